Source: an optimization exercise on an open RTL-to-GDS flow (aim: a short achievable clock period and few clock cycles). Production flows keep margins and buffers that such runs may drop. Where RTL was checked, it was by simulation tests only, not by an equivalence proof against the original. Runs are listed by start time; runs that overlapped did not see each other's results, and the first one shown may already differ from the original design. The series may have gaps, and a smaller design here may also do less where the tests do not look. Function not checked in runs 4 and 5: the RTL went through the layout flow alone. Power figures rest on the tool's default switching activity, not on a simulated workload.

==> flow/config.mk <==
export PLATFORM = sky130hd
export DESIGN_NAME = top_proc
export DESIGN_NICKNAME = top_proc
export VERILOG_FILES = /design/flow/design.v
export SDC_FILE = /design/flow/constraint.sdc
export NUM_CORES = 4
export LEC_CHECK = 0
export CAP_MARGIN = 20
export CORE_MARGIN = 2
export CORE_UTILIZATION = 40
export PLACE_DENSITY = 0.6
export SLEW_MARGIN = 20
==> flow/constraint.sdc <==
create_clock -name core_clock -period 13.0 [get_ports {clk}]
set_input_delay 2.6000 -clock core_clock [delete_from_list [all_inputs] [get_ports {clk}]]
set_output_delay 2.6000 -clock core_clock [all_outputs]
set_load 0.01 [all_outputs]
==> flow/design.v <==
`timescale 1ns/1ps
module alu (output reg [31:0] result,
            output reg zero,
    		input wire [31:0] op1,
    		input wire [31:0] op2,
    		input wire [3:0] alu_op);
  parameter [3:0] ALU_AND = 4'b0000,
                  ALU_OR = 4'b0001,
                  ALU_ADD = 4'b0010,
                  ALU_SUB = 4'b0110,
                  ALU_LESS = 4'b0100,
                  ALU_SHIFTR = 4'b1000,
                  ALU_SHIFTL = 4'b1001,
                  ALU_ARITHMR = 4'b1100,
                  ALU_XOR = 4'b0101;
  always @(*) 
    begin
      case (alu_op)  
        ALU_AND: result = op1 & op2;
        ALU_OR:  result = op1 | op2;
		ALU_ADD: result = op1 + op2;
		ALU_SUB: result = op1 - op2;
		ALU_LESS:  result = ($signed(op1) < $signed(op2)) ? 32'b1 : 32'b0;
		ALU_SHIFTR: result = op1 >> op2[4:0];
		ALU_SHIFTL: result = op1 << op2[4:0];
		ALU_ARITHMR: result = $signed(op1) >>> op2[4:0];
		ALU_XOR: result = op1 ^ op2;
        default: result = 32'b0;
      endcase
    end
  always @(*) 
    begin  
      zero = (result == 32'b0) ? 1'b1 : 1'b0;
    end
endmodule
`timescale 1ns/1ps
module regfile #(parameter DATAWIDTH = 32,  
                 parameter COUNT = 32)  
  (output wire [DATAWIDTH-1:0] readData1,  
   output wire [DATAWIDTH-1:0] readData2,  
   input wire clk,  
   input wire [4:0] readReg1,  
   input wire [4:0] readReg2,  
   input wire [4:0] writeReg,  
   input wire [DATAWIDTH-1:0] writeData,  
   input wire write);  
  reg[DATAWIDTH-1:0] registers [0:COUNT-1];  
  always @(posedge clk)
    begin
      if(write)  
        begin
          registers[writeReg] <= writeData;
        end
    end
  assign readData1 = (readReg1 == 5'd0) ? {DATAWIDTH{1'b0}} : registers[readReg1];
  assign readData2 = (readReg2 == 5'd0) ? {DATAWIDTH{1'b0}} : registers[readReg2];
endmodule
`timescale 1ns/1ps
module datapath #(parameter [31:0] INITIAL_PC = 32'h00400000)
(
  	output reg [31:0] PC,  
    output wire Zero,  
  	output wire [31:0] dAddress,  
  	output wire [31:0] dWriteData,  
  	output wire [31:0] WriteBackData,  
    input wire clk,  
    input wire rst,  
  	input wire [31:0] instr,  
    input wire PCSrc,  
    input wire ALUSrc,  
    input wire RegWrite,  
 	input wire MemToReg,  
  	input wire [3:0] ALUCtrl,  
  	input wire loadPC,  
  	input wire [31:0] dReadData);  
    wire [6:0] opcode = instr[6:0];
    wire [4:0] rd = instr[11:7];
    wire [2:0] funct3 = instr[14:12];
    wire [4:0] rs1 = instr[19:15];
    wire [4:0] rs2 = instr[24:20];
    wire [6:0] funct7 = instr[31:25];
    reg [31:0] imm;
    always @(*) begin
        case (opcode)
            7'b0010011, 7'b0000011, 7'b1100111:  
                imm = {{20{instr[31]}}, instr[31:20]};
            7'b0100011:  
                imm = {{20{instr[31]}}, instr[31:25], instr[11:7]};
            7'b1100011:  
                imm = {{19{instr[31]}}, instr[31], instr[7], instr[30:25], instr[11:8], 1'b0};
            7'b0110111, 7'b0010111:  
                imm = {instr[31:12], 12'b0};
            7'b1101111:  
                imm = {{11{instr[31]}}, instr[31], instr[19:12], instr[20], instr[30:21], 1'b0};
            default:
                imm = 32'b0;
        endcase
    end
    wire [31:0] readData1, readData2;
    regfile #(32, 32) regfile_inst (
      .readData1(readData1),
      .readData2(readData2),
      .clk(clk),
      .readReg1(rs1),
      .readReg2(rs2),
      .writeReg(rd),
      .writeData(WriteBackData),
      .write(RegWrite)
    );
  wire [31:0] alu_op2 = ALUSrc ? imm : readData2;
  wire [31:0] aluResult;
  alu alu_inst (
    .result(aluResult),
    .zero(Zero),
    .op1(readData1),
    .op2(alu_op2),
    .alu_op(ALUCtrl)
  );
  assign dAddress = aluResult;
  assign dWriteData = readData2;
  assign WriteBackData = MemToReg ? dReadData : aluResult;
  always @(posedge clk)
    begin
      if(rst)  
        PC <= INITIAL_PC;
      else if(loadPC)  
        PC <= PCSrc ? (PC + imm) : PC + 4;  
    end
endmodule
`timescale 1ns/1ps
module top_proc #(parameter [31:0] INITIAL_PC = 32'h00400000)
  (
    output wire [31:0] PC,             
    output wire [31:0] dAddress,       
    output wire [31:0] dWriteData,     
    output wire MemRead,               
    output wire MemWrite,              
    input wire clk,                    
    input wire rst,                    
    input wire [31:0] instr,           
    input wire [31:0] dReadData);      
  localparam [6:0] OP_R    = 7'b0110011,
                   OP_I    = 7'b0010011,
                   OP_LW   = 7'b0000011,
                   OP_SW   = 7'b0100011,
                   OP_BEQ  = 7'b1100011;
  localparam [2:0] S_IF  = 3'd0,
                   S_ID  = 3'd1,
                   S_EX  = 3'd2,
                   S_MEM = 3'd3,
                   S_WB  = 3'd4;
  wire [6:0] opcode = instr[6:0];
  wire [2:0] funct3 = instr[14:12];
  wire [6:0] funct7 = instr[31:25];
  wire is_r   = (opcode == OP_R);
  wire is_i   = (opcode == OP_I);
  wire is_lw  = (opcode == OP_LW);
  wire is_sw  = (opcode == OP_SW);
  wire is_beq = (opcode == OP_BEQ);
  reg [2:0] state;
  always @(posedge clk)
    begin
      if (rst)
        state <= S_IF;
      else
        case (state)
          S_IF:    state <= S_ID;
          S_ID:    state <= S_EX;
          S_EX:    state <= S_MEM;
          S_MEM:   state <= S_WB;
          default: state <= S_IF;
        endcase
    end
  reg [3:0] ALUCtrl;
  always @(*)
    begin
      if (is_lw || is_sw)
        ALUCtrl = 4'b0010;                  
      else if (is_beq)
        ALUCtrl = 4'b0110;                  
      else
        case (funct3)
          3'b000:  ALUCtrl = (is_r && funct7[5]) ? 4'b0110 : 4'b0010;  
          3'b001:  ALUCtrl = 4'b1001;       
          3'b010:  ALUCtrl = 4'b0100;       
          3'b100:  ALUCtrl = 4'b0101;       
          3'b101:  ALUCtrl = funct7[5] ? 4'b1100 : 4'b1000;  
          3'b110:  ALUCtrl = 4'b0001;       
          default: ALUCtrl = 4'b0000;       
        endcase
    end
  wire Zero;
  wire [31:0] WriteBackData;
  wire in_mem = (state == S_MEM);
  wire in_wb  = (state == S_WB);
  assign MemRead  = (in_mem | in_wb) & is_lw;
  assign MemWrite = in_mem & is_sw;
  wire RegWrite = in_wb & (is_r | is_i | is_lw);
  wire loadPC   = in_wb;
  wire PCSrc    = is_beq & Zero;
  wire ALUSrc   = is_i | is_lw | is_sw;
  wire MemToReg = is_lw;
  datapath #(
    .INITIAL_PC(INITIAL_PC)
  ) datapath_inst (
    .PC(PC),
    .Zero(Zero),
    .dAddress(dAddress),
    .dWriteData(dWriteData),
    .WriteBackData(WriteBackData),
    .clk(clk),
    .rst(rst),
    .instr(instr),
    .PCSrc(PCSrc),
    .ALUSrc(ALUSrc),
    .RegWrite(RegWrite),
    .MemToReg(MemToReg),
    .ALUCtrl(ALUCtrl),
    .loadPC(loadPC),
    .dReadData(dReadData)
  );
endmodule
==> flow/run.sh <==
#!/bin/bash
# synth_recipe.tcl (not shown) runs the flow's synth.tcl, then flattens the netlist and writes it again
# the make line also repeats each setting of config.mk as NAME=value (left out here)
make -C /OpenROAD-flow-scripts/flow DESIGN_CONFIG=/design/flow/config.mk WORK_HOME=/design/flow/orfs CLKGATE_MAP_FILE= SYNTH_SCRIPT=/design/flow/synth_recipe.tcl finish
==> summary.txt, run 1 <==
Run status
  – Status: complete, no violations

Synthesis
  – Share of async-settable or async-resettable flops after synthesis: 0%
  – Synthesis Warnings: 4
  – Synthesized instance count: roughly 4700
  – Count of cell types in the netlist: 97
  – EDFF count, synth: 1024
  – Top_reg_cell synth: edfxtp_1
  – Avg Inst Size Synth: ~13 um^2
  – Synth Cell Area: 61500 um^2
  – Top cell type's share of synthesized area: 50.0%
  – FF+latch count, synth: 1059
  – Post-synth top area cell: edfxtp_1
  – Synth area leaders: edfxtp_1, mux4_2, mux2i_1
  – Post-synthesis sequential area ratio: around 50%

Die
  – # IOs: 164
  – Die Span Y: 396 um
  – Die Wd: between 300 and 400 um
  – Die ar.: 157000 um^2
  – Cell Rows: 143
  – Initial core utilization: 40.4%
  – Core area: 152000 um^2

Route
  – DR WL/cell: 35.7 um
  – DR vias: ~47000
  – DR pass1 iterations: 7
  – 1st-iter DRT viols: 6532
  – Total Wirelength: 251 mm
  – Drt drc: 0
  – Vias per std cell: 6.71
  – Antenna Violating Nets Remaining: 0

Pwr
  – Peak supply drop: 113 uV
  – Net Sw Frac: 31.1%
  – Logic pwr share: between 20% and 30%
  – Clock Power Share: 32.9%
  – Cell internal pwr: 6570 uW
  – Static Leak: ~0.024 uW
  – Pwr dens: 136 nW/um^2
  – Sequential fraction of design power: 42.4%
  – NetSw: 2970 uW

CTS
  – Resized cells post-CTS: 0
  – Htree depth: 3
  – Clock Latency Late Sink: about 760 ps
  – # hold bufs at CTS: 0
  – CTS tree: built
  – Number of buffers created by CTS: 105
  – CTS root buffer: clkbuf_16
  – Clock sink total: 1059
  – Clk buf depth: 3
  – Clk slew on worst S/H paths: ~60 ps
  – Setup bufs post-CTS: 0

Layout
  – Non-Filler Instances: 7021
  – FILL cells: 13400
  – Area grow syn2layout: 14.1%
  – Final instance area: 70200 um^2
  – Nets: 5098
  – Most common cell after layout, fill and taps aside: edfxtp_1
  – Most frequent cells in the layout: edfxtp_1, mux2i_1, mux4_2
  – Area of the multi-input gates: 28500 um^2
  – Layout cells sized above 1: approximately a fifth
  – Sequential Area: 31500 um^2

Placement
  – RD Place Congestion: 1.04
  – Port Buffer Count: 163
  – # placed instances: about 6800
  – DP HPWL: 166 mm
  – Placed cell area: 66600 um^2

Global route
  – Largest net degree at the start of global routing: 107
  – Remaining global-route overflow: 0
  – Vias in the first global route: 45300
  – Total GRT Usage: 31.3%
  – Global-route wire length before repair: roughly 350 mm
  – Initial antenna violation count: 5

STA
  – RSZ-0062 raised after global routing: no
  – Worst hold slack: 492 ps
  – Period utilization: a little over nine tenths
  – Post-route minimum period: about 13000 ps
  – Max Transition Viols Final: 0
  – Skew final: 76.5 ps
  – Final setup TNS: 0 ps
  – Final hold viol count: 0
  – # setup viols final: 0
  – Achievable Freq: between 70 and 80 MHz
  – Slew HR: 21.7%
  – Least-Margin Pin Slew: 1150 ps

Hold path
  – Worst hold path type: flop to flop
  – Hold path cells: 2
  – Min-Delay Startpoint: datapath_inst.PC[0]
  – Hold EP: datapath_inst.PC[0]

Setup path
  – Worst EP required: roughly 10000 ps
  – Crit end category: primary output
  – Crit path launch type: primary input
  – Reg2Reg Depth: 28
  – Reg2reg end: datapath_inst.PC[27]
  – Flop2flop setup slack: 4410 ps
  – Worst Path Arrival: ~10000 ps
  – Critical path fanouts, max: 14
  – CP Class: primary input to primary output
  – R2r startpoint: datapath_inst.regfile_inst.registers[3][5]

Job
  – Max-cap violations: 0
metrics by stage:
stage                     utilization [%]  setup WS (ps)  total power, uW
final                                46.1            189             9540
after global routing                 46.1           13.9             9800
after CTS                            46.0           58.1             9500
after detailed placement             43.7           63.2             6400
after global placement               43.7           29.6             6400
after floorplan                         -           1230             5360
state kept, by name, indices dropped and copies added (netlist names):
signal                                flops
datapath_inst.regfile_inst.registers   1024
datapath_inst.PC                         32
state                                     3
worst max path at each step:
| stage | startpoint | endpoint | slack, ps |
|---|---|---|---|
| finish | instr[3] | dAddress[30] | 190 |
| global placement | instr[21] | dAddress[30] | 30 |
| floorplan | instr[20] | dAddress[30] | 1230 |
| CTS | instr[21] | dAddress[30] | 60 |
| detailed placement | instr[21] | dAddress[30] | 60 |
| global route | instr[4] | dAddress[30] | 10 |
critical path, stage by stage:
cell and delay (ps):
clkdlybuf4s50_1 540, or4bb_1 580, nor2_1 480, o21a_1 670, a21o_1 580, nand2_1 480, nand2_1 280, inv_1 100
ha_1 250, or3_1 310, o31ai_1 440, o21ai_0 270, a211oi_1 380, o211a_1 190, o21ai_0 80, buf_4 160
a21oi_1 140, o21bai_1 90, a221o_1 320, a21oi_2 470, buf_4 240, inv_1 40, clkdlybuf4s50_1 460
layout make-up:
| class | count | share of cell area (%) |
|---|---|---|
| clock buffer | 134 | 3.93 |
| antenna | 5 | 0.0178 |
| multi-input combinational | 3196 | 40.6 |
| tap | 2030 | 3.62 |
| clock inverter | 62 | 1.08 |
| sequential | 1059 | 44.8 |
| timing repair buffer | 420 | 5.27 |
| inverter | 115 | 0.615 |
kinds of logic after synthesis:
kind of cell / Yosys count / synth area share (%)
and+or+nand+nor: 1171 / 9.21
DFF: 1059 / 51.2
AOI/OAI and AO/OA: 1038 / 11.9
muxes: 814 / 21.2
buffers and inverters: 467 / 3.22
adders and majority gates: 135 / 2.78
xor gates and xnor gates: 38 / 0.541
per-layer routing:
metal / share of wire [%] / GRT usage [%]
met5: 0 / 0
met2: 46 / 49.9
met4: 6.6 / 17.4
met3: 9.5 / 5.33
met1: 38 / 40.7
synthesized netlist by cell type (all sizes together), types with 41 or more instances:
library cell and number:
a211oi 75, a21o 42, a21oi 190, a22oi 174, a31oi 42, buf 169
clkbuf 183, edfxtp 1024, ha 132, inv 114, mux2i 413, mux4 390
nand2 271, nand3 152, nor2 333, nor3 117, nor4 41, o211ai 57
o21ai 116, o22ai 58
power by group through the flow:
stage          Combinational (uW)  Sequential, uW  Clock [uW]
2_1_floorplan                1240            4120           0
3_3_place_gp                 2280            4120           0
3_5_place_dp                 2280            4120           0
4_1_cts                      2290            4040        3170
5_1_grt                      2470            4040        3290
6_report                     2360            4040        3140
Testbench counts, summed over its fixed seeds: cycles 81,386.
==> run 2: changes to the inputs <==
==> flow/design.v (replaced) <==
`timescale 1ns/1ps
module alu (output wire [31:0] result,
            input wire [31:0] op1,
            input wire [31:0] op2,
            input wire        sub,
            input wire        arith,
            input wire [6:0]  sel);
  wire [31:0] sum = op1 + op2 + {31'b0, sub};
  wire lt = (op1[31] == op2[31]) ? op1[31] : sum[31];
  wire [31:0] sll = op1 << op2[4:0];
  wire [32:0] sr_in = {arith & op1[31], op1};
  wire [32:0] sr_out = $signed(sr_in) >>> op2[4:0];
  assign result = ({32{sel[0]}} & sum)
                | ({32{sel[1]}} & {31'b0, lt})
                | ({32{sel[2]}} & (op1 ^ op2))
                | ({32{sel[3]}} & (op1 | op2))
                | ({32{sel[4]}} & (op1 & op2))
                | ({32{sel[5]}} & sll)
                | ({32{sel[6]}} & sr_out[31:0]);
endmodule
`timescale 1ns/1ps
module regfile (output wire [31:0] readData1,
                output wire [31:0] readData2,
                input wire clk,
                input wire [4:0] readReg1,
                input wire [4:0] readReg2,
                input wire [4:0] writeReg,
                input wire [31:0] writeData,
                input wire write);
  reg [31:0] registers [1:31];
  always @(posedge clk)
    if (write && writeReg != 5'd0)
      registers[writeReg] <= writeData;
  assign readData1 = (readReg1 == 5'd0) ? 32'b0 : registers[readReg1];
  assign readData2 = (readReg2 == 5'd0) ? 32'b0 : registers[readReg2];
endmodule
`timescale 1ns/1ps
module datapath #(parameter [31:0] INITIAL_PC = 32'h00400000)
  (output wire [31:0] PC,
   output wire [31:0] dAddress,
   output wire [31:0] dWriteData,
   output wire MemRead,
   output wire MemWrite,
   input wire clk,
   input wire rst,
   input wire [31:0] instr,
   input wire [31:0] dReadData);
  localparam [6:0] OP_R   = 7'b0110011,
                   OP_I   = 7'b0010011,
                   OP_LW  = 7'b0000011,
                   OP_SW  = 7'b0100011,
                   OP_BEQ = 7'b1100011;
  reg [31:2] pc_f;
  assign PC = {pc_f, 2'b00};
  reg        valid_d;
  reg [31:0] ir_d;
  reg [31:2] pc_d;
  reg        valid_e;
  reg [31:0] op1_e, op2_e, sd_e;
  reg        sub_e, arith_e;
  reg [6:0]  sel_e;
  reg [4:0]  rd_e;
  reg        we_e;       
  reg        lw_e;       
  reg        ld_e;       
  reg        st_e;       
  reg        br_e;       
  reg        pred_e;     
  reg [31:2] alt_e;      
  reg [31:0] res_m, sd_m;
  reg [4:0]  rd_m;
  reg        we_m, ld_m, st_m;
  wire [6:0] opc = ir_d[6:0];
  wire [2:0] f3  = ir_d[14:12];
  wire       f7b5 = ir_d[30];
  wire [4:0] rs1 = ir_d[19:15];
  wire [4:0] rs2 = ir_d[24:20];
  wire [4:0] rd  = ir_d[11:7];
  wire is_r   = (opc == OP_R);
  wire is_i   = (opc == OP_I);
  wire is_lw  = (opc == OP_LW);
  wire is_sw  = (opc == OP_SW);
  wire is_beq = (opc == OP_BEQ);
  wire is_alu = is_r | is_i;
  wire [31:0] imm_i = {{20{ir_d[31]}}, ir_d[31:20]};
  wire [31:0] imm_s = {{20{ir_d[31]}}, ir_d[31:25], ir_d[11:7]};
  wire [31:2] imm_b = {{19{ir_d[31]}}, ir_d[31], ir_d[7], ir_d[30:25], ir_d[11:9]};
  wire        imm_b1 = ir_d[8];  
  wire use1 = is_alu | is_lw | is_sw | is_beq;
  wire use2 = is_r | is_sw | is_beq;
  wire op_add = (is_alu & f3 == 3'b000 & ~(is_r & f7b5)) | is_lw | is_sw;
  wire op_sub = is_r & f3 == 3'b000 & f7b5;
  wire op_slt = is_alu & f3 == 3'b010;
  wire op_xor = is_alu & f3 == 3'b100;
  wire op_or  = is_alu & f3 == 3'b110;
  wire op_and = is_alu & f3 == 3'b111;
  wire op_sll = is_alu & f3 == 3'b001;
  wire op_sr  = is_alu & f3 == 3'b101;
  wire inv2   = op_sub | op_slt;
  wire [31:0] wb_m = ld_m ? dReadData : res_m;
  wire [31:0] rf1, rf2;
  regfile regfile_inst (
    .readData1(rf1), .readData2(rf2), .clk(clk),
    .readReg1(rs1), .readReg2(rs2),
    .writeReg(rd_m), .writeData(wb_m), .write(we_m));
  wire [31:0] alu_e;
  alu alu_inst (.result(alu_e), .op1(op1_e), .op2(op2_e),
                .sub(sub_e), .arith(arith_e), .sel(sel_e));
  wire hitE1 = we_e & (rd_e == rs1);
  wire hitE2 = we_e & (rd_e == rs2);
  wire hitM1 = we_m & (rd_m == rs1);
  wire hitM2 = we_m & (rd_m == rs2);
  wire [31:0] fwd1 = hitE1 ? alu_e : hitM1 ? wb_m : rf1;
  wire [31:0] fwd2 = hitE2 ? alu_e : hitM2 ? wb_m : rf2;
  wire stall = valid_d & lw_e & (((rd_e == rs1) & use1) | ((rd_e == rs2) & use2));
  wire [31:2] tgt_d  = pc_d + imm_b;
  wire [31:2] next_d = pc_d + 30'd1;
  wire        pred_d = (rs1 == rs2) | ir_d[31];
  wire        cond_d = (rs1 != rs2);
  wire eq_e = (op1_e == op2_e);
  wire mispred = br_e & (eq_e ^ pred_e);
  wire redirect_d = valid_d & is_beq & pred_d & ~stall;
  wire [31:0] b_sel = (is_i | is_lw) ? imm_i : is_sw ? imm_s : fwd2;
  always @(posedge clk) begin
    if (rst) begin
      pc_f    <= INITIAL_PC[31:2];
      valid_d <= 1'b0;
    end else if (mispred) begin
      pc_f    <= alt_e;
      valid_d <= 1'b0;
    end else if (stall) begin
    end else if (redirect_d) begin
      pc_f    <= tgt_d;
      valid_d <= 1'b0;
    end else begin
      pc_f    <= pc_f + 30'd1;
      valid_d <= 1'b1;
    end
    if (!stall) begin
      ir_d <= instr;
      pc_d <= pc_f;
    end
  end
  wire go_e = valid_d & ~stall & ~mispred;
  always @(posedge clk) begin
    if (rst) begin
      valid_e <= 1'b0; we_e <= 1'b0; lw_e <= 1'b0; ld_e <= 1'b0;
      st_e <= 1'b0; br_e <= 1'b0;
    end else begin
      valid_e <= go_e;
      we_e    <= go_e & (is_alu | is_lw) & (rd != 5'd0) & ~is_lw;
      lw_e    <= go_e & is_lw & (rd != 5'd0);
      ld_e    <= go_e & is_lw;
      st_e    <= go_e & is_sw;
      br_e    <= go_e & is_beq & cond_d;
    end
    op1_e   <= fwd1;
    op2_e   <= inv2 ? ~b_sel : b_sel;
    sd_e    <= fwd2;
    sub_e   <= inv2;
    arith_e <= f7b5;
    sel_e   <= {op_sr, op_sll, op_and, op_or, op_xor, op_slt, op_add | op_sub};
    rd_e    <= rd;
    pred_e  <= pred_d;
    alt_e   <= pred_d ? next_d : tgt_d;
  end
  always @(posedge clk) begin
    if (rst) begin
      we_m <= 1'b0; ld_m <= 1'b0; st_m <= 1'b0;
    end else begin
      we_m <= we_e | lw_e;
      ld_m <= ld_e;
      st_m <= st_e;
    end
    res_m <= alu_e;
    sd_m  <= sd_e;
    rd_m  <= rd_e;
  end
  assign dAddress   = res_m;
  assign dWriteData = sd_m;
  assign MemRead    = ld_m;
  assign MemWrite   = st_m;
endmodule
`timescale 1ns/1ps
module top_proc #(parameter [31:0] INITIAL_PC = 32'h00400000)
  (
    output wire [31:0] PC,             
    output wire [31:0] dAddress,       
    output wire [31:0] dWriteData,     
    output wire MemRead,               
    output wire MemWrite,              
    input wire clk,                    
    input wire rst,                    
    input wire [31:0] instr,           
    input wire [31:0] dReadData);      
  datapath #(.INITIAL_PC(INITIAL_PC)) datapath_inst (
    .PC(PC), .dAddress(dAddress), .dWriteData(dWriteData),
    .MemRead(MemRead), .MemWrite(MemWrite),
    .clk(clk), .rst(rst), .instr(instr), .dReadData(dReadData));
endmodule
--- a/flow/config.mk
+++ b/flow/config.mk
@@ -5,8 +5,10 @@
 export SDC_FILE = /design/flow/constraint.sdc
 export NUM_CORES = 4
 export LEC_CHECK = 0
+export ABC_CLOCK_PERIOD_IN_PS = 3000
 export CAP_MARGIN = 20
 export CORE_MARGIN = 2
 export CORE_UTILIZATION = 40
 export PLACE_DENSITY = 0.6
+export SETUP_SLACK_MARGIN = 5
 export SLEW_MARGIN = 20
==> summary.txt, run 2 <==
CTS
  – Clk buf depth: 3
  – Clock sink total: 1313
  – Clk slew on worst S/H paths: around 60 ps
  – Setup bufs post-CTS: 0
  – # hold bufs at CTS: 0
  – CTS tree: built
  – CTS root buffer: clkbuf_16
  – Htree depth: 4
  – Clock Latency Late Sink: about 800 ps
  – Resized cells post-CTS: 0
  – Number of buffers created by CTS: 141

Route
  – Drt drc: 0
  – DR pass1 iterations: 6
  – DR vias: 43600
  – Total Wirelength: roughly 220 mm
  – DR WL/cell: 32.0 um
  – Vias per std cell: around 6.4
  – 1st-iter DRT viols: 5415
  – Antenna Violating Nets Remaining: 0

Synthesis
  – Synthesis Warnings: 2
  – Avg Inst Size Synth: 14.8 um^2
  – Synthesized instance count: 4490
  – Post-synth top area cell: edfxtp_1
  – Synth Cell Area: about 66000 um^2
  – Share of async-settable or async-resettable flops after synthesis: 0%
  – Top_reg_cell synth: edfxtp_1
  – Top cells by instance count after synthesis: edfxtp_1, mux4_2, a21oi_1, nor2_1, dfxtp_1
  – EDFF count, synth: 1054
  – Synth area leaders: edfxtp_1, mux4_2, dfxtp_1
  – Count of cell types in the netlist: 81
  – Top cell type's share of synthesized area: 47.6%
  – Post-synthesis sequential area ratio: between 50% and 60%
  – Cell with the most instances after synthesis: edfxtp_1
  – FF+latch count, synth: 1313

Pwr
  – Cell internal pwr: 7320 uW
  – Static Leak: 0.0265 uW
  – NetSw: 2490 uW
  – Net Sw Frac: 25.4%
  – Overall Power: a little under 10000 uW
  – Pwr dens: around 130 nW/um^2
  – Peak supply drop: about 130 uV
  – Sequential fraction of design power: 47.9%
  – Clock Power Share: 40.3%
  – Logic pwr share: a little under an eighth

Layout
  – Max FFs per register: 992
  – Reg with most FFs: datapath_inst.regfile_inst.registers
  – Non-Filler Instances: 6857
  – FILL cells: 14200
  – Area grow syn2layout: 12.8%
  – Most common cell after layout, fill and taps aside: edfxtp_1
  – Layout cells sized above 1: 22.7%
  – Sequential Area: roughly 37000 um^2
  – Nets: 4717
  – Area of the multi-input gates: 28000 um^2
  – Most frequent cells in the layout: edfxtp_1, mux4_2, a21oi_1

STA
  – Period utilization: 37.7%
  – RSZ-0062 raised after global routing: no
  – Final setup TNS: 0 ps
  – Skew final: approximately 42 ps
  – Least-Margin Pin Slew: 1270 ps
  – Max Transition Viols Final: 0
  – Achievable Freq: 204 MHz
  – Post-route minimum period: 4910 ps
  – Final hold viol count: 0
  – Slew HR: 15.3%
  – Setup WS post-layout: 8090 ps
  – # setup viols final: 0

Placement
  – # placed instances: between 6000 and 7000
  – RD Place Congestion: 0.977
  – DP HPWL: around 130 mm
  – Port Buffer Count: ~160
  – Dpl ws: 8200 ps

Setup path
  – Crit path launch: datapath_inst.ld_m
  – Worst EP required: 10400 ps
  – Crit path max-delay family: buffers and inverters
  – Worst setup path end: MemRead
  – Crit end category: primary output
  – CP Class: flop to primary output
  – Reg2reg end: datapath_inst.lw_e
  – Worst Path Arrival: 2310 ps
  – Crit path launch type: flop
  – Reg2Reg Depth: 12
  – Buf/Inv on CP: 2
  – Flop2flop setup slack: 8140 ps
  – CP Cell Sequence: buf_4 > clkdlybuf4s50_1
  – Critical path fanouts, max: 33
  – Critical path depth: 2
  – Critical Path Max Stage Delay: 680 ps
  – R2r startpoint: datapath_inst.op1_e[19]
  – Critical path's slowest cell: clkdlybuf4s50_1

Die
  – Initial core utilization: 40.3%
  – Die Span Y: a little over 400 um
  – # IOs: 164
  – Die Wd: 412 um
  – Core area: between 150000 and 200000 um^2
  – Die ar.: 169000 um^2
  – Cell Rows: 149

Global route
  – Initial antenna violation count: 9
  – Global-route wire length before repair: 312 mm
  – Largest net degree at the start of global routing: 126
  – Vias in the first global route: 42800
  – Remaining global-route overflow: 0
  – Total GRT Usage: 25.7%

Job
  – Max-cap violations: 0

Hold path
  – Worst hold path type: flop to flop
  – Min-Delay Startpoint: datapath_inst.sd_e[8]

Run status
  – Status: complete, no violations
## run 2: cell types whose count changed after synthesis, sizes merged, moves of 72 or more
cell   delta
mux2i   -240
mux4    +228
dfxtp   +224
a22oi   -153
a21oi   +106
nand3    -85
xnor2    +72
## run 2: stage by stage
| stage | util (%) | area [um^2] | hold WS (ps) |
|---|---|---|---|
| finish | 45.4 | 75000 | 331 |
| global placement | 42.7 | 70400 | 316 |
| CTS | 45.4 | 74900 | 332 |
| global route | 45.4 | 75000 | 332 |
| detailed placement | 42.7 | 70400 | 317 |
| floorplan | - | 66500 | 310 |
## run 2: layout make-up
class                   instances  share of cell area, %
flip-flops and latches       1313                   49.2
multi-input cells            2714                   37.3
clock buffers                 189                   5.21
well taps                    2189                   3.65
repair buffers                260                   3.25
clock inverters                69                  0.806
inverters                     122                  0.612
diodes                          1                0.00334
## run 2: power by group through the flow
stage                     Clock [uW]  Combinational, uW  Sequential [uW]
final                           3960               1150             4700
after global routing            4180               1230             4700
after CTS                       4020               1140             4690
after detailed placement           0               1140             4780
after global placement             0               1140             4780
after floorplan                    0                835             4690
## run 2: worst min-delay path by stage
stage | end | slack (ps) | cells after the start
2_1_floorplan | datapath_inst.sd_m[0] | 310 | 0
3_3_place_gp | datapath_inst.sd_m[29] | 320 | 0
3_5_place_dp | datapath_inst.sd_m[8] | 320 | 0
4_1_cts | datapath_inst.sd_m[10] | 330 | 0
5_1_grt | datapath_inst.sd_m[29] | 330 | 0
6_report | datapath_inst.sd_m[8] | 330 | 0
## run 2: cell families (layout without fill, tap and decap cells)
| logic type | Yosys count | after routing | share of synthesized area [%] |
|---|---|---|---|
| DFF | 1313 | 1313 | 55.4 |
| muxes | 847 | 847 | 24.5 |
| AOI/OAI and AO/OA | 843 | 843 | 8.23 |
| and+or+nand+nor | 791 | 791 | 5.31 |
| buffers and inverters | 464 | 640 | 2.89 |
| xor gates and xnor gates | 132 | 132 | 1.74 |
| adders and majority gates | 99 | 99 | 1.90 |
| other | 1 | 3 | 0.00564 |
## run 2: routing by layer
| layer | GRT usage (%) | vias to the layer above | wire, um |
|---|---|---|---|
| met5 | 0 | - | 68 |
| met4 | 10.6 | 12 | 8950 |
| met3 | 5.32 | 455 | 21500 |
| met2 | 39.5 | 2382 | 101000 |
| met1 | 35.5 | 22600 | 87500 |
| li1 | - | 18100 | - |
Testbench counts for the RTL of run 2, summed over its fixed seeds: cycles 18,394.
==> run 3: changes to the inputs <==
--- a/flow/design.v
+++ b/flow/design.v
@@ -52,10 +52,6 @@
                    OP_BEQ = 7'b1100011;
   reg [31:2] pc_f;
   assign PC = {pc_f, 2'b00};
-  reg        valid_d;
-  reg [31:0] ir_d;
-  reg [31:2] pc_d;
-  reg        valid_e;
   reg [31:0] op1_e, op2_e, sd_e;
   reg        sub_e, arith_e;
   reg [6:0]  sel_e;
@@ -69,23 +65,24 @@
   reg [31:2] alt_e;      
   reg [31:0] res_m, sd_m;
   reg [4:0]  rd_m;
-  reg        we_m, ld_m, st_m;
-  wire [6:0] opc = ir_d[6:0];
-  wire [2:0] f3  = ir_d[14:12];
-  wire       f7b5 = ir_d[30];
-  wire [4:0] rs1 = ir_d[19:15];
-  wire [4:0] rs2 = ir_d[24:20];
-  wire [4:0] rd  = ir_d[11:7];
+  reg        we_m;       
+  reg        lw_m;       
+  reg        ld_m, st_m;
+  wire [6:0] opc  = instr[6:0];
+  wire [2:0] f3   = instr[14:12];
+  wire       f7b5 = instr[30];
+  wire [4:0] rs1  = instr[19:15];
+  wire [4:0] rs2  = instr[24:20];
+  wire [4:0] rd   = instr[11:7];
   wire is_r   = (opc == OP_R);
   wire is_i   = (opc == OP_I);
   wire is_lw  = (opc == OP_LW);
   wire is_sw  = (opc == OP_SW);
   wire is_beq = (opc == OP_BEQ);
   wire is_alu = is_r | is_i;
-  wire [31:0] imm_i = {{20{ir_d[31]}}, ir_d[31:20]};
-  wire [31:0] imm_s = {{20{ir_d[31]}}, ir_d[31:25], ir_d[11:7]};
-  wire [31:2] imm_b = {{19{ir_d[31]}}, ir_d[31], ir_d[7], ir_d[30:25], ir_d[11:9]};
-  wire        imm_b1 = ir_d[8];  
+  wire [31:0] imm_i = {{20{instr[31]}}, instr[31:20]};
+  wire [31:0] imm_s = {{20{instr[31]}}, instr[31:25], instr[11:7]};
+  wire [31:2] imm_b = {{19{instr[31]}}, instr[31], instr[7], instr[30:25], instr[11:9]};
   wire use1 = is_alu | is_lw | is_sw | is_beq;
   wire use2 = is_r | is_sw | is_beq;
   wire op_add = (is_alu & f3 == 3'b000 & ~(is_r & f7b5)) | is_lw | is_sw;
@@ -97,7 +94,7 @@
   wire op_sll = is_alu & f3 == 3'b001;
   wire op_sr  = is_alu & f3 == 3'b101;
   wire inv2   = op_sub | op_slt;
-  wire [31:0] wb_m = ld_m ? dReadData : res_m;
+  wire [31:0] wb_m = lw_m ? dReadData : res_m;
   wire [31:0] rf1, rf2;
   regfile regfile_inst (
     .readData1(rf1), .readData2(rf2), .clk(clk),
@@ -112,47 +109,36 @@
   wire hitM2 = we_m & (rd_m == rs2);
   wire [31:0] fwd1 = hitE1 ? alu_e : hitM1 ? wb_m : rf1;
   wire [31:0] fwd2 = hitE2 ? alu_e : hitM2 ? wb_m : rf2;
-  wire stall = valid_d & lw_e & (((rd_e == rs1) & use1) | ((rd_e == rs2) & use2));
-  wire [31:2] tgt_d  = pc_d + imm_b;
-  wire [31:2] next_d = pc_d + 30'd1;
-  wire        pred_d = (rs1 == rs2) | ir_d[31];
-  wire        cond_d = (rs1 != rs2);
-  wire eq_e = (op1_e == op2_e);
+  wire eq_e    = (op1_e == op2_e);
   wire mispred = br_e & (eq_e ^ pred_e);
-  wire redirect_d = valid_d & is_beq & pred_d & ~stall;
+  wire stall = lw_e & (((rd_e == rs1) & use1) | ((rd_e == rs2) & use2));
+  wire        pred   = (rs1 == rs2) | instr[31];
+  wire        taken  = is_beq & pred;
+  wire [31:2] tgt    = pc_f + imm_b;
+  wire [31:2] next   = pc_f + 30'd1;
   wire [31:0] b_sel = (is_i | is_lw) ? imm_i : is_sw ? imm_s : fwd2;
   always @(posedge clk) begin
-    if (rst) begin
-      pc_f    <= INITIAL_PC[31:2];
-      valid_d <= 1'b0;
-    end else if (mispred) begin
-      pc_f    <= alt_e;
-      valid_d <= 1'b0;
-    end else if (stall) begin
-    end else if (redirect_d) begin
-      pc_f    <= tgt_d;
-      valid_d <= 1'b0;
-    end else begin
-      pc_f    <= pc_f + 30'd1;
-      valid_d <= 1'b1;
-    end
-    if (!stall) begin
-      ir_d <= instr;
-      pc_d <= pc_f;
-    end
+    if (rst)
+      pc_f <= INITIAL_PC[31:2];
+    else if (mispred)
+      pc_f <= alt_e;
+    else if (stall)
+      pc_f <= pc_f;
+    else if (taken)
+      pc_f <= tgt;
+    else
+      pc_f <= next;
   end
-  wire go_e = valid_d & ~stall & ~mispred;
+  wire go = ~mispred & ~stall;
   always @(posedge clk) begin
     if (rst) begin
-      valid_e <= 1'b0; we_e <= 1'b0; lw_e <= 1'b0; ld_e <= 1'b0;
-      st_e <= 1'b0; br_e <= 1'b0;
+      we_e <= 1'b0; lw_e <= 1'b0; ld_e <= 1'b0; st_e <= 1'b0; br_e <= 1'b0;
     end else begin
-      valid_e <= go_e;
-      we_e    <= go_e & (is_alu | is_lw) & (rd != 5'd0) & ~is_lw;
-      lw_e    <= go_e & is_lw & (rd != 5'd0);
-      ld_e    <= go_e & is_lw;
-      st_e    <= go_e & is_sw;
-      br_e    <= go_e & is_beq & cond_d;
+      we_e <= go & is_alu & (rd != 5'd0);
+      lw_e <= go & is_lw & (rd != 5'd0);
+      ld_e <= go & is_lw;
+      st_e <= go & is_sw;
+      br_e <= go & is_beq & (rs1 != rs2);
     end
     op1_e   <= fwd1;
     op2_e   <= inv2 ? ~b_sel : b_sel;
@@ -161,14 +147,15 @@
     arith_e <= f7b5;
     sel_e   <= {op_sr, op_sll, op_and, op_or, op_xor, op_slt, op_add | op_sub};
     rd_e    <= rd;
-    pred_e  <= pred_d;
-    alt_e   <= pred_d ? next_d : tgt_d;
+    pred_e  <= pred;
+    alt_e   <= pred ? next : tgt;
   end
   always @(posedge clk) begin
     if (rst) begin
-      we_m <= 1'b0; ld_m <= 1'b0; st_m <= 1'b0;
+      we_m <= 1'b0; lw_m <= 1'b0; ld_m <= 1'b0; st_m <= 1'b0;
     end else begin
       we_m <= we_e | lw_e;
+      lw_m <= lw_e;
       ld_m <= ld_e;
       st_m <= st_e;
     end
==> flow/flow/run.sh (new file) <==
#!/bin/bash
# The standard layout, with timing repair aiming well past the design's
# clock period (setup margin), so that the achieved period is as short as
# the design allows. The constraints are the design's own.
set -euo pipefail
MARGIN=$(cat flow/margin.txt)
bash standard.sh SETUP_SLACK_MARGIN=$MARGIN finish > standard_flow.log 2>&1
==> flow/flow/margin.txt (new file) <==
9.3
==> flow/standard.sh (new file) <==
#!/bin/bash
# synth_recipe.tcl (not shown) runs the flow's synth.tcl, then flattens the netlist and writes it again
# the make line also repeats each setting of config.mk as NAME=value (left out here)
make -C /OpenROAD-flow-scripts/flow DESIGN_CONFIG=/design/flow/config.mk WORK_HOME=/design/flow/orfs CLKGATE_MAP_FILE= SYNTH_SCRIPT=/design/flow/synth_recipe.tcl "${@:-finish}"
--- a/flow/config.mk
+++ b/flow/config.mk
@@ -10,5 +10,4 @@
 export CORE_MARGIN = 2
 export CORE_UTILIZATION = 40
 export PLACE_DENSITY = 0.6
-export SETUP_SLACK_MARGIN = 5
 export SLEW_MARGIN = 20
removed: flow/run.sh
==> summary.txt, run 3 <==
STA
  – Post-route minimum period: around 4400 ps
  – Achievable Freq: 225 MHz
  – Worst hold slack: 327 ps
  – Skew final: 30.4 ps
  – RSZ-0062 raised after global routing: yes
  – Least-Margin Pin Slew: 1270 ps
  – # setup viols final: 0
  – Final setup TNS: 0 ps
  – Max Transition Viols Final: 0
  – Slew HR: 15.4%
  – Period utilization: ~34%
  – Final hold viol count: 0

Pwr
  – Sequential fraction of design power: 42.7%
  – Clock Power Share: between 30% and 40%
  – NetSw: 2840 uW
  – Peak supply drop: 167 uV
  – Pwr dens: between 100 and 150 nW/um^2
  – Cell internal pwr: 7530 uW
  – Net Sw Frac: 27.4%
  – Static Leak: 0.0313 uW
  – Overall Power: 10400 uW
  – Logic pwr share: 18.5%

Layout
  – Most common cell after layout, fill and taps aside: edfxtp_1
  – Area grow syn2layout: 31.1%
  – Nets: between 5000 and 6000
  – Max FFs per register: 992
  – Layout cells sized above 1: 39.6%
  – Most frequent cells in the layout: edfxtp_1, mux4_2, nor2_1
  – Reg with most FFs: datapath_inst.regfile_inst.registers

CTS
  – Clk slew on worst S/H paths: 60 ps
  – Clock Latency Late Sink: about 810 ps
  – Clock sink total: ~1200
  – Clk buf depth: 3
  – # hold bufs at CTS: 0
  – Htree depth: 4
  – CTS tree: built
  – CTS root buffer: clkbuf_16
  – Number of buffers created by CTS: 135

Setup path
  – Crit path launch type: primary input
  – Worst EP required: 13700 ps
  – Flop2flop setup slack: around 9000 ps
  – CP Class: primary input to flop
  – Worst Path Arrival: between 5000 and 6000 ps
  – Reg2Reg Depth: 14
  – Crit end category: flop
  – Critical path fanouts, max: 7

Die
  – Die ar.: 167000 um^2
  – Core area: about 160000 um^2
  – Initial core utilization: 40.2%
  – # IOs: 164
  – Cell Rows: 148
  – Die Wd: about 400 um
  – Die Span Y: 409 um

Route
  – Total Wirelength: between 200 and 300 mm
  – DR WL/cell: ~36 um
  – DR vias: 51200
  – Antenna Violating Nets Remaining: 0
  – DR pass1 iterations: 6
  – Vias per std cell: 6.67
  – 1st-iter DRT viols: 7054
  – Drt drc: 0

Global route
  – Initial antenna violation count: 10
  – Vias in the first global route: roughly 49000
  – Global-route wire length before repair: 377 mm
  – Remaining global-route overflow: 0
  – Total GRT Usage: 31.8%
  – Largest net degree at the start of global routing: 63

Placement
  – DP HPWL: 145 mm
  – Port Buffer Count: 161
  – RD Place Congestion: between 1 and 1.5

Synthesis
  – FF+latch count, synth: approximately 1200
  – Synth area leaders: edfxtp_1, mux4_2, dfxtp_1
  – Top cell type's share of synthesized area: 45.5%
  – Synthesized instance count: around 4800
  – Post-synth top area cell: edfxtp_1
  – Post-synthesis sequential area ratio: 53.1%
  – Avg Inst Size Synth: 13.5 um^2
  – EDFF count, synth: 992
  – Top cells by instance count after synthesis: edfxtp_1, mux4_2, nor2_1, mux2i_1, a21oi_1
  – Top_reg_cell synth: edfxtp_1
  – Cell with the most instances after synthesis: edfxtp_1
  – Share of async-settable or async-resettable flops after synthesis: 0%
  – Synthesis Warnings: 2
  – Count of cell types in the netlist: 98
  – Synth Cell Area: 65500 um^2

Run status
  – Status: complete, no violations

Hold path
  – Worst hold path type: flop to flop
  – Hold path cells: 0

Job
  – Max-cap violations: 0
==> run 3: cell count changes after synthesis, moves of 18 or more <==
cell      change
a221oi_1     +48
mux4_2      -154
nand2_1      -34
a22oi_1      +45
nor2_1       +66
edfxtp_1     -62
mux2i_1     +146
buf_2        +21
buf_6        +18
o211ai_1     +38
o21ai_0      +94
==> run 3: worst max-delay path, cell delays in order <==
cell,delay (ps)
buf_16,130
buf_16,160
buf_16,160
mux4_2,510
mux4_2,530
nor2_4,190
a2111oi_4,80
a211o_1,360
nor2_2,130
nor2_2,60
o21ai_1,130
xnor2_1,80
==> run 3: repair_timing <==
| action | in CTS | in global routing |
|---|---|---|
| resized for setup | 1414 | 348 |
| setup endpoints to repair | 407 | 338 |
| gates cloned | 112 | 14 |
| pin swaps | 209 | 214 |
| buffers inserted | 280 | 96 |
==> run 3: cell type report <==
cell class / count / area [um^2]
clock inverter: 72 / 875
antenna: 6 / 15.0
fill: 13000 / 76900
timing repair buffer: 778 / 10800
tap: 2175 / 2720
multi-input combinational: 3093 / 32100
clock buffer: 172 / 3720
inverter: 122 / 528
sequential: 1241 / 35000
timing repair inverter: 8 / 93.8
==> run 3: worst paths after layout <==
check / startpoint / endpoint
min: datapath_inst.sd_e[7] / datapath_inst.sd_m[7]
max reg2reg: datapath_inst.op2_e[3] / datapath_inst.pc_f[31]
min reg2reg: datapath_inst.sd_e[7] / datapath_inst.sd_m[7]
max: instr[20] / datapath_inst.op2_e[26]
==> run 3: power by group through the flow <==
stage | Sequential (uW) | Combinational [uW] | Clock (uW)
3_5_place_dp | 4510 | 1390 | 0
5_1_grt | 4430 | 1980 | 4210
2_1_floorplan | 4440 | 1010 | 0
4_1_cts | 4420 | 1750 | 4050
6_report | 4430 | 1920 | 4030
3_3_place_gp | 4510 | 1390 | 0
==> run 3: routing by layer <==
metal	part of all wire, %	vias up	GRT usage (%)	routed length [um]
met5	0.070	-	0.517	193
met1	35	26000	38.9	95400
met2	46	3715	49.4	126000
met4	8.6	12	22.7	23600
met3	11	1006	7.74	30700
li1	-	20400	-	-
==> run 3: kinds of logic after synthesis <==
group / after synthesis / synth area share [%]
multiplexers: 857 / 22.2
flip-flops: 1241 / 53.1
buffers and inverters: 515 / 3.58
XOR/XNOR: 120 / 1.60
AND/OR/NAND/NOR: 901 / 6.34
adder cells (fa/ha/maj): 98 / 1.91
AO/OA/AOI/OAI: 1113 / 11.3
other: 1 / 0.00573
==> run 3: stage by stage <==
step           cells  worst slack, ps  area (um^2)  utilization (%)
5_1_grt         7663             8500        85900             52.8
3_5_place_dp    6915             5970        69600             42.8
3_3_place_gp    6915             5970        69600             42.8
2_1_floorplan   4847             8190        66800                -
4_1_cts         7551             8650        83200             51.1
6_report        7667             8560        85900             52.8
Testbench counts for the RTL of run 3, summed over its fixed seeds: cycles 16,751.
==> run 4: changes to the inputs <==
--- a/flow/design.v
+++ b/flow/design.v
@@ -1,12 +1,16 @@
 `timescale 1ns/1ps
 module alu (output wire [31:0] result,
+            output wire        eq,       
             input wire [31:0] op1,
             input wire [31:0] op2,
             input wire        sub,
             input wire        arith,
             input wire [6:0]  sel);
-  wire [31:0] sum = op1 + op2 + {31'b0, sub};
-  wire lt = (op1[31] == op2[31]) ? op1[31] : sum[31];
+  wire [31:0] b = op2 ^ {32{sub}};
+  wire [32:0] sum1 = {op1, 1'b1} + {b, sub};
+  wire [31:0] sum = sum1[32:1];
+  wire lt = (op1[31] == b[31]) ? op1[31] : sum[31];
+  assign eq = (op1 == op2);
   wire [31:0] sll = op1 << op2[4:0];
   wire [32:0] sr_in = {arith & op1[31], op1};
   wire [32:0] sr_out = $signed(sr_in) >>> op2[4:0];
@@ -50,9 +54,14 @@
                    OP_LW  = 7'b0000011,
                    OP_SW  = 7'b0100011,
                    OP_BEQ = 7'b1100011;
-  reg [31:2] pc_f;
-  assign PC = {pc_f, 2'b00};
-  reg [31:0] op1_e, op2_e, sd_e;
+  reg [31:2] pc_out;     
+  reg [31:2] pcn_f;      
+  wire [31:2] pc_f = ~pcn_f;
+  assign PC = {pc_out, 2'b00};
+  reg [31:0] rf1_e, rf2_e, imm_e;
+  reg        s1m_e, s1w_e, s1r_e;           
+  reg        s2m_e, s2w_e, s2r_e, s2i_e;    
+  reg        t2m_e, t2w_e;                  
   reg        sub_e, arith_e;
   reg [6:0]  sel_e;
   reg [4:0]  rd_e;
@@ -63,11 +72,15 @@
   reg        br_e;       
   reg        pred_e;     
   reg [31:2] alt_e;      
-  reg [31:0] res_m, sd_m;
+  reg [31:0] res_m;      
+  reg [31:0] addr_m;     
+  reg [31:0] rwd_m;      
+  reg [31:0] sd_m;
   reg [4:0]  rd_m;
   reg        we_m;       
   reg        lw_m;       
   reg        ld_m, st_m;
+  reg [31:0] wb_w;       
   wire [6:0] opc  = instr[6:0];
   wire [2:0] f3   = instr[14:12];
   wire       f7b5 = instr[30];
@@ -82,7 +95,6 @@
   wire is_alu = is_r | is_i;
   wire [31:0] imm_i = {{20{instr[31]}}, instr[31:20]};
   wire [31:0] imm_s = {{20{instr[31]}}, instr[31:25], instr[11:7]};
-  wire [31:2] imm_b = {{19{instr[31]}}, instr[31], instr[7], instr[30:25], instr[11:9]};
   wire use1 = is_alu | is_lw | is_sw | is_beq;
   wire use2 = is_r | is_sw | is_beq;
   wire op_add = (is_alu & f3 == 3'b000 & ~(is_r & f7b5)) | is_lw | is_sw;
@@ -93,43 +105,51 @@
   wire op_and = is_alu & f3 == 3'b111;
   wire op_sll = is_alu & f3 == 3'b001;
   wire op_sr  = is_alu & f3 == 3'b101;
-  wire inv2   = op_sub | op_slt;
-  wire [31:0] wb_m = lw_m ? dReadData : res_m;
+  wire [31:0] wb_m = lw_m ? dReadData : rwd_m;
   wire [31:0] rf1, rf2;
   regfile regfile_inst (
     .readData1(rf1), .readData2(rf2), .clk(clk),
     .readReg1(rs1), .readReg2(rs2),
     .writeReg(rd_m), .writeData(wb_m), .write(we_m));
+  wire hitE1 = we_e & (rd_e == rs1);    
+  wire hitE2 = we_e & (rd_e == rs2);
+  wire hitM1 = we_m & (rd_m == rs1);    
+  wire hitM2 = we_m & (rd_m == rs2);
+  wire [31:0] op1 = ({32{s1m_e}} & res_m) | ({32{s1w_e}} & wb_w) | ({32{s1r_e}} & rf1_e);
+  wire [31:0] op2 = ({32{s2m_e}} & res_m) | ({32{s2w_e}} & wb_w) | ({32{s2r_e}} & rf2_e)
+                  | ({32{s2i_e}} & imm_e);
+  wire [31:0] sd  = t2m_e ? res_m : t2w_e ? wb_w : rf2_e;
   wire [31:0] alu_e;
-  alu alu_inst (.result(alu_e), .op1(op1_e), .op2(op2_e),
+  wire        eq_e;
+  alu alu_inst (.result(alu_e), .eq(eq_e), .op1(op1), .op2(op2),
                 .sub(sub_e), .arith(arith_e), .sel(sel_e));
-  wire hitE1 = we_e & (rd_e == rs1);
-  wire hitE2 = we_e & (rd_e == rs2);
-  wire hitM1 = we_m & (rd_m == rs1);
-  wire hitM2 = we_m & (rd_m == rs2);
-  wire [31:0] fwd1 = hitE1 ? alu_e : hitM1 ? wb_m : rf1;
-  wire [31:0] fwd2 = hitE2 ? alu_e : hitM2 ? wb_m : rf2;
-  wire eq_e    = (op1_e == op2_e);
   wire mispred = br_e & (eq_e ^ pred_e);
   wire stall = lw_e & (((rd_e == rs1) & use1) | ((rd_e == rs2) & use2));
-  wire        pred   = (rs1 == rs2) | instr[31];
-  wire        taken  = is_beq & pred;
-  wire [31:2] tgt    = pc_f + imm_b;
-  wire [31:2] next   = pc_f + 30'd1;
-  wire [31:0] b_sel = (is_i | is_lw) ? imm_i : is_sw ? imm_s : fwd2;
+  wire        pred  = (rs1 == rs2) | instr[31];
+  wire        taken = is_beq & pred;
+  wire [12:2] off   = {instr[31], instr[7], instr[30:25], instr[11:9]};
+  wire [13:2] lo    = {1'b0, pc_f[12:2]} + {1'b0, off};
+  wire [31:13] hi_p = pc_f[31:13] + 19'd1;
+  wire [31:13] hi_m = ~(pcn_f[31:13] + 19'd1);    
+  wire [31:13] hi_c0 = instr[31] ? hi_m : pc_f[31:13];
+  wire [31:13] hi_c1 = instr[31] ? pc_f[31:13] : hi_p;
+  wire [31:2] next  = pc_f + 30'd1;
+  reg [31:2] npc_o;
+  always @(*) begin
+    if (rst)          npc_o = INITIAL_PC[31:2];
+    else if (mispred) npc_o = alt_e;
+    else if (stall)   npc_o = pc_f;
+    else              npc_o = next;
+  end
+  wire to_tgt = taken & ~stall & ~mispred & ~rst;
+  wire [31:2] tgt = {lo[13] ? hi_c1 : hi_c0, lo[12:2]};
+  wire [31:2] npc = to_tgt ? tgt : npc_o;
   always @(posedge clk) begin
-    if (rst)
-      pc_f <= INITIAL_PC[31:2];
-    else if (mispred)
-      pc_f <= alt_e;
-    else if (stall)
-      pc_f <= pc_f;
-    else if (taken)
-      pc_f <= tgt;
-    else
-      pc_f <= next;
+    pc_out <= npc;
+    pcn_f  <= ~npc;
   end
   wire go = ~mispred & ~stall;
+  wire use_imm = is_i | is_lw | is_sw;
   always @(posedge clk) begin
     if (rst) begin
       we_e <= 1'b0; lw_e <= 1'b0; ld_e <= 1'b0; st_e <= 1'b0; br_e <= 1'b0;
@@ -140,10 +160,19 @@
       st_e <= go & is_sw;
       br_e <= go & is_beq & (rs1 != rs2);
     end
-    op1_e   <= fwd1;
-    op2_e   <= inv2 ? ~b_sel : b_sel;
-    sd_e    <= fwd2;
-    sub_e   <= inv2;
+    rf1_e   <= rf1;
+    rf2_e   <= rf2;
+    imm_e   <= is_sw ? imm_s : imm_i;
+    s1m_e   <= hitE1;
+    s1w_e   <= ~hitE1 & hitM1;
+    s1r_e   <= ~hitE1 & ~hitM1;
+    s2i_e   <= use_imm;
+    s2m_e   <= ~use_imm & hitE2;
+    s2w_e   <= ~use_imm & ~hitE2 & hitM2;
+    s2r_e   <= ~use_imm & ~hitE2 & ~hitM2;
+    t2m_e   <= hitE2;
+    t2w_e   <= ~hitE2 & hitM2;
+    sub_e   <= op_sub | op_slt;
     arith_e <= f7b5;
     sel_e   <= {op_sr, op_sll, op_and, op_or, op_xor, op_slt, op_add | op_sub};
     rd_e    <= rd;
@@ -159,11 +188,14 @@
       ld_m <= ld_e;
       st_m <= st_e;
     end
-    res_m <= alu_e;
-    sd_m  <= sd_e;
-    rd_m  <= rd_e;
-  end
-  assign dAddress   = res_m;
+    res_m  <= alu_e;
+    if (ld_e | st_e) addr_m <= alu_e;
+    if (we_e) rwd_m <= alu_e;
+    sd_m   <= sd;
+    rd_m   <= rd_e;
+    wb_w   <= wb_m;
+  end
+  assign dAddress   = addr_m;
   assign dWriteData = sd_m;
   assign MemRead    = ld_m;
   assign MemWrite   = st_m;
==> summary.txt, run 4 <==
Layout
  – Layout cells sized above 1: between 30% and 40%
  – Most frequent cells in the layout: edfxtp_1, mux4_2, buf_4
  – Non-Filler Instances: 7458
  – Area grow syn2layout: 28.3%
  – FILL cells: about 13000
  – Max FFs per register: 992
  – Area of the multi-input gates: 31300 um^2
  – Reg with most FFs: datapath_inst.regfile_inst.registers
  – Nets: between 5000 and 6000
  – Most common cell after layout, fill and taps aside: edfxtp_1
  – Sequential Area: 37800 um^2

Placement
  – Port Buffer Count: between 150 and 200
  – # placed instances: 6811
  – RD Place Congestion: around 1
  – DP HPWL: between 100 and 150 mm

Synthesis
  – Top cell type's share of synthesized area: 47.5%
  – Post-synthesis sequential area ratio: 56.5%
  – Synth Cell Area: 66700 um^2
  – Avg Inst Size Synth: 14.2 um^2
  – Adder-Cell Fraction of Synth Area: 2.09%
  – Share of async-settable or async-resettable flops after synthesis: 0%
  – Synthesized instance count: about 4700
  – Synth Area in Compound Gates: 9.91%
  – EDFF count, synth: about 1100
  – FF+latch count, synth: 1355
  – Post-synth top area cell: edfxtp_1
  – Largest family of logic cells by synthesized area: multiplexers
  – Top cells by instance count after synthesis: edfxtp_1, mux4_2, dfxtp_1, o21ai_0, clkbuf_1
  – Multiplexer area fraction after synthesis: a little over a fifth
  – Synth area leaders: edfxtp_1, mux4_2, dfxtp_1
  – Synthesis Warnings: 2
  – Count of cell types in the netlist: 82
  – Cell with the most instances after synthesis: edfxtp_1
  – Top_reg_cell synth: edfxtp_1
  – Simple-Gate Fraction of Synth Area: 5.88%
  – XOR/XNOR Fraction of Synth Area: about 2.0%

Route
  – DR vias: about 49000
  – DR WL/cell: 35.5 um
  – Total Wirelength: 265 mm
  – DR pass1 iterations: 8
  – Vias per std cell: between 6 and 7
  – Drt drc: 0
  – 1st-iter DRT viols: 6461
  – Antenna Violating Nets Remaining: 0

Setup path
  – Worst EP required: 13680 ps
  – Worst Path Arrival: 4950 ps
  – Critical path fanouts, max: 6
  – Flop2flop setup slack: slightly below 9000 ps
  – Crit end category: flop
  – Crit path launch type: primary input
  – CP Class: primary input to flop
  – Critical Path Max Stage Delay: 300 ps
  – CP Cell Sequence: buf_12 > ha_4 > a211oi_4 > o21a_1 > o31ai_4 > o41ai_4 > buf_4 > buf_6 > buf_12 > buf_6 > mux2_4 > nand2_2 > a21oi_2 > a211o_1
  – Reg2Reg Depth: 18
  – R2r startpoint: datapath_inst.s1m_e
  – Reg2reg end: datapath_inst.pcn_f[15]
  – Critical path's slowest cell: mux2_4

Hold path
  – Hold path cells: 0
  – Min-Delay Startpoint: datapath_inst.rd_e[0]
  – Worst hold path type: flop to flop
  – Hold EP: datapath_inst.rd_m[0]

STA
  – Least-Margin Pin Slew: 1160 ps
  – Slew HR: 22.1%
  – # setup viols final: 0
  – Final hold viol count: 0
  – Final setup TNS: 0 ps
  – Max Transition Viols Final: 0
  – Skew final: roughly 29 ps
  – Achievable Freq: around 230 MHz
  – Period utilization: 32.9%
  – Post-route minimum period: 4280 ps
  – RSZ-0062 raised after global routing: yes

CTS
  – Clock Latency Late Sink: between 800 and 900 ps
  – # hold bufs at CTS: 0
  – Clk buf depth: 3
  – Number of buffers created by CTS: roughly 140
  – CTS tree: built
  – Clk slew on worst S/H paths: 60 ps
  – Clock sink total: 1355
  – CTS root buffer: clkbuf_16
  – Htree depth: 4

Die
  – # IOs: 164
  – Die Wd: 412 um
  – Cell Rows: 149
  – Die Span Y: ~410 um
  – Core area: 165000 um^2
  – Die ar.: 170000 um^2
  – Initial core utilization: 40.3%

Run status
  – Status: complete, no violations

Global route
  – Initial antenna violation count: 16
  – Largest net degree at the start of global routing: 65
  – Total GRT Usage: between 20% and 30%
  – Remaining global-route overflow: 0
  – Global-route wire length before repair: 356 mm
  – Vias in the first global route: 47500

Job
  – Max-cap violations: 0

Pwr
  – Pwr dens: 127 nW/um^2
  – Peak supply drop: 126 uV
  – Static Leak: a little under 0.03 uW
==> run 4: worst max-delay path by stage <==
| stage | startpoint | slack (ps) | end | depth (start not counted) |
|---|---|---|---|---|
| floorplan | instr[26] | 8380 | datapath_inst.pc_out[20] | 10 |
| global placement | instr[20] | 6710 | datapath_inst.rf2_e[30] | 7 |
| detailed placement | instr[20] | 6750 | datapath_inst.rf2_e[30] | 7 |
| CTS | datapath_inst.s2m_e | 8770 | datapath_inst.addr_m[28] | 16 |
| global route | instr[10] | 8660 | datapath_inst.pc_out[17] | 14 |
| finish | instr[10] | 8720 | datapath_inst.pc_out[24] | 14 |
==> run 4: repair_timing <==
action                     in CTS  in global routing
setup endpoints to repair     362                329
resized for setup            1011                382
setup buffers                 165                105
pin swaps                     192                189
cloned                         79                 27
==> run 4: cell type report <==
cell class                 instances  share of cell area (%)
clock inverter                    73                   0.957
timing repair inverter             3                  0.0482
inverter                         101                   0.576
clock buffer                     192                    4.62
multi-input combinational       2879                    36.5
timing repair buffer             661                    9.95
sequential                      1355                    44.1
antenna                            5                  0.0146
tap                             2189                    3.20
==> run 4: metrics by stage <==
stage               hold slack (ps)  util [%]  power, uW  setup WS (ps)  cell area, um^2
CTS                             402      49.7      10600           8770            82200
detailed placement              393      43.5       6170           6750            71900
global placement                396      43.4       6170           6710            71800
finish                          409      51.8      10900           8720            85600
global route                    404      51.8      11100           8660            85600
floorplan                       375         -       5720           8380            68700
==> run 4: report_power, final <==
group	switching, uW	total, uW	internal (uW)
sequential	60.0	4720	4660
combinational	1090	1940	853
clock	1780	4210	2430
total	2930	10900	7950
==> run 4: cells by family after synthesis <==
kind of cell,after synthesis
buf+inv,473
xor+xnor,153
mux,822
flops,1355
simple gates,813
other cells,1
compound gates,973
fa+ha+maj,111
==> run 4: worst max-delay path: cells and delay by family <==
| kind | cells | cell delay, ps |
|---|---|---|
| adder cells (fa/ha/maj) | 1 | 240 |
| AO/OA/AOI/OAI | 6 | 1060 |
| buffers and inverters | 5 | 690 |
| AND/OR/NAND/NOR | 1 | 70 |
| multiplexers | 1 | 300 |
==> run 4: per-layer routing <==
metal  vias to the layer above  GRT usage (%)  share of wire (%)
met4                        12           16.8                7.4
met1                     25200           36.8                 35
li1                      19800              -                  -
met3                       893           5.76                 10
met5                         -              0              0.026
met2                      3447           48.5                 47
==> run 5: changes to the inputs <==
==> flow/design.v (replaced) <==
`timescale 1ns/1ps
module alu (output wire [31:0] result,
            output wire [31:0] aresult,
            output wire [31:0] wresult,
            input wire [31:0] op1,
            input wire [31:0] op2,
            input wire        cin,
            input wire [31:0] sop1,
            input wire [4:0]  shamt,
            input wire        arith,
            input wire [6:0]  sel,
            input wire [6:0]  asel,      
            input wire [6:0]  wsel);     
  wire [32:0] sum1 = {op1, 1'b1} + {op2, cin};
  wire [31:0] sum = sum1[32:1];
  wire lt = (op1[31] == op2[31]) ? op1[31] : sum[31];
  wire [31:0] sll = sop1 << shamt;
  wire [32:0] sr_in = {arith & sop1[31], sop1};
  wire [32:0] sr_out = $signed(sr_in) >>> shamt;
  wire [31:0] t_xor = op1 ^ op2;
  wire [31:0] t_or  = op1 | op2;
  wire [31:0] t_and = op1 & op2;
  wire [31:0] t_srx = sr_out[31:0];
  assign result = ({32{sel[0]}} & sum)
                | ({32{sel[1]}} & {31'b0, lt})
                | ({32{sel[2]}} & t_xor)
                | ({32{sel[3]}} & t_or)
                | ({32{sel[4]}} & t_and)
                | ({32{sel[5]}} & sll)
                | ({32{sel[6]}} & t_srx);
  assign aresult = ({32{asel[0]}} & sum)
                 | ({32{asel[1]}} & {31'b0, lt})
                 | ({32{asel[2]}} & t_xor)
                 | ({32{asel[3]}} & t_or)
                 | ({32{asel[4]}} & t_and)
                 | ({32{asel[5]}} & sll)
                 | ({32{asel[6]}} & t_srx);
  assign wresult = ({32{wsel[0]}} & sum)
                 | ({32{wsel[1]}} & {31'b0, lt})
                 | ({32{wsel[2]}} & t_xor)
                 | ({32{wsel[3]}} & t_or)
                 | ({32{wsel[4]}} & t_and)
                 | ({32{wsel[5]}} & sll)
                 | ({32{wsel[6]}} & t_srx);
endmodule
`timescale 1ns/1ps
module regfile (output wire [31:0] readData1,
                output wire [31:0] readData2,
                input wire clk,
                input wire [4:0] readReg1,
                input wire [4:0] readReg2,
                input wire [4:0] writeReg,
                input wire [31:0] writeData,
                input wire write);
  reg [31:0] registers [1:31];
  always @(posedge clk)
    if (write && writeReg != 5'd0)
      registers[writeReg] <= writeData;
  assign readData1 = (readReg1 == 5'd0) ? 32'b0 : registers[readReg1];
  assign readData2 = (readReg2 == 5'd0) ? 32'b0 : registers[readReg2];
endmodule
`timescale 1ns/1ps
module datapath #(parameter [31:0] INITIAL_PC = 32'h00400000)
  (output wire [31:0] PC,
   output wire [31:0] dAddress,
   output wire [31:0] dWriteData,
   output wire MemRead,
   output wire MemWrite,
   input wire clk,
   input wire rst,
   input wire [31:0] instr,
   input wire [31:0] dReadData);
  localparam [6:0] OP_R   = 7'b0110011,
                   OP_I   = 7'b0010011,
                   OP_LW  = 7'b0000011,
                   OP_SW  = 7'b0100011,
                   OP_BEQ = 7'b1100011;
  reg [31:2] pc_out;     
  reg [31:2] pcn_f;      
  wire [31:2] pc_f = ~pcn_f;
  assign PC = {pc_out, 2'b00};
  reg [31:0] rf1_e, rf2_e, imm_e;
  reg        s1m_e, s1w_e, s1r_e;           
  reg        s2m_e, s2w_e, s2r_e, s2i_e;    
  reg        s2mp_e, s2mn_e, s2wp_e, s2wn_e, s2rp_e, s2rn_e;   
  reg        h1m_e, h1w_e, h1r_e, h2m_e, h2w_e, h2r_e, h2i_e;
  reg        c1m_e, c1w_e, c1r_e, c2m_e, c2w_e, c2r_e;
  reg        d2m_e, d2w_e, d2r_e;
  reg        sub_e, arith_e;
  reg [6:0]  sel_e, asel_e, wsel_e;
  reg [4:0]  rd_e;
  reg        we_e;       
  reg        lw_e;       
  reg        ld_e;       
  reg        st_e;       
  reg        br_e;       
  reg        pred_e;     
  reg        rp_e;       
  reg [31:2] pc_e;       
  reg [31:0] res_m;      
  reg [31:0] addr_m;     
  reg [31:0] rwd_m;      
  reg [31:0] sd_m;
  reg [4:0]  rd_m;
  reg        we_m;       
  reg        lw_m;       
  reg        ld_m, st_m;
  reg [31:0] wb_w;       
  wire [6:0] opc  = instr[6:0];
  wire [2:0] f3   = instr[14:12];
  wire       f7b5 = instr[30];
  wire [4:0] rs1  = instr[19:15];
  wire [4:0] rs2  = instr[24:20];
  wire [4:0] rd   = instr[11:7];
  wire is_r   = (opc == OP_R);
  wire is_i   = (opc == OP_I);
  wire is_lw  = (opc == OP_LW);
  wire is_sw  = (opc == OP_SW);
  wire is_beq = (opc == OP_BEQ);
  wire is_alu = is_r | is_i;
  wire [31:0] imm_i = {{20{instr[31]}}, instr[31:20]};
  wire [31:0] imm_s = {{20{instr[31]}}, instr[31:25], instr[11:7]};
  wire [31:0] imm_b = {{20{instr[31]}}, instr[7], instr[30:25], instr[11:8], 1'b0};
  wire use1 = is_alu | is_lw | is_sw | is_beq;
  wire use2 = is_r | is_sw | is_beq;
  wire op_add = (is_alu & f3 == 3'b000 & ~(is_r & f7b5)) | is_lw | is_sw;
  wire op_sub = is_r & f3 == 3'b000 & f7b5;
  wire op_slt = is_alu & f3 == 3'b010;
  wire op_xor = is_alu & f3 == 3'b100;
  wire op_or  = is_alu & f3 == 3'b110;
  wire op_and = is_alu & f3 == 3'b111;
  wire op_sll = is_alu & f3 == 3'b001;
  wire op_sr  = is_alu & f3 == 3'b101;
  wire inv2   = op_sub | op_slt;    
  wire is_sh  = op_sll | op_sr;
  wire [31:0] wb_m = lw_m ? dReadData : rwd_m;
  wire [31:0] rf1, rf2;
  regfile regfile_inst (
    .readData1(rf1), .readData2(rf2), .clk(clk),
    .readReg1(rs1), .readReg2(rs2),
    .writeReg(rd_m), .writeData(wb_m), .write(we_m));
  wire hitE1 = we_e & (rd_e == rs1);    
  wire hitE2 = we_e & (rd_e == rs2);
  wire hitM1 = we_m & (rd_m == rs1);    
  wire hitM2 = we_m & (rd_m == rs2);
  wire [31:0] op1, op2, sop1, cmp1, cmp2, sd;
  wire [4:0]  shamt;
  opmux #(32) op1_mux (.y(op1), .a(res_m), .b(wb_w), .c(rf1_e), .d(32'b0),
                       .sa(s1m_e), .sb(s1w_e), .sc(s1r_e), .sd(1'b0));
  opmux_pn op2_mux (.y(op2), .a(res_m), .b(wb_w), .c(rf2_e), .d(imm_e),
                    .sap(s2mp_e), .san(s2mn_e), .sbp(s2wp_e), .sbn(s2wn_e),
                    .scp(s2rp_e), .scn(s2rn_e), .sd(s2i_e));
  opmux #(32) sop1_mux (.y(sop1), .a(res_m), .b(wb_w), .c(rf1_e), .d(32'b0),
                        .sa(h1m_e), .sb(h1w_e), .sc(h1r_e), .sd(1'b0));
  opmux #(5) shamt_mux (.y(shamt), .a(res_m[4:0]), .b(wb_w[4:0]), .c(rf2_e[4:0]), .d(imm_e[4:0]),
                        .sa(h2m_e), .sb(h2w_e), .sc(h2r_e), .sd(h2i_e));
  opmux #(32) cmp1_mux (.y(cmp1), .a(res_m), .b(wb_w), .c(rf1_e), .d(32'b0),
                        .sa(c1m_e), .sb(c1w_e), .sc(c1r_e), .sd(1'b0));
  opmux #(32) cmp2_mux (.y(cmp2), .a(res_m), .b(wb_w), .c(rf2_e), .d(32'b0),
                        .sa(c2m_e), .sb(c2w_e), .sc(c2r_e), .sd(1'b0));
  opmux #(32) sd_mux (.y(sd), .a(res_m), .b(wb_w), .c(rf2_e), .d(32'b0),
                      .sa(d2m_e), .sb(d2w_e), .sc(d2r_e), .sd(1'b0));
  wire [31:0] alu_e, alu_a, alu_w;
  alu alu_inst (.result(alu_e), .aresult(alu_a), .wresult(alu_w),
                .op1(op1), .op2(op2), .cin(sub_e),
                .sop1(sop1), .shamt(shamt), .arith(arith_e), .sel(sel_e),
                .asel(asel_e), .wsel(wsel_e));
  wire eq_e = (cmp1 == cmp2);
  wire mispred = br_e & (eq_e ^ pred_e);
  wire dep = lw_e & (((rd_e == rs1) & use1) | ((rd_e == rs2) & use2));
  wire redo = rp_e;
  wire        near  = (instr[30:26] == {5{instr[31]}}) & (instr[7] == instr[31]);
  wire        pred  = ((rs1 == rs2) | instr[31]) & near;
  wire [31:2] alt_e = pred_e ? pc_e + 30'd1 : pc_e + imm_e[31:2];
  wire [31:7] hi_p, hi_m;
  wire [31:2] npc_run;
  pc_early #(.INITIAL_PC(INITIAL_PC)) pc_early_inst (
    .pc(pc_f), .pcn(pcn_f), .alt(redo ? pc_e : alt_e), .redirect(mispred | redo), .rst(rst),
    .hi_p(hi_p), .hi_m(hi_m), .npc_run(npc_run));
  wire [31:2] npc;
  pc_late pc_late_inst (
    .instr(instr), .pc(pc_f), .hi_p(hi_p), .hi_m(hi_m),
    .npc_run(npc_run), .kill(mispred | redo | rst), .npc(npc));
  always @(posedge clk) begin
    pc_out <= npc;
    pcn_f  <= ~npc;
  end
  wire go = ~mispred & ~redo;
  wire ex = go & ~dep;    
  wire use_imm = is_i | is_lw | is_sw;
  always @(posedge clk) begin
    if (rst) begin
      we_e <= 1'b0; lw_e <= 1'b0; ld_e <= 1'b0; st_e <= 1'b0; br_e <= 1'b0;
      rp_e <= 1'b0;
    end else begin
      we_e <= ex & is_alu & (rd != 5'd0);
      lw_e <= ex & is_lw & (rd != 5'd0);
      ld_e <= ex & is_lw;
      st_e <= ex & is_sw;
      br_e <= ex & is_beq & ((rs1 != rs2) | ~near);
      rp_e <= go & dep;
    end
    rf1_e   <= rf1;
    rf2_e   <= rf2;
    imm_e   <= is_beq ? imm_b : is_sw ? imm_s : op_slt ? ~imm_i : imm_i;
    s1m_e   <= hitE1;
    s1w_e   <= ~hitE1 & hitM1;
    s1r_e   <= ~hitE1 & ~hitM1;
    s2i_e   <= use_imm;
    s2m_e   <= ~use_imm & hitE2;
    s2w_e   <= ~use_imm & ~hitE2 & hitM2;
    s2r_e   <= ~use_imm & ~hitE2 & ~hitM2;
    s2mp_e  <= ~use_imm & hitE2 & ~inv2;
    s2mn_e  <= ~use_imm & hitE2 & inv2;
    s2wp_e  <= ~use_imm & ~hitE2 & hitM2 & ~inv2;
    s2wn_e  <= ~use_imm & ~hitE2 & hitM2 & inv2;
    s2rp_e  <= ~use_imm & ~hitE2 & ~hitM2 & ~inv2;
    s2rn_e  <= ~use_imm & ~hitE2 & ~hitM2 & inv2;
    h1m_e   <= is_sh & hitE1;
    h1w_e   <= is_sh & ~hitE1 & hitM1;
    h1r_e   <= is_sh & ~hitE1 & ~hitM1;
    h2i_e   <= is_sh & use_imm;
    h2m_e   <= is_sh & ~use_imm & hitE2;
    h2w_e   <= is_sh & ~use_imm & ~hitE2 & hitM2;
    h2r_e   <= is_sh & ~use_imm & ~hitE2 & ~hitM2;
    c1m_e   <= is_beq & hitE1;
    c1w_e   <= is_beq & ~hitE1 & hitM1;
    c1r_e   <= is_beq & ~hitE1 & ~hitM1;
    c2m_e   <= is_beq & hitE2;
    c2w_e   <= is_beq & ~hitE2 & hitM2;
    c2r_e   <= is_beq & ~hitE2 & ~hitM2;
    d2m_e   <= is_sw & hitE2;
    d2w_e   <= is_sw & ~hitE2 & hitM2;
    d2r_e   <= is_sw & ~hitE2 & ~hitM2;
    sub_e   <= inv2;
    arith_e <= f7b5;
    sel_e   <= {op_sr, op_sll, op_and, op_or, op_xor, op_slt, op_add | op_sub};
    asel_e  <= {6'b0, is_lw | is_sw};
    wsel_e  <= {op_sr, op_sll, op_and, op_or, op_xor, op_slt, op_add | op_sub} & {7{is_alu}};
    rd_e    <= rd;
    pred_e  <= pred;
    pc_e    <= pc_f;
  end
  always @(posedge clk) begin
    if (rst) begin
      we_m <= 1'b0; lw_m <= 1'b0; ld_m <= 1'b0; st_m <= 1'b0;
    end else begin
      we_m <= we_e | lw_e;
      lw_m <= lw_e;
      ld_m <= ld_e;
      st_m <= st_e;
    end
    res_m  <= alu_e;
    addr_m <= alu_a;
    rwd_m  <= alu_w;
    sd_m   <= sd;
    rd_m   <= rd_e;
    wb_w   <= wb_m;
  end
  assign dAddress   = addr_m;
  assign dWriteData = sd_m;
  assign MemRead    = ld_m;
  assign MemWrite   = st_m;
endmodule
module pc_early #(parameter [31:0] INITIAL_PC = 32'h00400000)
  (input wire [31:2] pc,
   input wire [31:2] pcn,       
   input wire [31:2] alt,
   input wire redirect,         
   input wire rst,
   output wire [31:7] hi_p,
   output wire [31:7] hi_m,
   output wire [31:2] npc_run);
  assign hi_p = pc[31:7] + 25'd1;
  assign hi_m = ~(pcn[31:7] + 25'd1);    
  wire [31:2] next = pc + 30'd1;
  assign npc_run = rst ? INITIAL_PC[31:2] : redirect ? alt : next;
endmodule
module pc_late
  (input wire [31:0] instr,
   input wire [31:2] pc,
   input wire [31:7] hi_p,
   input wire [31:7] hi_m,
   input wire [31:2] npc_run,
   input wire kill,             
   output wire [31:2] npc);
  wire near  = (instr[30:26] == {5{instr[31]}}) & (instr[7] == instr[31]);
  wire taken = (instr[6:0] == 7'b1100011) & ((instr[19:15] == instr[24:20]) | instr[31]) & near;
  wire [6:2] off = {instr[26:25], instr[11:9]};
  wire [7:2] lo  = {1'b0, pc[6:2]} + {1'b0, off};
  wire [31:7] hi_c0 = instr[31] ? hi_m : pc[31:7];
  wire [31:7] hi_c1 = instr[31] ? pc[31:7] : hi_p;
  wire [31:2] tgt = {lo[7] ? hi_c1 : hi_c0, lo[6:2]};
  wire to_tgt = taken & ~kill;
  assign npc = to_tgt ? tgt : npc_run;
endmodule
module opmux #(parameter W = 32)
  (output wire [W-1:0] y,
   input wire [W-1:0] a, b, c, d,
   input wire sa, sb, sc, sd);
  assign y = ({W{sa}} & a) | ({W{sb}} & b) | ({W{sc}} & c) | ({W{sd}} & d);
endmodule
module opmux_pn
  (output wire [31:0] y,
   input wire [31:0] a, b, c, d,
   input wire sap, san, sbp, sbn, scp, scn, sd);
  assign y = ({32{sap}} & a) | ({32{san}} & ~a) | ({32{sbp}} & b) | ({32{sbn}} & ~b)
           | ({32{scp}} & c) | ({32{scn}} & ~c) | ({32{sd}} & d);
endmodule
`timescale 1ns/1ps
module top_proc #(parameter [31:0] INITIAL_PC = 32'h00400000)
  (
    output wire [31:0] PC,             
    output wire [31:0] dAddress,       
    output wire [31:0] dWriteData,     
    output wire MemRead,               
    output wire MemWrite,              
    input wire clk,                    
    input wire rst,                    
    input wire [31:0] instr,           
    input wire [31:0] dReadData);      
  datapath #(.INITIAL_PC(INITIAL_PC)) datapath_inst (
    .PC(PC), .dAddress(dAddress), .dWriteData(dWriteData),
    .MemRead(MemRead), .MemWrite(MemWrite),
    .clk(clk), .rst(rst), .instr(instr), .dReadData(dReadData));
endmodule
--- a/flow/config.mk
+++ b/flow/config.mk
@@ -8,6 +8,9 @@
 export ABC_CLOCK_PERIOD_IN_PS = 3000
 export CAP_MARGIN = 20
 export CORE_MARGIN = 2
-export CORE_UTILIZATION = 40
-export PLACE_DENSITY = 0.6
+export CORE_UTILIZATION = 60
+export CTS_CLUSTER_DIAMETER = 200
+export CTS_CLUSTER_SIZE = 20
+export PLACE_DENSITY = 0.72
 export SLEW_MARGIN = 20
+export SYNTH_HIERARCHICAL = 1
==> summary.txt, run 5 <==
Run status
  – Status: complete, no violations

Global route
  – Vias in the first global route: 56900
  – Largest net degree at the start of global routing: 107
  – Initial antenna violation count: 19
  – Total GRT Usage: roughly 44%
  – Global-route wire length before repair: around 400 mm
  – Remaining global-route overflow: 0

Synthesis
  – Synth Cell Area: 75700 um^2
  – Avg Inst Size Synth: approximately 12 um^2
  – Synthesized instance count: 6146
  – Share of async-settable or async-resettable flops after synthesis: 0%
  – Top_reg_cell synth: edfxtp_1
  – Synth area leaders: edfxtp_1, mux4_2, dfxtp_1
  – Count of cell types in the netlist: 99
  – Cell with the most instances after synthesis: edfxtp_1
  – EDFF count, synth: 992
  – Top cells by instance count after synthesis: edfxtp_1, nand2_1, mux2i_1, a22oi_1, mux4_2
  – Post-synthesis sequential area ratio: between 40% and 50%
  – FF+latch count, synth: 1378
  – Synthesis Warnings: 8
  – Post-synth top area cell: edfxtp_1
  – Top cell type's share of synthesized area: 39.3%

Die
  – Core area: 125000 um^2
  – Die Wd: 359 um
  – Die ar.: between 100000 and 150000 um^2
  – Die Span Y: between 300 and 400 um
  – # IOs: 164
  – Cell Rows: 130
  – Initial core utilization: 60.4%

Setup path
  – Flop2flop setup slack: 9130 ps
  – Worst EP required: 13620 ps
  – Worst Path Arrival: 4520 ps
  – CP Class: primary input to flop
  – Crit end category: flop
  – CP Cell Sequence: buf_8 > buf_12 > nor2_4 > nand2_4 > nor4bb_2 > nand4_1 > nor3_4 > buf_6 > buf_12 > buf_16 > mux2_4
  – Reg2Reg Depth: 17
  – R2r startpoint: datapath_inst.c2m_e
  – Crit path launch type: primary input
  – Critical path's most frequent cell: buf_12
  – Worst setup path end: datapath_inst.pc_out[11]
  – Reg2reg end: datapath_inst.pc_out[11]
  – Critical path's slowest cell: mux2_4
  – Critical Path Max Stage Delay: 320 ps
  – Crit path launch: rst
  – Critical path fanouts, max: 7

Route
  – Drt drc: 0
  – Vias per std cell: between 7 and 8
  – 1st-iter DRT viols: 10600
  – DR pass1 iterations: 10
  – Total Wirelength: 289 mm
  – DR WL/cell: about 36 um
  – DR vias: 60100
  – Antenna Violating Nets Remaining: 0

Placement
  – Port Buffer Count: about 160
  – RD Place Congestion: 1.04
  – DP HPWL: 175 mm

STA
  – # setup viols final: 0
  – Max Transition Viols Final: 0
  – Achievable Freq: 256 MHz
  – Skew final: 51.3 ps
  – Least-Margin Pin Slew: 1280 ps
  – RSZ-0062 raised after global routing: yes
  – Final hold viol count: 0
  – Slew HR: 14.5%
  – Post-route minimum period: between 3000 and 4000 ps
  – Final setup TNS: 0 ps
  – Period utilization: 30.0%

CTS
  – # hold bufs at CTS: 0
  – Clock Latency Late Sink: 750 ps
  – Clk slew on worst S/H paths: approximately 90 ps
  – Clock sink total: 1378
  – Clk buf depth: 3
  – CTS tree: built
  – Number of buffers created by CTS: 78
  – CTS root buffer: clkbuf_16
  – Htree depth: 3

Pwr
  – Peak supply drop: about 140 uV
  – Cell internal pwr: around 6400 uW
  – NetSw: 2460 uW
  – Static Leak: between 0.03 and 0.04 uW
  – Overall Power: 8910 uW
  – Clock Power Share: 29.9%
  – Pwr dens: 104 nW/um^2
  – Logic pwr share: roughly 16%
  – Net Sw Frac: 27.6%
  – Sequential fraction of design power: 54.0%

Hold path
  – Worst hold path type: flop to flop
  – Min-Delay Startpoint: datapath_inst.rd_e[2]

Layout
  – Area grow syn2layout: 12.8%
  – Reg with most FFs: datapath_inst.regfile_inst.registers
  – Max FFs per register: 992
  – Layout cells sized above 1: 20.2%
  – FILL cells: 8887
  – Most frequent cells in the layout: edfxtp_1, nand2_1, mux2i_1
  – Nets: 6510
  – Most common cell after layout, fill and taps aside: edfxtp_1

Job
  – Max-cap violations: 0
==> run 5: changes by cell type after synthesis, sizes merged, moves of 78 or more <==
cell | before | now
a22oi | 54 | 447
nand2 | 213 | 548
mux2i | 223 | 456
nor2 | 162 | 345
buf | 133 | 271
nand4 | 20 | 115
inv | 99 | 190
nor3 | 142 | 51
dfxtp | 299 | 386
o21ai | 267 | 189
==> run 5: final cells by class <==
type | instances | area [um^2] | area share, %
clock inverters | 6 | 131 | 0.154
inverters | 194 | 733 | 0.859
well taps | 1650 | 2060 | 2.42
repair buffers | 417 | 5750 | 6.73
multi-input cells | 4290 | 36900 | 43.2
flip-flops and latches | 1378 | 37600 | 44.1
diodes | 6 | 15.0 | 0.0176
clock buffers | 129 | 2170 | 2.55
==> run 5: power by group through the flow <==
stage	registers (uW)	logic (uW)	clock network [uW]
6_report	4810	1440	2660
5_1_grt	4810	1490	2810
2_1_floorplan	4850	815	0
3_5_place_dp	4890	1180	0
4_1_cts	4800	1320	2660
3_3_place_gp	4890	1170	0
==> run 5: metrics by stage <==
step	instance area, um^2	hold WS (ps)	setup WS, ps	instances	util [%]
after global placement	79100	385	6950	7786	63.0
final	85400	402	9100	8070	68.1
after global routing	85400	411	9050	8065	68.1
after CTS	84300	402	9130	8031	67.2
after detailed placement	79100	383	6880	7786	63.0
after floorplan	77200	373	8860	6356	-
==> run 5: worst min path at each step <==
stage               depth (start not counted)                    end
finish                                      0  datapath_inst.rd_m[2]
CTS                                         0  datapath_inst.rd_m[0]
global placement                            0  datapath_inst.rd_m[3]
floorplan                                   0  datapath_inst.rd_m[3]
global route                                0  datapath_inst.rd_m[2]
detailed placement                          0  datapath_inst.rd_m[0]
==> run 5: cell families after synthesis <==
logic type	count (synthesis)	synth area share, %
muxes	986	20.2
buffers and inverters	690	4.40
and+or+nand+nor	1508	9.56
xor gates and xnor gates	182	2.11
DFF	1378	49.5
adders and majority gates	85	1.43
AOI/OAI and AO/OA	1316	12.7
other	1	0.00495
==> run 5: critical path: cells and delay by family <==
| kind | cells | cell delay [ps] |
|---|---|---|
| buffers and inverters | 5 | 630 |
| multiplexers | 1 | 320 |
| AND/OR/NAND/NOR | 5 | 970 |
==> run 5: what timing repair did <==
item	in CTS	in global routing
cloned	55	11
endpoints found under the setup margin	348	264
gates resized for setup	761	196
pin swaps	26	23
setup buffers	55	22
==> run 5: modules after synthesis (local to each module, per instance), a selection <==
module    cells  times used  area [um^2]
opmux_pn    181           1         1440
regfile    2601           1        46500
pc_late     244           1         1820
alu        1307           1         9210
==> run 5: metal layers <==
layer  up-vias  track usage [%]  part of all wire [%]
li1      24300                -                     -
met1     29300             55.8                    34
met2      5272             66.4                    44
met3      1250             11.7                    14
met4        12             26.9                   7.9
met5         -                0                 0.026
==> run 6: changes to the inputs <==
--- a/flow/design.v
+++ b/flow/design.v
@@ -96,6 +96,7 @@
   reg        br_e;       
   reg        pred_e;     
   reg        rp_e;       
+  reg        add_e;      
   reg [31:2] pc_e;       
   reg [31:0] res_m;      
   reg [31:0] addr_m;     
@@ -166,21 +167,24 @@
                 .sop1(sop1), .shamt(shamt), .arith(arith_e), .sel(sel_e),
                 .asel(asel_e), .wsel(wsel_e));
   wire eq_e = (cmp1 == cmp2);
+  wire zero_e;           
+  sum_zero sum_zero_inst (.z(zero_e), .a(op1), .b(op2));
   wire mispred = br_e & (eq_e ^ pred_e);
   wire dep = lw_e & (((rd_e == rs1) & use1) | ((rd_e == rs2) & use2));
   wire redo = rp_e;
   wire        near  = (instr[30:26] == {5{instr[31]}}) & (instr[7] == instr[31]);
-  wire        pred  = ((rs1 == rs2) | instr[31]) & near;
+  wire        pred;      
   wire [31:2] alt_e = pred_e ? pc_e + 30'd1 : pc_e + imm_e[31:2];
   wire [31:7] hi_p, hi_m;
-  wire [31:2] npc_run;
+  wire [31:2] next, altr;
   pc_early #(.INITIAL_PC(INITIAL_PC)) pc_early_inst (
-    .pc(pc_f), .pcn(pcn_f), .alt(redo ? pc_e : alt_e), .redirect(mispred | redo), .rst(rst),
-    .hi_p(hi_p), .hi_m(hi_m), .npc_run(npc_run));
+    .pc(pc_f), .pcn(pcn_f), .alt(redo ? pc_e : alt_e), .rst(rst),
+    .hi_p(hi_p), .hi_m(hi_m), .next(next), .altr(altr));
   wire [31:2] npc;
   pc_late pc_late_inst (
     .instr(instr), .pc(pc_f), .hi_p(hi_p), .hi_m(hi_m),
-    .npc_run(npc_run), .kill(mispred | redo | rst), .npc(npc));
+    .next(next), .altr(altr), .red(mispred | redo | rst),
+    .rd_e(rd_e), .add_e(add_e), .zero_e(zero_e), .pred(pred), .npc(npc));
   always @(posedge clk) begin
     pc_out <= npc;
     pcn_f  <= ~npc;
@@ -191,7 +195,7 @@
   always @(posedge clk) begin
     if (rst) begin
       we_e <= 1'b0; lw_e <= 1'b0; ld_e <= 1'b0; st_e <= 1'b0; br_e <= 1'b0;
-      rp_e <= 1'b0;
+      rp_e <= 1'b0; add_e <= 1'b0;
     end else begin
       we_e <= ex & is_alu & (rd != 5'd0);
       lw_e <= ex & is_lw & (rd != 5'd0);
@@ -199,6 +203,7 @@
       st_e <= ex & is_sw;
       br_e <= ex & is_beq & ((rs1 != rs2) | ~near);
       rp_e <= go & dep;
+      add_e <= ex & is_alu & (f3 == 3'b000) & ~(is_r & f7b5) & (rd != 5'd0);
     end
     rf1_e   <= rf1;
     rf2_e   <= rf2;
@@ -266,33 +271,41 @@
   (input wire [31:2] pc,
    input wire [31:2] pcn,       
    input wire [31:2] alt,
-   input wire redirect,         
    input wire rst,
    output wire [31:7] hi_p,
    output wire [31:7] hi_m,
-   output wire [31:2] npc_run);
+   output wire [31:2] next,
+   output wire [31:2] altr);
   assign hi_p = pc[31:7] + 25'd1;
   assign hi_m = ~(pcn[31:7] + 25'd1);    
-  wire [31:2] next = pc + 30'd1;
-  assign npc_run = rst ? INITIAL_PC[31:2] : redirect ? alt : next;
+  assign next = pc + 30'd1;
+  assign altr = rst ? INITIAL_PC[31:2] : alt;
 endmodule
 module pc_late
   (input wire [31:0] instr,
    input wire [31:2] pc,
    input wire [31:7] hi_p,
    input wire [31:7] hi_m,
-   input wire [31:2] npc_run,
-   input wire kill,             
+   input wire [31:2] next,
+   input wire [31:2] altr,
+   input wire red,              
+   input wire [4:0] rd_e,       
+   input wire add_e,            
+   input wire zero_e,           
+   output wire pred,            
    output wire [31:2] npc);
   wire near  = (instr[30:26] == {5{instr[31]}}) & (instr[7] == instr[31]);
-  wire taken = (instr[6:0] == 7'b1100011) & ((instr[19:15] == instr[24:20]) | instr[31]) & near;
+  wire [4:0] rs1 = instr[19:15];
+  wire [4:0] rs2 = instr[24:20];
+  wire fused = add_e & (((rs1 == rd_e) & (rs2 == 5'd0)) | ((rs2 == rd_e) & (rs1 == 5'd0)));
+  assign pred = near & (fused ? zero_e : ((rs1 == rs2) | instr[31]));
+  wire taken = (instr[6:0] == 7'b1100011) & pred;
   wire [6:2] off = {instr[26:25], instr[11:9]};
   wire [7:2] lo  = {1'b0, pc[6:2]} + {1'b0, off};
   wire [31:7] hi_c0 = instr[31] ? hi_m : pc[31:7];
   wire [31:7] hi_c1 = instr[31] ? pc[31:7] : hi_p;
   wire [31:2] tgt = {lo[7] ? hi_c1 : hi_c0, lo[6:2]};
-  wire to_tgt = taken & ~kill;
-  assign npc = to_tgt ? tgt : npc_run;
+  assign npc = red ? altr : taken ? tgt : next;
 endmodule
 module opmux #(parameter W = 32)
   (output wire [W-1:0] y,
@@ -307,6 +320,9 @@
   assign y = ({32{sap}} & a) | ({32{san}} & ~a) | ({32{sbp}} & b) | ({32{sbn}} & ~b)
            | ({32{scp}} & c) | ({32{scn}} & ~c) | ({32{sd}} & d);
 endmodule
+module sum_zero (output wire z, input wire [31:0] a, input wire [31:0] b);
+  assign z = &((a ^ b) ~^ {a[30:0] | b[30:0], 1'b0});
+endmodule
 `timescale 1ns/1ps
 module top_proc #(parameter [31:0] INITIAL_PC = 32'h00400000)
   (
--- a/flow/config.mk
+++ b/flow/config.mk
@@ -8,9 +8,7 @@
 export ABC_CLOCK_PERIOD_IN_PS = 3000
 export CAP_MARGIN = 20
 export CORE_MARGIN = 2
-export CORE_UTILIZATION = 60
-export CTS_CLUSTER_DIAMETER = 200
-export CTS_CLUSTER_SIZE = 20
-export PLACE_DENSITY = 0.72
+export CORE_UTILIZATION = 40
+export PLACE_DENSITY = 0.6
 export SLEW_MARGIN = 20
 export SYNTH_HIERARCHICAL = 1
==> summary.txt, run 6 <==
Synthesis
  – Synth area leaders: edfxtp_1, mux4_2, dfxtp_1
  – Top cells by instance count after synthesis: edfxtp_1, nand2_1, mux2i_1, a22oi_1, dfxtp_1
  – Top cell type's share of synthesized area: 38.8%
  – Avg Inst Size Synth: 12.3 um^2
  – Synthesis Warnings: 8
  – Post-synth top area cell: edfxtp_1
  – Post-synthesis sequential area ratio: 48.9%
  – Top_reg_cell synth: edfxtp_1
  – Share of async-settable or async-resettable flops after synthesis: 0%
  – FF+latch count, synth: 1378
  – EDFF count, synth: slightly below 1000
  – Count of cell types in the netlist: 98
  – Cell with the most instances after synthesis: edfxtp_1
  – Synth Cell Area: 76700 um^2
  – Synthesized instance count: 6253

Route
  – DR vias: about 60000
  – Drt drc: 0
  – DR pass1 iterations: 12
  – Antenna Violating Nets Remaining: 0
  – Vias per std cell: around 6.5
  – Total Wirelength: 303 mm
  – 1st-iter DRT viols: 9131
  – DR WL/cell: 32.7 um

Pwr
  – Pwr dens: 136 nW/um^2
  – Overall Power: between 10000 and 15000 uW
  – Static Leak: 0.0346 uW
  – Peak supply drop: 137 uV

Setup path
  – Reg2reg end: datapath_inst.pcn_f[28]
  – Worst EP required: 13690 ps
  – Worst Path Arrival: between 4000 and 5000 ps
  – Crit path max-delay family: simple AND/OR/NAND/NOR gates
  – Worst setup path end: datapath_inst.pcn_f[28]
  – Buf/Inv on CP: 5
  – Crit end category: flop
  – R2r startpoint: datapath_inst.rf2_e[26]
  – Critical path's slowest cell: nor4_4
  – Crit path launch: instr[24]
  – Critical path's most frequent cell: buf_12
  – Flop2flop setup slack: 9150 ps
  – CP Class: primary input to flop
  – Reg2Reg Depth: 16
  – Critical path depth: 11
  – CP Cell Sequence: buf_6 > buf_12 > xor2_2 > nor4_4 > o21ai_2 > or2_4 > buf_12 > and2_4 > buf_12 > o31ai_4 > inv_1
  – Critical path fanouts, max: 14
  – Crit path launch type: primary input
  – Critical Path Max Stage Delay: around 360 ps

Global route
  – Total GRT Usage: 30.0%
  – Vias in the first global route: 56900
  – Global-route wire length before repair: 424 mm
  – Remaining global-route overflow: 0
  – Largest net degree at the start of global routing: 74
  – Initial antenna violation count: 24

CTS
  – CTS root buffer: clkbuf_16
  – CTS tree: built
  – Clock sink total: 1378
  – # hold bufs at CTS: 0
  – Number of buffers created by CTS: 155
  – Clk buf depth: 3
  – Clk slew on worst S/H paths: about 60 ps
  – Clock Latency Late Sink: 870 ps
  – Htree depth: 4

STA
  – Achievable Freq: 255 MHz
  – Least-Margin Pin Slew: 1170 ps
  – Final setup TNS: 0 ps
  – Skew final: between 70 and 80 ps
  – RSZ-0062 raised after global routing: yes
  – Final hold viol count: 0
  – Post-route minimum period: 3930 ps
  – Max Transition Viols Final: 0
  – Setup WS post-layout: 9070 ps
  – Slew HR: 21.7%
  – # setup viols final: 0
  – Period utilization: a little under a third

Hold path
  – Worst hold path type: flop to flop

Layout
  – Layout cells sized above 1: 23.5%
  – Nets: around 7000
  – Most frequent cells in the layout: edfxtp_1, nand2_1, mux2i_1
  – Area grow syn2layout: 19.9%
  – Most common cell after layout, fill and taps aside: edfxtp_1
  – Final instance area: 92000 um^2
  – Max FFs per register: 992
  – Reg with most FFs: datapath_inst.regfile_inst.registers

Die
  – Die ar.: approximately 200000 um^2
  – Cell Rows: 160
  – Core area: approximately 190000 um^2
  – Die Wd: 442 um
  – # IOs: between 150 and 200
  – Die Span Y: roughly 440 um
  – Initial core utilization: around two fifths

Placement
  – DP HPWL: 184 mm
  – Port Buffer Count: 161
  – RD Place Congestion: about 0.96
  – Dpl ws: 6670 ps
  – Placed cell area: 81500 um^2

Run status
  – Status: complete, no violations

Job
  – Max-cap violations: 0
[run 6: cell types whose count changed in the layout (fill, tap and decap cells not counted), sizes merged, moves of 31 or more]
cell and change:
ha +50, xor2 -41, nor2b +51, mux2i +80, nor2 -87, xnor2 +93, clkbuf +64, buf +97
nand4b -31, inv +76, clkinv +58, mux4 -31
[run 6: final cells by class]
type,instances,area (um^2)
multi-input combinational,4336,38400
inverter,268,1010
clock inverter,83,963
timing repair buffer,492,6440
fill,16400,98400
sequential,1378,37700
tap,2511,3140
clock buffer,200,4220
antenna,10,25.0
[run 6: worst min path at each step]
stage / cells after the start / from / end
finish: 1 / datapath_inst.st_e / datapath_inst.st_m
global route: 1 / datapath_inst.st_e / datapath_inst.st_m
CTS: 1 / datapath_inst.st_e / datapath_inst.st_m
detailed placement: 1 / datapath_inst.st_e / datapath_inst.st_m
global placement: 1 / datapath_inst.st_e / datapath_inst.st_m
floorplan: 1 / datapath_inst.ld_e / datapath_inst.ld_m
[run 6: per-stage QoR]
| step | hold slack [ps] | util (%) | instances |
|---|---|---|---|
| 4_1_cts | 441 | 47.5 | 9205 |
| 5_1_grt | 462 | 48.3 | 9275 |
| 3_5_place_dp | 434 | 42.8 | 8770 |
| 2_1_floorplan | 414 | - | 6456 |
| 6_report | 438 | 48.3 | 9278 |
| 3_3_place_gp | 432 | 42.8 | 8770 |
[run 6: what timing repair did]
| item | in CTS | in global routing |
|---|---|---|
| hold endpoints to repair | 0 | 0 |
| resized for setup | 912 | 213 |
| gates cloned | 53 | 4 |
| endpoints found under the setup margin | 336 | 252 |
| pin swaps | 51 | 67 |
| setup buffers | 99 | 59 |
[run 6: logic make-up after synthesis]
family / count (synthesis) / synth area share (%)
DFF: 1378 / 48.9
AOI/OAI and AO/OA: 1375 / 13.2
and+or+nand+nor: 1344 / 8.35
muxes: 1039 / 20.1
buffers and inverters: 747 / 4.60
xor gates and xnor gates: 234 / 2.67
adders and majority gates: 135 / 2.23
other: 1 / 0.00489
[run 6: metal layers]
layer  routed length [um]  vias up  track usage (%)
met1               115000    30200             40.0
met5                   13        -                0
met3                32900      793             5.73
met4                19100        2             15.9
met2               136000     4057             46.4
li1                     -    25000                -
[run 6: where the power goes]
group | internal, uW | total [uW] | leakage [uW] | switching (uW)
sequential | 4840 | 5050 | 0.0129 | 211
combinational | 1310 | 2980 | 0.0191 | 1680
clock | 2530 | 4470 | 0.00251 | 1940
total | 8670 | 12500 | 0.0346 | 3830
[run 6: worst reg2reg max path, cell delays in order, from the launching register on]
cell     delay [ps]
dfxtp_1         560
mux2i_1         260
nand4_1         200
inv_1           110
ha_1            180
xnor2_1         190
nor4_1          380
nand4_1         200
nor4_4          290
buf_4           200
nand3_1          90
or2_4           260
buf_12          180
and2_4          190
buf_12          150
o31ai_4         190
inv_1            70
[run 6: Yosys stat by module, one instance, submodules excluded, excerpt]
module	cells inside	area, um^2	copies in the design	flip-flops and latches
regfile	2601	46500	1	992
alu	1306	8940	1	0
pc_late	254	2060	1	0
opmux_pn	181	1440	1	0
sum_zero	136	973	1	0
Testbench counts for the RTL of run 6, summed over its fixed seeds: cycles 16,470.
==> run 7: changes to the inputs <==
==> flow/flow/margin.txt (replaced) <==
9.6
==> summary.txt, run 7 <==
Run status
  – Status: complete, no violations

Die
  – Die Span Y: roughly 440 um
  – Die Wd: 442 um
  – Cell Rows: 160
  – # IOs: between 150 and 200
  – Initial core utilization: 40.3%
  – Core area: 190000 um^2
  – Die ar.: approximately 200000 um^2

Synthesis
  – Count of cell types in the netlist: 98
  – Synth Area in Compound Gates: a little over an eighth
  – Top cells by instance count after synthesis: edfxtp_1, nand2_1, mux2i_1, a22oi_1, dfxtp_1
  – EDFF count, synth: roughly 990
  – Top cell type's share of synthesized area: approximately two fifths
  – Largest family of logic cells by synthesized area: multiplexers
  – FF+latch count, synth: roughly 1400
  – XOR/XNOR Fraction of Synth Area: 2.67%
  – Synthesized instance count: 6253
  – Post-synthesis sequential area ratio: 48.9%
  – Simple-Gate Fraction of Synth Area: about 8.4%
  – Synth Cell Area: 76700 um^2
  – Synthesis Warnings: 8
  – Adder-Cell Fraction of Synth Area: 2.23%
  – Post-synth top area cell: edfxtp_1
  – Avg Inst Size Synth: between 10 and 15 um^2
  – Top_reg_cell synth: edfxtp_1
  – Synth area leaders: edfxtp_1, mux4_2, dfxtp_1
  – Share of async-settable or async-resettable flops after synthesis: 0%
  – Multiplexer area fraction after synthesis: around a fifth
  – Cell with the most instances after synthesis: edfxtp_1

STA
  – Period utilization: 30.5%
  – RSZ-0062 raised after global routing: yes
  – Max Transition Viols Final: 0
  – Achievable Freq: 252 MHz
  – Final hold viol count: 0
  – Final setup TNS: 0 ps
  – # setup viols final: 0
  – Skew final: 55.8 ps
  – Least-Margin Pin Slew: 1120 ps
  – Slew HR: 25.4%
  – Post-route minimum period: 3960 ps

Layout
  – Non-Filler Instances: 9436
  – Reg with most FFs: datapath_inst.regfile_inst.registers
  – FILL cells: 16100
  – Most frequent cells in the layout: edfxtp_1, mux2i_1, nand2_1
  – Nets: approximately 7000
  – Layout cells sized above 1: between 20% and 30%
  – Area of the multi-input gates: 39400 um^2
  – Sequential Area: 37800 um^2
  – Area grow syn2layout: 24.6%
  – Max FFs per register: 992
  – Most common cell after layout, fill and taps aside: edfxtp_1
  – Final instance area: about 96000 um^2

Setup path
  – CP Class: primary input to flop
  – Worst Path Arrival: 4670 ps
  – Worst EP required: 13710 ps
  – Crit path launch type: primary input
  – Critical path fanouts, max: 7
  – Crit end category: flop

Job
  – Max-cap violations: 0

Pwr
  – Clock Power Share: 34.9%
  – Logic pwr share: between 20% and 30%
  – Pwr dens: around 130 nW/um^2
  – Net Sw Frac: 30.6%
  – Sequential fraction of design power: 39.8%
  – Peak supply drop: 123 uV
  – Cell internal pwr: 8800 uW
  – NetSw: 3890 uW
  – Static Leak: 0.0360 uW

Global route
  – Remaining global-route overflow: 0
  – Initial antenna violation count: 35
  – Vias in the first global route: 57900
  – Total GRT Usage: 30.7%
  – Largest net degree at the start of global routing: 74
  – Global-route wire length before repair: 434 mm

Route
  – Antenna Violating Nets Remaining: 0
  – DR WL/cell: 33.4 um
  – Total Wirelength: 315 mm
  – DR pass1 iterations: 11
  – 1st-iter DRT viols: 9091
  – Vias per std cell: 6.50
  – Drt drc: 0
  – DR vias: 61300

Hold path
  – Worst hold path type: flop to flop

CTS
  – Clock Latency Late Sink: 850 ps
  – Clk buf depth: 3
  – # hold bufs at CTS: 0
  – Htree depth: 4
  – CTS root buffer: clkbuf_16
  – Number of buffers created by CTS: roughly 150
  – CTS tree: built
  – Clk slew on worst S/H paths: 60 ps
  – Clock sink total: 1378

Placement
  – # placed instances: between 8000 and 9000
  – DP HPWL: roughly 190 mm
  – Placed cell area: just over 80000 um^2
  – RD Place Congestion: 0.966
  – Port Buffer Count: roughly 160
-- run 7: cell counts after synthesis --
Identical to the previous run, type by type.
-- run 7: layout make-up --
cell class	instances	share of cell area, %
tap	2511	3.29
timing repair buffer	640	9.50
clock buffer	192	4.31
clock inverter	92	0.995
multi-input combinational	4338	41.3
antenna	17	0.0445
sequential	1378	39.5
inverter	268	1.06
-- run 7: cell families after synthesis --
family,after synthesis
muxes,1039
and+or+nand+nor,1344
xor gates and xnor gates,234
DFF,1378
AOI/OAI and AO/OA,1375
adders and majority gates,135
buffers and inverters,747
other,1
-- run 7: path summary, 6_finish.rpt --
check | from | to | slack, ps | cells past startpoint
setup / recovery | instr[18] | datapath_inst.pcn_f[7] | 9040 | 11
hold / removal | datapath_inst.st_e | datapath_inst.st_m | 460 | 1
setup reg to reg | datapath_inst.res_m[23] | datapath_inst.pc_out[11] | 9070 | 16
hold reg to reg | datapath_inst.st_e | datapath_inst.st_m | 460 | 1
-- run 7: routing by layer --
metal	global-route usage, %	vias up	share of wire [%]
met4	19.0	6	7.8
met2	47.8	4338	45
met5	0	-	0.012
met1	39.4	30600	36
met3	6.08	1001	11
li1	-	25300	-
-- run 7: timing repair --
item	in CTS	in global routing
pin swaps	176	141
setup endpoints to repair	465	496
setup buffers	184	83
endpoints found under the hold margin	0	0
gates cloned	86	22
resized for setup	1146	320
-- run 7: stage by stage --
stage / worst slack [ps] / total power [uW] / utilization, % / hold slack [ps]
2_1_floorplan: 8580 / 6790 / - / 414
3_3_place_gp: 6600 / 7530 / 42.8 / 443
3_5_place_dp: 6610 / 7550 / 42.8 / 452
4_1_cts: 9040 / 12500 / 48.9 / 472
5_1_grt: 9010 / 13100 / 50.2 / 481
6_report: 9040 / 12700 / 50.2 / 461
-- run 7: power groups by stage --
stage | registers, uW | clock network, uW | logic [uW]
after CTS | 5040 | 4470 | 2960
after floorplan | 5030 | 0 | 1760
after global routing | 5060 | 4640 | 3360
final | 5050 | 4430 | 3200
after detailed placement | 5110 | 0 | 2440
after global placement | 5110 | 0 | 2420
-- run 7: modules after synthesis, one instance, submodules excluded, excerpt --
module | cells | flip-flops and latches
pc_late | 254 | 0
sum_zero | 136 | 0
alu | 1306 | 0
regfile | 2601 | 992
opmux_pn | 181 | 0
-- run 7: critical path, stage by stage --
cell     delay (ps)
buf_16          120
buf_16          150
xor2_4          200
nor4_4           80
o21ai_2         230
or3b_4          480
buf_12          170
and2_4          170
buf_12          150
o31ai_4         230
inv_1            70
==> run 8: changes to the inputs <==
==> flow/flow/margin.txt (replaced) <==
9.3
--- a/flow/config.mk
+++ b/flow/config.mk
@@ -9,6 +9,8 @@
 export CAP_MARGIN = 20
 export CORE_MARGIN = 2
 export CORE_UTILIZATION = 40
+export CTS_CLUSTER_DIAMETER = 100
+export CTS_CLUSTER_SIZE = 18
 export PLACE_DENSITY = 0.6
 export SLEW_MARGIN = 20
 export SYNTH_HIERARCHICAL = 1
==> summary.txt, run 8 <==
Run status
  – Status: complete, no violations

CTS
  – Clock sink total: 1378
  – Clk slew on worst S/H paths: 80 ps
  – Number of buffers created by CTS: between 90 and 100
  – CTS tree: built
  – Clk buf depth: 3
  – Htree depth: 3
  – # hold bufs at CTS: 0
  – Clock Latency Late Sink: between 700 and 800 ps
  – CTS root buffer: clkbuf_16

Global route
  – M2 GR Usage: 46.5%
  – Met1 Usage GRT: 39.9%
  – Most Crowded Layer GR: met2
  – Initial antenna violation count: 29
  – Met3 Usage GRT: 5.05%
  – Largest net degree at the start of global routing: 74
  – Global-route wire length before repair: 422 mm
  – Vias in the first global route: 56200
  – Remaining global-route overflow: 0
  – Total GRT Usage: 29.9%

Synthesis
  – Adder-Cell Fraction of Synth Area: 2.23%
  – Count of cell types in the netlist: 98
  – EDFF count, synth: 992
  – Synthesized instance count: 6253
  – Cell with the most instances after synthesis: edfxtp_1
  – Post-synth top area cell: edfxtp_1
  – Post-synthesis sequential area ratio: 48.9%
  – Top cells by instance count after synthesis: edfxtp_1, nand2_1, mux2i_1, a22oi_1, dfxtp_1
  – FF+latch count, synth: 1378
  – XOR/XNOR Fraction of Synth Area: 2.67%
  – Top cell type's share of synthesized area: about two fifths
  – Largest family of logic cells by synthesized area: multiplexers
  – Avg Inst Size Synth: 12.3 um^2
  – Top_reg_cell synth: edfxtp_1
  – Synthesis Warnings: 8
  – Share of async-settable or async-resettable flops after synthesis: 0%
  – Synth Cell Area: 76700 um^2
  – Simple-Gate Fraction of Synth Area: 8.35%
  – Synth Area in Compound Gates: 13.2%
  – Multiplexer area fraction after synthesis: 20.1%
  – Synth area leaders: edfxtp_1, mux4_2, dfxtp_1

STA
  – Setup WS post-layout: 8940 ps
  – RSZ-0062 raised after global routing: yes
  – # setup viols final: 0
  – Max Transition Viols Final: 0
  – Slew HR: 19.0%
  – Period utilization: 31.2%
  – Post-route minimum period: 4060 ps
  – Skew final: ~54 ps
  – Least-Margin Pin Slew: 1210 ps
  – Achievable Freq: 247 MHz
  – Final hold viol count: 0
  – Final setup TNS: 0 ps

Layout
  – Most frequent cells in the layout: edfxtp_1, nand2_1, mux2i_1
  – Most common cell after layout, fill and taps aside: edfxtp_1
  – Max FFs per register: 992
  – Non-Filler Instances: 9169
  – Reg with most FFs: datapath_inst.regfile_inst.registers
  – Nets: 6775
  – Area grow syn2layout: 17.0%
  – FILL cells: roughly 17000
  – Layout cells sized above 1: 21.9%

Route
  – Total Wirelength: slightly above 300 mm
  – Drt drc: 0
  – Vias per std cell: 6.54
  – DR vias: 60000
  – 1st-iter DRT viols: 9249
  – Antenna Violating Nets Remaining: 0
  – DR WL/cell: approximately 33 um
  – DR pass1 iterations: 12

Die
  – Die ar.: 195000 um^2
  – Cell Rows: 160
  – Die Span Y: 442 um
  – Initial core utilization: 40.3%
  – Core area: 190000 um^2
  – Die Wd: 442 um
  – # IOs: around 160

Pwr
  – Pwr dens: 123 nW/um^2
  – Static Leak: 0.0334 uW
  – Peak supply drop: 105 uV

Job
  – Max-cap violations: 0

Setup path
  – Crit path max-delay family: simple AND/OR/NAND/NOR gates
  – Buf/Inv on CP: 3
  – CP Cell Sequence: clkdlybuf4s15_2 > nand2_2 > nor3_4 > nand2_2 > or3b_4 > buf_4 > buf_16 > a32oi_4 > o31ai_4
  – Critical path's slowest cell: or3b_4
  – Worst EP required: approximately 14000 ps
  – Crit end category: flop
  – Worst Path Arrival: between 4000 and 5000 ps
  – Crit path launch type: primary input
  – Critical Path Max Stage Delay: 430 ps
  – CP Class: primary input to flop
  – Critical path's most frequent cell: nand2_2
  – Critical path fanouts, max: 8

Placement
  – # placed instances: about 8800
  – DP HPWL: 184 mm
  – Port Buffer Count: 161
  – Dpl ws: 6670 ps
  – RD Place Congestion: approximately 0.96

Hold path
  – Worst hold path type: flop to flop
run 8: cell counts after synthesis:
No cell type changed its count.
run 8: layout make-up:
cell class | instances | area, um^2 | area share (%)
multi-input combinational | 4337 | 38400 | 42.8
sequential | 1378 | 37700 | 42.0
timing repair buffer | 497 | 6660 | 7.42
tap | 2511 | 3140 | 3.50
clock buffer | 149 | 2570 | 2.86
inverter | 268 | 1010 | 1.13
clock inverter | 15 | 250 | 0.279
antenna | 14 | 35.0 | 0.0390
run 8: repair_timing:
action,4_1_cts,5_1_grt
gates cloned,54,16
resized for setup,877,206
pin swaps,77,70
buffers inserted,86,65
setup endpoints to repair,346,315
run 8: stage by stage:
stage,power [uW],hold WS [ps],util [%],instance area (um^2)
3_5_place_dp,7560,434,42.8,81500
3_3_place_gp,7530,432,42.8,81500
2_1_floorplan,6790,414,-,78600
5_1_grt,11400,476,47.1,89700
4_1_cts,10800,464,46.3,88200
6_report,11000,458,47.1,89800
run 8: logic make-up (layout without fill, tap and decap cells):
kind of cell	after synthesis	after routing
AND/OR/NAND/NOR	1344	1348
adder cells (fa/ha/maj)	135	135
multiplexers	1039	1039
AO/OA/AOI/OAI	1375	1377
buffers and inverters	747	929
other	1	218
flip-flops	1378	1378
XOR/XNOR	234	234
run 8: worst paths after layout:
| path | cells after the start | start | slack [ps] | to |
|---|---|---|---|---|
| setup / recovery | 9 | instr[5] | 8940 | datapath_inst.pc_out[22] |
| hold / removal | 1 | datapath_inst.st_e | 460 | datapath_inst.st_m |
| setup reg to reg | 15 | datapath_inst.rf1_e[28] | 9020 | datapath_inst.pcn_f[15] |
| hold reg to reg | 1 | datapath_inst.st_e | 460 | datapath_inst.st_m |
run 8: Yosys stat by module, one instance, submodules excluded, excerpt:
module,cells,flops+latches,times used
alu,1306,0,1
opmux_pn,181,0,1
pc_late,254,0,1
regfile,2601,992,1
sum_zero,136,0,1
run 8: routing by layer:
layer  share of wire (%)  vias up  wire length [um]
met1                  37    30100            114000
met3                  11      806             34100
met2                  45     4213            138000
met4                 6.2        8             18900
li1                    -    24800                 -
met5               0.019        -                57
run 8: report_power, final:
group          leakage (uW)  internal, uW  switching (uW)  total [uW]
clock network       0.00135          1420            1610        3030
logic                0.0192          1250            1670        2930
registers            0.0129          4830             207        5040
==> run 9: changes to the inputs <==
--- a/flow/design.v
+++ b/flow/design.v
@@ -56,8 +56,39 @@
   always @(posedge clk)
     if (write && writeReg != 5'd0)
       registers[writeReg] <= writeData;
-  assign readData1 = (readReg1 == 5'd0) ? 32'b0 : registers[readReg1];
-  assign readData2 = (readReg2 == 5'd0) ? 32'b0 : registers[readReg2];
+  wire [32*32-1:0] flat;
+  assign flat[31:0] = 32'b0;
+  genvar k;
+  generate
+    for (k = 1; k < 32; k = k + 1) begin : g_flat
+      assign flat[32*k +: 32] = registers[k];
+    end
+  endgenerate
+  wire [31:0] sel1, sel2;
+  rf_decode dec1 (.sel(sel1), .a(readReg1));
+  rf_decode dec2 (.sel(sel2), .a(readReg2));
+  rf_read rd1 (.d(readData1), .sel(sel1), .flat(flat));
+  rf_read rd2 (.d(readData2), .sel(sel2), .flat(flat));
+endmodule
+module rf_decode (output wire [31:0] sel, input wire [4:0] a);
+  genvar k;
+  generate
+    for (k = 0; k < 32; k = k + 1) begin : g_dec
+      assign sel[k] = (k != 0) && (a == k);
+    end
+  endgenerate
+endmodule
+module rf_read (output wire [31:0] d, input wire [31:0] sel, input wire [32*32-1:0] flat);
+  genvar b, k;
+  generate
+    for (b = 0; b < 32; b = b + 1) begin : g_bit
+      wire [31:0] col;
+      for (k = 0; k < 32; k = k + 1) begin : g_reg
+        assign col[k] = sel[k] & flat[32*k + b];
+      end
+      assign d[b] = |col;
+    end
+  endgenerate
 endmodule
 `timescale 1ns/1ps
 module datapath #(parameter [31:0] INITIAL_PC = 32'h00400000)
@@ -170,6 +201,12 @@
   wire zero_e;           
   sum_zero sum_zero_inst (.z(zero_e), .a(op1), .b(op2));
   wire mispred = br_e & (eq_e ^ pred_e);
+  reg        mp_r;
+  reg [31:2] alt_r;
+  always @(posedge clk) begin
+    mp_r  <= ~rst & mispred;
+    alt_r <= alt_e;
+  end
   wire dep = lw_e & (((rd_e == rs1) & use1) | ((rd_e == rs2) & use2));
   wire redo = rp_e;
   wire        near  = (instr[30:26] == {5{instr[31]}}) & (instr[7] == instr[31]);
@@ -178,18 +215,27 @@
   wire [31:7] hi_p, hi_m;
   wire [31:2] next, altr;
   pc_early #(.INITIAL_PC(INITIAL_PC)) pc_early_inst (
-    .pc(pc_f), .pcn(pcn_f), .alt(redo ? pc_e : alt_e), .rst(rst),
+    .pc(pc_f), .pcn(pcn_f), .alt(redo ? pc_e : alt_r), .rst(rst),
     .hi_p(hi_p), .hi_m(hi_m), .next(next), .altr(altr));
   wire [31:2] npc;
-  pc_late pc_late_inst (
+  pc_late #(.LO(2), .HI(6)) pc_late_0 (
+    .instr(instr), .pc(pc_f), .hi_p(hi_p), .hi_m(hi_m),
+    .next(next), .altr(altr), .red(mp_r | redo | rst),
+    .rd_e(rd_e), .add_e(add_e), .zero_e(zero_e), .npc(npc[6:2]));
+  pc_late #(.LO(7), .HI(18)) pc_late_1 (
+    .instr(instr), .pc(pc_f), .hi_p(hi_p), .hi_m(hi_m),
+    .next(next), .altr(altr), .red(mp_r | redo | rst),
+    .rd_e(rd_e), .add_e(add_e), .zero_e(zero_e), .npc(npc[18:7]));
+  pc_late #(.LO(19), .HI(31)) pc_late_2 (
     .instr(instr), .pc(pc_f), .hi_p(hi_p), .hi_m(hi_m),
-    .next(next), .altr(altr), .red(mispred | redo | rst),
-    .rd_e(rd_e), .add_e(add_e), .zero_e(zero_e), .pred(pred), .npc(npc));
+    .next(next), .altr(altr), .red(mp_r | redo | rst),
+    .rd_e(rd_e), .add_e(add_e), .zero_e(zero_e), .npc(npc[31:19]));
+  pc_pred pc_pred_inst (.taken(pred), .instr(instr), .rd_e(rd_e), .add_e(add_e), .zero_e(zero_e));
   always @(posedge clk) begin
     pc_out <= npc;
     pcn_f  <= ~npc;
   end
-  wire go = ~mispred & ~redo;
+  wire go = ~mispred & ~mp_r & ~redo;
   wire ex = go & ~dep;    
   wire use_imm = is_i | is_lw | is_sw;
   always @(posedge clk) begin
@@ -281,7 +327,7 @@
   assign next = pc + 30'd1;
   assign altr = rst ? INITIAL_PC[31:2] : alt;
 endmodule
-module pc_late
+module pc_late #(parameter LO = 2, parameter HI = 31)
   (input wire [31:0] instr,
    input wire [31:2] pc,
    input wire [31:7] hi_p,
@@ -292,20 +338,34 @@
    input wire [4:0] rd_e,       
    input wire add_e,            
    input wire zero_e,           
-   output wire pred,            
-   output wire [31:2] npc);
-  wire near  = (instr[30:26] == {5{instr[31]}}) & (instr[7] == instr[31]);
-  wire [4:0] rs1 = instr[19:15];
-  wire [4:0] rs2 = instr[24:20];
-  wire fused = add_e & (((rs1 == rd_e) & (rs2 == 5'd0)) | ((rs2 == rd_e) & (rs1 == 5'd0)));
-  assign pred = near & (fused ? zero_e : ((rs1 == rs2) | instr[31]));
-  wire taken = (instr[6:0] == 7'b1100011) & pred;
+   output wire [HI:LO] npc);
+  wire taken;
+  pc_pred pc_pred_inst (.taken(taken), .instr(instr), .rd_e(rd_e), .add_e(add_e), .zero_e(zero_e));
   wire [6:2] off = {instr[26:25], instr[11:9]};
   wire [7:2] lo  = {1'b0, pc[6:2]} + {1'b0, off};
   wire [31:7] hi_c0 = instr[31] ? hi_m : pc[31:7];
   wire [31:7] hi_c1 = instr[31] ? pc[31:7] : hi_p;
   wire [31:2] tgt = {lo[7] ? hi_c1 : hi_c0, lo[6:2]};
-  assign npc = red ? altr : taken ? tgt : next;
+  pc_mux #(.W(HI - LO + 1)) pc_mux_inst (
+    .y(npc), .red(red), .taken(taken), .a(altr[HI:LO]), .b(tgt[HI:LO]), .c(next[HI:LO]));
+endmodule
+module pc_mux #(parameter W = 1)
+  (output wire [W-1:0] y, input wire red, input wire taken,
+   input wire [W-1:0] a, input wire [W-1:0] b, input wire [W-1:0] c);
+  assign y = red ? a : taken ? b : c;
+endmodule
+module pc_pred
+  (output wire taken,
+   input wire [31:0] instr,
+   input wire [4:0] rd_e,
+   input wire add_e,
+   input wire zero_e);
+  wire beq  = (instr[6:0] == 7'b1100011);
+  wire near = (instr[30:26] == {5{instr[31]}}) & (instr[7] == instr[31]);
+  wire [4:0] rs1 = instr[19:15];
+  wire [4:0] rs2 = instr[24:20];
+  wire fused = add_e & (((rs1 == rd_e) & (rs2 == 5'd0)) | ((rs2 == rd_e) & (rs1 == 5'd0)));
+  assign taken = beq & near & ((fused & zero_e) | (~fused & ((rs1 == rs2) | instr[31])));
 endmodule
 module opmux #(parameter W = 32)
   (output wire [W-1:0] y,
--- a/flow/config.mk
+++ b/flow/config.mk
@@ -9,8 +9,6 @@
 export CAP_MARGIN = 20
 export CORE_MARGIN = 2
 export CORE_UTILIZATION = 40
-export CTS_CLUSTER_DIAMETER = 100
-export CTS_CLUSTER_SIZE = 18
 export PLACE_DENSITY = 0.6
 export SLEW_MARGIN = 20
 export SYNTH_HIERARCHICAL = 1
==> summary.txt, run 9 <==
Setup path
  – Critical Path Max Stage Delay: approximately 570 ps
  – CP Class: primary input to flop
  – Buf/Inv on CP: 8
  – Crit path max-delay family: buffers and inverters
  – Worst Path Arrival: 4920 ps
  – Crit path launch type: primary input
  – CP Cell Sequence: buf_6 > buf_12 > buf_12 > nand2b_4 > buf_12 > buf_12 > buf_6 > nor2_4 > buf_12 > buf_4 > a22oi_1 > nand4_1 > or4_1
  – Critical path fanouts, max: 7
  – Critical path's slowest cell: or4_1
  – Worst EP required: 13690 ps
  – Crit end category: flop
  – Critical path's most frequent cell: buf_12

CTS
  – Clk slew on worst S/H paths: 60 ps
  – Clk buf depth: 3
  – Clock Latency Late Sink: 850 ps
  – Htree depth: 4
  – CTS tree: built
  – CTS root buffer: clkbuf_16
  – Clock sink total: 1409
  – # hold bufs at CTS: 0
  – Number of buffers created by CTS: 153

Layout
  – Non-Filler Instances: 9544
  – Most frequent cells in the layout: a22oi_1, edfxtp_1, nand2_1
  – Nets: between 7000 and 8000
  – Core Util, Final: 50.3%
  – Area grow syn2layout: 24.6%
  – Layout cells sized above 1: 22.5%
  – Reg with most FFs: datapath_inst.regfile_inst.registers
  – Max FFs per register: 992
  – Most common cell after layout, fill and taps aside: a22oi_1

Route
  – DR vias: ~64000
  – 1st-iter DRT viols: between 9000 and 10000
  – Vias per std cell: roughly 6.7
  – Antenna Violating Nets Remaining: 0
  – DR WL/cell: 33.8 um
  – Drt drc: 0
  – DR pass1 iterations: 13
  – Total Wirelength: 323 mm

Pwr
  – Clock Power Share: 37.2%
  – Peak supply drop: around 160 uV
  – NetSw: between 3000 and 4000 uW
  – Static Leak: ~0.033 uW
  – Sequential fraction of design power: 43.8%
  – Cell internal pwr: 8270 uW
  – Net Sw Frac: 29.4%
  – Overall Power: 11700 uW
  – Logic pwr share: between 10% and 20%
  – Pwr dens: 129 nW/um^2

STA
  – Period utilization: 32.5%
  – Achievable Freq: 236 MHz
  – Max Transition Viols Final: 0
  – Final setup TNS: 0 ps
  – RSZ-0062 raised after global routing: yes
  – Setup WS post-layout: between 8000 and 9000 ps
  – Final hold viol count: 0
  – # setup viols final: 0
  – Slew HR: 24.6%
  – Least-Margin Pin Slew: 1120 ps
  – Post-route minimum period: 4230 ps
  – Skew final: 61.1 ps

Synthesis
  – EDFF count, synth: roughly 990
  – Post-synthesis sequential area ratio: 52.2%
  – Synth area leaders: edfxtp_1, a22oi_1, dfxtp_1
  – Count of cell types in the netlist: between 90 and 100
  – Cell with the most instances after synthesis: a22oi_1
  – Synthesis Warnings: 8
  – Top cell type's share of synthesized area: 40.8%
  – Top cells by instance count after synthesis: a22oi_1, edfxtp_1, nand2_1, dfxtp_1, nand4_1
  – Avg Inst Size Synth: 11.3 um^2
  – Synthesized instance count: 6443
  – Synth Cell Area: 73100 um^2
  – FF+latch count, synth: 1409
  – Share of async-settable or async-resettable flops after synthesis: 0%
  – Top_reg_cell synth: edfxtp_1
  – Post-synth top area cell: edfxtp_1

Global route
  – Remaining global-route overflow: 0
  – Initial antenna violation count: 25
  – Met1 Usage GRT: 41.1%
  – Vias in the first global route: 59700
  – M2 GR Usage: 50.1%
  – Total GRT Usage: between 30% and 40%
  – Most Crowded Layer GR: met2
  – Met3 Usage GRT: 8.77%
  – Global-route wire length before repair: 446 mm
  – Largest net degree at the start of global routing: 74

Die
  – Die ar.: 186000 um^2
  – Cell Rows: between 150 and 200
  – Die Wd: 431 um
  – Initial core utilization: 40.3%
  – # IOs: 164
  – Die Span Y: around 430 um
  – Core area: 181000 um^2

Placement
  – RD Place Congestion: 0.986
  – DP HPWL: 188 mm
  – Port Buffer Count: 161
  – # placed instances: roughly 8900
  – Dpl ws: 7180 ps

Job
  – Max-cap violations: 0

Hold path
  – Worst hold path type: flop to flop

Run status
  – Status: complete, no violations
run 9: worst register-to-register path, stage by stage (launching register included):
cell and delay (ps):
dfxtp_1 510, mux2i_1 240, nand4_1 330, inv_1 150
ha_1 310, xnor2_1 170, nor4_1 370, nand4_1 170
nor4_2 240, buf_4 260, nor2b_1 100, a221oi_2 250
buf_4 230, buf_12 160, mux2i_1 230, o21ai_1 100
run 9: per-module statistics from Yosys (local to each module, per instance), excerpt:
| module | cell area (um^2) | cells | flip-flops and latches | copies in the design |
|---|---|---|---|---|
| rf_read | 5380 | 768 | 0 | 2 |
| rf_decode | 229 | 48 | 0 | 2 |
| pc_pred | 305 | 38 | 0 | 4 |
| regfile | 30000 | 1039 | 992 | 1 |
| alu | 8940 | 1306 | 0 | 1 |
| sum_zero | 973 | 136 | 0 | 1 |
| opmux_pn | 1440 | 181 | 0 | 1 |
run 9: per-layer routing:
| layer | share of wire [%] | vias to the layer above |
|---|---|---|
| li1 | - | 26500 |
| met2 | 43 | 4777 |
| met1 | 36 | 31400 |
| met5 | 0.011 | - |
| met4 | 9.1 | 6 |
| met3 | 12 | 1285 |
run 9: worst paths after layout:
check | end | slack, ps | cells past startpoint | from
setup reg to reg | datapath_inst.pc_out[13] | 9020 | 15 | datapath_inst.rf2_e[21]
hold / removal | datapath_inst.alt_r[2] | 480 | 1 | datapath_inst.pc_e[2]
setup / recovery | datapath_inst.rf1_e[11] | 8770 | 13 | instr[18]
hold reg to reg | datapath_inst.alt_r[2] | 480 | 1 | datapath_inst.pc_e[2]
run 9: cells by family after synthesis:
group	share of synthesized area, %
buffers and inverters	4.74
other	0.0205
muxes	6.20
and+or+nand+nor	10.5
AOI/OAI and AO/OA	20.4
xor gates and xnor gates	3.49
DFF	52.2
adders and majority gates	2.46
run 9: area by class of cell:
type | instances | area (um^2)
Sequential cell | 1409 | 38300
Antenna cell | 9 | 22.5
Inverter | 266 | 1020
Clock inverter | 80 | 803
Tap cell | 2370 | 2970
Multi-Input combinational cell | 4573 | 35200
Clock buffer | 200 | 4150
Fill cell | 15700 | 90100
Timing Repair Buffer | 637 | 8580
run 9: stage by stage:
step | cell area [um^2] | hold slack, ps
2_1_floorplan | 75200 | 414
3_5_place_dp | 78200 | 471
6_report | 91100 | 481
3_3_place_gp | 78100 | 467
4_1_cts | 89400 | 485
5_1_grt | 91000 | 508
run 9: power groups by stage:
stage	Sequential, uW	Combinational [uW]	Clock [uW]
6_report	5130	2220	4360
5_1_grt	5150	2370	4560
4_1_cts	5120	2060	4390
3_5_place_dp	5200	1920	0
3_3_place_gp	5200	1890	0
2_1_floorplan	5140	1320	0
run 9: timing repair:
item,4_1_cts,5_1_grt
gates cloned,78,3
buffers inserted,192,57
gates resized for setup,1208,275
pin swaps,244,165
endpoints found under the setup margin,335,286
Testbench counts for the RTL of run 9, summed over its fixed seeds: cycles 16,524.
==> run 10: changes to the inputs <==
--- a/flow/design.v
+++ b/flow/design.v
@@ -56,39 +56,8 @@
   always @(posedge clk)
     if (write && writeReg != 5'd0)
       registers[writeReg] <= writeData;
-  wire [32*32-1:0] flat;
-  assign flat[31:0] = 32'b0;
-  genvar k;
-  generate
-    for (k = 1; k < 32; k = k + 1) begin : g_flat
-      assign flat[32*k +: 32] = registers[k];
-    end
-  endgenerate
-  wire [31:0] sel1, sel2;
-  rf_decode dec1 (.sel(sel1), .a(readReg1));
-  rf_decode dec2 (.sel(sel2), .a(readReg2));
-  rf_read rd1 (.d(readData1), .sel(sel1), .flat(flat));
-  rf_read rd2 (.d(readData2), .sel(sel2), .flat(flat));
-endmodule
-module rf_decode (output wire [31:0] sel, input wire [4:0] a);
-  genvar k;
-  generate
-    for (k = 0; k < 32; k = k + 1) begin : g_dec
-      assign sel[k] = (k != 0) && (a == k);
-    end
-  endgenerate
-endmodule
-module rf_read (output wire [31:0] d, input wire [31:0] sel, input wire [32*32-1:0] flat);
-  genvar b, k;
-  generate
-    for (b = 0; b < 32; b = b + 1) begin : g_bit
-      wire [31:0] col;
-      for (k = 0; k < 32; k = k + 1) begin : g_reg
-        assign col[k] = sel[k] & flat[32*k + b];
-      end
-      assign d[b] = |col;
-    end
-  endgenerate
+  assign readData1 = (readReg1 == 5'd0) ? 32'b0 : registers[readReg1];
+  assign readData2 = (readReg2 == 5'd0) ? 32'b0 : registers[readReg2];
 endmodule
 `timescale 1ns/1ps
 module datapath #(parameter [31:0] INITIAL_PC = 32'h00400000)
@@ -218,18 +187,10 @@
     .pc(pc_f), .pcn(pcn_f), .alt(redo ? pc_e : alt_r), .rst(rst),
     .hi_p(hi_p), .hi_m(hi_m), .next(next), .altr(altr));
   wire [31:2] npc;
-  pc_late #(.LO(2), .HI(6)) pc_late_0 (
-    .instr(instr), .pc(pc_f), .hi_p(hi_p), .hi_m(hi_m),
-    .next(next), .altr(altr), .red(mp_r | redo | rst),
-    .rd_e(rd_e), .add_e(add_e), .zero_e(zero_e), .npc(npc[6:2]));
-  pc_late #(.LO(7), .HI(18)) pc_late_1 (
-    .instr(instr), .pc(pc_f), .hi_p(hi_p), .hi_m(hi_m),
-    .next(next), .altr(altr), .red(mp_r | redo | rst),
-    .rd_e(rd_e), .add_e(add_e), .zero_e(zero_e), .npc(npc[18:7]));
-  pc_late #(.LO(19), .HI(31)) pc_late_2 (
+  pc_late #(.LO(2), .HI(31)) pc_late_inst (
     .instr(instr), .pc(pc_f), .hi_p(hi_p), .hi_m(hi_m),
     .next(next), .altr(altr), .red(mp_r | redo | rst),
-    .rd_e(rd_e), .add_e(add_e), .zero_e(zero_e), .npc(npc[31:19]));
+    .rd_e(rd_e), .add_e(add_e), .zero_e(zero_e), .npc(npc));
   pc_pred pc_pred_inst (.taken(pred), .instr(instr), .rd_e(rd_e), .add_e(add_e), .zero_e(zero_e));
   always @(posedge clk) begin
     pc_out <= npc;
==> summary.txt, run 10 <==
Run status
  – Status: complete, no violations

Route
  – Vias per std cell: 6.45
  – DR WL/cell: between 30 and 40 um
  – DR vias: 60600
  – 1st-iter DRT viols: 8665
  – Antenna Violating Nets Remaining: 0
  – DR pass1 iterations: 10
  – Drt drc: 0
  – Total Wirelength: 311 mm

Die
  – Initial core utilization: between 40% and 50%
  – Core area: 193000 um^2
  – Die Span Y: between 400 and 500 um
  – # IOs: 164
  – Die Wd: 445 um
  – Die ar.: 198000 um^2
  – Cell Rows: 161

CTS
  – Number of buffers created by CTS: 157
  – CTS root buffer: clkbuf_16
  – # hold bufs at CTS: 0
  – Clk slew on worst S/H paths: 60 ps
  – Clock Latency Late Sink: 840 ps
  – Htree depth: 4
  – Clock sink total: 1409
  – CTS tree: built
  – Clk buf depth: 3

Layout
  – Nets: 6916
  – Layout cells sized above 1: a little over a fifth
  – Most frequent cells in the layout: edfxtp_1, nand2_1, mux2i_1
  – Area grow syn2layout: 18.1%
  – Reg with most FFs: datapath_inst.regfile_inst.registers
  – Most common cell after layout, fill and taps aside: edfxtp_1
  – Core Util, Final: 47.7%
  – Max FFs per register: 992
  – Non-Filler Instances: 9383

Pwr
  – Peak supply drop: 153 uV
  – Static Leak: 0.0347 uW
  – Pwr dens: around 130 nW/um^2

Setup path
  – Worst EP required: approximately 14000 ps
  – R2r startpoint: datapath_inst.rf2_e[30]
  – Flop2flop setup slack: just over 9000 ps
  – CP Class: primary input to flop
  – Crit path launch type: primary input
  – Critical path fanouts, max: 8
  – Reg2Reg Depth: 15
  – Worst Path Arrival: 4600 ps
  – Reg2reg end: datapath_inst.pc_out[30]
  – Crit end category: flop

Placement
  – RD Place Congestion: around 0.95
  – DP HPWL: 186 mm
  – # placed instances: between 8000 and 9000
  – Port Buffer Count: 161

STA
  – Period utilization: between 30% and 40%
  – Final setup TNS: 0 ps
  – Least-Margin Pin Slew: 1190 ps
  – Final hold viol count: 0
  – Max Transition Viols Final: 0
  – Achievable Freq: 254 MHz
  – Slew HR: 19.9%
  – RSZ-0062 raised after global routing: yes
  – # setup viols final: 0
  – Post-route minimum period: 3930 ps
  – Skew final: 56.4 ps

Synthesis
  – Cell with the most instances after synthesis: edfxtp_1
  – Share of async-settable or async-resettable flops after synthesis: 0%
  – Count of cell types in the netlist: 103
  – Post-synth top area cell: edfxtp_1
  – Synth area leaders: edfxtp_1, mux4_2, dfxtp_1
  – Top_reg_cell synth: edfxtp_1
  – Synthesized instance count: 6360
  – Synth Cell Area: between 70000 and 80000 um^2
  – Post-synthesis sequential area ratio: 49.0%
  – EDFF count, synth: roughly 1000
  – FF+latch count, synth: 1409
  – Synthesis Warnings: 8
  – Avg Inst Size Synth: 12.2 um^2
  – Top cell type's share of synthesized area: a little under two fifths
  – Top cells by instance count after synthesis: edfxtp_1, nand2_1, mux2i_1, a22oi_1, dfxtp_1

Global route
  – Largest net degree at the start of global routing: 97
  – Initial antenna violation count: 26
  – Vias in the first global route: 57500
  – Global-route wire length before repair: 430 mm
  – Total GRT Usage: between 30% and 40%
  – Remaining global-route overflow: 0

Hold path
  – Min-Delay Startpoint: datapath_inst.st_e
  – Worst hold path type: flop to flop
  – Hold EP: datapath_inst.st_m
  – Hold path cells: 1

Job
  – Max-cap violations: 0
run 10: changes by cell type in the layout (fill, tap and decap cells not counted), sizes merged, moves of 70 or more:
cell and delta:
nand3 +74, buf -199, mux4 +348, nand2 +97, a22oi -932, nand4 -219, mux2i +240, a22o +70
run 10: worst max-delay path by stage:
stage	startpoint	end	slack, ps
4_1_cts	datapath_inst.pc_out[7]	PC[7]	9040
6_report	instr[5]	datapath_inst.pc_out[30]	9070
5_1_grt	instr[5]	datapath_inst.pcn_f[22]	9050
3_3_place_gp	instr[16]	datapath_inst.rf1_e[29]	6500
2_1_floorplan	instr[28]	datapath_inst.pc_out[10]	8820
3_5_place_dp	instr[16]	datapath_inst.rf1_e[25]	6470
run 10: Yosys stat by module (local to each module, per instance), a selection:
module / cells inside / flops+latches
opmux_pn: 181 / 0
sum_zero: 136 / 0
pc_pred: 38 / 0
regfile: 2601 / 992
alu: 1306 / 0
run 10: cells by family after synthesis:
kind of cell    Yosys count  synth area share (%)
simple gates           1456                  9.17
buf+inv                 754                  4.67
fa+ha+maj               135                  2.20
mux                    1018                  19.5
flops                  1409                  49.0
compound gates         1328                  12.6
other cells               1               0.00482
xor+xnor                259                  2.92
run 10: critical path, stage by stage:
cell and delay (ps):
clkdlybuf4s15_2 340, nand3b_1 160, nor4_4 380, o21ai_2 160, a221oi_4 250, buf_12 190
buf_16 170, mux2i_2 240, o21ai_2 90
run 10: final cells by class:
class,count,area (um^2)
fill,16900,101000
sequential,1409,38300
multi-input combinational,4402,37900
timing repair buffer,479,6340
clock buffer,216,4390
tap,2526,3160
inverter,266,1010
clock inverter,77,920
antenna,8,20.0
run 10: per-layer routing:
| metal | GRT usage, % | wire length (um) | share of wire, % | vias to the layer above |
|---|---|---|---|---|
| met2 | 47.5 | 141000 | 45 | 4018 |
| met4 | 17.1 | 20300 | 6.5 | 14 |
| li1 | - | - | - | 25200 |
| met1 | 38.7 | 115000 | 37 | 30400 |
| met5 | 0 | 103 | 0.033 | - |
| met3 | 6.58 | 34600 | 11 | 898 |
run 10: power by group:
group / internal, uW / total, uW / switching (uW)
Combinational: 948 / 2260 / 1310
Clock: 2650 / 4600 / 1950
Sequential: 4940 / 5120 / 179
run 10: stage by stage:
step / area, um^2 / hold slack (ps) / worst slack (ps) / power, uW
6_report: 92000 / 476 / 9070 / 12000
5_1_grt: 92000 / 484 / 9050 / 12400
4_1_cts: 90400 / 483 / 9040 / 11900
3_5_place_dp: 82200 / 462 / 6470 / 7140
3_3_place_gp: 82200 / 462 / 6500 / 7130
2_1_floorplan: 79400 / 414 / 8820 / 6520
run 10: repair_timing:
item                       CTS  global route
setup buffers               71            70
gates cloned                51            16
resized for setup          722           187
setup endpoints to repair  352           254
pin swaps                   33            58
Testbench counts for the RTL of run 10, summed over its fixed seeds: cycles 16,524.
==> run 11: changes to the inputs <==
--- a/flow/config.mk
+++ b/flow/config.mk
@@ -9,6 +9,8 @@
 export CAP_MARGIN = 20
 export CORE_MARGIN = 2
 export CORE_UTILIZATION = 40
+export CTS_CLUSTER_DIAMETER = 100
+export CTS_CLUSTER_SIZE = 18
 export PLACE_DENSITY = 0.6
 export SLEW_MARGIN = 20
 export SYNTH_HIERARCHICAL = 1
==> summary.txt, run 11 <==
Run status
  – Status: complete, no violations

STA
  – Post-route minimum period: 3960 ps
  – # setup viols final: 0
  – Period utilization: 30.4%
  – Final setup TNS: 0 ps
  – Slew HR: 18.5%
  – Skew final: 59.1 ps
  – RSZ-0062 raised after global routing: yes
  – Max Transition Viols Final: 0
  – Achievable Freq: 253 MHz
  – Final hold viol count: 0
  – Least-Margin Pin Slew: between 1000 and 1500 ps

Layout
  – Layout cells sized above 1: roughly a fifth
  – Final instance area: a little under 90000 um^2
  – Nets: 6863
  – Most common cell after layout, fill and taps aside: edfxtp_1
  – Max FFs per register: about 1000
  – Area grow syn2layout: 15.0%
  – Most frequent cells in the layout: edfxtp_1, nand2_1, mux2i_1
  – Non-Filler Instances: 9262
  – Reg with most FFs: datapath_inst.regfile_inst.registers

Die
  – Initial core utilization: approximately 40%
  – Die ar.: 198000 um^2
  – Cell Rows: 161
  – Core area: 193000 um^2
  – # IOs: 164
  – Die Wd: 445 um
  – Die Span Y: 445 um

Synthesis
  – FF+latch count, synth: 1409
  – Top cells by instance count after synthesis: edfxtp_1, nand2_1, mux2i_1, a22oi_1, dfxtp_1
  – Share of async-settable or async-resettable flops after synthesis: 0%
  – Top_reg_cell synth: edfxtp_1
  – EDFF count, synth: 992
  – Top cell type's share of synthesized area: 38.3%
  – Post-synth top area cell: edfxtp_1
  – Cell with the most instances after synthesis: edfxtp_1
  – Count of cell types in the netlist: 103
  – Avg Inst Size Synth: 12.2 um^2
  – Synth area leaders: edfxtp_1, mux4_2, dfxtp_1
  – Synthesized instance count: 6360
  – Post-synthesis sequential area ratio: 49.0%
  – Synth Cell Area: 77900 um^2
  – Synthesis Warnings: 8

Pwr
  – Static Leak: 0.0335 uW
  – Logic pwr share: 21.8%
  – Peak supply drop: 102 uV
  – Cell internal pwr: 7230 uW
  – Overall Power: 10300 uW
  – Clock Power Share: 28.7%
  – Pwr dens: roughly 120 nW/um^2
  – Sequential fraction of design power: 49.5%
  – NetSw: 3100 uW
  – Net Sw Frac: 30.0%

Setup path
  – Critical path fanouts, max: 9
  – CP Class: primary input to flop
  – Critical path's slowest cell: nor4_4
  – Worst Path Arrival: 4560 ps
  – Worst EP required: 13610 ps
  – Reg2Reg Depth: 16
  – R2r startpoint: datapath_inst.rf2_e[30]
  – Critical Path Max Stage Delay: ~490 ps
  – Crit end category: flop
  – Crit path launch type: primary input
  – Crit path launch: instr[4]
  – Reg2reg end: datapath_inst.pcn_f[29]
  – CP Cell Sequence: buf_6 > nand3b_1 > nor4_4 > o21ai_2 > a221oi_4 > buf_12 > buf_16 > mux2i_1 > o21ai_1 > inv_1
  – Flop2flop setup slack: roughly 9100 ps

CTS
  – Number of buffers created by CTS: 91
  – CTS tree: built
  – Htree depth: 3
  – Clock Latency Late Sink: roughly 770 ps
  – # hold bufs at CTS: 0
  – Clk buf depth: 3
  – CTS root buffer: clkbuf_16
  – Clock sink total: 1409
  – Clk slew on worst S/H paths: ~80 ps

Placement
  – Port Buffer Count: 161
  – Placed cell area: 82200 um^2
  – # placed instances: 8874
  – DP HPWL: 186 mm
  – RD Place Congestion: 0.954

Global route
  – Global-route wire length before repair: 427 mm
  – Total GRT Usage: 30.0%
  – Vias in the first global route: roughly 57000
  – Initial antenna violation count: 21
  – Largest net degree at the start of global routing: 97
  – Remaining global-route overflow: 0

Route
  – Antenna Violating Nets Remaining: 0
  – DR WL/cell: 33.5 um
  – Drt drc: 0
  – Vias per std cell: 6.50
  – DR pass1 iterations: 9
  – DR vias: 60200
  – Total Wirelength: 310 mm
  – 1st-iter DRT viols: 8621

Hold path
  – Hold path cells: 1
  – Worst hold path type: flop to flop
  – Hold EP: datapath_inst.st_m
  – Min-Delay Startpoint: datapath_inst.st_e

Job
  – Max-cap violations: 0
-- run 11: final cells by class --
type | instances | area [um^2]
Antenna cell | 6 | 15.0
Clock buffer | 147 | 2500
Clock inverter | 14 | 174
Fill cell | 17200 | 103000
Inverter | 266 | 1010
Multi-Input combinational cell | 4402 | 37900
Sequential cell | 1409 | 38300
Tap cell | 2526 | 3160
Timing Repair Buffer | 492 | 6440
-- run 11: worst max path at each step --
stage	slack, ps	to
after floorplan	8820	datapath_inst.pc_out[10]
after global placement	6500	datapath_inst.rf1_e[29]
after detailed placement	6470	datapath_inst.rf1_e[25]
after CTS	9100	datapath_inst.pc_out[17]
after global routing	9000	datapath_inst.pcn_f[29]
final	9040	datapath_inst.pcn_f[29]
-- run 11: timing repair --
| item | 4_1_cts | 5_1_grt |
|---|---|---|
| setup endpoints to repair | 353 | 271 |
| pin swaps | 40 | 59 |
| gates resized for setup | 718 | 229 |
| gates cloned | 49 | 17 |
| buffers inserted | 80 | 75 |
-- run 11: cell families (layout without fill, tap and decap cells) --
group,Yosys count,count (layout),share of synthesized area (%)
AOI/OAI and AO/OA,1328,1328,12.6
xor gates and xnor gates,259,259,2.92
adders and majority gates,135,135,2.20
buffers and inverters,754,919,4.67
DFF,1409,1409,49.0
muxes,1018,1018,19.5
other,1,210,0.00482
and+or+nand+nor,1456,1458,9.17
-- run 11: stage by stage --
stage	worst slack [ps]	utilization [%]	hold slack (ps)
2_1_floorplan	8820	-	414
3_3_place_gp	6500	42.6	462
3_5_place_dp	6470	42.6	462
4_1_cts	9100	45.5	489
5_1_grt	9000	46.4	490
6_report	9040	46.4	487
-- run 11: power groups by stage --
stage               logic [uW]  registers (uW)  clock network (uW)
finish                    2250            5110                2960
global route              2390            5130                3150
CTS                       2110            5100                3000
detailed placement        1950            5190                   0
global placement          1930            5190                   0
floorplan                 1390            5130                   0
-- run 11: worst max-delay path, delay by kind of cell --
| kind | cells | cell delay, ps |
|---|---|---|
| buf+inv | 4 | 550 |
| mux | 1 | 90 |
| compound gates | 3 | 640 |
| simple gates | 2 | 690 |
-- run 11: routing by layer --
| layer | vias to the layer above | wire length, um | track usage (%) |
|---|---|---|---|
| li1 | 25000 | - | - |
| met1 | 30400 | 115000 | 38.3 |
| met2 | 3955 | 141000 | 47.1 |
| met3 | 808 | 34600 | 6.68 |
| met4 | 8 | 19200 | 16.9 |
| met5 | - | 46 | 0 |
-- run 11: per-module statistics from Yosys, one instance, submodules excluded, a selection --
module,copies in the design,cell area [um^2]
regfile,1,46500
alu,1,8940
opmux_pn,1,1440
sum_zero,1,973
pc_pred,2,305
==> run 12: changes to the inputs <==
--- a/flow/design.v
+++ b/flow/design.v
@@ -86,6 +86,7 @@
   reg        h1m_e, h1w_e, h1r_e, h2m_e, h2w_e, h2r_e, h2i_e;
   reg        c1m_e, c1w_e, c1r_e, c2m_e, c2w_e, c2r_e;
   reg        d2m_e, d2w_e, d2r_e;
+  reg        z1m_e, z1w_e, z1r_e, z2m_e, z2w_e, z2r_e, z2i_e;    
   reg        sub_e, arith_e;
   reg [6:0]  sel_e, asel_e, wsel_e;
   reg [4:0]  rd_e;
@@ -134,6 +135,7 @@
   wire op_sr  = is_alu & f3 == 3'b101;
   wire inv2   = op_sub | op_slt;    
   wire is_sh  = op_sll | op_sr;
+  wire is_add = is_alu & (f3 == 3'b000) & ~(is_r & f7b5);    
   wire [31:0] wb_m = lw_m ? dReadData : rwd_m;
   wire [31:0] rf1, rf2;
   regfile regfile_inst (
@@ -167,8 +169,13 @@
                 .sop1(sop1), .shamt(shamt), .arith(arith_e), .sel(sel_e),
                 .asel(asel_e), .wsel(wsel_e));
   wire eq_e = (cmp1 == cmp2);
-  wire zero_e;           
-  sum_zero sum_zero_inst (.z(zero_e), .a(op1), .b(op2));
+  wire [31:0] zop1, zop2;
+  opmux #(32) zop1_mux (.y(zop1), .a(res_m), .b(wb_w), .c(rf1_e), .d(32'b0),
+                        .sa(z1m_e), .sb(z1w_e), .sc(z1r_e), .sd(1'b0));
+  opmux #(32) zop2_mux (.y(zop2), .a(res_m), .b(wb_w), .c(rf2_e), .d(imm_e),
+                        .sa(z2m_e), .sb(z2w_e), .sc(z2r_e), .sd(z2i_e));
+  wire zero_e;
+  sum_zero sum_zero_inst (.z(zero_e), .a(zop1), .b(zop2));
   wire mispred = br_e & (eq_e ^ pred_e);
   reg        mp_r;
   reg [31:2] alt_r;
@@ -210,7 +217,7 @@
       st_e <= ex & is_sw;
       br_e <= ex & is_beq & ((rs1 != rs2) | ~near);
       rp_e <= go & dep;
-      add_e <= ex & is_alu & (f3 == 3'b000) & ~(is_r & f7b5) & (rd != 5'd0);
+      add_e <= ex & is_add & (rd != 5'd0);
     end
     rf1_e   <= rf1;
     rf2_e   <= rf2;
@@ -241,6 +248,13 @@
     c2m_e   <= is_beq & hitE2;
     c2w_e   <= is_beq & ~hitE2 & hitM2;
     c2r_e   <= is_beq & ~hitE2 & ~hitM2;
+    z1m_e   <= is_add & hitE1;
+    z1w_e   <= is_add & ~hitE1 & hitM1;
+    z1r_e   <= is_add & ~hitE1 & ~hitM1;
+    z2i_e   <= is_add & is_i;
+    z2m_e   <= is_add & is_r & hitE2;
+    z2w_e   <= is_add & is_r & ~hitE2 & hitM2;
+    z2r_e   <= is_add & is_r & ~hitE2 & ~hitM2;
     d2m_e   <= is_sw & hitE2;
     d2w_e   <= is_sw & ~hitE2 & hitM2;
     d2r_e   <= is_sw & ~hitE2 & ~hitM2;
--- a/flow/config.mk
+++ b/flow/config.mk
@@ -9,8 +9,6 @@
 export CAP_MARGIN = 20
 export CORE_MARGIN = 2
 export CORE_UTILIZATION = 40
-export CTS_CLUSTER_DIAMETER = 100
-export CTS_CLUSTER_SIZE = 18
 export PLACE_DENSITY = 0.6
 export SLEW_MARGIN = 20
 export SYNTH_HIERARCHICAL = 1
==> summary.txt, run 12 <==
Run status
  – Status: complete, no violations

Layout
  – Core Util, Final: 47.0%
  – Layout cells sized above 1: 20.2%
  – Final instance area: 92600 um^2
  – Most frequent cells in the layout: edfxtp_1, nand2_1, a22oi_1
  – Most common cell after layout, fill and taps aside: edfxtp_1
  – Area grow syn2layout: 16.8%
  – Max FFs per register: 992
  – Reg with most FFs: datapath_inst.regfile_inst.registers
  – Nets: 7083

Global route
  – Total GRT Usage: between 30% and 40%
  – Vias in the first global route: approximately 59000
  – Global-route wire length before repair: 442 mm
  – Remaining global-route overflow: 0
  – Initial antenna violation count: 33
  – Largest net degree at the start of global routing: 73

Setup path
  – Worst EP required: 10400 ps
  – CP Class: flop to primary output
  – Crit end category: primary output
  – Critical path fanouts, max: 1
  – Critical path depth: 1
  – Worst Path Arrival: 1350 ps
  – Flop2flop setup slack: 9100 ps
  – Crit path launch type: flop
  – Worst setup path end: PC[8]
  – R2r startpoint: datapath_inst.res_m[12]
  – Critical path's slowest cell: dfxtp_4
  – CP Cell Sequence: buf_6
  – Buf/Inv on CP: 1
  – Critical Path Max Stage Delay: approximately 400 ps
  – Reg2reg end: datapath_inst.pc_out[25]
  – Crit path launch: datapath_inst.pc_out[8]
  – Crit path max-delay family: flip-flops
  – Reg2Reg Depth: 16

Hold path
  – Worst hold path type: flop to flop

CTS
  – Clock sink total: 1417
  – Htree depth: 4
  – Clk slew on worst S/H paths: about 50 ps
  – CTS root buffer: clkbuf_16
  – Number of buffers created by CTS: 157
  – # hold bufs at CTS: 0
  – Clock Latency Late Sink: 840 ps
  – Clk buf depth: 3
  – CTS tree: built

Synthesis
  – Largest family of logic cells by synthesized area: multiplexers
  – EDFF count, synth: a little under 1000
  – Adder-Cell Fraction of Synth Area: 1.87%
  – Top cell type's share of synthesized area: 37.6%
  – XOR/XNOR Fraction of Synth Area: between 2 and 3%
  – Top_reg_cell synth: edfxtp_1
  – Top cells by instance count after synthesis: edfxtp_1, nand2_1, a22oi_1, mux2i_1, dfxtp_1
  – Simple-Gate Fraction of Synth Area: 9.53%
  – Multiplexer area fraction after synthesis: 19.2%
  – Post-synth top area cell: edfxtp_1
  – Synth Area in Compound Gates: 13.3%
  – Synthesized instance count: 6606
  – Synthesis Warnings: 8
  – Share of async-settable or async-resettable flops after synthesis: 0%
  – FF+latch count, synth: 1417
  – Count of cell types in the netlist: 94
  – Post-synthesis sequential area ratio: 48.3%
  – Cell with the most instances after synthesis: edfxtp_1
  – Avg Inst Size Synth: 12.0 um^2
  – Synth area leaders: edfxtp_1, dfxtp_1, mux4_2
  – Synth Cell Area: 79300 um^2

Pwr
  – Pwr dens: 127 nW/um^2
  – Peak supply drop: approximately 150 uV
  – Static Leak: roughly 0.035 uW

Die
  – # IOs: ~160
  – Die Wd: 449 um
  – Initial core utilization: about two fifths
  – Die Span Y: about 450 um
  – Cell Rows: around 160
  – Die ar.: roughly 200000 um^2
  – Core area: 197000 um^2

STA
  – Final hold viol count: 0
  – Max Transition Viols Final: 0
  – Achievable Freq: 253 MHz
  – Post-route minimum period: 3950 ps
  – # setup viols final: 0
  – Period utilization: a little under a third
  – Final setup TNS: 0 ps
  – Least-Margin Pin Slew: 1130 ps
  – RSZ-0062 raised after global routing: yes
  – Slew HR: between 20% and 30%
  – Skew final: 52.8 ps

Route
  – Drt drc: 0
  – DR vias: 62600
  – Antenna Violating Nets Remaining: 0
  – DR pass1 iterations: 15
  – Vias per std cell: 6.47
  – Total Wirelength: 318 mm
  – DR WL/cell: 32.8 um
  – 1st-iter DRT viols: 9698

Placement
  – RD Place Congestion: 0.956
  – Placed cell area: 83600 um^2
  – Port Buffer Count: between 150 and 200
  – DP HPWL: 194 mm

Job
  – Max-cap violations: 0
## run 12: changes by cell type in the layout (fill, tap and decap cells not counted), sizes merged, moves of 19 or more
cell and change:
nand2 +71, buf -82, clkbuf +60, a21oi -20
a22oi +129, clkinv +52, ha -19, conb +37
## run 12: cell type report
class	count	area (um^2)
Fill cell	17600	105000
Multi-Input combinational cell	4642	39000
Sequential cell	1417	38500
Timing Repair Buffer	418	5650
Clock buffer	210	4320
Tap cell	2640	3300
Inverter	265	1010
Clock inverter	80	832
Antenna cell	11	27.5
## run 12: where the power goes
| group | leakage (uW) | internal [uW] | switching [uW] |
|---|---|---|---|
| Sequential | 0.0132 | 4950 | 228 |
| Clock | 0.00253 | 2540 | 1970 |
| Combinational | 0.0188 | 860 | 1220 |
## run 12: per-layer routing
metal	track usage, %	up-vias	part of all wire (%)
met5	0	-	0.013
li1	-	26000	-
met2	46.7	4235	45
met3	6.41	909	11
met1	38.9	31400	37
met4	17.8	6	6.5
## run 12: worst min-delay path by stage
stage / cells past startpoint / slack (ps) / end / startpoint
global placement: 1 / 440 / datapath_inst.alt_r[31] / datapath_inst.pc_e[31]
CTS: 1 / 470 / datapath_inst.pc_e[2] / datapath_inst.pcn_f[2]
floorplan: 1 / 410 / datapath_inst.ld_m / datapath_inst.ld_e
global route: 1 / 490 / datapath_inst.alt_r[31] / datapath_inst.pc_e[31]
detailed placement: 1 / 460 / datapath_inst.alt_r[31] / datapath_inst.pc_e[31]
finish: 1 / 470 / datapath_inst.alt_r[31] / datapath_inst.pc_e[31]
## run 12: per-stage QoR
stage                     std cells  hold WS (ps)  total power (uW)  setup WS [ps]
after global placement         9239           442              7020           6460
after CTS                      9620           467             11700           9000
final                          9683           465             11800           9050
after global routing           9677           493             12100           9000
after floorplan                6846           414              6430           8820
after detailed placement       9239           461              7040           6460
## run 12: logic make-up after synthesis
| logic type | Yosys count |
|---|---|
| other cells | 1 |
| xor+xnor | 264 |
| simple gates | 1560 |
| compound gates | 1433 |
| fa+ha+maj | 117 |
| flops | 1417 |
| buf+inv | 789 |
| mux | 1025 |
## run 12: what timing repair did
item / in CTS / in global routing
pin swaps: 25 / 17
resized for setup: 760 / 163
buffers inserted: 44 / 34
setup endpoints to repair: 359 / 265
cloned: 47 / 18
endpoints found under the hold margin: 0 / 0
## run 12: Yosys stat by module, one instance, submodules excluded, a selection
| module | cells | area, um^2 | times used |
|---|---|---|---|
| regfile | 2601 | 46500 | 1 |
| sum_zero | 136 | 973 | 1 |
| pc_pred | 38 | 305 | 2 |
| alu | 1306 | 8940 | 1 |
| opmux_pn | 181 | 1440 | 1 |
Testbench counts for the RTL of run 12, summed over its fixed seeds: cycles 16,524.
==> run 13: changes to the inputs <==
--- a/flow/config.mk
+++ b/flow/config.mk
@@ -9,6 +9,8 @@
 export CAP_MARGIN = 20
 export CORE_MARGIN = 2
 export CORE_UTILIZATION = 40
+export CTS_CLUSTER_DIAMETER = 100
+export CTS_CLUSTER_SIZE = 18
 export PLACE_DENSITY = 0.6
 export SLEW_MARGIN = 20
 export SYNTH_HIERARCHICAL = 1
==> summary.txt, run 13 <==
Global route
  – Remaining global-route overflow: 0
  – Initial antenna violation count: 42
  – Vias in the first global route: 58900
  – Largest net degree at the start of global routing: 73
  – Total GRT Usage: 30.1%
  – Global-route wire length before repair: 441 mm

Layout
  – Core Util, Final: roughly 46%
  – Reg with most FFs: datapath_inst.regfile_inst.registers
  – Layout cells sized above 1: between 10% and 20%
  – Area grow syn2layout: 13.9%
  – Most frequent cells in the layout: edfxtp_1, nand2_1, a22oi_1
  – Most common cell after layout, fill and taps aside: edfxtp_1
  – Nets: 7019
  – Max FFs per register: 992
  – FILL cells: ~18000

STA
  – # setup viols final: 0
  – Post-route minimum period: 3960 ps
  – Final hold viol count: 0
  – Final setup TNS: 0 ps
  – Least-Margin Pin Slew: roughly 1200 ps
  – Achievable Freq: 252 MHz
  – Period utilization: between 30% and 40%
  – Skew final: 38.6 ps
  – Setup WS post-layout: 9040 ps
  – Slew HR: 21.7%
  – Max Transition Viols Final: 0
  – Worst hold slack: 472 ps
  – RSZ-0062 raised after global routing: yes

Synthesis
  – Top cell type's share of synthesized area: a little under two fifths
  – Top_reg_cell synth: edfxtp_1
  – FF+latch count, synth: 1417
  – Post-synth top area cell: edfxtp_1
  – Synthesis Warnings: 8
  – Share of async-settable or async-resettable flops after synthesis: 0%
  – Cell with the most instances after synthesis: edfxtp_1
  – Count of cell types in the netlist: 94
  – Synth Cell Area: between 70000 and 80000 um^2
  – Post-synthesis sequential area ratio: 48.3%
  – Synthesized instance count: about 6600
  – Synth area leaders: edfxtp_1, dfxtp_1, mux4_2
  – Avg Inst Size Synth: about 12 um^2
  – EDFF count, synth: between 900 and 1000
  – Top cells by instance count after synthesis: edfxtp_1, nand2_1, a22oi_1, mux2i_1, dfxtp_1

CTS
  – Clk slew on worst S/H paths: 90 ps
  – Clock Latency Late Sink: 770 ps
  – Clock sink total: 1417
  – CTS root buffer: clkbuf_16
  – # hold bufs at CTS: 0
  – Htree depth: 3
  – CTS tree: built
  – Number of buffers created by CTS: 94
  – Clk buf depth: 3

Die
  – # IOs: 164
  – Die ar.: 202000 um^2
  – Core area: 197000 um^2
  – Die Span Y: roughly 450 um
  – Initial core utilization: around two fifths
  – Cell Rows: 163
  – Die Wd: 449 um

Setup path
  – Flop2flop setup slack: 9070 ps
  – Worst Path Arrival: between 4000 and 5000 ps
  – Worst EP required: 13640 ps
  – Reg2reg end: datapath_inst.pcn_f[21]
  – Crit path launch: instr[23]
  – R2r startpoint: datapath_inst.z2i_e
  – Crit path launch type: primary input
  – CP Class: primary input to flop
  – Reg2Reg Depth: 18
  – Critical path fanouts, max: 7
  – Crit end category: flop
  – Worst setup path end: datapath_inst.pcn_f[21]

Job
  – Max-cap violations: 0

Route
  – DR pass1 iterations: 14
  – Drt drc: 0
  – Vias per std cell: ~6.5
  – Total Wirelength: 316 mm
  – DR vias: 62000
  – 1st-iter DRT viols: 9359
  – DR WL/cell: 33.0 um
  – Antenna Violating Nets Remaining: 0

Hold path
  – Min-Delay Startpoint: datapath_inst.pc_e[31]
  – Worst hold path type: flop to flop

Placement
  – Port Buffer Count: 161
  – DP HPWL: 194 mm
  – RD Place Congestion: 0.956
  – Dpl ws: 6460 ps

Pwr
  – Overall Power: 10300 uW
  – Pwr dens: 114 nW/um^2
  – Peak supply drop: 121 uV
  – Static Leak: 0.0333 uW

Run status
  – Status: complete, no violations
-- run 13: how the worst min path moves through the flow --
stage | endpoint | slack, ps | depth (start not counted)
3_3_place_gp | datapath_inst.alt_r[31] | 440 | 1
5_1_grt | datapath_inst.alt_r[31] | 500 | 1
3_5_place_dp | datapath_inst.alt_r[31] | 460 | 1
4_1_cts | datapath_inst.alt_r[31] | 480 | 1
2_1_floorplan | datapath_inst.ld_m | 410 | 1
6_report | datapath_inst.alt_r[31] | 470 | 1
-- run 13: metal layers --
layer	up-vias	global-route usage, %	wire, um
met3	942	6.02	34500
met1	31000	38.8	117000
met5	-	0	53
li1	25900	-	-
met4	8	18.0	22500
met2	4151	46.8	142000
-- run 13: stage by stage --
stage / std cells / cell area, um^2
2_1_floorplan: 6846 / 80900
3_3_place_gp: 9239 / 83600
3_5_place_dp: 9239 / 83600
4_1_cts: 9520 / 89400
5_1_grt: 9564 / 90300
6_report: 9573 / 90300
-- run 13: logic make-up (layout without fill, tap and decap cells) --
kind of cell    after synthesis  after routing  share of synthesized area [%]
simple gates               1560           1562                           9.53
compound gates             1433           1433                           13.3
flops                      1417           1417                           48.3
mux                        1025           1025                           19.2
buf+inv                     789            853                           4.87
xor+xnor                    264            264                           2.92
fa+ha+maj                   117            117                           1.87
other cells                   1            262                        0.00473
-- run 13: what timing repair did --
action                                  in CTS  in global routing
endpoints found under the setup margin     362                262
buffers inserted                            54                 24
gates resized for setup                    782                142
cloned                                      56                  8
pin swaps                                   25                 21
-- run 13: power by group --
group | internal [uW] | leakage [uW] | switching, uW | total (uW)
Combinational | 858 | 0.0188 | 1210 | 2070
Clock | 1430 | 0.00136 | 1640 | 3070
Sequential | 4940 | 0.0132 | 227 | 5170
-- run 13: critical path: stages --
cell	delay [ps]
buf_12	100
buf_12	130
nor2_1	120
nand4_1	170
nor4_2	210
o21ai_1	150
a221oi_4	320
buf_12	190
buf_12	110
buf_16	140
mux2i_1	80
o21ai_1	200
inv_1	70
-- run 13: cell type report --
cell class	count	area, um^2	area share [%]
clock inverters	16	219	0.243
clock buffers	155	2650	2.93
diodes	21	52.6	0.0582
multi-input cells	4642	38900	43.1
flip-flops and latches	1417	38500	42.6
repair buffers	417	5660	6.27
inverters	265	1010	1.11
well taps	2640	3300	3.66
-- run 13: modules after synthesis, one instance, submodules excluded, a selection --
module	times used	cell area [um^2]	flops+latches
regfile	1	46500	992
alu	1	8940	0
opmux_pn	1	1440	0
sum_zero	1	973	0
pc_pred	2	305	0

-- what the ideal ports hide --
The results above use ideal ports. As a check the final layouts listed here were re-extracted and re-timed, cells and wires unchanged. Step 1: set_driving_cell puts a clkbuf_16 on clk and a buf_2 on each other input, an assumption about the parent block. Step 2, shift: input delay + t, output delay - t, t = (earliest + latest rising clock arrival at the registers) / 2. This alone moves slack from input paths to output paths. a / b / c = no drivers / after step 1 / after step 2; a / b = the first two.
run | shift t [ns] | slack for setup (ns) | worst setup path after step 2 | clock arrival spread, ns
run 1 | 0.796 | 0.189 / 0.114 / 0.114 | input to output | 0.076 / 0.076
run 2 | 0.872 | 8.095 / 8.004 / 8.105 | input to register | 0.042 / 0.042
run 3 | 0.876 | 8.559 / 8.322 / 7.446 | input to register | 0.035 / 0.036
run 4 | 0.885 | 8.724 / 8.677 / 7.792 | input to register | 0.030 / 0.030
run 5 | 0.806 | 9.096 / 9.023 / 8.216 | input to register | 0.053 / 0.053
run 6 | 0.910 | 9.071 / 8.909 / 7.999 | input to register | 0.080 / 0.080
run 7 | 0.916 | 9.039 / 8.819 / 7.903 | input to register | 0.056 / 0.056
run 8 | 0.828 | 8.943 / 8.838 / 8.010 | input to register | 0.071 / 0.071
run 9 | 0.908 | 8.771 / 8.803 / 7.895 | input to register | 0.061 / 0.061
run 10 | 0.897 | 9.067 / 8.927 / 8.029 | input to register | 0.057 / 0.057
run 11 | 0.828 | 9.044 / 8.941 / 8.113 | input to register | 0.059 / 0.059
run 12 | 0.913 | 9.049 / 8.898 / 7.985 | input to register | 0.069 / 0.068
run 13 | 0.842 | 9.036 / 8.815 / 7.973 | input to register | 0.040 / 0.040
After both steps every run listed still meets setup and hold. The setup slack of run 7, which loses most, moves by -0.220 ns with the drivers and by -1.136 ns with both steps.
